Context: an optimization exercise on an open-source flow, tuned for small area. The choices shown serve that exercise and are no tape-out recipe.
Where RTL was checked, it was by simulation tests only, not by an equivalence proof against the original.
Order is by start time. A run may have started before the one above it ended, and the first run may already hold edits.
Not every run is shown, and edits may drop behaviour that the tests do not exercise.
For runs 7 to 9, only the layout was checked, not whether the RTL still works.
In runs 18 to 21 the design's own scripts or RTL, not TritonCTS, make the clock network.
The clock port is modelled as an ideal driver, which makes a skipped or thinned clock tree look cheaper than it is; a real chip needs a root buffer or a tree.
Power and IR drop assume default switching activity.

### design.v
`timescale 1ns / 100ps
module dx_spi_core
#(
	parameter DATA_WIDTH = 32,
	parameter DATA_COUNT_WIDTH = 8,   
	parameter SCLK_COUNT_WIDTH = 16
)
(
	input wire clk,
	input wire rst,
	input wire [DATA_COUNT_WIDTH-1:0] spi_width_i,
	input wire cpol_i,  
	input wire cpha_i,
	input wire [SCLK_COUNT_WIDTH-1:0] sclk_div_i,
	input wire mosi_stb,
	input wire [DATA_WIDTH-1:0] mosi_data_i,
	output reg miso_stb,
	output wire [DATA_WIDTH-1:0] miso_data_o,
	output wire ready_o,
	output reg [2:0] state_o,
	output wire [DATA_COUNT_WIDTH-1:0] data_count_o,
	output reg wr_edge,
	output reg rd_edge,
	output reg sclk,
	output reg mosi,
	input wire miso,
	output reg csn
);
reg [2:0] state;
reg ready;
reg [DATA_COUNT_WIDTH-1:0] spi_width;
reg cpol;
reg cpha;
reg [SCLK_COUNT_WIDTH-1:0] sclk_div;
reg [DATA_COUNT_WIDTH-1:0] data_count;
reg [DATA_WIDTH-1:0] mosi_data;
reg [DATA_WIDTH-1:0] miso_data;
reg [SCLK_COUNT_WIDTH-1:0] sclk_count;
wire sclk_count_begin;
wire sclk_count_done;
always @(posedge clk) begin
	if(rst | (mosi_stb & ready) | (mosi_stb & miso_stb)) begin
		sclk_count <= {SCLK_COUNT_WIDTH{1'b0}};
	end else if(~ready) begin
		if(sclk_count_done) begin
			sclk_count <= {SCLK_COUNT_WIDTH{1'b0}};
		end
		else begin
			sclk_count <= sclk_count + 1'b1;
		end
	end else begin
		sclk_count <= {SCLK_COUNT_WIDTH{1'b0}};
	end
end
assign sclk_count_begin = (sclk_count == {SCLK_COUNT_WIDTH{1'b0}});
assign sclk_count_done  = (sclk_count == sclk_div);
wire   data_count_done;
assign data_count_done  = (data_count == spi_width);
localparam ST_IDLE = 0;
localparam ST_CONFIG = 1;
localparam ST_PRE = 2;
localparam ST_EDGE_A = 3;
localparam ST_EDGE_B = 4;
localparam ST_POST = 5;
always @(posedge clk) begin
	if(rst) begin
		state <= ST_IDLE;
		ready <= 1'b1;
		data_count <= {DATA_COUNT_WIDTH{1'b0}};
		wr_edge    <= 1'b0;
		rd_edge    <= 1'b0;
		csn  <= 1'b1;
		sclk <= cpol;
		cpol <= 1'b0;
		mosi <= 1'b0;
		miso_data <= {DATA_WIDTH{1'b0}};
		miso_stb  <= 1'b0;
	end else begin
		case(state)
		ST_IDLE: begin
			data_count <= {DATA_COUNT_WIDTH{1'b0}};
			wr_edge    <= 1'b0;
			rd_edge    <= 1'b0;
			csn  <= 1'b1;
			sclk <= cpol;
			mosi <= 1'b0;
			miso_stb <= 1'b0;
			if(mosi_stb) begin
				state <= ST_CONFIG;
				ready <= 1'b0;
				spi_width <= spi_width_i;
				cpol      <= cpol_i;
				cpha      <= cpha_i;
				sclk_div  <= sclk_div_i;
				mosi_data <= mosi_data_i;
			end else begin
				ready <= 1'b1;
			end
		end
		ST_CONFIG: begin
			if(sclk_count_done) begin
				state <= ST_PRE;
			end else begin
				sclk <= cpol;
				miso_data <= {DATA_WIDTH{1'b0}};
			end
		end
		ST_PRE: begin
			if(sclk_count_done) begin
				state <= ST_EDGE_A;
			end
			if(sclk_count_begin) begin
				csn <= 1'b0;
			end
			if(~cpha) begin  
				if(sclk_count_done) begin
				end else if(sclk_count_begin) begin
					data_count <= data_count + 1'b1;
					wr_edge    <= 1'b1;
					mosi      <= mosi_data[DATA_WIDTH-1];
					mosi_data <= {mosi_data[DATA_WIDTH-2:0], 1'b0};
				end else begin
				end
			end else begin   
				if(sclk_count_done) begin
				end else if(sclk_count_begin) begin
				end else begin
				end
			end
		end
		ST_EDGE_A: begin
			if(sclk_count_done) begin
				if(data_count_done) begin
					state <= ST_POST;
				end else begin
					state <= ST_EDGE_B;
				end
			end
			sclk <= ~cpol;
			if(~cpha) begin  
				if(sclk_count_done) begin
				end else if(sclk_count_begin) begin
    				wr_edge    <= 1'b0;
					rd_edge    <= 1'b1;
					miso_data <= {miso_data[DATA_WIDTH-2:0], miso};
				end else begin
				end
			end else begin   
				if(sclk_count_done) begin
				end else if(sclk_count_begin) begin
					data_count <= data_count + 1'b1;
					wr_edge    <= 1'b1;
					rd_edge    <= 1'b0;
					mosi      <= mosi_data[DATA_WIDTH-1];
					mosi_data <= {mosi_data[DATA_WIDTH-2:0], 1'b0};
				end else begin
				end
			end
		end
		ST_EDGE_B: begin
			if(sclk_count_done) begin
				state <= ST_EDGE_A;
			end
			sclk <= cpol;
			if(~cpha) begin  
				if(sclk_count_done) begin
				end else if(sclk_count_begin) begin
					data_count <= data_count + 1'b1;
					wr_edge    <= 1'b1;
					rd_edge    <= 1'b0;
					mosi      <= mosi_data[DATA_WIDTH-1];
					mosi_data <= {mosi_data[DATA_WIDTH-2:0], 1'b0};
				end else begin
				end
			end else begin   
				if(sclk_count_done) begin
				end else if(sclk_count_begin) begin
    				wr_edge    <= 1'b0;
					rd_edge    <= 1'b1;
					miso_data <= {miso_data[DATA_WIDTH-2:0], miso};
				end else begin
				end
			end
		end
		ST_POST: begin
			if(sclk_count_done) begin
				state <= ST_IDLE;
				miso_stb <= 1'b1;
			end
			sclk <= cpol;
			if(~cpha) begin  
				if(sclk_count_done) begin
				end else if(sclk_count_begin) begin
					data_count <= {DATA_COUNT_WIDTH{1'b0}};
					rd_edge    <= 1'b0;
					mosi <= 1'b0;
				end else begin
				end
			end else begin   
				if(sclk_count_done) begin
				end else if(sclk_count_begin) begin
				    wr_edge    <= 1'b0;
					rd_edge    <= 1'b1;
					miso_data <= {miso_data[DATA_WIDTH-2:0], miso};
				end else begin
				end
			end
		end
		default: begin
			state <= ST_IDLE;
		end
		endcase
	end
end
assign miso_data_o = miso_data;
assign ready_o = ready;
assign data_count_o = data_count;
always @(posedge clk) begin
	state_o <= state;
end
endmodule
### run.sh
#!/bin/bash
# synth_recipe.tcl (not shown) runs the flow's synth.tcl, then flattens the netlist and writes it again
# the make line also repeats each setting of config.mk as NAME=value (left out here)
make -C /OpenROAD-flow-scripts/flow DESIGN_CONFIG=/design/flow/config.mk WORK_HOME=/design/flow/orfs CLKGATE_MAP_FILE= SYNTH_SCRIPT=/design/flow/synth_recipe.tcl finish
### config.mk
export PLATFORM = sky130hd
export DESIGN_NAME = dx_spi_core
export DESIGN_NICKNAME = dx_spi_core
export VERILOG_FILES = /design/flow/design.v
export SDC_FILE = /design/flow/constraint.sdc
export NUM_CORES = 4
export LEC_CHECK = 0
export CAP_MARGIN = 20
export CORE_MARGIN = 2
export CORE_UTILIZATION = 40
export SLEW_MARGIN = 20
### constraint.sdc
create_clock -name core_clock -period 5.0 [get_ports {clk}]
set_input_delay 1.0000 -clock core_clock [delete_from_list [all_inputs] [get_ports {clk}]]
set_output_delay 1.0000 -clock core_clock [all_outputs]
set_load 0.01 [all_outputs]
==> results of run 1 <==
worst max-delay path, cell delays in order (launching register included):
cell	delay [ps]
dfxtp_1	910
nor2_1	280
a21oi_4	840
nor2_1	130
nor3_2	150
buf_4	390
cell usage after synthesis (all sizes together) (3+ instances only):
master | instances | area (um2)
nor2b | 3 | 18.8
xnor2 | 12 | 105
dfxtp | 69 | 1380
a211oi | 4 | 35.0
o21ai | 5 | 25.0
buf | 10 | 68.8
nand4 | 4 | 31.3
xor2 | 33 | 289
ha | 3 | 37.5
edfxtp | 58 | 1740
a21oi | 50 | 250
clkbuf | 21 | 78.8
nor3 | 9 | 45.0
nand2 | 45 | 169
inv | 7 | 26.3
nor4 | 10 | 87.6
and3 | 3 | 18.8
nor2 | 41 | 154
mux2 | 31 | 349
nand3 | 49 | 245
and2 | 6 | 37.5
power by group through the flow:
stage | clock network, W | logic (W) | registers, W
detailed placement | 0 | 0.000168 | 0.00116
global placement | 0 | 0.000166 | 0.00116
finish | 0.00117 | 0.000167 | 0.00114
CTS | 0.00120 | 0.000169 | 0.00114
global route | 0.00124 | 0.000183 | 0.00114
floorplan | 0 | 0.0000894 | 0.00116
cell type report:
type / instances / area share, %
flip-flops and latches: 127 / 43.3
multi-input cells: 332 / 29.5
repair buffers: 114 / 15.7
clock buffers: 29 / 7.81
well taps: 176 / 3.05
inverters: 8 / 0.416
clock inverters: 3 / 0.226
stage by stage:
step,worst slack [ps],instances
floorplan,784,498
global placement,1990,757
detailed placement,1920,757
CTS,1910,789
global route,1640,789
finish,1930,789
sequential cells by signal (all words and copies together), names as in the netlist:
register,flops
miso_data,32
mosi_data,32
sclk_count,16
sclk_div,16
data_count,8
spi_width,8
state,3
state_o,3
cpha,1
cpol,1
csn,1
miso_stb,1
mosi,1
rd_edge,1
ready,1
sclk,1
wr_edge,1
worst min path at each step:
stage	endpoint	slack (ps)	startpoint	depth (start not counted)
after floorplan	state_o[1]	380	state[1]	0
after CTS	miso_data[31]	460	miso_data[31]	2
after global routing	miso_data[31]	480	miso_data[31]	2
after detailed placement	miso_data[31]	450	miso_data[31]	2
after global placement	miso_data[31]	440	miso_data[31]	2
final	miso_data[31]	450	miso_data[31]	2
routing by layer:
metal  wire length (um)  share of wire (%)  vias to the layer above
met5                  0                  0                        -
met3                766                6.6                       17
met1               5200                 45                     1872
li1                   -                  -                     1975
met4                195                1.7                        0
met2               5360                 47                      101
cells by family after synthesis:
group / Yosys count
DFF: 127
xor gates and xnor gates: 45
AOI/OAI and AO/OA: 73
and+or+nand+nor: 178
muxes: 33
buffers and inverters: 39
adders and majority gates: 3
==> flow_metrics.tcl, run 1 <==
set metrics [dict create \
    crit_required_ps 5060 \
    ctsRootBufferMaster "clkbuf_16" \
    powerDensity_nw_per_um2 344 \
    grt_most_used_layer "met2" \
    hold_ws_ps 454 \
    grt_first_pass_wirelength_um 18800 \
    wirelength_um 11500 \
    slew_viol_final 0 \
    multi_input_area_um2 2120 \
    grt_pass1_vias 3861 \
    synthMuxAreaShare_pct 6.84 \
    synthCells 498 \
    dieWidth_um 120 \
    crit_type "reg2reg" \
    grt_use_met2_pct 25.9 \
    clock_path_buffers 2 \
    hold_viol 0 \
    gp_congestion 0.824 \
    final_layout_size_suffix_gt1_share_pct 12.1 \
    clock_sinks 127 \
    r2r_end "mosi_data[7]" \
    hp-class "reg2reg" \
    place_area_um2 6630 \
    synthSimpleGateAreaFrac_pct 16.0 \
    core.rowCount 42 \
    final_core_util_pct 54.7 \
    final_common_cell "clkdlybuf4s50_1" \
    period_minus_slack_ps 3070 \
    critPathMaxFanout 33 \
    clk_latency_ps 410 \
    crit-reg2reg-launch "state[2]" \
    ctsResizeCount 0 \
    total_power_w 0.00248 \
    die_h_um 120 \
    cts_made_buffers 17 \
    cp-startpoint "state[2]" \
    leakagePower_nw 2.49 \
    critPathArrivalTime_ps 3130 \
    swShare_pct 20.8 \
    die_area_um2 14400 \
    period_share_pct 61.3 \
    relSlewSlack_pct 29.4 \
    remaining_drc_errors 0 \
    antenna_found_initial 0 \
    max_freq_mhz 326 \
    synth_top_family_by_area "simple AND/OR/NAND/NOR gates" \
    sequentialPowerShare_pct 46.0 \
    vias_per_cell 5.03 \
    synth_adder_area_share_pct 0.696 \
    clockPowerShare_pct 47.3 \
    critPathLaunchType "flop" \
    status "complete, no violations" \
    synth_xor_area_share_pct 7.31 \
    use_met3_pct 6.42 \
    antenna_cells 0 \
    firstDrtPassIters 4 \
    area_growth_pct 33.7 \
    grt_usage_pct 16.7 \
    wl_per_cell_um 14.6 \
    nets 665 \
    seq_area_frac_synth_pct 57.9 \
    htreeDepth 4 \
    cts_tree "built" \
    rsz0062_at_grt "false" \
    dp_hpwl_um 7750 \
    ios 112 \
    path_clk_slew_ps 50 \
    regArea_um2 3120 \
    synth-compound-area-share_pct 7.93 \
    tightest_slew_ps 1060 \
    synth_warnings 1 \
    fillers 1127 \
    ff2ff_path_depth 5 \
    internal_power_w 0.00196 \
    end_kind "flop" \
    syn_area_um2 5390 \
    crit_path_end "mosi_data[7]" \
    port_buffers 111 \
    ys.flop_type "dfxtp_1" \
    ant_nets 0 \
    synth_seq_cells 127 \
    drt_iter0_drc 211 \
    final_area_um2 7210 \
    p_comb_share_pct 6.7 \
    grt_overflow 0 \
    start_util_pct 40.9 \
    skew_ps 10.6 \
    final_cell_mix "111 x clkdlybuf4s50_1, 69 x dfxtp_1, 58 x edfxtp_1" \
    cts_hold_buf 0 \
    syn_area_per_cell_um2 10.8 \
    use_met1_pct 21.0 \
    yosysUniqueCellTypes 43 \
    r2r_slack_ps 1930 \
    switching_power_w 0.000516 \
    ir_drop_v 0.000271 \
    vias 3965 \
    synth_edf_count 58 \
    async_flop_share_pct 0 \
    finalSetupViolCount 0 \
    fin_tns_setup_ps 0 \
    post-cts-setup-buffer-count 0 \
    maxCapViolations 0 \
    grt_max_degree 34 \
    core_um2 13200 \
]
==> run 2, diff against run 1 <==
==> design.v (replaced) <==
`timescale 1ns / 100ps
module dx_spi_core
#(
	parameter DATA_WIDTH = 32,
	parameter DATA_COUNT_WIDTH = 8,
	parameter SCLK_COUNT_WIDTH = 16
)
(
	input wire clk,
	input wire rst,
	input wire [DATA_COUNT_WIDTH-1:0] spi_width_i,
	input wire cpol_i,
	input wire cpha_i,
	input wire [SCLK_COUNT_WIDTH-1:0] sclk_div_i,
	input wire mosi_stb,
	input wire [DATA_WIDTH-1:0] mosi_data_i,
	output wire miso_stb,
	output wire [DATA_WIDTH-1:0] miso_data_o,
	output wire ready_o,
	output reg [2:0] state_o,
	output wire [DATA_COUNT_WIDTH-1:0] data_count_o,
	output reg wr_edge,
	output reg rd_edge,
	output reg sclk,
	output reg mosi,
	input wire miso,
	output wire csn
);
localparam ST_IDLE   = 3'd0;
localparam ST_CONFIG = 3'd1;
localparam ST_PRE    = 3'd2;
localparam ST_EDGE_A = 3'd3;
localparam ST_EDGE_B = 3'd4;
localparam ST_POST   = 3'd5;
reg [2:0] state;
reg [4:0] spi_width;      
reg cpol;
reg cpha;
reg [15:0] sclk_div;
reg [15:0] sclk_count;
reg [5:0] data_count;
reg [31:0] sr;
wire st_idle = (state == ST_IDLE);
wire st_cfg  = (state == ST_CONFIG);
wire st_pre  = (state == ST_PRE);
wire st_a    = (state == ST_EDGE_A);
wire st_b    = (state == ST_EDGE_B);
wire st_post = (state == ST_POST);
wire accept  = st_idle & mosi_stb;
wire cnt_begin = (sclk_count == 16'd0);
wire cnt_done  = (sclk_count == sclk_div);
wire wr_ev = cnt_begin & (cpha ? st_a : (st_pre | st_b));
wire rd_ev = cnt_begin & (cpha ? (st_b | st_post) : st_a);
wire end_ev = cnt_begin & st_post & ~cpha;
wire [4:0] w_in = spi_width_i[4:0];
wire [31:0] keep;
genvar gi;
generate
	for (gi = 0; gi < 32; gi = gi + 1) begin : g_keep
		if (gi == 31)
			assign keep[gi] = ~rst;
		else
			assign keep[gi] = ~rst & ((w_in == 5'd0) | ({1'b0, w_in} >= 6'd32 - gi));
	end
endgenerate
always @(posedge clk) begin
	if (st_idle | cnt_done)
		sclk_count <= 16'd0;
	else
		sclk_count <= sclk_count + 1'b1;
end
always @(posedge clk) begin
	if (rst) begin
		state <= ST_IDLE;
	end else begin
		case (state)
		ST_IDLE:   if (mosi_stb) state <= ST_CONFIG;
		ST_CONFIG: if (cnt_done) state <= ST_PRE;
		ST_PRE:    if (cnt_done) state <= ST_EDGE_A;
		ST_EDGE_A: if (cnt_done) state <= (data_count[4:0] == spi_width) ? ST_POST : ST_EDGE_B;
		ST_EDGE_B: if (cnt_done) state <= ST_EDGE_A;
		ST_POST:   if (cnt_done) state <= ST_IDLE;
		default:   state <= ST_IDLE;
		endcase
	end
end
always @(posedge clk) begin
	if (rst)
		cpol <= 1'b0;
	else if (accept)
		cpol <= cpol_i;
end
always @(posedge clk) begin
	if (accept) begin
		spi_width <= spi_width_i[4:0];
		cpha      <= cpha_i;
		sclk_div  <= sclk_div_i;
	end
end
always @(posedge clk) begin
	if (rst | accept)
		sr <= mosi_data_i & keep;
	else if (wr_ev)
		sr <= {sr[30:0], 1'b0};
	else if (rd_ev)
		sr[0] <= miso;
end
always @(posedge clk) begin
	sclk <= cpol ^ st_a;
end
always @(posedge clk) begin
	if (st_idle | end_ev)
		mosi <= 1'b0;
	else if (wr_ev)
		mosi <= sr[31];
end
always @(posedge clk) begin
	if (st_idle | end_ev)
		data_count <= 6'd0;
	else if (wr_ev)
		data_count <= data_count + 1'b1;
end
always @(posedge clk) begin
	if (st_idle) begin
		wr_edge <= 1'b0;
		rd_edge <= 1'b0;
	end else if (wr_ev) begin
		wr_edge <= 1'b1;
		rd_edge <= 1'b0;
	end else if (rd_ev) begin
		wr_edge <= 1'b0;
		rd_edge <= 1'b1;
	end else if (end_ev) begin
		rd_edge <= 1'b0;
	end
end
always @(posedge clk) begin
	state_o <= state;
end
assign miso_stb = st_idle & (state_o == ST_POST);
assign ready_o = st_idle & ~miso_stb;
assign csn = ready_o | st_cfg | (st_pre & cnt_begin);
assign miso_data_o = sr;
assign data_count_o = {2'b00, data_count};
endmodule
==> run 2 against run 1 <==
  * Register-to-register slack improved by 490 ps
  * Count of clock-buffer cells in the layout fell by 19
  * Critical path depth up 2
  * Flip-flop and latch count down 40
  * Total power is 36% lower
  * Global-route usage grew 2.9 points
  * Clock power is 58% lower
  * Via count decreased by 12%
==> flow_metrics.tcl, run 2 <==
set metrics [dict create \
    max_freq_mhz 255 \
    largest_reg_flops 32 \
    synth.most_common_cell "nand2_1" \
    die_h_um 108 \
    clk_latency_ps 360 \
    skew_ps 14.1 \
    yosysUniqueCellTypes 56 \
    ys.flop_type "edfxtp_1" \
    area_growth_pct 31.0 \
    critPathArrivalTime_ps 2920 \
    port_buffers 106 \
    wl_per_cell_um 16.1 \
    sequentialPowerShare_pct 53.0 \
    grt_overflow 0 \
    core_um2 10400 \
    dieWidth_um 108 \
    antenna_found_initial 0 \
    die_area_um2 11600 \
    critPathLaunchType "flop" \
    relSlewSlack_pct 51.3 \
    maxCapViolations 0 \
    ctsResizeCount 0 \
    final_layout_size_suffix_gt1_share_pct 6.16 \
    cts_made_buffers 9 \
    crit_required_ps 4000 \
    internal_power_w 0.00118 \
    ir_drop_v 0.000181 \
    top_register "sr" \
    final_cell_mix "106 x clkdlybuf4s50_1, 64 x nand2_1, 54 x edfxtp_1" \
    clock_path_buffers 2 \
    fillers 987 \
    grt_usage_pct 19.6 \
    synthCells 439 \
    htreeDepth 3 \
    dp.cells 656 \
    finalSetupViolCount 0 \
    slew_viol_final 0 \
    cts_tree "built" \
    fin_tns_setup_ps 0 \
    clock_sinks 87 \
    dp_hpwl_um 7420 \
    final_common_cell "clkdlybuf4s50_1" \
    synth_edf_count 54 \
    cts_hold_buf 0 \
    syn_area_um2 4300 \
    synth_seq_cells 87 \
    finalNonFillerCells 672 \
    core.rowCount 37 \
    syn_area_per_cell_um2 9.79 \
    critPathMaxFanout 18 \
    ant_nets 0 \
    leakagePower_nw 1.94 \
    switching_power_w 0.000405 \
    hold_ws_ps 470 \
    firstDrtPassIters 4 \
    vias_per_cell 5.20 \
    ios 112 \
    seq_area_frac_synth_pct 53.1 \
    period_minus_slack_ps 3920 \
    largest_registers "sr x32, sclk_count x16, sclk_div x16" \
    crit_type "reg2out" \
    vias 3495 \
    remaining_drc_errors 0 \
    synth.area.top_cells "edfxtp_1 38%, dfxtp_1 15%, nand2_1 5.6%" \
    async_flop_share_pct 0 \
    path_clk_slew_ps 90 \
    hold_viol 0 \
    period_share_pct 78.4 \
    end_kind "output port" \
    post-cts-setup-buffer-count 0 \
    tightest_slew_ps 728 \
    start_util_pct 41.4 \
    grt_first_pass_wirelength_um 17700 \
    swShare_pct 25.5 \
    nets 596 \
    synth_common_cells "64 x nand2_1, 54 x edfxtp_1, 42 x a21oi_1" \
    ctsRootBufferMaster "clkbuf_8" \
    rsz0062_at_grt "false" \
    antenna_cells 0 \
    wirelength_um 10800 \
    grt_max_degree 36 \
    synth_top_area_share_pct 37.7 \
    yosys.area.top_type "edfxtp_1" \
    gp_congestion 0.867 \
    synth_warnings 1 \
    grt_pass1_vias 3481 \
    p_comb_share_pct 16.0 \
    clockPowerShare_pct 31.0 \
    status "complete, no violations" \
    drt_iter0_drc 169 \
    powerDensity_nw_per_um2 282 \
    hp-class "reg2reg" \
]
run 2: kinds of logic after synthesis:
kind of cell    after synthesis  synth area share, %
buf+inv                      38                 3.87
compound gates               86                 12.1
flops                        87                 53.1
simple gates                181                 21.1
mux                           2                0.466
other cells                   1               0.0873
xor+xnor                     41                 8.36
fa+ha+maj                     3                0.874
run 2: through the flow:
step	instance area, um2	power, W	util, %	setup slack (ps)
floorplan	4300	0.000973	-	1120
detailed placement	5430	0.00111	52.4	1530
CTS	5630	0.00161	54.3	1080
finish	5630	0.00159	54.3	1080
global route	5630	0.00166	54.3	916
global placement	5430	0.00111	52.4	1540
run 2: final cells by class:
type,count,area (um2),area share (%)
clock buffer,10,138,2.45
clock inverter,6,60.1,1.07
inverter,8,30.0,0.534
multi-input combinational,315,1860,33.0
sequential,87,2280,40.6
tap,136,170,3.02
timing repair buffer,110,1090,19.4
run 2: critical path: stages, from the launching register on:
cell and delay, ps:
dfxtp_1 360, inv_1 100, ha_1 180, nor4b_2 270, nand4_2 470, or3_1 480
a21oi_1 140, clkdlybuf4s50_1 560
run 2: per-layer routing:
layer,vias up,GRT usage [%],routed length (um)
li1,1733,-,-
met1,1647,26.8,4900
met2,107,29.6,4980
met3,8,6.60,791
met4,0,5.86,132
met5,-,0,0
run 2: path summary, 6_finish.rpt:
kind	slack, ps	from	cells after the start	end
min reg2reg	470	cpol	1	sclk
min	470	cpol	1	sclk
max	1080	sclk_count[0]	7	csn
max reg2reg	2420	state[2]	7	sr[27]
run 2: power groups by stage:
stage	combinational (W)	clock, W	sequential, W
after detailed placement	0.000255	0	0.000857
after global placement	0.000253	0	0.000857
after global routing	0.000277	0.000539	0.000849
final	0.000254	0.000492	0.000842
after CTS	0.000257	0.000507	0.000842
after floorplan	0.000108	0	0.000865
==> run 3, diff against run 2 <==
--- a/design.v
+++ b/design.v
@@ -47,7 +47,7 @@
 wire st_b    = (state == ST_EDGE_B);
 wire st_post = (state == ST_POST);
 wire accept  = st_idle & mosi_stb;
-wire cnt_begin = (sclk_count == 16'd0);
+reg cnt_begin;            
 wire cnt_done  = (sclk_count == sclk_div);
 wire wr_ev = cnt_begin & (cpha ? st_a : (st_pre | st_b));
 wire rd_ev = cnt_begin & (cpha ? (st_b | st_post) : st_a);
@@ -68,6 +68,7 @@
 		sclk_count <= 16'd0;
 	else
 		sclk_count <= sclk_count + 1'b1;
+	cnt_begin <= st_idle | cnt_done;
 end
 always @(posedge clk) begin
 	if (rst) begin
@@ -100,10 +101,8 @@
 always @(posedge clk) begin
 	if (rst | accept)
 		sr <= mosi_data_i & keep;
-	else if (wr_ev)
-		sr <= {sr[30:0], 1'b0};
 	else if (rd_ev)
-		sr[0] <= miso;
+		sr <= {sr[30:0], miso};
 end
 always @(posedge clk) begin
 	sclk <= cpol ^ st_a;
==> flow/run.sh (new file) <==
#!/bin/bash
export BUFFER_PORTS_ARGS="-buffer_cell sky130_fd_sc_hd__buf_1"
bash standard.sh > standard.log 2>&1
==> standard.sh (new file) <==
#!/bin/bash
# synth_recipe.tcl (not shown) runs the flow's synth.tcl, then flattens the netlist and writes it again
# the make line also repeats each setting of config.mk as NAME=value (left out here)
make -C /OpenROAD-flow-scripts/flow DESIGN_CONFIG=/design/flow/config.mk WORK_HOME=/design/flow/orfs CLKGATE_MAP_FILE= SYNTH_SCRIPT=/design/flow/synth_recipe.tcl "${@:-finish}"
removed: run.sh
==> run 3 against run 2 <==
  * Register-to-register slack worse by 650 ps
  * Synthesized area decreased by 4.2%
  * Count of clock-buffer cells in the layout is the same
  * Cell count is 5.7% lower
  * Highest routed layer unchanged
  * Via count shrank 6.9%
  * Wire length down 12%
  * Fmax grew 21%
  * Non-clock buffer count fell by 1
  * First-iteration DRC count down 5.3%
  * Total power grew 2.3%
  * Critical path depth is the same
==> flow_metrics.tcl, run 3 <==
set metrics [dict create \
    use_met1_pct 23.0 \
    synthMuxAreaShare_pct 0.486 \
    grt_max_degree 45 \
    vias 3255 \
    port_buffers 106 \
    swShare_pct 26.6 \
    wl_per_cell_um 15.1 \
    antenna_found_initial 0 \
    synth_xor_area_share_pct 8.94 \
    ctsRootBufferMaster "clkbuf_8" \
    clock_path_buffers 2 \
    drt_iter0_drc 160 \
    synth_edf_count 54 \
    crit_top_cell "buf_4" \
    ios 112 \
    die_h_um 105 \
    finalNonFillerCells 634 \
    use_met3_pct 6.06 \
    fin_tns_setup_ps 0 \
    top_register "sr" \
    synth_top_area_share_pct 39.4 \
    syn_area_per_cell_um2 10.4 \
    end_kind "flop" \
    synth-compound-area-share_pct 10.4 \
    ys.flop_type "edfxtp_1" \
    hold_viol 0 \
    grt_first_pass_wirelength_um 15000 \
    ant_nets 0 \
    finalSetupViolCount 0 \
    maxCapViolations 0 \
    synth.area.top_cells "edfxtp_1 39%, dfxtp_1 17%, xnor2_1 5.5%" \
    synth.most_common_cell "edfxtp_1" \
    max_freq_mhz 309 \
    cts_tree "built" \
    crit_type "reg2reg" \
    start_util_pct 40.6 \
    leakagePower_nw 1.58 \
    synth_seq_cells 88 \
    total_power_w 0.00162 \
    grt_overflow 0 \
    post-cts-setup-buffer-count 0 \
    final_cell_mix "106 x buf_1, 54 x edfxtp_1, 51 x nand2_1" \
    firstDrtPassIters 4 \
    grt_pass1_vias 3028 \
    r2r_end "sr[3]" \
    ctsResizeCount 0 \
    critPathLaunchType "flop" \
    largest_registers "sr x32, sclk_count x16, sclk_div x16" \
    multi_input_area_um2 1670 \
    yosys.area.top_type "edfxtp_1" \
    hp-class "reg2reg" \
    vias_per_cell 5.13 \
    crit-reg2reg-launch "state[0]" \
    htreeDepth 3 \
    wirelength_um 9540 \
    remaining_drc_errors 0 \
    synthCells 395 \
    slowest_delay_ps 920 \
    min_to "mosi" \
    slowest_stage "nor2_1" \
    nets 557 \
    relSlewSlack_pct 30.3 \
    period_share_pct 64.7 \
    tightest_slew_ps 1040 \
    regArea_um2 2300 \
    crit_required_ps 5080 \
    clk_latency_ps 370 \
    final_common_cell "buf_1" \
    worst-path-buf-inv 3 \
    async_flop_share_pct 0 \
    powerDensity_nw_per_um2 339 \
    clock_sinks 88 \
    critPathArrivalTime_ps 3320 \
    status "complete, no violations" \
    area_growth_pct 16.6 \
    grt_usage_pct 17.5 \
    slew_viol_final 0 \
    hold_depth 2 \
    synth_adder_area_share_pct 0.851 \
    yosysUniqueCellTypes 49 \
    dp_hpwl_um 6780 \
    period_minus_slack_ps 3230 \
    path_clk_slew_ps 90 \
    synth_warnings 1 \
    sequentialPowerShare_pct 54.6 \
    ff2ff_path_depth 7 \
    cts_made_buffers 9 \
    gp_congestion 0.805 \
    synth_common_cells "54 x edfxtp_1, 51 x nand2_1, 36 x nor2_1" \
    cts_hold_buf 0 \
    core_um2 10100 \
    r2r_slack_ps 1770 \
    core.rowCount 37 \
    critPathMaxFanout 44 \
    dieWidth_um 105 \
    fillers 1003 \
    dp.cells 618 \
    switching_power_w 0.000432 \
    grt_use_met2_pct 26.3 \
    grt_most_used_layer "met2" \
    syn_area_um2 4120 \
    crit_chain "nor3_2, nand2_1, buf_4, inv_2, nor2_1, o21ai_2, buf_4" \
    largest_reg_flops 32 \
    ir_drop_v 0.000128 \
    rsz0062_at_grt "false" \
    clockPowerShare_pct 32.7 \
    die_area_um2 11100 \
    cp-startpoint "state[0]" \
    synth_top_family_by_area "simple AND/OR/NAND/NOR gates" \
    final_layout_size_suffix_gt1_share_pct 5.02 \
    synthSimpleGateAreaFrac_pct 19.6 \
    p_comb_share_pct 12.7 \
    min-delay-start "mosi" \
    internal_power_w 0.00119 \
    skew_ps 9.63 \
    seq_area_frac_synth_pct 55.9 \
    crit_family "simple AND/OR/NAND/NOR gates" \
    antenna_cells 0 \
]
## run 3: changes by cell type after synthesis, moves of 5 or more
cell and change:
a21oi_1 -10, a32o_1 +11, clkbuf_1 -9, nand2_1 -13, nand3_1 +5, nor3_1 -6, o211ai_1 -5, o21ai_0 -8
## run 3: stage by stage
step / area, um2 / utilization [%] / hold WS, ps / worst slack, ps
after floorplan: 4120 / - / 326 / 1300
final: 4800 / 47.3 / 466 / 1770
after global placement: 4590 / 45.2 / 446 / 1550
after CTS: 4800 / 47.3 / 470 / 1710
after detailed placement: 4590 / 45.2 / 456 / 1470
after global routing: 4800 / 47.3 / 520 / 1430
## run 3: worst min-delay path, cell delays in order (launching register included)
cell and delay (ps):
dfxtp_1 320, nand2_1 50, a21oi_1 60
## run 3: worst max-delay path by stage
stage                        end  slack [ps]  cells after the start
after detailed placement   sr[5]        1470                      7
after global placement     sr[8]        1550                      7
after floorplan            sr[0]        1300                      6
after global routing       sr[3]        1430                      7
final                      sr[3]        1770                      7
after CTS                 sr[22]        1710                      7
## run 3: power by group through the flow
stage / registers (W) / logic (W) / clock network, W
floorplan: 0.000906 / 0.000129 / 0
global placement: 0.000901 / 0.000206 / 0
detailed placement: 0.000902 / 0.000210 / 0
CTS: 0.000887 / 0.000211 / 0.000547
global route: 0.000895 / 0.000233 / 0.000574
finish: 0.000887 / 0.000207 / 0.000531
## run 3: cells by family after synthesis
logic type	count (synthesis)
compound gates	66
xor+xnor	42
fa+ha+maj	3
buf+inv	29
flops	88
mux	2
other cells	1
simple gates	164
## run 3: final cells by class
| class | instances | area share, % |
|---|---|---|
| multi-input cells | 279 | 34.8 |
| inverters | 6 | 0.469 |
| clock inverters | 6 | 1.75 |
| repair buffers | 109 | 8.76 |
| clock buffers | 10 | 2.66 |
| flip-flops and latches | 88 | 48.0 |
| well taps | 136 | 3.55 |
## run 3: per-layer routing
metal	share of wire, %	wire, um
met1	44	4240
met2	46	4380
met3	8.1	777
met4	1.5	142
met5	0	0
==> run 4, diff against run 3 <==
==> flow/run.sh (replaced) <==
#!/bin/bash
export BUFFER_PORTS_ARGS="-buffer_cell sky130_fd_sc_hd__buf_1"
export CTS_ARGS="-sink_clustering_enable -repair_clock_nets -dont_use_dummy_load -buf_list sky130_fd_sc_hd__clkbuf_8"
bash standard.sh > standard.log 2>&1
==> run 4 against run 3 <==
  * Largest power group unchanged
  * Die area did not move
  * Critical path type unchanged
  * Fmax down 0.68%
  * Wire length decreased by 0.47%
  * Combinational power about the same
  * Synthesized area unchanged
  * Highest routed layer unchanged
==> flow_metrics.tcl, run 4 <==
set metrics [dict create \
    dp_hpwl_um 6780 \
    ctsRootBufferMaster "clkbuf_8" \
    area_growth_pct 14.4 \
    hold_viol 0 \
    async_flop_share_pct 0 \
    finalSetupViolCount 0 \
    critPathArrivalTime_ps 3320 \
    synth_top_area_share_pct 39.4 \
    firstDrtPassIters 5 \
    period_share_pct 65.1 \
    dieWidth_um 105 \
    fin_tns_setup_ps 0 \
    synthMuxAreaShare_pct 0.486 \
    fillers 1007 \
    die_area_um2 11100 \
    critPathLaunchType "flop" \
    largest_reg_flops 32 \
    core_um2 10100 \
    ir_drop_v 0.000127 \
    crit_required_ps 5060 \
    clock_path_buffers 2 \
    worst-path-buf-inv 3 \
    vias 3236 \
    final_core_util_pct 46.5 \
    end_kind "flop" \
    path_clk_slew_ps 80 \
    hp-class "reg2reg" \
    synth_common_cells "54 x edfxtp_1, 51 x nand2_1, 36 x nor2_1" \
    remaining_drc_errors 0 \
    final_common_cell "buf_1" \
    skew_ps 19.9 \
    vias_per_cell 5.16 \
    gp_congestion 0.805 \
    slowest_stage "nor2_1" \
    ctsResizeCount 0 \
    core.rowCount 37 \
    crit-reg2reg-launch "state[1]" \
    ys.flop_type "edfxtp_1" \
    seq_area_frac_synth_pct 55.9 \
    maxCapViolations 0 \
    syn_area_per_cell_um2 10.4 \
    synth.most_common_cell "edfxtp_1" \
    slew_viol_final 0 \
    synth_edf_count 54 \
    max_freq_mhz 307 \
    die_h_um 105 \
    crit_top_cell "buf_4" \
    grt_max_degree 45 \
    top_register "sr" \
    synth-compound-area-share_pct 10.4 \
    min_to "mosi" \
    multi_input_area_um2 1670 \
    nets 557 \
    cts_tree "built" \
    crit_chain "nor3_2, nand2_1, buf_4, inv_2, nor2_1, o21ai_2, buf_4" \
    powerDensity_nw_per_um2 313 \
    synth_adder_area_share_pct 0.851 \
    layout_setup_ws_ps 1740 \
    yosys.area.top_type "edfxtp_1" \
    antenna_found_initial 0 \
    leakagePower_nw 1.54 \
    ff2ff_path_depth 7 \
    synth.area.top_cells "edfxtp_1 39%, dfxtp_1 17%, xnor2_1 5.5%" \
    synth_top_family_by_area "simple AND/OR/NAND/NOR gates" \
    critPathMaxFanout 44 \
    drt_iter0_drc 156 \
    synthCells 395 \
    tightest_slew_ps 1050 \
    port_buffers 106 \
    place_ws_ps 1470 \
    wirelength_um 9500 \
    relSlewSlack_pct 29.5 \
    start_util_pct 40.6 \
    status "complete, no violations" \
    grt_overflow 0 \
    synthSimpleGateAreaFrac_pct 19.6 \
    r2r_slack_ps 1740 \
    min-delay-start "mosi" \
    antenna_cells 0 \
    slowest_delay_ps 930 \
    rsz0062_at_grt "false" \
    grt_first_pass_wirelength_um 14900 \
    cts_made_buffers 9 \
    period_minus_slack_ps 3260 \
    r2r_end "sr[3]" \
    clock_sinks 88 \
    cp-startpoint "state[1]" \
    yosysUniqueCellTypes 49 \
    ios 112 \
    htreeDepth 3 \
    synth_xor_area_share_pct 8.94 \
    ant_nets 0 \
    wl_per_cell_um 15.1 \
    grt_usage_pct 17.3 \
    post-cts-setup-buffer-count 0 \
    final_layout_size_suffix_gt1_share_pct 4.07 \
    crit_type "reg2reg" \
    grt_pass1_vias 3021 \
    crit_family "simple AND/OR/NAND/NOR gates" \
    synth_seq_cells 88 \
    cts_hold_buf 0 \
    regArea_um2 2300 \
    syn_area_um2 4120 \
    largest_registers "sr x32, sclk_count x16, sclk_div x16" \
    synth_warnings 1 \
    final_cell_mix "106 x buf_1, 54 x edfxtp_1, 51 x nand2_1" \
    clk_latency_ps 360 \
    hold_depth 2 \
]
==> run 4: cell counts after synthesis <==
Identical to the previous run, type by type.
==> run 4: worst max-delay path by stage <==
stage,slack (ps),cells past startpoint,to
3_3_place_gp,1550,7,sr[8]
4_1_cts,1710,7,sr[22]
6_report,1740,7,sr[3]
2_1_floorplan,1300,6,sr[0]
5_1_grt,1430,7,sr[3]
3_5_place_dp,1470,7,sr[5]
==> run 4: cell families (layout without fill, tap and decap cells) <==
family                   count (synthesis)  count (layout)
AND/OR/NAND/NOR                        164             164
flip-flops                              88              88
AO/OA/AOI/OAI                           66              66
XOR/XNOR                                42              42
buffers and inverters                   29             124
adder cells (fa/ha/maj)                  3               3
multiplexers                             2               2
other                                    1               2
==> run 4: metrics by stage <==
step | cells | hold slack, ps | total power, W | cell area, um2
2_1_floorplan | 396 | 326 | 0.00103 | 4120
3_3_place_gp | 618 | 446 | 0.00111 | 4590
3_5_place_dp | 618 | 456 | 0.00111 | 4590
4_1_cts | 627 | 469 | 0.00149 | 4710
5_1_grt | 627 | 519 | 0.00155 | 4710
6_report | 627 | 467 | 0.00148 | 4710
==> run 4: worst min-delay path, stage by stage (launching register included) <==
cell and delay [ps]:
dfxtp_1 320, nand2_1 50, a21oi_1 60
==> run 4: cell type report <==
type                       count  share of cell area, %
clock buffer                   9                   2.63
tap                          136                   3.61
inverter                       6                  0.478
timing repair buffer         109                   8.93
multi-input combinational    279                   35.5
sequential                    88                   48.9
==> run 4: metal layers <==
metal	global-route usage (%)	wire length (um)	vias up
met5	0	0	-
met4	6.57	143	0
met3	6.06	646	14
met2	26.2	4420	98
met1	22.9	4290	1525
li1	-	-	1599
==> run 4: power by group <==
part           total, W  leakage [nW]  internal [W]  switching (W)
registers      0.000887         0.829      0.000843      0.0000446
clock network  0.000381        0.0647      0.000161       0.000219
logic          0.000207         0.647     0.0000716       0.000135
total           0.00148          1.54       0.00108       0.000399
==> run 5, diff against run 4 <==
==> flow/run.sh (replaced) <==
#!/bin/bash
export BUFFER_PORTS_ARGS="-buffer_cell sky130_fd_sc_hd__buf_1"
export CTS_ARGS="-sink_clustering_enable -repair_clock_nets -dont_use_dummy_load -buf_list {sky130_fd_sc_hd__clkbuf_4 sky130_fd_sc_hd__clkbuf_8}"
bash standard.sh > standard.log 2>&1
==> run 5 against run 4 <==
  * Largest cell class unchanged
  * Cell count unchanged
  * Critical path depth unchanged
  * Critical endpoint unchanged
  * Still clean on timing, DRC and antenna
  * Largest power group unchanged
  * First-iteration DRC count unchanged
  * Via count unchanged
  * Fmax stayed put
  * Die area stayed put
  * Sequential power hardly changed
  * Flip-flop and latch count did not move
  * Wire length did not move
  * Register-to-register slack is essentially flat
  * Sequential share of layout area stayed put
==> flow_metrics.tcl, run 5 <==
set metrics [dict create \
    status "complete, no violations" \
    slew_viol_final 0 \
    async_flop_share_pct 0 \
    switching_power_w 0.000399 \
    final_common_cell "buf_1" \
    worst-path-buf-inv 3 \
    clock_sinks 88 \
    min-delay-start "mosi" \
    relSlewSlack_pct 29.5 \
    core_um2 10100 \
    end_kind "flop" \
    synth.area.top_cells "edfxtp_1 39%, dfxtp_1 17%, xnor2_1 5.5%" \
    cts_tree "built" \
    gp_congestion 0.805 \
    r2r_end "sr[3]" \
    antenna_found_initial 0 \
    slowest_stage "nor2_1" \
    synth_edf_count 54 \
    die_h_um 105 \
    crit_top_cell "buf_4" \
    internal_power_w 0.00108 \
    tightest_slew_ps 1050 \
    crit_required_ps 5060 \
    fin_tns_setup_ps 0 \
    crit_chain "nor3_2, nand2_1, buf_4, inv_2, nor2_1, o21ai_2, buf_4" \
    yosysUniqueCellTypes 49 \
    cts_made_buffers 9 \
    period_share_pct 65.1 \
    dieWidth_um 105 \
    critPathArrivalTime_ps 3320 \
    syn_area_per_cell_um2 10.4 \
    antenna_cells 0 \
    remaining_drc_errors 0 \
    hold_depth 2 \
    largest_reg_flops 32 \
    yosys.area.top_type "edfxtp_1" \
    synthSimpleGateAreaFrac_pct 19.6 \
    synth_top_family_by_area "simple AND/OR/NAND/NOR gates" \
    powerDensity_nw_per_um2 313 \
    p_comb_share_pct 14.0 \
    synthCells 395 \
    leakagePower_nw 1.54 \
    skew_ps 19.9 \
    seq_area_frac_synth_pct 55.9 \
    synth_warnings 1 \
    crit_family "simple AND/OR/NAND/NOR gates" \
    slowest_delay_ps 930 \
    grt_usage_pct 17.3 \
    wl_met1_um 4290 \
    ios 112 \
    path_clk_slew_ps 80 \
    hp-class "reg2reg" \
    synth_top_area_share_pct 39.4 \
    cts_hold_buf 0 \
    synth-compound-area-share_pct 10.4 \
    synth_common_cells "54 x edfxtp_1, 51 x nand2_1, 36 x nor2_1" \
    r2r_slack_ps 1740 \
    htreeDepth 3 \
    core.rowCount 37 \
    ff2ff_path_depth 7 \
    finalSetupViolCount 0 \
    wl_per_cell_um 15.1 \
    sequentialPowerShare_pct 60.1 \
    top_register "sr" \
    hold_ws_ps 467 \
    final_layout_size_suffix_gt1_share_pct 4.07 \
    ys.flop_type "edfxtp_1" \
    clock_path_buffers 2 \
    port_buffers 106 \
    area_growth_pct 14.4 \
    wl_met2_um 4420 \
    highest_layer "met4" \
    grt_overflow 0 \
    start_util_pct 40.6 \
    clockPowerShare_pct 25.8 \
    final_cell_mix "106 x buf_1, 54 x edfxtp_1, 51 x nand2_1" \
    swShare_pct 27.1 \
    min_to "mosi" \
    critPathMaxFanout 44 \
    critPathLaunchType "flop" \
    vias_per_cell 5.16 \
    maxCapViolations 0 \
    largest_registers "sr x32, sclk_count x16, sclk_div x16" \
    routed-wl-met3_um 646 \
    period_minus_slack_ps 3260 \
    clk_latency_ps 360 \
    grt_pass1_vias 3021 \
    synthMuxAreaShare_pct 0.486 \
    post-cts-setup-buffer-count 0 \
    ant_nets 0 \
    ctsResizeCount 0 \
    crit_type "reg2reg" \
    crit-reg2reg-launch "state[1]" \
    die_area_um2 11100 \
    synth_seq_cells 88 \
    dp_hpwl_um 6780 \
    synth_adder_area_share_pct 0.851 \
    hold_viol 0 \
    firstDrtPassIters 5 \
    wirelength_um 9500 \
    syn_area_um2 4120 \
    ir_drop_v 0.000127 \
    grt_max_degree 45 \
    synth.most_common_cell "edfxtp_1" \
    synth_xor_area_share_pct 8.94 \
    nets 557 \
    max_freq_mhz 307 \
    ctsRootBufferMaster "clkbuf_8" \
    drt_iter0_drc 156 \
    rsz0062_at_grt "false" \
    grt_first_pass_wirelength_um 14900 \
    vias 3236 \
]
==> run 5: cell families after synthesis <==
logic type,after synthesis
AOI/OAI and AO/OA,66
xor gates and xnor gates,42
adders and majority gates,3
buffers and inverters,29
DFF,88
muxes,2
other,1
and+or+nand+nor,164
==> run 5: final cells by class <==
| cell class | count | area (um2) |
|---|---|---|
| Sequential cell | 88 | 2300 |
| Clock buffer | 9 | 124 |
| Tap cell | 136 | 170 |
| Fill cell | 1007 | 5430 |
| Multi-Input combinational cell | 279 | 1670 |
| Inverter | 6 | 22.5 |
| Timing Repair Buffer | 109 | 420 |
==> run 5: power groups by stage <==
stage / Sequential [W] / Clock, W / Combinational [W]
floorplan: 0.000906 / 0 / 0.000129
finish: 0.000887 / 0.000381 / 0.000207
global route: 0.000895 / 0.000422 / 0.000233
detailed placement: 0.000902 / 0 / 0.000210
CTS: 0.000887 / 0.000396 / 0.000211
global placement: 0.000901 / 0 / 0.000206
==> run 5: layer usage <==
layer  track usage (%)  vias to the layer above
li1                  -                     1599
met1              22.9                     1525
met4              6.57                        0
met2              26.2                       98
met5                 0                        -
met3              6.06                       14
==> run 5: worst max path at each step <==
stage	from	end	slack [ps]	depth (start not counted)
after global placement	mosi_stb	sr[8]	1550	7
final	state[1]	sr[3]	1740	7
after global routing	state[0]	sr[3]	1430	7
after detailed placement	mosi_stb	sr[5]	1470	7
after floorplan	state[1]	sr[0]	1300	6
after CTS	state[0]	sr[22]	1710	7
==> run 5: worst register-to-register path, stage by stage (launching register included) <==
cell and delay (ps):
dfxtp_1 690, nor3_2 110, nand2_1 110, buf_4 290, inv_2 410, nor2_1 940
o21ai_2 100, buf_4 310
==> run 5: stage by stage <==
step                      area (um2)  power, W  util, %  std cells  worst slack (ps)
after global placement          4590   0.00111     45.2        618              1550
after global routing            4710   0.00155     46.5        627              1430
final                           4710   0.00148     46.5        627              1740
after floorplan                 4120   0.00103        -        396              1300
after CTS                       4710   0.00149     46.5        627              1710
after detailed placement        4590   0.00111     45.2        618              1470
==> run 6, diff against run 5 <==
==> flow/run.sh (replaced) <==
#!/bin/bash
# The standard layout (standard.sh) with three changes:
#  - synthesis maps the logic with an area-oriented ABC script (synth_area.tcl),
#  - the port buffers are the smallest buffer cell (buf_1),
#  - the clock tree uses clkbuf_8 and no dummy loads.
set -euo pipefail
here=$(pwd)
export AREA_ABC_SCRIPT="$here/flow/area.abc"
export BUFFER_PORTS_ARGS="-buffer_cell sky130_fd_sc_hd__buf_1"
export CTS_ARGS="-sink_clustering_enable -repair_clock_nets -dont_use_dummy_load -buf_list sky130_fd_sc_hd__clkbuf_8"
sed "s#SYNTH_SCRIPT=[^ ]*#SYNTH_SCRIPT=$here/flow/synth_area.tcl#" standard.sh > standard_area.sh
grep -q "SYNTH_SCRIPT=$here/flow/synth_area.tcl" standard_area.sh
bash standard_area.sh > standard.log 2>&1
==> flow/area.abc (new file) <==
strash
dch
amap
strash
dch -f
amap
strash
dch -f
amap
strash
dch -f
amap
topo
==> flow/synth_area.tcl (new file) <==
# The standard synthesis (synth_recipe.tcl), with the final technology
# mapping done by an area-oriented ABC script (flow/area.abc) instead of
# ORFS's delay-oriented one. Registers are not touched by ABC.
proc synth {args} { yosys synth -nofsm -noshare {*}$args }
proc abc {args} {
  set i [lsearch -exact $args -script]
  if { $i >= 0 } {
    set args [lreplace $args [expr {$i + 1}] [expr {$i + 1}] $::env(AREA_ABC_SCRIPT)]
  }
  yosys abc {*}$args
}
source $::env(SCRIPTS_DIR)/synth.tcl
# left out here: clear keep_hierarchy, flatten, clean up, hide names made inside functions, write 1_2_yosys.v
==> run 6 against run 5 <==
  * Critical path depth shrank 1
  * Flip-flop and latch count is the same
  * Worst setup slack gained 150 ps
  * Clock power is essentially flat
  * Highest routed layer unchanged
  * Worst hold slack lost 64 ps
  * Total power grew 45%
  * Largest cell class unchanged
==> flow_metrics.tcl, run 6 <==
set metrics [dict create \
    status "complete, no violations" \
    synthCells 368 \
    cts_tree "built" \
    final_common_cell "buf_1" \
    swShare_pct 35.8 \
    wl_per_cell_um 15.0 \
    largest_reg_flops 32 \
    async_flop_share_pct 0 \
    yosys.area.top_type "edfxtp_1" \
    critPathMaxFanout 7 \
    finalSetupViolCount 0 \
    htreeDepth 3 \
    crit-reg2reg-launch "state[2]" \
    die_h_um 101 \
    hold_viol 0 \
    ys.flop_type "edfxtp_1" \
    seq_area_frac_synth_pct 61.5 \
    dp_hpwl_um 6700 \
    cts_made_buffers 9 \
    period_share_pct 62.2 \
    sequentialPowerShare_pct 53.4 \
    nets 551 \
    ir_drop_v 0.000201 \
    r2r_end "sr[7]" \
    vias_per_cell 5.25 \
    syn_area_per_cell_um2 10.2 \
    max_freq_mhz 322 \
    cts_hold_buf 0 \
    synth.most_common_cell "nor2_1" \
    path_clk_slew_ps 50 \
    grt_max_degree 34 \
    syn_area_um2 3740 \
    final_cell_mix "106 x buf_1, 57 x nor2_1, 54 x edfxtp_1" \
    top_register "sr" \
    ant_nets 0 \
    clk_latency_ps 360 \
    post-cts-setup-buffer-count 0 \
    largest_registers "sr x32, sclk_count x16, sclk_div x16" \
    die_area_um2 10100 \
    switching_power_w 0.000767 \
    synth_warnings 1 \
    antenna_cells 0 \
    ctsResizeCount 0 \
    crit_required_ps 4000 \
    vias 3130 \
    core_um2 9150 \
    synth_common_cells "58 x nor2_1, 54 x edfxtp_1, 45 x nand2_1" \
    antenna_found_initial 0 \
    wirelength_um 8950 \
    leakagePower_nw 1.45 \
    final_layout_size_suffix_gt1_share_pct 2.68 \
    core.rowCount 35 \
    powerDensity_nw_per_um2 486 \
    tightest_slew_ps 866 \
    slew_viol_final 0 \
    critPathLaunchType "flop" \
    p_comb_share_pct 28.8 \
    grt_first_pass_wirelength_um 14400 \
    gp_congestion 0.794 \
    clock_path_buffers 2 \
    synth_top_area_share_pct 43.3 \
    crit_path_end "csn" \
    hp-class "reg2reg" \
    cp-startpoint "state[2]" \
    ctsRootBufferMaster "clkbuf_8" \
    skew_ps 30.7 \
    firstDrtPassIters 4 \
    relSlewSlack_pct 41.9 \
    yosysUniqueCellTypes 35 \
    ios 112 \
    final_core_util_pct 48.3 \
    grt_overflow 0 \
    period_minus_slack_ps 3110 \
    fin_tns_setup_ps 0 \
    remaining_drc_errors 0 \
    dieWidth_um 101 \
    grt_pass1_vias 2992 \
    clock_sinks 88 \
    area_growth_pct 18.0 \
    end_kind "output port" \
    crit_type "reg2out" \
    r2r_slack_ps 2050 \
    ff2ff_path_depth 8 \
    synth.area.top_cells "edfxtp_1 43%, dfxtp_1 18%, nor2_1 5.8%" \
    drt_iter0_drc 111 \
    grt_usage_pct 18.7 \
    rsz0062_at_grt "false" \
    port_buffers 106 \
    synth_edf_count 54 \
    critPathArrivalTime_ps 2110 \
    start_util_pct 40.9 \
    internal_power_w 0.00138 \
    synth_seq_cells 88 \
    maxCapViolations 0 \
    clockPowerShare_pct 17.8 \
]
## run 6: changes by cell type in the layout (fill, tap and decap cells not counted), sizes merged, moves of 16 or more
| cell | change |
|---|---|
| nand3 | -32 |
| xnor2 | -26 |
| o21ai | +23 |
| nor2 | +22 |
| clkinv | +36 |
| xor2 | -16 |
## run 6: power groups by stage
stage               Clock, W  Combinational (W)  Sequential, W
floorplan                  0           0.000326        0.00120
global placement           0           0.000616        0.00115
detailed placement         0           0.000625        0.00116
CTS                 0.000393           0.000626        0.00115
global route        0.000419           0.000695        0.00117
finish              0.000382           0.000617        0.00115
## run 6: cell type report
cell class	instances	area [um2]
clock buffers	9	124
fillers	882	4740
inverters	36	135
multi-input cells	243	1300
flip-flops and latches	88	2300
well taps	111	139
repair buffers	109	420
## run 6: critical path, stage by stage (launching register included)
cell	delay [ps]
dfxtp_1	350
nor3_1	640
clkinv_1	280
nor2b_1	200
nor2_1	60
o31ai_1	60
buf_1	180
## run 6: routing by layer
| metal | vias to the layer above | GRT usage, % | wire length, um |
|---|---|---|---|
| li1 | 1584 | - | - |
| met1 | 1425 | 24.0 | 4140 |
| met2 | 119 | 29.4 | 4030 |
| met3 | 2 | 8.18 | 737 |
| met4 | 0 | 3.79 | 30 |
| met5 | - | 0 | 0 |
## run 6: stage by stage
stage               power (W)  setup slack [ps]  cells  hold slack (ps)  area [um2]
CTS                   0.00217              1890    596              403        4420
floorplan             0.00153               688    369              380        3750
global route          0.00229              1540    596              418        4420
finish                0.00215              1890    596              402        4420
global placement      0.00177              1610    587              394        4290
detailed placement    0.00178              1560    587              394        4290
## run 6: how the worst min path moves through the flow
stage             start    endpoint  slack [ps]  cells past startpoint
2_1_floorplan  state[0]  state_o[0]         380                      0
3_3_place_gp   state[0]  state_o[0]         390                      0
3_5_place_dp   state[0]  state_o[0]         390                      0
4_1_cts        state[0]  state_o[0]         400                      0
5_1_grt        state[0]  state_o[0]         420                      0
6_report       state[0]  state_o[0]         400                      0
## run 6: kinds of logic (layout without fill, tap and decap cells)
| family | Yosys count | in the layout | share of synthesized area (%) |
|---|---|---|---|
| AOI/OAI and AO/OA | 110 | 110 | 19.3 |
| adders and majority gates | 2 | 2 | 0.669 |
| buffers and inverters | 38 | 154 | 4.01 |
| DFF | 88 | 88 | 61.5 |
| other | 1 | 2 | 0.100 |
| and+or+nand+nor | 129 | 129 | 14.4 |
==> run 7, diff against run 6 <==
--- a/design.v
+++ b/design.v
@@ -98,11 +98,13 @@
 		sclk_div  <= sclk_div_i;
 	end
 end
+wire sr_load  = rst | accept;
+wire sr_shift = ~sr_load & rd_ev;
+wire sr_hold  = ~sr_load & ~rd_ev;
 always @(posedge clk) begin
-	if (rst | accept)
-		sr <= mosi_data_i & keep;
-	else if (rd_ev)
-		sr <= {sr[30:0], miso};
+	sr <= (mosi_data_i & keep & {32{accept}})
+	    | ({sr[30:0], miso} & {32{sr_shift}})
+	    | (sr & {32{sr_hold}});
 end
 always @(posedge clk) begin
 	sclk <= cpol ^ st_a;
==> flow/run.sh (replaced) <==
#!/bin/bash
# The standard layout (standard.sh) with these changes:
#  - synthesis maps the logic with an area-oriented ABC script (synth_area.tcl),
#  - the port buffers are the smallest buffer cell (buf_1),
#  - the clock tree uses clkbuf_8 and no dummy loads; after CTS, clock
#    buffers driving at most CLK_SMALL_FANOUT pins become clkbuf_4.
set -euo pipefail
here=$(pwd)
export AREA_ABC_SCRIPT="$here/flow/area.abc"
export BUFFER_PORTS_ARGS="-buffer_cell sky130_fd_sc_hd__buf_1"
export CTS_ARGS="-sink_clustering_enable -repair_clock_nets -dont_use_dummy_load -buf_list sky130_fd_sc_hd__clkbuf_8"
export POST_CTS_TCL="$here/flow/clk_resize.tcl"
export CLK_SMALL_FANOUT=11
sed "s#SYNTH_SCRIPT=[^ ]*#SYNTH_SCRIPT=$here/flow/synth_area.tcl#" standard.sh > standard_area.sh
grep -q "SYNTH_SCRIPT=$here/flow/synth_area.tcl" standard_area.sh
bash standard_area.sh > standard.log 2>&1
==> flow/clk_resize.tcl (new file) <==
# POST_CTS hook: the clock tree is built with clkbuf_8; buffers that drive
# few pins are then swapped to clkbuf_4 (same footprint origin, narrower, so
# the placement stays legal).
set small_fanout $::env(CLK_SMALL_FANOUT)
set block [ord::get_db_block]
foreach inst [$block getInsts] {
  if { [[$inst getMaster] getName] ne "sky130_fd_sc_hd__clkbuf_8" } { continue }
  set fo 0
  foreach it [$inst getITerms] {
    if { [$it isOutputSignal] && [$it getNet] ne "NULL" } {
      set fo [expr {[llength [[$it getNet] getITerms]] - 1}]
    }
  }
  if { $fo <= $small_fanout } {
    puts "clk_resize: [$inst getName] fanout $fo -> clkbuf_4"
    replace_cell [$inst getName] sky130_fd_sc_hd__clkbuf_4
  }
}
==> run 7 against run 6 <==
  * Still clean
  * Synthesized cell count up 9.5%
  * Worst setup slack lost 9.3 ps
  * Via count up 7.1%
  * Fmax down 0.30%
  * Cell count up 5.4%
  * Design area decreased by 3.1%
  * Synthesized area decreased by 2.5%
  * Combinational power fell by 5.3%
==> flow_metrics.tcl, run 7 <==
set metrics [dict create \
    die_h_um 99.5 \
    dp.cells 619 \
    grt_first_pass_wirelength_um 14600 \
    wirelength_um 9240 \
    finalNonFillerCells 628 \
    skew_ps 42.6 \
    synth.most_common_cell "dfxtp_1" \
    crit_required_ps 5290 \
    p_comb_share_pct 30.8 \
    yosysUniqueCellTypes 36 \
    cts_tree "built" \
    status "complete, no violations" \
    top_register "sr" \
    relSlewSlack_pct 48.3 \
    r2r_end "sr[23]" \
    period_minus_slack_ps 3120 \
    final_cell_mix "106 x buf_1, 66 x dfxtp_1, 60 x clkinv_1" \
    core_um2 8760 \
    yosys.area.top_type "dfxtp_1" \
    syn_area_um2 3650 \
    dp_hpwl_um 7000 \
    maxCapViolations 0 \
    critPathArrivalTime_ps 3410 \
    grt_max_degree 24 \
    grt_overflow 0 \
    r2r_slack_ps 1890 \
    tightest_slew_ps 771 \
    hold_ws_ps 379 \
    vias_per_cell 5.34 \
    grt_usage_pct 18.8 \
    internal_power_w 0.00118 \
    multi_input_area_um2 1430 \
    area_growth_pct 17.3 \
    dieWidth_um 99.5 \
    remaining_drc_errors 0 \
    clock_sinks 88 \
    firstDrtPassIters 5 \
    synth_seq_cells 88 \
    crit_type "in2reg" \
    antenna_cells 0 \
    crit_path_end "sr[23]" \
    crit-reg2reg-launch "state[1]" \
    cp-startpoint "mosi_stb" \
    max_freq_mhz 321 \
    final_layout_size_suffix_gt1_share_pct 2.31 \
    ios 112 \
    port_buffers 106 \
    async_flop_share_pct 0 \
    start_util_pct 41.6 \
    path_clk_slew_ps 80 \
    synth_warnings 1 \
    syn_area_per_cell_um2 9.05 \
    drt_iter0_drc 205 \
    regArea_um2 1980 \
    ys.flop_type "dfxtp_1" \
    period_share_pct 62.4 \
    synth_top_area_share_pct 36.2 \
    switching_power_w 0.000711 \
    seq_area_frac_synth_pct 54.3 \
    fillers 876 \
    fin_tns_setup_ps 0 \
    hp-class "reg2reg" \
    die_area_um2 9900 \
    critPathLaunchType "input pin" \
    antenna_found_initial 0 \
    synth_common_cells "66 x dfxtp_1, 60 x clkinv_1, 53 x nor2_1" \
    critPathMaxFanout 23 \
    clockPowerShare_pct 16.9 \
    ant_nets 0 \
    ff2ff_path_depth 9 \
    end_kind "flop" \
    largest_reg_flops 32 \
    synth_edf_count 22 \
    rsz0062_at_grt "false" \
    ir_drop_v 0.000197 \
    leakagePower_nw 1.39 \
    wl_per_cell_um 14.7 \
    vias 3353 \
    hold_viol 0 \
    core.rowCount 34 \
    grt_pass1_vias 3068 \
    gp_congestion 0.900 \
    finalSetupViolCount 0 \
    synth.area.top_cells "dfxtp_1 36%, edfxtp_1 18%, clkinv_1 6.2%" \
    final_common_cell "buf_1" \
    nets 586 \
    synthCells 403 \
    powerDensity_nw_per_um2 443 \
    slew_viol_final 0 \
    clk_latency_ps 420 \
    sequentialPowerShare_pct 52.3 \
    swShare_pct 37.5 \
    largest_registers "sr x32, sclk_count x16, sclk_div x16" \
]
## run 7: cell types whose count changed in the layout (fill, tap and decap cells not counted), moves of 10 or more
| cell | delta |
|---|---|
| a32o_1 | -11 |
| nand3_1 | +10 |
| edfxtp_1 | -32 |
| dfxtp_1 | +32 |
| clkinv_1 | +24 |
| o221ai_1 | +17 |
## run 7: how the worst min path moves through the flow
stage / startpoint / to / slack [ps] / depth (start not counted)
floorplan: state[2] / state_o[2] / 350 / 0
global placement: state[2] / state_o[2] / 360 / 0
detailed placement: state[2] / state_o[2] / 360 / 0
global route: state[2] / state_o[2] / 390 / 0
finish: state[2] / state_o[2] / 380 / 0
## run 7: power groups by stage
stage          clock, W  sequential [W]  combinational [W]
2_1_floorplan         0         0.00102           0.000348
3_3_place_gp          0         0.00101           0.000575
3_5_place_dp          0         0.00101           0.000586
5_1_grt        0.000359         0.00101           0.000657
6_report       0.000321        0.000992           0.000584
## run 7: cell type report
cell class	count	area share, %
sequential	88	46.3
multi-input combinational	254	33.4
timing repair buffer	109	9.83
clock buffer	9	2.02
tap	108	3.16
inverter	60	5.26
## run 7: per-stage QoR
step / total power, W / setup slack, ps / utilization (%) / area [um2]
after floorplan: 0.00137 / 1650 / - / 3650
after global placement: 0.00158 / 1480 / 47.8 / 4190
after detailed placement: 0.00159 / 1410 / 47.8 / 4190
after global routing: 0.00203 / 1510 / 48.8 / 4280
final: 0.00190 / 1880 / 48.8 / 4280
## run 7: kinds of logic (layout without fill, tap and decap cells)
kind of cell             Yosys count  in the layout  share of synthesized area [%]
AND/OR/NAND/NOR                  136            136                           16.3
AO/OA/AOI/OAI                    111            111                           21.3
flip-flops                        88             88                           54.3
buffers and inverters             62            178                           6.59
XOR/XNOR                           3              3                          0.721
adder cells (fa/ha/maj)            2              2                          0.686
other                              1              2                          0.103
## run 7: worst max-delay path, stage by stage
cell and delay [ps]:
buf_1 90, nand2_1 100, clkinv_1 620, or2_0 490, nor2_1 100, buf_4 240, clkinv_1 430, o221ai_1 340
## run 7: metal layers
layer	part of all wire [%]	track usage, %	vias up	wire length (um)
met2	44	28.0	117	4090
met4	1.2	7.06	0	107
met3	6.4	4.71	11	593
met1	48	26.4	1529	4440
li1	-	-	1696	-
met5	0	0	-	0
==> run 8, diff against run 7 <==
--- a/flow/run.sh
+++ b/flow/run.sh
@@ -10,7 +10,7 @@
 export BUFFER_PORTS_ARGS="-buffer_cell sky130_fd_sc_hd__buf_1"
 export CTS_ARGS="-sink_clustering_enable -repair_clock_nets -dont_use_dummy_load -buf_list sky130_fd_sc_hd__clkbuf_8"
 export POST_CTS_TCL="$here/flow/clk_resize.tcl"
-export CLK_SMALL_FANOUT=11
+export CLK_SMALL_FANOUT=10
 sed "s#SYNTH_SCRIPT=[^ ]*#SYNTH_SCRIPT=$here/flow/synth_area.tcl#" standard.sh > standard_area.sh
 grep -q "SYNTH_SCRIPT=$here/flow/synth_area.tcl" standard_area.sh
 bash standard_area.sh > standard.log 2>&1
==> flow/clk_resize.tcl (replaced) <==
# POST_CTS hook: the clock tree is built with clkbuf_8; buffers that drive
# few pins (all but the root) are then swapped to clkbuf_4 (same footprint origin, narrower, so
# the placement stays legal).
set small_fanout $::env(CLK_SMALL_FANOUT)
set block [ord::get_db_block]
foreach inst [$block getInsts] {
  if { [[$inst getMaster] getName] ne "sky130_fd_sc_hd__clkbuf_8" } { continue }
  set fo 0
  set root 0
  foreach it [$inst getITerms] {
    if { [$it getNet] eq "NULL" } { continue }
    if { [$it isOutputSignal] } {
      set fo [expr {[llength [[$it getNet] getITerms]] - 1}]
    } elseif { [$it isInputSignal] && [llength [[$it getNet] getBTerms]] > 0 } {
      # driven straight from the clock port: the root buffer, left as it is
      set root 1
    }
  }
  if { $root } { continue }
  if { $fo <= $small_fanout } {
    puts "clk_resize: [$inst getName] fanout $fo -> clkbuf_4"
    replace_cell [$inst getName] sky130_fd_sc_hd__clkbuf_4
  }
}
==> run 8 against run 7 <==
  * Still clean on timing, DRC and antenna
  * Die area stayed put
  * Global-route usage stayed put
  * Sequential power hardly changed
  * Flip-flop and latch count stayed put
  * Non-clock buffer count stayed put
  * Count of clock-buffer cells in the layout stayed put
  * Clock skew is 22 ps lower
  * Utilization is 0.29 points higher
  * Critical path depth stayed put
  * Synthesized cell count stayed put
  * First-iteration DRC count is 3.9% lower
  * Largest cell class unchanged
==> flow_metrics.tcl, run 8 <==
set metrics [dict create \
    status "complete, no violations" \
    worst-path-buf-inv 4 \
    synth_warnings 1 \
    multi_input_area_um2 1430 \
    area_growth_pct 18.0 \
    grt_first_pass_wirelength_um 14600 \
    ff2ff_path_depth 9 \
    place_area_um2 4190 \
    synthSimpleGateAreaFrac_pct 16.3 \
    wl_per_cell_um 14.7 \
    crit_family "buffers and inverters" \
    syn_area_um2 3650 \
    critPathMaxFanout 23 \
    synth_top_family_by_area "compound AO/OA/AOI/OAI gates" \
    gp_congestion 0.900 \
    final_layout_size_suffix_gt1_share_pct 2.31 \
    synthMuxAreaShare_pct 0 \
    final_core_util_pct 49.1 \
    critPathLaunchType "input pin" \
    synth.most_common_cell "dfxtp_1" \
    final_cell_mix "106 x buf_1, 66 x dfxtp_1, 60 x clkinv_1" \
    final_area_um2 4300 \
    leakagePower_nw 1.40 \
    yosysUniqueCellTypes 36 \
    yosys.area.top_type "dfxtp_1" \
    tightest_slew_ps 777 \
    r2r_end "sr[5]" \
    synthCells 403 \
    place_ws_ps 1410 \
    crit_top_cell "clkinv_1" \
    clock_sinks 88 \
    synth_top_area_share_pct 36.2 \
    grt_overflow 0 \
    port_buffers 106 \
    crit_path_end "sr[5]" \
    synth_edf_count 22 \
    r2r_slack_ps 1890 \
    synth_adder_area_share_pct 0.686 \
    skew_ps 20.8 \
    ys.flop_type "dfxtp_1" \
    final_common_cell "buf_1" \
    relSlewSlack_pct 47.9 \
    core.rowCount 34 \
    dieWidth_um 99.5 \
    vias_per_cell 5.36 \
    nets 586 \
    maxCapViolations 0 \
    path_clk_slew_ps 80 \
    slew_viol_final 0 \
    period_share_pct 63.5 \
    regArea_um2 1980 \
    top_register "sr" \
    ir_drop_v 0.000197 \
    synth_common_cells "66 x dfxtp_1, 60 x clkinv_1, 53 x nor2_1" \
    antenna_found_initial 0 \
    cts_tree "built" \
    grt_pass1_vias 3068 \
    fillers 874 \
    synth-compound-area-share_pct 21.3 \
    async_flop_share_pct 0 \
    synth_xor_area_share_pct 0.720 \
    hp-class "reg2reg" \
    remaining_drc_errors 0 \
    synth.area.top_cells "dfxtp_1 36%, edfxtp_1 18%, clkinv_1 6.2%" \
    slowest_stage "clkinv_1" \
    synth_seq_cells 88 \
    cp-startpoint "mosi_stb" \
    vias 3365 \
    seq_area_frac_synth_pct 54.3 \
    grt_max_degree 24 \
    crit_chain "buf_1, nand2_1, clkinv_1, or2_0, nor2_1, buf_4, clkinv_1, o221ai_1" \
    syn_area_per_cell_um2 9.05 \
    slowest_delay_ps 620 \
    crit_required_ps 5240 \
    grt_usage_pct 18.8 \
    die_h_um 99.5 \
    crit-reg2reg-launch "state[1]" \
    start_util_pct 41.6 \
    critPathArrivalTime_ps 3420 \
    finalSetupViolCount 0 \
    ios 112 \
    wirelength_um 9240 \
    rsz0062_at_grt "false" \
    hold_viol 0 \
    clk_latency_ps 350 \
    max_freq_mhz 315 \
    drt_iter0_drc 197 \
    largest_registers "sr x32, sclk_count x16, sclk_div x16" \
    ant_nets 0 \
    period_minus_slack_ps 3180 \
    antenna_cells 0 \
    core_um2 8760 \
    fin_tns_setup_ps 0 \
    dp_hpwl_um 7000 \
    firstDrtPassIters 5 \
    cp_num_cells 8 \
    die_area_um2 9900 \
    layout_setup_ws_ps 1820 \
    end_kind "flop" \
    largest_reg_flops 32 \
    crit_type "in2reg" \
    powerDensity_nw_per_um2 450 \
]
==> run 8: cell counts after synthesis <==
No cell type changed its count.
==> run 8: where the power goes <==
group	switching, W	internal (W)
sequential	0.0000963	0.000896
combinational	0.000403	0.000180
clock	0.000214	0.000145
total	0.000714	0.00122
==> run 8: cell families after synthesis <==
kind of cell / after synthesis
buf+inv: 62
flops: 88
fa+ha+maj: 2
xor+xnor: 3
simple gates: 136
compound gates: 111
other cells: 1
==> run 8: area by class of cell <==
cell class | instances | share of cell area, %
sequential | 88 | 46.1
multi-input combinational | 254 | 33.2
timing repair buffer | 109 | 9.77
inverter | 60 | 5.23
tap | 108 | 3.14
clock buffer | 9 | 2.59
==> run 8: per-layer routing <==
layer,share of wire (%),GRT usage [%],vias to the layer above
li1,-,-,1696
met1,48,26.4,1538
met2,44,28.0,122
met3,6.5,4.71,9
met4,1.0,7.06,0
met5,0,0,-
==> run 8: how the worst min path moves through the flow <==
stage               cells after the start     start          to
global placement                        0  state[2]  state_o[2]
finish                                  0  state[2]  state_o[2]
floorplan                               0  state[2]  state_o[2]
global route                            0  state[2]  state_o[2]
detailed placement                      0  state[2]  state_o[2]
==> run 8: metrics by stage <==
stage	std cells	hold slack, ps	total power [W]
after floorplan	404	351	0.00137
final	628	379	0.00193
after global placement	619	361	0.00158
after detailed placement	619	360	0.00159
after global routing	628	389	0.00207
==> run 9, diff against run 8 <==
--- a/flow/run.sh
+++ b/flow/run.sh
@@ -10,7 +10,7 @@
 export BUFFER_PORTS_ARGS="-buffer_cell sky130_fd_sc_hd__buf_1"
 export CTS_ARGS="-sink_clustering_enable -repair_clock_nets -dont_use_dummy_load -buf_list sky130_fd_sc_hd__clkbuf_8"
 export POST_CTS_TCL="$here/flow/clk_resize.tcl"
-export CLK_SMALL_FANOUT=10
+export CLK_SMALL_FANOUT=11
 sed "s#SYNTH_SCRIPT=[^ ]*#SYNTH_SCRIPT=$here/flow/synth_area.tcl#" standard.sh > standard_area.sh
 grep -q "SYNTH_SCRIPT=$here/flow/synth_area.tcl" standard_area.sh
 bash standard_area.sh > standard.log 2>&1
==> run 9 against run 8 <==
  * Still clean
  * Count of clock-buffer cells in the layout is the same
  * Fmax is essentially flat
  * Register-to-register slack is essentially flat
  * Non-clock buffer count is the same
  * Combinational power is essentially flat
  * Die area is the same
  * Sequential power is essentially flat
  * Sequential share of layout area grew 0.20 points
  * Global-route usage is the same
  * Synthesized cell count is the same
  * Worst hold slack is essentially flat
  * Clock power shrank 7.8%
==> flow_metrics.tcl, run 9 <==
set metrics [dict create \
    status "complete, no violations" \
    period_share_pct 63.5 \
    finalNonFillerCells 628 \
    rsz0062_at_grt "false" \
    syn_area_per_cell_um2 9.05 \
    highest_layer "met4" \
    synth.area.top_cells "dfxtp_1 36%, edfxtp_1 18%, clkinv_1 6.2%" \
    wl_per_cell_um 14.7 \
    nets 586 \
    slew_viol_final 0 \
    path_clk_slew_ps 80 \
    core_um2 8760 \
    remaining_drc_errors 0 \
    seq_area_frac_synth_pct 54.3 \
    core.rowCount 34 \
    gp_congestion 0.900 \
    synthCells 403 \
    fin_tns_setup_ps 0 \
    crit_chain "buf_1, nand2_1, clkinv_1, or2_0, nor2_1, buf_4, clkinv_1, o221ai_1" \
    yosysUniqueCellTypes 36 \
    dieWidth_um 99.5 \
    largest_registers "sr x32, sclk_count x16, sclk_div x16" \
    hold_viol 0 \
    ant_nets 0 \
    critPathArrivalTime_ps 3410 \
    die_area_um2 9900 \
    synth_seq_cells 88 \
    leakagePower_nw 1.40 \
    maxCapViolations 0 \
    dp_hpwl_um 7000 \
    cp-startpoint "mosi_stb" \
    clk_latency_ps 360 \
    yosys.area.top_type "dfxtp_1" \
    ys.flop_type "dfxtp_1" \
    synth_edf_count 22 \
    slowest_stage "clkinv_1" \
    routed-wl-met3_um 578 \
    crit-reg2reg-launch "state[1]" \
    largest_reg_flops 32 \
    critPathLaunchType "input pin" \
    start_util_pct 41.6 \
    final_common_cell "buf_1" \
    synth_common_cells "66 x dfxtp_1, 60 x clkinv_1, 53 x nor2_1" \
    async_flop_share_pct 0 \
    final_cell_mix "106 x buf_1, 66 x dfxtp_1, 60 x clkinv_1" \
    finalSetupViolCount 0 \
    switching_power_w 0.000710 \
    slowest_delay_ps 620 \
    grt_pass1_vias 3068 \
    clockPowerShare_pct 17.4 \
    cp_num_cells 8 \
    hp-class "reg2reg" \
    die_h_um 99.5 \
    period_minus_slack_ps 3170 \
    clock_sinks 88 \
    syn_area_um2 3650 \
    wl_met2_um 4080 \
    relSlewSlack_pct 48.3 \
    wirelength_um 9220 \
    grt_usage_pct 18.8 \
    crit_required_ps 5230 \
    synth_warnings 1 \
    regArea_um2 1980 \
    grt_overflow 0 \
    skew_ps 41.3 \
    crit_type "in2reg" \
    vias 3355 \
    crit_family "buffers and inverters" \
    ios 112 \
    wl_met1_um 4440 \
    ff2ff_path_depth 9 \
    worst-path-buf-inv 4 \
    vias_per_cell 5.34 \
    synth_top_area_share_pct 36.2 \
    synth.most_common_cell "dfxtp_1" \
    grt_max_degree 24 \
    swShare_pct 37.3 \
    end_kind "flop" \
    grt_first_pass_wirelength_um 14600 \
    crit_path_end "sr[23]" \
    powerDensity_nw_per_um2 445 \
    antenna_cells 0 \
    r2r_end "sr[23]" \
    firstDrtPassIters 5 \
    sequentialPowerShare_pct 52.1 \
    final_layout_size_suffix_gt1_share_pct 2.31 \
    fillers 875 \
    top_register "sr" \
    max_freq_mhz 315 \
    drt_iter0_drc 211 \
    internal_power_w 0.00119 \
    p_comb_share_pct 30.6 \
    antenna_found_initial 0 \
    crit_top_cell "clkinv_1" \
    ir_drop_v 0.000197 \
    r2r_slack_ps 1900 \
    cts_tree "built" \
    dp.cells 619 \
    critPathMaxFanout 23 \
    area_growth_pct 17.5 \
    multi_input_area_um2 1430 \
    port_buffers 106 \
    tightest_slew_ps 771 \
]
-- run 9: cell types whose count changed in the layout (fill, tap and decap cells not counted) --
| cell | before | now |
|---|---|---|
| clkbuf_4 | 2 | 5 |
| clkbuf_8 | 7 | 4 |
-- run 9: logic make-up after synthesis --
kind of cell | share of synthesized area, %
DFF | 54.3
other | 0.103
and+or+nand+nor | 16.3
xor gates and xnor gates | 0.721
AOI/OAI and AO/OA | 21.3
adders and majority gates | 0.686
buffers and inverters | 6.59
-- run 9: layout make-up --
class                           count  share of cell area (%)
Inverter                           60                    5.26
Clock buffer                        9                    2.16
Multi-Input combinational cell    254                    33.4
Tap cell                          108                    3.15
Sequential cell                    88                    46.3
Timing Repair Buffer              109                    9.81
-- run 9: worst min path at each step --
| stage | from | to | slack, ps | cells past startpoint |
|---|---|---|---|---|
| finish | state[2] | state_o[2] | 380 | 0 |
| global route | state[2] | state_o[2] | 390 | 0 |
| detailed placement | state[2] | state_o[2] | 360 | 0 |
| global placement | state[2] | state_o[2] | 360 | 0 |
| floorplan | state[2] | state_o[2] | 350 | 0 |
-- run 9: power by group through the flow --
stage	logic, W	clock network (W)	registers [W]
after floorplan	0.000348	0	0.00102
after global placement	0.000575	0	0.00101
after detailed placement	0.000586	0	0.00101
after global routing	0.000657	0.000369	0.00101
final	0.000582	0.000331	0.000992
-- run 9: metal layers --
layer	up-vias	track usage, %
li1	1696	-
met1	1534	26.4
met2	112	28.0
met3	13	4.71
met4	0	7.06
met5	-	0
-- run 9: metrics by stage --
step | cell area, um2 | worst slack (ps) | hold WS, ps | power, W | utilization, %
3_3_place_gp | 4190 | 1480 | 361 | 0.00158 | 47.8
3_5_place_dp | 4190 | 1410 | 360 | 0.00159 | 47.8
5_1_grt | 4280 | 1510 | 389 | 0.00204 | 48.9
2_1_floorplan | 3650 | 1650 | 351 | 0.00137 | -
6_report | 4280 | 1830 | 379 | 0.00190 | 48.9
==> run 10, diff against run 9 <==
--- a/design.v
+++ b/design.v
@@ -19,8 +19,8 @@
 	output wire ready_o,
 	output reg [2:0] state_o,
 	output wire [DATA_COUNT_WIDTH-1:0] data_count_o,
-	output reg wr_edge,
-	output reg rd_edge,
+	output wire wr_edge,
+	output wire rd_edge,
 	output reg sclk,
 	output reg mosi,
 	input wire miso,
@@ -121,20 +121,12 @@
 	else if (wr_ev)
 		data_count <= data_count + 1'b1;
 end
-always @(posedge clk) begin
-	if (st_idle) begin
-		wr_edge <= 1'b0;
-		rd_edge <= 1'b0;
-	end else if (wr_ev) begin
-		wr_edge <= 1'b1;
-		rd_edge <= 1'b0;
-	end else if (rd_ev) begin
-		wr_edge <= 1'b0;
-		rd_edge <= 1'b1;
-	end else if (end_ev) begin
-		rd_edge <= 1'b0;
-	end
-end
+wire st_bp = st_b | st_post;
+wire first_a = (state_o == ST_PRE);    
+assign wr_edge = cpha ? ((st_a & ~cnt_begin) | (st_bp & cnt_begin))
+                      : (((st_pre | st_b) & ~cnt_begin) | (st_a & cnt_begin));
+assign rd_edge = cpha ? ((st_a & cnt_begin & ~first_a) | (st_bp & ~cnt_begin) | miso_stb)
+                      : ((st_a & ~cnt_begin) | (st_bp & cnt_begin));
 always @(posedge clk) begin
 	state_o <= state;
 end
--- a/flow/run.sh
+++ b/flow/run.sh
@@ -10,7 +10,7 @@
 export BUFFER_PORTS_ARGS="-buffer_cell sky130_fd_sc_hd__buf_1"
 export CTS_ARGS="-sink_clustering_enable -repair_clock_nets -dont_use_dummy_load -buf_list sky130_fd_sc_hd__clkbuf_8"
 export POST_CTS_TCL="$here/flow/clk_resize.tcl"
-export CLK_SMALL_FANOUT=11
+export CLK_SMALL_FANOUT=10
 sed "s#SYNTH_SCRIPT=[^ ]*#SYNTH_SCRIPT=$here/flow/synth_area.tcl#" standard.sh > standard_area.sh
 grep -q "SYNTH_SCRIPT=$here/flow/synth_area.tcl" standard_area.sh
 bash standard_area.sh > standard.log 2>&1
==> run 10 against run 9 <==
  * Sequential share of layout area down 0.70 points
  * Utilization is 0.26 points lower
  * Combinational power is 4.6% higher
  * Sequential power shrank 5.0%
  * First-iteration DRC count shrank 18%
==> flow_metrics.tcl, run 10 <==
set metrics [dict create \
    yosysUniqueCellTypes 37 \
    antenna_found_initial 0 \
    vias_per_cell 5.35 \
    yosys.area.top_type "dfxtp_1" \
    hold_viol 0 \
    hold_ws_ps 409 \
    ant_nets 0 \
    antenna_cells 0 \
    drt_iter0_drc 174 \
    crit_required_ps 4000 \
    clk_latency_ps 360 \
    wirelength_um 9370 \
    core_um2 8760 \
    final_common_cell "buf_1" \
    largest_reg_flops 32 \
    synth_top_area_share_pct 35.3 \
    critPathMaxFanout 6 \
    synthCells 410 \
    place_area_um2 4160 \
    die_area_um2 9840 \
    start_util_pct 41.4 \
    finalSetupViolCount 0 \
    ios 112 \
    path_clk_slew_ps 110 \
    min_to "state_o[1]" \
    grt_usage_pct 19.3 \
    max_freq_mhz 294 \
    wl_per_cell_um 14.8 \
    grt_max_degree 23 \
    synth_seq_cells 86 \
    hold_depth 0 \
    synth.most_common_cell "clkinv_1" \
    ir_drop_v 0.000143 \
    fin_tns_setup_ps 0 \
    dp_hpwl_um 7240 \
    synth_common_cells "68 x clkinv_1, 64 x dfxtp_1, 64 x nor2_1" \
    ys.flop_type "dfxtp_1" \
    maxCapViolations 0 \
    tightest_slew_ps 800 \
    remaining_drc_errors 0 \
    min-delay-start "state[1]" \
    nets 592 \
    period_minus_slack_ps 3400 \
    powerDensity_nw_per_um2 443 \
    crit-reg2reg-launch "state[0]" \
    relSlewSlack_pct 46.3 \
    grt_overflow 0 \
    core.rowCount 34 \
    slew_viol_final 0 \
    finalNonFillerCells 634 \
    final_area_um2 4260 \
    dieWidth_um 99.2 \
    cts_tree "built" \
    end_kind "output port" \
    area_growth_pct 17.5 \
    synth.area.top_cells "dfxtp_1 35%, edfxtp_1 18%, clkinv_1 7.0%" \
    critPathArrivalTime_ps 2400 \
    period_share_pct 68.0 \
    die_h_um 99.2 \
    r2r_end "sr[30]" \
    final_cell_mix "106 x buf_1, 68 x clkinv_1, 64 x nor2_1, 64 x dfxtp_1, 32 x o21ai_0" \
    skew_ps 33.2 \
    clock_sinks 86 \
    leakagePower_nw 1.41 \
    status "complete, no violations" \
    ff2ff_path_depth 7 \
    grt_first_pass_wirelength_um 15000 \
    final_layout_size_suffix_gt1_share_pct 2.09 \
    largest_registers "sr x32, sclk_count x16, sclk_div x16" \
    rsz0062_at_grt "false" \
    crit_type "reg2out" \
    critPathLaunchType "flop" \
    r2r_slack_ps 1780 \
    synth_edf_count 22 \
    firstDrtPassIters 5 \
    async_flop_share_pct 0 \
    vias 3395 \
    top_register "sr" \
    port_buffers 106 \
    synth_warnings 1 \
    dp.cells 625 \
    syn_area_um2 3630 \
    hp-class "reg2reg" \
    gp_congestion 0.887 \
    grt_pass1_vias 3225 \
    seq_area_frac_synth_pct 53.6 \
    syn_area_per_cell_um2 8.84 \
]
==> run 10: changes by cell type after synthesis, sizes merged, moves of 3 or more <==
cell | before | now
o22ai | 3 | 6
clkinv | 60 | 68
o21ai | 27 | 32
nor2b | 4 | 1
o211ai | 6 | 2
nand2 | 38 | 27
nor2 | 53 | 64
==> run 10: worst max-delay path by stage <==
stage	start	endpoint	slack [ps]
floorplan	spi_width_i[2]	sr[29]	2260
global placement	spi_width_i[2]	sr[29]	1440
detailed placement	spi_width_i[2]	sr[29]	1350
global route	state[0]	rd_edge	1370
finish	state[0]	rd_edge	1600
==> run 10: power by group <==
group / switching, W / leakage, nW / internal (W)
clock network: 0.000207 / 0.0544 / 0.000128
logic: 0.000425 / 0.623 / 0.000184
registers: 0.0000861 / 0.728 / 0.000856
total: 0.000718 / 1.41 / 0.00117
==> run 10: per-stage QoR <==
| stage | utilization (%) | total power, W | worst slack (ps) |
|---|---|---|---|
| after floorplan | - | 0.00135 | 2260 |
| after global placement | 47.5 | 0.00156 | 1440 |
| after detailed placement | 47.5 | 0.00157 | 1350 |
| after global routing | 48.6 | 0.00202 | 1370 |
| final | 48.6 | 0.00189 | 1600 |
==> run 10: kinds of logic after synthesis <==
logic type	count (synthesis)	synth area share [%]
adder cells (fa/ha/maj)	2	0.690
AND/OR/NAND/NOR	134	15.9
flip-flops	86	53.6
other	1	0.103
buffers and inverters	70	7.45
AO/OA/AOI/OAI	117	22.3
==> run 10: cell type report <==
class / count / area [um2]
fillers: 890 / 4500
flip-flops and latches: 86 / 1940
multi-input cells: 255 / 1420
repair buffers: 108 / 413
inverters: 68 / 255
well taps: 108 / 135
clock buffers: 9 / 98.8
==> run 10: critical path, cell delays in order, from the launching register on <==
cell and delay [ps]:
dfxtp_1 440, clkinv_1 160, nor3_1 460, clkinv_1 240, nor2_1 220, a221oi_1 110, o21ai_0 230, buf_1 190
==> run 10: metal layers <==
metal,track usage (%),vias up,wire length (um)
met2,32.0,129,4340
li1,-,1721,-
met3,6.32,6,733
met1,24.3,1539,4210
met4,4.74,0,85
met5,0,-,0
==> run 11, diff against run 10 <==
--- a/design.v
+++ b/design.v
@@ -52,15 +52,31 @@
 wire wr_ev = cnt_begin & (cpha ? st_a : (st_pre | st_b));
 wire rd_ev = cnt_begin & (cpha ? (st_b | st_post) : st_a);
 wire end_ev = cnt_begin & st_post & ~cpha;
-wire [4:0] w_in = spi_width_i[4:0];
-wire [31:0] keep;
+wire ld_ok = accept & ~rst;
+wire [1:0] w_hi = spi_width_i[4:3];
+wire [2:0] w_lo = spi_width_i[2:0];
+wire w_32 = (spi_width_i[4:0] == 5'd0);
+wire [3:0] hi_gt, hi_eq;     
+wire [7:0] lo_ge;            
 genvar gi;
+generate
+	for (gi = 0; gi < 4; gi = gi + 1) begin : g_hi
+		assign hi_gt[gi] = ld_ok & (w_32 | (w_hi > gi));
+		assign hi_eq[gi] = ld_ok & ~w_32 & (w_hi == gi);
+	end
+	for (gi = 0; gi < 8; gi = gi + 1) begin : g_lo
+		assign lo_ge[gi] = (w_lo >= gi);
+	end
+endgenerate
+wire [31:0] sr_keep;
 generate
 	for (gi = 0; gi < 32; gi = gi + 1) begin : g_keep
 		if (gi == 31)
-			assign keep[gi] = ~rst;
+			assign sr_keep[gi] = ld_ok;
+		else if (gi == 0)
+			assign sr_keep[gi] = ld_ok & w_32;
 		else
-			assign keep[gi] = ~rst & ((w_in == 5'd0) | ({1'b0, w_in} >= 6'd32 - gi));
+			assign sr_keep[gi] = hi_gt[(32 - gi) / 8] | (hi_eq[(32 - gi) / 8] & lo_ge[(32 - gi) % 8]);
 	end
 endgenerate
 always @(posedge clk) begin
@@ -102,7 +118,7 @@
 wire sr_shift = ~sr_load & rd_ev;
 wire sr_hold  = ~sr_load & ~rd_ev;
 always @(posedge clk) begin
-	sr <= (mosi_data_i & keep & {32{accept}})
+	sr <= (mosi_data_i & sr_keep)
 	    | ({sr[30:0], miso} & {32{sr_shift}})
 	    | (sr & {32{sr_hold}});
 end
==> run 11 against run 10 <==
  * Clock power increased by 2%
  * Fmax up 7.5%
  * Register-to-register slack better by 440 ps
  * Sequential power rose by 1%
  * Via count is 2.8% lower
  * Largest cell class unchanged
==> flow_metrics.tcl, run 11 <==
set metrics [dict create \
    wirelength_um 8920 \
    fin_tns_setup_ps 0 \
    slew_viol_final 0 \
    dieWidth_um 98.8 \
    grt_pass1_vias 3166 \
    ios 112 \
    grt_overflow 0 \
    synth.area.top_cells "dfxtp_1 36%, edfxtp_1 18%, nor2_1 7.2%" \
    syn_area_per_cell_um2 8.99 \
    nets 584 \
    finalNonFillerCells 626 \
    multi_input_area_um2 1460 \
    end_kind "flop" \
    path_clk_slew_ps 110 \
    gp_congestion 0.836 \
    critPathArrivalTime_ps 3450 \
    regArea_um2 1940 \
    start_util_pct 41.2 \
    drt_iter0_drc 163 \
    skew_ps 31.1 \
    yosys.area.top_type "dfxtp_1" \
    grt_usage_pct 19.1 \
    synth.most_common_cell "nor2_1" \
    synth_edf_count 22 \
    synth_seq_cells 86 \
    die_h_um 98.8 \
    hold_ws_ps 407 \
    largest_registers "sr x32, sclk_count x16, sclk_div x16" \
    core.rowCount 34 \
    tightest_slew_ps 618 \
    grt_max_degree 26 \
    top_register "sr" \
    firstDrtPassIters 5 \
    relSlewSlack_pct 58.4 \
    hp-class "reg2reg" \
    crit_type "in2reg" \
    rsz0062_at_grt "false" \
    vias_per_cell 5.27 \
    final_common_cell "buf_1" \
    syn_area_um2 3600 \
    clock_sinks 86 \
    period_share_pct 63.3 \
    largest_reg_flops 32 \
    vias 3300 \
    status "complete, no violations" \
    crit_required_ps 5290 \
    max_freq_mhz 316 \
    synth_common_cells "69 x nor2_1, 64 x dfxtp_1, 50 x clkinv_1" \
    synthCells 400 \
    final_core_util_pct 48.8 \
    grt_first_pass_wirelength_um 14900 \
    clk_latency_ps 360 \
    remaining_drc_errors 0 \
    ys.flop_type "dfxtp_1" \
    dp_hpwl_um 6790 \
    ir_drop_v 0.000124 \
    critPathLaunchType "input pin" \
    critPathMaxFanout 11 \
    ant_nets 0 \
    final_cell_mix "106 x buf_1, 69 x nor2_1, 64 x dfxtp_1" \
    seq_area_frac_synth_pct 54.0 \
    synth_warnings 1 \
    dp.cells 617 \
    maxCapViolations 0 \
    area_growth_pct 18.3 \
    port_buffers 106 \
    powerDensity_nw_per_um2 426 \
    antenna_cells 0 \
    core_um2 8720 \
    cts_tree "built" \
    wl_per_cell_um 14.3 \
    finalSetupViolCount 0 \
    yosysUniqueCellTypes 33 \
    hold_viol 0 \
    fillers 877 \
    async_flop_share_pct 0 \
    leakagePower_nw 1.41 \
    die_area_um2 9770 \
    synth_top_area_share_pct 35.6 \
    final_layout_size_suffix_gt1_share_pct 2.70 \
    antenna_found_initial 0 \
    period_minus_slack_ps 3160 \
]
[run 11: cell types whose count changed after synthesis, sizes merged, moves of 6 or more]
cell | before | now
a221o | 4 | 14
nand3 | 15 | 9
nand2 | 27 | 33
o21a | 1 | 10
clkinv | 68 | 50
o221ai | 17 | 7
[run 11: kinds of logic (layout without fill, tap and decap cells)]
group | count (synthesis) | count (layout) | share of synthesized area [%]
buffers and inverters | 52 | 169 | 5.63
AOI/OAI and AO/OA | 121 | 121 | 23.4
and+or+nand+nor | 138 | 138 | 16.1
adders and majority gates | 2 | 2 | 0.696
other | 1 | 2 | 0.104
DFF | 86 | 86 | 54.0
[run 11: final timing paths]
check	start	endpoint	slack [ps]	depth (start not counted)
max	spi_width_i[2]	sr[11]	1840	11
min	state[0]	state_o[0]	410	0
max reg2reg	state[0]	sr[11]	2220	13
min reg2reg	state[0]	state_o[0]	410	0
[run 11: area by class of cell]
class / instances / share of cell area, %
Sequential cell: 86 / 45.6
Multi-Input combinational cell: 263 / 34.3
Timing Repair Buffer: 110 / 10.1
Inverter: 50 / 4.41
Tap cell: 108 / 3.17
Clock buffer: 9 / 2.47
[run 11: report_power, final]
part / switching (W) / internal, W
sequential: 0.0000980 / 0.000857
clock: 0.000206 / 0.000136
combinational: 0.000344 / 0.000173
[run 11: worst max-delay path, stage by stage]
cell and delay (ps):
buf_1 170, nor2_1 380, clkinv_1 150, nor2_1 210
nand2_1 110, nor3_1 530, a31oi_1 190, nand2_1 360
nand2_1 110, a21oi_1 130, a221o_1 110
[run 11: through the flow]
step | setup WS [ps] | cell area, um2 | power, W
after floorplan | 1440 | 3600 | 0.00129
after global placement | 1570 | 4150 | 0.00148
after detailed placement | 1530 | 4150 | 0.00149
after global routing | 1440 | 4260 | 0.00196
final | 1840 | 4260 | 0.00181
[run 11: metal layers]
metal | wire [um] | vias to the layer above | GRT usage [%]
li1 | - | 1696 | -
met1 | 4120 | 1489 | 25.1
met2 | 3990 | 107 | 30.0
met3 | 727 | 8 | 6.17
met4 | 80 | 0 | 6.32
met5 | 0 | - | 0
==> run 12, diff against run 11 <==
--- a/design.v
+++ b/design.v
@@ -52,31 +52,15 @@
 wire wr_ev = cnt_begin & (cpha ? st_a : (st_pre | st_b));
 wire rd_ev = cnt_begin & (cpha ? (st_b | st_post) : st_a);
 wire end_ev = cnt_begin & st_post & ~cpha;
-wire ld_ok = accept & ~rst;
-wire [1:0] w_hi = spi_width_i[4:3];
-wire [2:0] w_lo = spi_width_i[2:0];
-wire w_32 = (spi_width_i[4:0] == 5'd0);
-wire [3:0] hi_gt, hi_eq;     
-wire [7:0] lo_ge;            
+wire [4:0] w_in = spi_width_i[4:0];
+wire [31:0] keep;
 genvar gi;
-generate
-	for (gi = 0; gi < 4; gi = gi + 1) begin : g_hi
-		assign hi_gt[gi] = ld_ok & (w_32 | (w_hi > gi));
-		assign hi_eq[gi] = ld_ok & ~w_32 & (w_hi == gi);
-	end
-	for (gi = 0; gi < 8; gi = gi + 1) begin : g_lo
-		assign lo_ge[gi] = (w_lo >= gi);
-	end
-endgenerate
-wire [31:0] sr_keep;
 generate
 	for (gi = 0; gi < 32; gi = gi + 1) begin : g_keep
 		if (gi == 31)
-			assign sr_keep[gi] = ld_ok;
-		else if (gi == 0)
-			assign sr_keep[gi] = ld_ok & w_32;
+			assign keep[gi] = ~rst;
 		else
-			assign sr_keep[gi] = hi_gt[(32 - gi) / 8] | (hi_eq[(32 - gi) / 8] & lo_ge[(32 - gi) % 8]);
+			assign keep[gi] = ~rst & ((w_in == 5'd0) | ({1'b0, w_in} >= 6'd32 - gi));
 	end
 endgenerate
 always @(posedge clk) begin
@@ -118,7 +102,7 @@
 wire sr_shift = ~sr_load & rd_ev;
 wire sr_hold  = ~sr_load & ~rd_ev;
 always @(posedge clk) begin
-	sr <= (mosi_data_i & sr_keep)
+	sr <= (mosi_data_i & keep & {32{accept}})
 	    | ({sr[30:0], miso} & {32{sr_shift}})
 	    | (sr & {32{sr_hold}});
 end
--- a/flow/run.sh
+++ b/flow/run.sh
@@ -8,7 +8,7 @@
 here=$(pwd)
 export AREA_ABC_SCRIPT="$here/flow/area.abc"
 export BUFFER_PORTS_ARGS="-buffer_cell sky130_fd_sc_hd__buf_1"
-export CTS_ARGS="-sink_clustering_enable -repair_clock_nets -dont_use_dummy_load -buf_list sky130_fd_sc_hd__clkbuf_8"
+export CTS_ARGS="-repair_clock_nets -dont_use_dummy_load -buf_list sky130_fd_sc_hd__clkbuf_16"
 export POST_CTS_TCL="$here/flow/clk_resize.tcl"
 export CLK_SMALL_FANOUT=10
 sed "s#SYNTH_SCRIPT=[^ ]*#SYNTH_SCRIPT=$here/flow/synth_area.tcl#" standard.sh > standard_area.sh
==> run 12 against run 11 <==
  * Still clean on timing, DRC and antenna
  * Non-clock buffer count is 2 lower
  * Highest routed layer unchanged
  * Design area is 3.1% higher
  * Global-route usage is 0.17 points higher
  * Cell count is 1.3% higher
  * Clock skew is 18 ps lower
  * Via count is 2.9% higher
  * First-iteration DRC count is 6.1% higher
  * Largest power group unchanged
  * Synthesized area is 0.80% higher
  * Register-to-register slack worse by 430 ps
  * Sequential share of layout area is 1.4 points lower
  * Flip-flop and latch count stayed put
==> flow_metrics.tcl, run 12 <==
set metrics [dict create \
    antenna_cells 0 \
    grt_usage_pct 19.3 \
    ir_drop_v 0.000207 \
    synth_warnings 1 \
    end_kind "output port" \
    synth_common_cells "68 x clkinv_1, 64 x dfxtp_1, 64 x nor2_1" \
    critPathMaxFanout 6 \
    fillers 871 \
    final_layout_size_suffix_gt1_share_pct 2.09 \
    antenna_found_initial 0 \
    synth_seq_cells 86 \
    firstDrtPassIters 5 \
    swShare_pct 35.3 \
    internal_power_w 0.00136 \
    nets 592 \
    core_um2 8760 \
    synth_top_family_by_area "compound AO/OA/AOI/OAI gates" \
    largest_registers "sr x32, sclk_count x16, sclk_div x16" \
    core.rowCount 34 \
    ios 112 \
    async_flop_share_pct 0 \
    die_area_um2 9840 \
    final_cell_mix "106 x buf_1, 68 x clkinv_1, 64 x nor2_1, 64 x dfxtp_1, 32 x o21ai_0" \
    gp_congestion 0.887 \
    synth_adder_area_share_pct 0.690 \
    clk_latency_ps 330 \
    crit-reg2reg-launch "state[0]" \
    regArea_um2 1940 \
    total_power_w 0.00210 \
    yosys.area.top_type "dfxtp_1" \
    synth_xor_area_share_pct 0 \
    rsz0062_at_grt "false" \
    drt_iter0_drc 173 \
    path_clk_slew_ps 50 \
    start_util_pct 41.4 \
    r2r_slack_ps 1790 \
    period_share_pct 67.0 \
    slew_viol_final 0 \
    switching_power_w 0.000740 \
    synth.most_common_cell "clkinv_1" \
    wl_per_cell_um 14.8 \
    sequentialPowerShare_pct 45.0 \
    die_h_um 99.2 \
    dieWidth_um 99.2 \
    grt_pass1_vias 3233 \
    ys.flop_type "dfxtp_1" \
    max_freq_mhz 298 \
    min-delay-start "state[1]" \
    p_comb_share_pct 29.1 \
    syn_area_um2 3630 \
    finalSetupViolCount 0 \
    maxCapViolations 0 \
    seq_area_frac_synth_pct 53.6 \
    remaining_drc_errors 0 \
    synthMuxAreaShare_pct 0 \
    hold_depth 0 \
    synthSimpleGateAreaFrac_pct 15.9 \
    place_ws_ps 1350 \
    vias 3396 \
    synth-compound-area-share_pct 22.3 \
    critPathLaunchType "flop" \
    critPathArrivalTime_ps 2350 \
    powerDensity_nw_per_um2 478 \
    grt_overflow 0 \
    skew_ps 12.7 \
    dp_hpwl_um 7240 \
    final_common_cell "buf_1" \
    largest_reg_flops 32 \
    status "complete, no violations" \
    synthCells 410 \
    clockPowerShare_pct 26.0 \
    fin_tns_setup_ps 0 \
    area_growth_pct 21.0 \
    top_register "sr" \
    synth_edf_count 22 \
    synth_top_area_share_pct 35.3 \
    tightest_slew_ps 798 \
    hp-class "reg2reg" \
    wirelength_um 9360 \
    period_minus_slack_ps 3350 \
    yosysUniqueCellTypes 37 \
    ff2ff_path_depth 7 \
    min_to "state_o[1]" \
    layout_setup_ws_ps 1650 \
    vias_per_cell 5.36 \
    crit_required_ps 4000 \
    r2r_end "sr[31]" \
    relSlewSlack_pct 46.5 \
    leakagePower_nw 1.46 \
    ant_nets 0 \
    clock_sinks 86 \
    crit_type "reg2out" \
    syn_area_per_cell_um2 8.84 \
    port_buffers 106 \
    synth.area.top_cells "dfxtp_1 35%, edfxtp_1 18%, clkinv_1 7.0%" \
    cts_tree "built" \
    multi_input_area_um2 1420 \
    grt_first_pass_wirelength_um 15100 \
    grt_max_degree 23 \
    hold_viol 0 \
]
==> run 12: cell count changes after synthesis, moves of 4 or more <==
| cell | change |
|---|---|
| nor2_1 | -5 |
| a22oi_1 | -4 |
| nand2_1 | -6 |
| clkinv_1 | +18 |
| o21a_1 | -9 |
| nand3_1 | +6 |
| and3_1 | +5 |
| a221o_1 | -10 |
| o221ai_1 | +10 |
==> run 12: worst max path at each step <==
stage,start,to,slack (ps),cells past startpoint
6_report,state[0],rd_edge,1650,7
5_1_grt,spi_width_i[2],sr[29],1390,13
3_5_place_dp,spi_width_i[2],sr[29],1350,13
3_3_place_gp,spi_width_i[2],sr[29],1440,13
2_1_floorplan,spi_width_i[2],sr[29],2260,12
==> run 12: cell type report <==
class / count / area share, %
Inverter: 68 / 5.82
Timing Repair Buffer: 108 / 9.41
Clock buffer: 9 / 5.13
Tap cell: 108 / 3.08
Multi-Input combinational cell: 255 / 32.3
Sequential cell: 86 / 44.3
==> run 12: critical path, cell delays in order (launching register included) <==
cell and delay (ps):
dfxtp_1 410, clkinv_1 160, nor3_1 460, clkinv_1 240
nor2_1 220, a221oi_1 110, o21ai_0 230, buf_1 190
==> run 12: power by group through the flow <==
stage,Sequential (W),Combinational [W],Clock [W]
after floorplan,0.000967,0.000383,0
after global placement,0.000955,0.000603,0
after detailed placement,0.000958,0.000612,0
after global routing,0.000960,0.000687,0.000589
final,0.000944,0.000610,0.000545
==> run 12: per-layer routing <==
layer,wire length [um],GRT usage [%],vias up
met5,0,0,-
met4,140,5.58,0
met3,647,5.90,10
met2,4320,32.0,107
met1,4240,24.4,1556
li1,-,-,1723
==> run 12: cells by family (layout without fill, tap and decap cells) <==
family | Yosys count | count (layout)
buf+inv | 70 | 185
other cells | 1 | 2
compound gates | 117 | 117
flops | 86 | 86
fa+ha+maj | 2 | 2
simple gates | 134 | 134
==> run 12: per-stage QoR <==
stage | cells | hold WS, ps | cell area (um2) | utilization [%]
5_1_grt | 634 | 410 | 4390 | 50.1
2_1_floorplan | 411 | 368 | 3630 | -
6_report | 634 | 402 | 4390 | 50.1
3_5_place_dp | 625 | 391 | 4160 | 47.5
3_3_place_gp | 625 | 391 | 4160 | 47.5
==> run 13, diff against run 12 <==
--- a/flow/run.sh
+++ b/flow/run.sh
@@ -8,7 +8,7 @@
 here=$(pwd)
 export AREA_ABC_SCRIPT="$here/flow/area.abc"
 export BUFFER_PORTS_ARGS="-buffer_cell sky130_fd_sc_hd__buf_1"
-export CTS_ARGS="-repair_clock_nets -dont_use_dummy_load -buf_list sky130_fd_sc_hd__clkbuf_16"
+export CTS_ARGS="-sink_clustering_enable -repair_clock_nets -dont_use_dummy_load -buf_list sky130_fd_sc_hd__clkbuf_16 -sink_clustering_size 90 -sink_clustering_max_diameter 400"
 export POST_CTS_TCL="$here/flow/clk_resize.tcl"
 export CLK_SMALL_FANOUT=10
 sed "s#SYNTH_SCRIPT=[^ ]*#SYNTH_SCRIPT=$here/flow/synth_area.tcl#" standard.sh > standard_area.sh
==> run 13 against run 12 <==
  * Still clean on timing, DRC and antenna
  * Synthesized area is the same
  * Critical path type unchanged
  * Clock power is essentially flat
  * Wire length is the same
  * Critical endpoint unchanged
  * Worst hold slack is the same
  * Count of clock-buffer cells in the layout is the same
  * Worst setup slack is the same
  * Fmax is the same
==> flow_metrics.tcl, run 13 <==
set metrics [dict create \
    largest_registers "sr x32, sclk_count x16, sclk_div x16" \
    path_clk_slew_ps 50 \
    tightest_slew_ps 798 \
    grt_first_pass_wirelength_um 15100 \
    finalSetupViolCount 0 \
    synth_warnings 1 \
    dp.cells 625 \
    nets 592 \
    wl_per_cell_um 14.8 \
    critPathLaunchType "flop" \
    ir_drop_v 0.000207 \
    port_buffers 106 \
    switching_power_w 0.000740 \
    dp_hpwl_um 7240 \
    finalNonFillerCells 634 \
    p_comb_share_pct 29.1 \
    synthCells 410 \
    synth_common_cells "68 x clkinv_1, 64 x dfxtp_1, 64 x nor2_1" \
    drt_iter0_drc 173 \
    slowest_stage "nor3_1" \
    yosysUniqueCellTypes 37 \
    grt_usage_pct 19.3 \
    seq_area_frac_synth_pct 53.6 \
    swShare_pct 35.3 \
    antenna_cells 0 \
    crit_top_cell "clkinv_1" \
    critPathMaxFanout 6 \
    maxCapViolations 0 \
    synth.most_common_cell "clkinv_1" \
    grt_max_degree 23 \
    firstDrtPassIters 5 \
    ys.flop_type "dfxtp_1" \
    async_flop_share_pct 0 \
    remaining_drc_errors 0 \
    synth_seq_cells 86 \
    final_common_cell "buf_1" \
    yosys.area.top_type "dfxtp_1" \
    sequentialPowerShare_pct 45.0 \
    grt_overflow 0 \
    crit_required_ps 4000 \
    grt_pass1_vias 3233 \
    leakagePower_nw 1.46 \
    core.rowCount 34 \
    start_util_pct 41.4 \
    hold_viol 0 \
    cts_tree "built" \
    end_kind "output port" \
    dieWidth_um 99.2 \
    status "complete, no violations" \
    period_share_pct 67.0 \
    use_met3_pct 5.90 \
    antenna_found_initial 0 \
    min-delay-start "state[1]" \
    wirelength_um 9360 \
    rsz0062_at_grt "false" \
    powerDensity_nw_per_um2 478 \
    area_growth_pct 21.0 \
    core_um2 8760 \
    final_cell_mix "106 x buf_1, 68 x clkinv_1, 64 x nor2_1, 64 x dfxtp_1, 32 x o21ai_0" \
    vias_per_cell 5.36 \
    hp-class "reg2reg" \
    max_freq_mhz 298 \
    clock_sinks 86 \
    clockPowerShare_pct 26.0 \
    syn_area_per_cell_um2 8.84 \
    use_met1_pct 24.4 \
    clk_latency_ps 330 \
    slew_viol_final 0 \
    top_register "sr" \
    grt_most_used_layer "met2" \
    final_layout_size_suffix_gt1_share_pct 2.09 \
    fin_tns_setup_ps 0 \
    relSlewSlack_pct 46.5 \
    internal_power_w 0.00136 \
    critPathArrivalTime_ps 2350 \
    largest_reg_flops 32 \
    synth.area.top_cells "dfxtp_1 35%, edfxtp_1 18%, clkinv_1 7.0%" \
    skew_ps 12.7 \
    synth_top_area_share_pct 35.3 \
    period_minus_slack_ps 3350 \
    die_area_um2 9840 \
    die_h_um 99.2 \
    synth_edf_count 22 \
    gp_congestion 0.887 \
    slowest_delay_ps 460 \
    cp-startpoint "state[0]" \
    layout_setup_ws_ps 1650 \
    r2r_slack_ps 1790 \
    ant_nets 0 \
    ios 112 \
    crit_type "reg2out" \
    syn_area_um2 3630 \
    crit_chain "clkinv_1, nor3_1, clkinv_1, nor2_1, a221oi_1, o21ai_0, buf_1" \
    place_ws_ps 1350 \
    crit-reg2reg-launch "state[0]" \
    grt_use_met2_pct 32.0 \
    vias 3396 \
]
-- run 13: through the flow --
step	area (um2)	total power [W]	utilization, %	hold slack (ps)
2_1_floorplan	3630	0.00135	-	368
3_3_place_gp	4160	0.00156	47.5	391
3_5_place_dp	4160	0.00157	47.5	391
5_1_grt	4390	0.00224	50.1	410
6_report	4390	0.00210	50.1	402
-- run 13: area by class of cell --
class / count / area, um2
multi-input cells: 255 / 1420
well taps: 108 / 135
fillers: 871 / 4380
clock buffers: 9 / 225
inverters: 68 / 255
flip-flops and latches: 86 / 1940
repair buffers: 108 / 413
-- run 13: power by group through the flow --
stage                     Clock (W)  Combinational, W  Sequential [W]
after floorplan                   0          0.000383        0.000967
after global placement            0          0.000603        0.000955
after detailed placement          0          0.000612        0.000958
after global routing       0.000589          0.000687        0.000960
final                      0.000545          0.000610        0.000944
-- run 13: worst paths after layout --
| path | end | cells past startpoint |
|---|---|---|
| max reg2reg | sr[31] | 7 |
| min reg2reg | state_o[1] | 0 |
| max | rd_edge | 7 |
| min | state_o[1] | 0 |
-- run 13: per-layer routing --
metal | share of wire, % | routed length, um
met5 | 0 | 0
met2 | 46 | 4320
met3 | 6.9 | 647
met4 | 1.5 | 140
met1 | 45 | 4240
-- run 13: logic make-up (layout without fill, tap and decap cells) --
family	after synthesis	in the layout	synth area share (%)
AO/OA/AOI/OAI	117	117	22.3
AND/OR/NAND/NOR	134	134	15.9
flip-flops	86	86	53.6
buffers and inverters	70	185	7.45
other	1	2	0.103
adder cells (fa/ha/maj)	2	2	0.690
-- run 13: critical path, delay by kind of cell, from the launching register on --
family / cells / cell delay (ps)
simple gates: 2 / 680
compound gates: 2 / 340
buf+inv: 3 / 590
flops: 1 / 410
==> run 14, diff against run 13 <==
--- a/design.v
+++ b/design.v
@@ -52,15 +52,31 @@
 wire wr_ev = cnt_begin & (cpha ? st_a : (st_pre | st_b));
 wire rd_ev = cnt_begin & (cpha ? (st_b | st_post) : st_a);
 wire end_ev = cnt_begin & st_post & ~cpha;
-wire [4:0] w_in = spi_width_i[4:0];
-wire [31:0] keep;
+wire ld_ok = accept & ~rst;
+wire [1:0] w_hi = spi_width_i[4:3];
+wire [2:0] w_lo = spi_width_i[2:0];
+wire w_32 = (spi_width_i[4:0] == 5'd0);
+wire [3:0] hi_gt, hi_eq;     
+wire [7:0] lo_ge;            
 genvar gi;
+generate
+	for (gi = 0; gi < 4; gi = gi + 1) begin : g_hi
+		assign hi_gt[gi] = ld_ok & (w_32 | (w_hi > gi));
+		assign hi_eq[gi] = ld_ok & ~w_32 & (w_hi == gi);
+	end
+	for (gi = 0; gi < 8; gi = gi + 1) begin : g_lo
+		assign lo_ge[gi] = (w_lo >= gi);
+	end
+endgenerate
+wire [31:0] sr_keep;
 generate
 	for (gi = 0; gi < 32; gi = gi + 1) begin : g_keep
 		if (gi == 31)
-			assign keep[gi] = ~rst;
+			assign sr_keep[gi] = ld_ok;
+		else if (gi == 0)
+			assign sr_keep[gi] = ld_ok & w_32;
 		else
-			assign keep[gi] = ~rst & ((w_in == 5'd0) | ({1'b0, w_in} >= 6'd32 - gi));
+			assign sr_keep[gi] = hi_gt[(32 - gi) / 8] | (hi_eq[(32 - gi) / 8] & lo_ge[(32 - gi) % 8]);
 	end
 endgenerate
 always @(posedge clk) begin
@@ -102,7 +118,7 @@
 wire sr_shift = ~sr_load & rd_ev;
 wire sr_hold  = ~sr_load & ~rd_ev;
 always @(posedge clk) begin
-	sr <= (mosi_data_i & keep & {32{accept}})
+	sr <= (mosi_data_i & sr_keep)
 	    | ({sr[30:0], miso} & {32{sr_shift}})
 	    | (sr & {32{sr_hold}});
 end
--- a/flow/run.sh
+++ b/flow/run.sh
@@ -8,7 +8,7 @@
 here=$(pwd)
 export AREA_ABC_SCRIPT="$here/flow/area.abc"
 export BUFFER_PORTS_ARGS="-buffer_cell sky130_fd_sc_hd__buf_1"
-export CTS_ARGS="-sink_clustering_enable -repair_clock_nets -dont_use_dummy_load -buf_list sky130_fd_sc_hd__clkbuf_16 -sink_clustering_size 90 -sink_clustering_max_diameter 400"
+export CTS_ARGS="-sink_clustering_enable -repair_clock_nets -dont_use_dummy_load -buf_list sky130_fd_sc_hd__clkbuf_8"
 export POST_CTS_TCL="$here/flow/clk_resize.tcl"
 export CLK_SMALL_FANOUT=10
 sed "s#SYNTH_SCRIPT=[^ ]*#SYNTH_SCRIPT=$here/flow/synth_area.tcl#" standard.sh > standard_area.sh
==> flow/area.abc (replaced) <==
&get -n
&st
&dch
&nf -R 1000 -p
&put
&get -n
&st
&dch
&nf -R 1000 -p
&put
&get -n
&st
&dch
&nf -R 1000 -p
&put
&get -n
&st
&dch
&nf -R 1000 -p
&put
&get -n
&st
&dch
&nf -R 1000 -p
&put
&get -n
&st
&dch
&nf -R 1000 -p
&put
&get -n
&st
&dch
&nf -R 1000 -p
&put
&get -n
&st
&dch
&nf -R 1000 -p
&put
topo
==> run 14 against run 13 <==
  * Fmax grew 9.1%
  * Global-route usage fell by 1.3 points
  * Flip-flop and latch count unchanged
  * Worst setup slack better by 280 ps
  * Clock skew increased by 9.0 ps
  * Register-to-register slack better by 280 ps
  * Non-clock buffer count rose by 2
  * Die area fell by 3.1%
==> flow_metrics.tcl, run 14 <==
set metrics [dict create \
    end_kind "flop" \
    final_area_um2 4170 \
    tightest_slew_ps 882 \
    hold_ws_ps 446 \
    firstDrtPassIters 4 \
    synth_top_area_share_pct 36.5 \
    dp_hpwl_um 6320 \
    top_register "sr" \
    grt_pass1_vias 2895 \
    place_area_um2 4070 \
    largest_registers "sr x32, sclk_count x16, sclk_div x16" \
    multi_input_area_um2 1520 \
    fillers 878 \
    nets 535 \
    die_h_um 97.7 \
    syn_area_per_cell_um2 10.0 \
    syn_area_um2 3510 \
    yosysUniqueCellTypes 37 \
    seq_area_frac_synth_pct 55.3 \
    ir_drop_v 0.000178 \
    critPathArrivalTime_ps 3290 \
    core_um2 8640 \
    dieWidth_um 97.7 \
    rsz0062_at_grt "false" \
    leakagePower_nw 1.47 \
    fin_tns_setup_ps 0 \
    grt_usage_pct 18.0 \
    crit_type "in2reg" \
    status "complete, no violations" \
    ios 112 \
    final_layout_size_suffix_gt1_share_pct 2.99 \
    vias_per_cell 5.42 \
    wl_per_cell_um 14.9 \
    period_minus_slack_ps 3070 \
    path_clk_slew_ps 100 \
    powerDensity_nw_per_um2 417 \
    critPathMaxFanout 25 \
    port_buffers 106 \
    async_flop_share_pct 0 \
    maxCapViolations 0 \
    crit_required_ps 5220 \
    yosys.area.top_type "dfxtp_1" \
    area_growth_pct 18.7 \
    critPathLaunchType "input pin" \
    regArea_um2 1940 \
    final_common_cell "buf_1" \
    wirelength_um 8610 \
    synth_edf_count 22 \
    remaining_drc_errors 0 \
    grt_max_degree 33 \
    max_freq_mhz 325 \
    drt_iter0_drc 149 \
    synthCells 351 \
    antenna_found_initial 0 \
    dp.cells 568 \
    finalSetupViolCount 0 \
    synth_warnings 1 \
    hold_viol 0 \
    relSlewSlack_pct 40.7 \
    vias 3126 \
    final_cell_mix "106 x buf_1, 64 x dfxtp_1, 43 x nand2_1" \
    gp_congestion 0.837 \
    antenna_cells 0 \
    skew_ps 21.7 \
    die_area_um2 9540 \
    synth.area.top_cells "dfxtp_1 36%, edfxtp_1 19%, xnor2_1 4.7%" \
    synth.most_common_cell "dfxtp_1" \
    grt_overflow 0 \
    final_core_util_pct 48.2 \
    period_share_pct 61.4 \
    synth_common_cells "64 x dfxtp_1, 43 x nand2_1, 30 x nor2_1" \
    hp-class "reg2reg" \
    start_util_pct 40.7 \
    ys.flop_type "dfxtp_1" \
    core.rowCount 34 \
    synth_seq_cells 86 \
    grt_first_pass_wirelength_um 14000 \
    largest_reg_flops 32 \
    finalNonFillerCells 577 \
    clk_latency_ps 350 \
    ant_nets 0 \
    slew_viol_final 0 \
    clock_sinks 86 \
    cts_tree "built" \
]
==> run 14: final timing paths <==
path | startpoint | to | slack, ps | cells after the start
setup reg to reg | state[2] | sr[5] | 2070 | 10
hold reg to reg | state[2] | state_o[2] | 450 | 0
setup / recovery | mosi_stb | sr[5] | 1930 | 10
hold / removal | state[2] | state_o[2] | 450 | 0
==> run 14: kinds of logic (layout without fill, tap and decap cells) <==
kind of cell / Yosys count / in the layout / share of synthesized area (%)
AOI/OAI and AO/OA: 93 / 93 / 18.4
xor gates and xnor gates: 25 / 25 / 6.24
adders and majority gates: 2 / 2 / 0.713
buffers and inverters: 14 / 131 / 1.71
DFF: 86 / 86 / 55.3
muxes: 3 / 3 / 0.855
other: 1 / 2 / 0.107
and+or+nand+nor: 127 / 127 / 16.7
==> run 14: cell type report <==
type                            instances  share of cell area [%]
Multi-Input combinational cell        252                    36.4
Inverter                               12                    1.08
Timing Repair Buffer                  110                    10.3
Tap cell                              108                    3.24
Sequential cell                        86                    46.6
Clock buffer                            9                    2.37
==> run 14: per-layer routing <==
metal	GRT usage, %	vias up	share of wire (%)
met1	24.5	1466	47
met4	5.45	0	1.7
met2	27.6	91	45
li1	-	1556	-
met5	0	-	0
met3	5.47	13	6.6
==> run 14: worst max-delay path: stages <==
cell and delay [ps]:
buf_1 90, and3_1 160, buf_4 240, nor2b_1 180
and3_1 280, a21oi_1 580, nor2_1 300, nand2_1 140
a21oi_1 50, a221o_1 270
==> run 14: where the power goes <==
group          internal, W  switching [W]
Sequential        0.000845      0.0000983
Combinational     0.000167       0.000291
Clock             0.000128       0.000208
==> run 14: per-stage QoR <==
| step | setup WS [ps] | total power, W |
|---|---|---|
| after floorplan | 1360 | 0.00124 |
| after global placement | 1620 | 0.00141 |
| after detailed placement | 1600 | 0.00142 |
| after global routing | 1760 | 0.00185 |
| final | 1930 | 0.00174 |
==> run 15, diff against run 14 <==
--- a/flow/run.sh
+++ b/flow/run.sh
@@ -8,7 +8,7 @@
 here=$(pwd)
 export AREA_ABC_SCRIPT="$here/flow/area.abc"
 export BUFFER_PORTS_ARGS="-buffer_cell sky130_fd_sc_hd__buf_1"
-export CTS_ARGS="-sink_clustering_enable -repair_clock_nets -dont_use_dummy_load -buf_list sky130_fd_sc_hd__clkbuf_8"
+export CTS_ARGS="-sink_clustering_enable -repair_clock_nets -dont_use_dummy_load -buf_list sky130_fd_sc_hd__clkbuf_8 -sink_clustering_levels 1 -sink_clustering_size 30"
 export POST_CTS_TCL="$here/flow/clk_resize.tcl"
 export CLK_SMALL_FANOUT=10
 sed "s#SYNTH_SCRIPT=[^ ]*#SYNTH_SCRIPT=$here/flow/synth_area.tcl#" standard.sh > standard_area.sh
==> run 15 against run 14 <==
  * Total power is the same
  * Clock power about the same
  * Wire length stayed put
  * Still clean on timing, DRC and antenna
  * Highest routed layer unchanged
==> flow_metrics.tcl, run 15 <==
set metrics [dict create \
    grt_max_degree 33 \
    grt_overflow 0 \
    antenna_cells 0 \
    clock_sinks 86 \
    rsz0062_at_grt "false" \
    ys.flop_type "dfxtp_1" \
    grt_usage_pct 18.0 \
    synth_seq_cells 86 \
    final_common_cell "buf_1" \
    final_layout_size_suffix_gt1_share_pct 2.99 \
    synth_top_area_share_pct 36.5 \
    critPathArrivalTime_ps 3290 \
    finalNonFillerCells 577 \
    syn_area_um2 3510 \
    r2r_slack_ps 2070 \
    ant_nets 0 \
    path_clk_slew_ps 100 \
    syn_area_per_cell_um2 10.0 \
    min_to "state_o[2]" \
    dp_hpwl_um 6320 \
    synth.most_common_cell "dfxtp_1" \
    period_minus_slack_ps 3070 \
    nets 535 \
    hold_viol 0 \
    largest_registers "sr x32, sclk_count x16, sclk_div x16" \
    start_util_pct 40.7 \
    grt_first_pass_wirelength_um 14000 \
    area_growth_pct 18.7 \
    die_h_um 97.7 \
    tightest_slew_ps 882 \
    r2r_end "sr[5]" \
    ios 112 \
    end_kind "flop" \
    wl_per_cell_um 14.9 \
    total_power_w 0.00174 \
    max_freq_mhz 325 \
    grt_pass1_vias 2895 \
    final_cell_mix "106 x buf_1, 64 x dfxtp_1, 43 x nand2_1" \
    synth_warnings 1 \
    yosysUniqueCellTypes 37 \
    crit_required_ps 5220 \
    largest_reg_flops 32 \
    crit_type "in2reg" \
    finalSetupViolCount 0 \
    maxCapViolations 0 \
    synth.area.top_cells "dfxtp_1 36%, edfxtp_1 19%, xnor2_1 4.7%" \
    hp-class "reg2reg" \
    crit-reg2reg-launch "state[2]" \
    relSlewSlack_pct 40.7 \
    firstDrtPassIters 4 \
    powerDensity_nw_per_um2 417 \
    core_um2 8640 \
    status "complete, no violations" \
    vias_per_cell 5.42 \
    ff2ff_path_depth 10 \
    seq_area_frac_synth_pct 55.3 \
    leakagePower_nw 1.47 \
    async_flop_share_pct 0 \
    vias 3126 \
    dieWidth_um 97.7 \
    slew_viol_final 0 \
    min-delay-start "state[2]" \
    ir_drop_v 0.000178 \
    skew_ps 21.7 \
    synth_common_cells "64 x dfxtp_1, 43 x nand2_1, 30 x nor2_1" \
    antenna_found_initial 0 \
    die_area_um2 9540 \
    dp.cells 568 \
    period_share_pct 61.4 \
    synth_edf_count 22 \
    core.rowCount 34 \
    yosys.area.top_type "dfxtp_1" \
    wirelength_um 8610 \
    remaining_drc_errors 0 \
    hold_depth 0 \
    hold_ws_ps 446 \
    gp_congestion 0.837 \
    critPathMaxFanout 25 \
    top_register "sr" \
    cts_tree "built" \
    fin_tns_setup_ps 0 \
    synthCells 351 \
    clk_latency_ps 350 \
    drt_iter0_drc 149 \
    critPathLaunchType "input pin" \
    port_buffers 106 \
]
==> run 15: per-layer routing <==
| metal | global-route usage, % | share of wire, % | vias up |
|---|---|---|---|
| met5 | 0 | 0 | - |
| met4 | 5.45 | 1.7 | 0 |
| met3 | 5.47 | 6.6 | 13 |
| met2 | 27.6 | 45 | 91 |
| met1 | 24.5 | 47 | 1466 |
| li1 | - | - | 1556 |
==> run 15: layout make-up <==
class / instances / area, um2
fillers: 878 / 4470
flip-flops and latches: 86 / 1940
multi-input cells: 252 / 1520
repair buffers: 110 / 428
well taps: 108 / 135
clock buffers: 9 / 98.8
inverters: 12 / 45.0
==> run 15: logic make-up after synthesis <==
family	Yosys count	synth area share, %
other	1	0.107
buffers and inverters	14	1.71
xor gates and xnor gates	25	6.24
adders and majority gates	2	0.713
DFF	86	55.3
and+or+nand+nor	127	16.7
muxes	3	0.855
AOI/OAI and AO/OA	93	18.4
==> run 15: per-stage QoR <==
stage	setup WS, ps	instance area (um2)	utilization [%]
global placement	1620	4070	47.1
global route	1760	4170	48.2
floorplan	1360	3510	-
finish	1930	4170	48.2
detailed placement	1600	4070	47.1
==> run 15: worst max path at each step <==
| stage | startpoint | to | slack (ps) | depth (start not counted) |
|---|---|---|---|---|
| 6_report | mosi_stb | sr[5] | 1930 | 10 |
| 5_1_grt | mosi_stb | sr[3] | 1760 | 10 |
| 3_5_place_dp | mosi_stb | sr[8] | 1600 | 9 |
| 3_3_place_gp | mosi_stb | sr[8] | 1620 | 9 |
| 2_1_floorplan | mosi_stb | sr[12] | 1360 | 4 |
==> run 15: power by group <==
| part | internal (W) | total, W | switching (W) |
|---|---|---|---|
| clock | 0.000128 | 0.000335 | 0.000208 |
| sequential | 0.000845 | 0.000943 | 0.0000983 |
| combinational | 0.000167 | 0.000458 | 0.000291 |
==> run 15: worst max-delay path, stage by stage <==
cell and delay (ps):
buf_1 90, and3_1 160, buf_4 240, nor2b_1 180, and3_1 280, a21oi_1 580
nor2_1 300, nand2_1 140, a21oi_1 50, a221o_1 270
==> run 16, diff against run 15 <==
--- a/flow/run.sh
+++ b/flow/run.sh
@@ -8,7 +8,7 @@
 here=$(pwd)
 export AREA_ABC_SCRIPT="$here/flow/area.abc"
 export BUFFER_PORTS_ARGS="-buffer_cell sky130_fd_sc_hd__buf_1"
-export CTS_ARGS="-sink_clustering_enable -repair_clock_nets -dont_use_dummy_load -buf_list sky130_fd_sc_hd__clkbuf_8 -sink_clustering_levels 1 -sink_clustering_size 30"
+export CTS_ARGS="-sink_clustering_enable -repair_clock_nets -dont_use_dummy_load -buf_list sky130_fd_sc_hd__clkbuf_8"
 export POST_CTS_TCL="$here/flow/clk_resize.tcl"
 export CLK_SMALL_FANOUT=10
 sed "s#SYNTH_SCRIPT=[^ ]*#SYNTH_SCRIPT=$here/flow/synth_area.tcl#" standard.sh > standard_area.sh
--- a/config.mk
+++ b/config.mk
@@ -5,7 +5,7 @@
 export SDC_FILE = /design/flow/constraint.sdc
 export NUM_CORES = 4
 export LEC_CHECK = 0
-export CAP_MARGIN = 20
+export CAP_MARGIN = 0
 export CORE_MARGIN = 2
 export CORE_UTILIZATION = 40
-export SLEW_MARGIN = 20
+export SLEW_MARGIN = 0
==> run 16 against run 15 <==
  * Critical endpoint unchanged
  * Highest routed layer unchanged
  * Still clean on timing, DRC and antenna
  * Via count did not move
  * Fmax unchanged
  * Clock power is essentially flat
  * Combinational power about the same
  * First-iteration DRC count unchanged
  * Sequential power barely moved
  * Design area stayed put
  * Clock skew unchanged
  * Wire length did not move
==> flow_metrics.tcl, run 16 <==
set metrics [dict create \
    dp_hpwl_um 6320 \
    cp-startpoint "mosi_stb" \
    r2r_slack_ps 2070 \
    die_area_um2 9540 \
    syn_area_per_cell_um2 10.0 \
    drt_iter0_drc 149 \
    final_layout_size_suffix_gt1_share_pct 2.99 \
    synth_edf_count 22 \
    yosysUniqueCellTypes 37 \
    vias_per_cell 5.42 \
    fillers 878 \
    largest_reg_flops 32 \
    finalSetupViolCount 0 \
    grt_pass1_vias 2895 \
    critPathMaxFanout 25 \
    syn_area_um2 3510 \
    fin_tns_setup_ps 0 \
    slew_viol_final 0 \
    clk_latency_ps 350 \
    top_register "sr" \
    ios 112 \
    firstDrtPassIters 4 \
    yosys.area.top_type "dfxtp_1" \
    seq_area_frac_synth_pct 55.3 \
    status "complete, no violations" \
    critPathLaunchType "input pin" \
    maxCapViolations 0 \
    antenna_cells 0 \
    skew_ps 21.7 \
    wirelength_um 8610 \
    path_clk_slew_ps 100 \
    layout_setup_ws_ps 1930 \
    synth_seq_cells 86 \
    hold_viol 0 \
    synthCells 351 \
    synth_top_area_share_pct 36.5 \
    wl_per_cell_um 14.9 \
    tightest_slew_ps 882 \
    start_util_pct 40.7 \
    area_growth_pct 18.7 \
    end_kind "flop" \
    synth_common_cells "64 x dfxtp_1, 43 x nand2_1, 30 x nor2_1" \
    core_um2 8640 \
    max_freq_mhz 325 \
    min-delay-start "state[2]" \
    r2r_end "sr[5]" \
    crit_type "in2reg" \
    leakagePower_nw 1.47 \
    grt_usage_pct 18.0 \
    nets 535 \
    synth.area.top_cells "dfxtp_1 36%, edfxtp_1 19%, xnor2_1 4.7%" \
    async_flop_share_pct 0 \
    critPathArrivalTime_ps 3290 \
    final_common_cell "buf_1" \
    crit-reg2reg-launch "state[2]" \
    port_buffers 106 \
    rsz0062_at_grt "false" \
    grt_max_degree 33 \
    clock_sinks 86 \
    final_cell_mix "106 x buf_1, 64 x dfxtp_1, 43 x nand2_1" \
    relSlewSlack_pct 40.7 \
    ff2ff_path_depth 10 \
    largest_registers "sr x32, sclk_count x16, sclk_div x16" \
    period_share_pct 61.4 \
    period_minus_slack_ps 3070 \
    die_h_um 97.7 \
    antenna_found_initial 0 \
    hp-class "reg2reg" \
    synth.most_common_cell "dfxtp_1" \
    place_ws_ps 1600 \
    cts_tree "built" \
    ir_drop_v 0.000178 \
    crit_required_ps 5220 \
    vias 3126 \
    grt_overflow 0 \
    dieWidth_um 97.7 \
    gp_congestion 0.837 \
    remaining_drc_errors 0 \
    hold_ws_ps 446 \
    ys.flop_type "dfxtp_1" \
    core.rowCount 34 \
    ant_nets 0 \
    grt_first_pass_wirelength_um 14000 \
    crit_path_end "sr[5]" \
    synth_warnings 1 \
    powerDensity_nw_per_um2 417 \
]
## run 16: cell counts in the layout (fill, tap and decap cells not counted)
No cell type changed its count.
## run 16: kinds of logic (layout without fill, tap and decap cells)
family          after synthesis  count (layout)  synth area share (%)
fa+ha+maj                     2               2                 0.713
compound gates               93              93                  18.4
simple gates                127             127                  16.7
mux                           3               3                 0.855
buf+inv                      14             131                  1.71
flops                        86              86                  55.3
xor+xnor                     25              25                  6.24
other cells                   1               2                 0.107
## run 16: how the worst min path moves through the flow
stage / end / slack [ps] / depth (start not counted)
3_5_place_dp: state_o[0] / 440 / 0
5_1_grt: state_o[2] / 460 / 0
3_3_place_gp: state_o[1] / 440 / 0
2_1_floorplan: state_o[0] / 400 / 0
6_report: state_o[2] / 450 / 0
## run 16: through the flow
step / area, um2 / util, % / total power [W] / std cells
finish: 4170 / 48.2 / 0.00174 / 577
global route: 4170 / 48.2 / 0.00185 / 577
detailed placement: 4070 / 47.1 / 0.00142 / 568
global placement: 4070 / 47.1 / 0.00141 / 568
floorplan: 3510 / - / 0.00124 / 352
## run 16: critical path, cell delays in order
cell,delay [ps]
buf_1,90
and3_1,160
buf_4,240
nor2b_1,180
and3_1,280
a21oi_1,580
nor2_1,300
nand2_1,140
a21oi_1,50
a221o_1,270
## run 16: area by class of cell
class,instances,area (um2),share of cell area (%)
repair buffers,110,428,10.3
inverters,12,45.0,1.08
flip-flops and latches,86,1940,46.6
well taps,108,135,3.24
multi-input cells,252,1520,36.4
clock buffers,9,98.8,2.37
## run 16: routing by layer
metal | share of wire (%) | up-vias | global-route usage, % | routed length, um
met5 | 0 | - | 0 | 0
met4 | 1.7 | 0 | 5.45 | 148
met1 | 47 | 1466 | 24.5 | 4020
met3 | 6.6 | 13 | 5.47 | 568
li1 | - | 1556 | - | -
met2 | 45 | 91 | 27.6 | 3870
## run 16: power by group
group | switching [W] | total, W | internal (W)
clock network | 0.000208 | 0.000335 | 0.000128
registers | 0.0000983 | 0.000943 | 0.000845
logic | 0.000291 | 0.000458 | 0.000167
total | 0.000597 | 0.00174 | 0.00114
==> run 17, diff against run 16 <==
--- a/config.mk
+++ b/config.mk
@@ -7,5 +7,5 @@
 export LEC_CHECK = 0
 export CAP_MARGIN = 0
 export CORE_MARGIN = 2
-export CORE_UTILIZATION = 40
+export CORE_UTILIZATION = 60
 export SLEW_MARGIN = 0
==> run 17 against run 16 <==
  * Still clean
  * Global-route usage rose by 8.7 points
  * Design area shrank 1.1%
  * Synthesized cell count unchanged
  * Wire length decreased by 3.9%
  * Sequential share of layout area is 0.51 points higher
  * Critical path type unchanged
  * Largest power group unchanged
==> flow_metrics.tcl, run 17 <==
set metrics [dict create \
    wirelength_um 8280 \
    area_growth_pct 17.4 \
    largest_registers "sr x32, sclk_count x16, sclk_div x16" \
    synth_top_family_by_area "compound AO/OA/AOI/OAI gates" \
    synth_common_cells "64 x dfxtp_1, 43 x nand2_1, 30 x nor2_1" \
    clk_latency_ps 360 \
    end_kind "flop" \
    critPathArrivalTime_ps 3280 \
    powerDensity_nw_per_um2 421 \
    top_register "sr" \
    syn_area_per_cell_um2 10.0 \
    ios 112 \
    clock_sinks 86 \
    nets 535 \
    slew_viol_final 0 \
    crit-reg2reg-launch "state[2]" \
    antenna_found_initial 0 \
    grt_usage_pct 26.7 \
    hold_viol 0 \
    hp-class "reg2reg" \
    core_um2 5570 \
    hold_depth 0 \
    largest_reg_flops 32 \
    ys.flop_type "dfxtp_1" \
    synth-compound-area-share_pct 18.4 \
    use_met3_pct 6.18 \
    ir_drop_v 0.000273 \
    syn_area_um2 3510 \
    async_flop_share_pct 0 \
    synth_xor_area_share_pct 6.24 \
    grt_overflow 0 \
    max_freq_mhz 326 \
    seq_area_frac_synth_pct 55.3 \
    period_minus_slack_ps 3060 \
    maxCapViolations 0 \
    dp_hpwl_um 6110 \
    min_to "state_o[0]" \
    grt_first_pass_wirelength_um 13200 \
    r2r_slack_ps 2050 \
    yosysUniqueCellTypes 37 \
    r2r_end "sr[3]" \
    yosys.area.top_type "dfxtp_1" \
    vias_per_cell 5.89 \
    port_buffers 106 \
    grt_max_degree 33 \
    synth_edf_count 22 \
    grt_most_used_layer "met2" \
    synthSimpleGateAreaFrac_pct 16.7 \
    place_area_um2 4020 \
    final_common_cell "buf_1" \
    fin_tns_setup_ps 0 \
    grt_use_met2_pct 45.9 \
    critPathLaunchType "input pin" \
    status "complete, no violations" \
    wl_per_cell_um 15.3 \
    crit_type "in2reg" \
    synth_warnings 1 \
    tightest_slew_ps 916 \
    dieWidth_um 80.5 \
    use_met1_pct 31.8 \
    relSlewSlack_pct 38.4 \
    synth_top_area_share_pct 36.5 \
    rsz0062_at_grt "false" \
    crit_required_ps 5220 \
    firstDrtPassIters 6 \
    vias 3186 \
    final_core_util_pct 73.9 \
    min-delay-start "state[0]" \
    antenna_cells 0 \
    start_util_pct 63.0 \
    final_cell_mix "106 x buf_1, 64 x dfxtp_1, 43 x nand2_1" \
    critPathMaxFanout 25 \
    ff2ff_path_depth 10 \
    grt_pass1_vias 2956 \
    path_clk_slew_ps 100 \
    ant_nets 0 \
    synth.most_common_cell "dfxtp_1" \
    finalSetupViolCount 0 \
    synth_seq_cells 86 \
    remaining_drc_errors 0 \
    synth_adder_area_share_pct 0.713 \
    period_share_pct 61.3 \
    synthCells 351 \
    leakagePower_nw 1.47 \
    final_area_um2 4120 \
    die_area_um2 6480 \
    fillers 452 \
    drt_iter0_drc 234 \
    final_layout_size_suffix_gt1_share_pct 2.99 \
    die_h_um 80.5 \
    cts_tree "built" \
    skew_ps 30.3 \
    synth.area.top_cells "dfxtp_1 36%, edfxtp_1 19%, xnor2_1 4.7%" \
    core.rowCount 27 \
    total_power_w 0.00173 \
    gp_congestion 0.853 \
    synthMuxAreaShare_pct 0.855 \
]
[run 17: cell counts in the layout (fill, tap and decap cells not counted)]
No cell type changed its count.
[run 17: worst max-delay path by stage]
stage                        start      to  depth (start not counted)
after floorplan           mosi_stb  sr[12]                          4
after global placement    mosi_stb   sr[3]                         10
after detailed placement  mosi_stb   sr[3]                         10
after global routing      mosi_stb   sr[3]                         10
final                     mosi_stb   sr[3]                         10
[run 17: cells by family (layout without fill, tap and decap cells)]
group | Yosys count | in the layout
and+or+nand+nor | 127 | 127
AOI/OAI and AO/OA | 93 | 93
DFF | 86 | 86
xor gates and xnor gates | 25 | 25
buffers and inverters | 14 | 131
muxes | 3 | 3
adders and majority gates | 2 | 2
other | 1 | 2
[run 17: cell type report]
| type | instances | area (um2) | area share (%) |
|---|---|---|---|
| Sequential cell | 86 | 1940 | 47.1 |
| Multi-Input combinational cell | 252 | 1520 | 36.8 |
| Inverter | 12 | 45.0 | 1.09 |
| Clock buffer | 9 | 98.8 | 2.40 |
| Tap cell | 72 | 90.1 | 2.19 |
| Timing Repair Buffer | 110 | 428 | 10.4 |
[run 17: metrics by stage]
step	worst slack [ps]	cells	hold slack, ps
final	1940	541	445
after global routing	1700	541	462
after detailed placement	1630	532	431
after global placement	1600	532	432
after floorplan	1360	352	403
[run 17: per-layer routing]
metal / wire length, um / vias to the layer above
li1: - / 1560
met4: 180 / 0
met1: 3360 / 1476
met3: 581 / 21
met2: 4150 / 129
met5: 0 / -
[run 17: critical path, cell delays in order]
cell,delay (ps)
buf_1,80
and3_1,160
buf_4,230
nor2b_1,180
and3_1,280
a21oi_1,570
nor2_1,290
nand2_1,130
a21oi_1,60
a221o_1,290
[run 17: where the power goes]
group	leakage (nW)	internal, W	switching, W
clock	0.0544	0.000128	0.000204
combinational	0.692	0.000167	0.000293
sequential	0.729	0.000845	0.0000970
==> run 18, diff against run 17 <==
==> flow/run.sh (replaced) <==
#!/bin/bash
# The standard layout (standard.sh) with these changes:
#  - synthesis maps the logic with an area-oriented ABC script (synth_area.tcl),
#  - the port buffers are the smallest buffer cell (buf_1),
#  - after CTS, the clock tree is replaced by one level of three clkbuf_16,
#    each driving a band of flip-flops (clk_tree.tcl).
set -euo pipefail
here=$(pwd)
export AREA_ABC_SCRIPT="$here/flow/area.abc"
export BUFFER_PORTS_ARGS="-buffer_cell sky130_fd_sc_hd__buf_1"
export CTS_ARGS="-sink_clustering_enable -repair_clock_nets -dont_use_dummy_load -buf_list sky130_fd_sc_hd__clkbuf_8"
export POST_CTS_TCL="$here/flow/clk_tree.tcl"
export CLK_TREE_K=3
export CLK_TREE_BUF=sky130_fd_sc_hd__clkbuf_16
sed "s#SYNTH_SCRIPT=[^ ]*#SYNTH_SCRIPT=$here/flow/synth_area.tcl#" standard.sh > standard_area.sh
grep -q "SYNTH_SCRIPT=$here/flow/synth_area.tcl" standard_area.sh
bash standard_area.sh > standard.log 2>&1
==> flow/clk_tree.tcl (new file) <==
# POST_CTS hook: replace the clock tree that CTS built by a single level of
# CLK_TREE_K buffers (CLK_TREE_BUF), each driving one band of flip-flops
# (split by y position) and all driven by the clock port; then legalize.
proc rebuild_clock_tree {K buf} {
  set block [ord::get_db_block]
  set clknet [$block findNet clk]
  set sinks {}
  set bufs {}
  set todo [list $clknet]
  while {[llength $todo]} {
    set n [lindex $todo 0]
    set todo [lrange $todo 1 end]
    foreach it [$n getITerms] {
      if {![$it isInputSignal]} { continue }
      set inst [$it getInst]
      set m [[$inst getMaster] getName]
      if {[string match "*clkbuf*" $m] || [string match "*clkinv*" $m]} {
        lappend bufs $inst
        foreach o [$inst getITerms] {
          if {[$o isOutputSignal] && [$o getNet] ne "NULL"} { lappend todo [$o getNet] }
        }
      } else {
        lappend sinks $it
      }
    }
  }
  set nets {}
  foreach b $bufs {
    foreach o [$b getITerms] {
      if {[$o isOutputSignal] && [$o getNet] ne "NULL"} { lappend nets [$o getNet] }
    }
  }
  puts "clk_tree: removing [llength $bufs] clock buffers, [llength $sinks] sinks"
  foreach it $sinks { $it disconnect }
  foreach b $bufs { odb::dbInst_destroy $b }
  foreach n $nets { odb::dbNet_destroy $n }
  set pts {}
  foreach it $sinks {
    set l [[$it getInst] getLocation]
    lappend pts [list [lindex $l 0] [lindex $l 1] $it]
  }
  set pts [lsort -integer -index 1 $pts]
  set n [llength $pts]
  set master [[ord::get_db] findMaster $buf]
  for {set g 0} {$g < $K} {incr g} {
    set grp [lrange $pts [expr {$g * $n / $K}] [expr {($g + 1) * $n / $K - 1}]]
    set sx 0
    set sy 0
    foreach p $grp {
      set sx [expr {$sx + [lindex $p 0]}]
      set sy [expr {$sy + [lindex $p 1]}]
    }
    set cx [expr {$sx / [llength $grp]}]
    set cy [expr {$sy / [llength $grp]}]
    set inst [odb::dbInst_create $block $master "clkbuf_leaf_$g"]
    $inst setLocation $cx $cy
    $inst setPlacementStatus PLACED
    $inst setSourceType TIMING
    set net [odb::dbNet_create $block "clknet_leaf_$g"]
    $net setSigType CLOCK
    foreach it [$inst getITerms] {
      set mt [[$it getMTerm] getName]
      if {$mt eq "A"} { $it connect $clknet }
      if {$mt eq "X"} { $it connect $net }
    }
    foreach p $grp { [lindex $p 2] connect $net }
    puts "clk_tree: clkbuf_leaf_$g drives [llength $grp] sinks"
  }
}
rebuild_clock_tree $::env(CLK_TREE_K) $::env(CLK_TREE_BUF)
detailed_placement
check_placement -verbose
estimate_parasitics -placement
report_clock_skew
--- a/config.mk
+++ b/config.mk
@@ -5,7 +5,7 @@
 export SDC_FILE = /design/flow/constraint.sdc
 export NUM_CORES = 4
 export LEC_CHECK = 0
-export CAP_MARGIN = 0
+export CAP_MARGIN = 20
 export CORE_MARGIN = 2
-export CORE_UTILIZATION = 60
-export SLEW_MARGIN = 0
+export CORE_UTILIZATION = 40
+export SLEW_MARGIN = 20
removed: flow/clk_resize.tcl
==> run 18 against run 17 <==
  * Register-to-register slack is essentially flat
  * Utilization down 26 points
  * Clock skew decreased by 21 ps
  * Cell count increased by 5.5%
  * Worst hold slack gained 12 ps
  * Combinational power barely moved
  * Via count is 3.5% lower
  * Fmax fell by 5.8%
  * Critical endpoint is now sr[8]
  * Largest cell class unchanged
  * Highest routed layer unchanged
==> flow_metrics.tcl, run 18 <==
set metrics [dict create \
    status "complete, no violations" \
    vias 3075 \
    tightest_slew_ps 887 \
    dieWidth_um 97.7 \
    final_common_cell "buf_1" \
    ant_nets 0 \
    start_util_pct 40.7 \
    grt_pass1_vias 2841 \
    antenna_cells 0 \
    ios 112 \
    synth.area.top_cells "dfxtp_1 36%, edfxtp_1 19%, xnor2_1 4.7%" \
    remaining_drc_errors 0 \
    syn_area_per_cell_um2 10.0 \
    firstDrtPassIters 5 \
    gp_congestion 0.837 \
    ys.flop_type "dfxtp_1" \
    period_share_pct 65.0 \
    relSlewSlack_pct 40.4 \
    final_core_util_pct 48.0 \
    crit_type "in2reg" \
    antenna_found_initial 0 \
    fin_tns_setup_ps 0 \
    final_cell_mix "106 x buf_1, 64 x dfxtp_1, 43 x nand2_1" \
    critPathArrivalTime_ps 3320 \
    critPathLaunchType "input pin" \
    r2r_slack_ps 2040 \
    leakagePower_nw 1.46 \
    fillers 867 \
    yosys.area.top_type "dfxtp_1" \
    die_area_um2 9540 \
    crit_required_ps 5060 \
    wl_per_cell_um 14.9 \
    slew_viol_final 0 \
    critPathMaxFanout 25 \
    synth_edf_count 22 \
    hold_viol 0 \
    end_kind "flop" \
    grt_max_degree 33 \
    synth_common_cells "64 x dfxtp_1, 43 x nand2_1, 30 x nor2_1" \
    synth.most_common_cell "dfxtp_1" \
    die_h_um 97.7 \
    syn_area_um2 3510 \
    nets 529 \
    hp-class "reg2reg" \
    port_buffers 106 \
    powerDensity_nw_per_um2 407 \
    largest_registers "sr x32, sclk_count x16, sclk_div x16" \
    drt_iter0_drc 189 \
    largest_reg_flops 32 \
    area_growth_pct 18.0 \
    synth_seq_cells 86 \
    synthCells 351 \
    maxCapViolations 0 \
    period_minus_slack_ps 3250 \
    top_register "sr" \
    final_layout_size_suffix_gt1_share_pct 1.73 \
    grt_usage_pct 17.4 \
    skew_ps 9.73 \
    core_um2 8640 \
    seq_area_frac_synth_pct 55.3 \
    finalSetupViolCount 0 \
    yosysUniqueCellTypes 37 \
    grt_overflow 0 \
    synth_top_area_share_pct 36.5 \
    grt_first_pass_wirelength_um 13900 \
    path_clk_slew_ps 110 \
    core.rowCount 34 \
    clock_sinks 86 \
    vias_per_cell 5.39 \
    ir_drop_v 0.000175 \
    dp_hpwl_um 6320 \
    clk_latency_ps 170 \
    max_freq_mhz 307 \
    rsz0062_at_grt "false" \
    wirelength_um 8510 \
    async_flop_share_pct 0 \
    synth_warnings 1 \
]
run 18: cell count changes in the layout (fill, tap and decap cells not counted):
cell	delta
clkbuf_16	+3
clkbuf_4	-4
clkbuf_8	-5
run 18: cells by family (layout without fill, tap and decap cells):
logic type | count (synthesis) | in the layout | share of synthesized area, %
adders and majority gates | 2 | 2 | 0.713
and+or+nand+nor | 127 | 127 | 16.7
buffers and inverters | 14 | 125 | 1.71
AOI/OAI and AO/OA | 93 | 93 | 18.4
xor gates and xnor gates | 25 | 25 | 6.24
other | 1 | 2 | 0.107
DFF | 86 | 86 | 55.3
muxes | 3 | 3 | 0.855
run 18: worst paths after layout:
check / endpoint / depth (start not counted) / from
min: state_o[1] / 0 / state[1]
max: sr[8] / 9 / mosi_stb
min reg2reg: state_o[1] / 0 / state[1]
max reg2reg: sr[8] / 9 / state[2]
run 18: final cells by class, without the clock buffers:
cell class / instances / area, um2 / share of cell area (%)
inverter: 12 / 45.0 / 1.09
multi-input combinational: 252 / 1520 / 36.6
sequential: 86 / 1940 / 46.9
tap: 108 / 135 / 3.26
timing repair buffer: 110 / 428 / 10.3
run 18: metal layers:
metal	track usage (%)	vias up	part of all wire [%]
met5	0	-	0
met4	4.17	0	1.6
met3	2.95	10	5.9
met2	27.5	86	45
met1	24.9	1441	48
li1	-	1538	-
run 18: power breakdown:
group          switching (W)  internal [W]
Combinational       0.000293      0.000167
Clock               0.000172      0.000111
Sequential         0.0000985      0.000845
run 18: critical path, stage by stage:
cell      delay (ps)
buf_1             90
and3_1           160
buf_4            240
nor2b_1          180
and3_1           290
a21oi_1          580
nor2_1           310
a222oi_1         360
clkinv_1         100
run 18: metrics by stage:
step / power [W] / instances / cell area (um2) / worst slack, ps / hold WS [ps]
after floorplan: 0.00124 / 352 / 3510 / 1360 / 403
after global placement: 0.00141 / 568 / 4070 / 1620 / 435
after detailed placement: 0.00142 / 568 / 4070 / 1600 / 440
after global routing: 0.00180 / 571 / 4140 / 1580 / 477
final: 0.00169 / 571 / 4140 / 1750 / 457
==> run 19, diff against run 18 <==
--- a/flow/run.sh
+++ b/flow/run.sh
@@ -4,12 +4,14 @@
 #  - the port buffers are the smallest buffer cell (buf_1),
 #  - after CTS, the clock tree is replaced by one level of three clkbuf_16,
 #    each driving a band of flip-flops (clk_tree.tcl).
+#  - buf_4 buffers added by placement repair become buf_1 (buf_down.tcl).
 set -euo pipefail
 here=$(pwd)
 export AREA_ABC_SCRIPT="$here/flow/area.abc"
 export BUFFER_PORTS_ARGS="-buffer_cell sky130_fd_sc_hd__buf_1"
 export CTS_ARGS="-sink_clustering_enable -repair_clock_nets -dont_use_dummy_load -buf_list sky130_fd_sc_hd__clkbuf_8"
 export POST_CTS_TCL="$here/flow/clk_tree.tcl"
+export POST_GLOBAL_PLACE_TCL="$here/flow/buf_down.tcl"
 export CLK_TREE_K=3
 export CLK_TREE_BUF=sky130_fd_sc_hd__clkbuf_16
 sed "s#SYNTH_SCRIPT=[^ ]*#SYNTH_SCRIPT=$here/flow/synth_area.tcl#" standard.sh > standard_area.sh
==> flow/buf_down.tcl (new file) <==
# POST_GLOBAL_PLACE hook: buffers that placement's repair inserted as buf_4
# become buf_1; the repair_design of the next step fixes any slew or
# capacitance limit that this would break.
set block [ord::get_db_block]
foreach inst [$block getInsts] {
  if { [[$inst getMaster] getName] eq "sky130_fd_sc_hd__buf_4" } {
    puts "buf_down: [$inst getName] -> buf_1"
    replace_cell [$inst getName] sky130_fd_sc_hd__buf_1
  }
}
==> run 19 against run 18 <==
  * Worst hold slack worse by 3.1 ps
  * Still clean
  * Largest cell class unchanged
  * Clock skew down 0.71 ps
  * Fmax down 9.6%
  * Critical endpoint is now sr[3]
  * Design area down 0.27%
  * Clock power about the same
  * Global-route usage up 0.31 points
  * Utilization down 0.13 points
  * Die area unchanged
  * Cell count unchanged
==> flow_metrics.tcl, run 19 <==
set metrics [dict create \
    grt_overflow 0 \
    yosys.area.top_type "dfxtp_1" \
    period_minus_slack_ps 3600 \
    hold_ws_ps 454 \
    port_buffers 106 \
    max_freq_mhz 278 \
    synth_common_cells "64 x dfxtp_1, 43 x nand2_1, 30 x nor2_1" \
    core.rowCount 34 \
    critPathMaxFanout 25 \
    seq_area_frac_synth_pct 55.3 \
    remaining_drc_errors 0 \
    slew_viol_final 0 \
    wl_per_cell_um 14.9 \
    ff2ff_path_depth 10 \
    period_share_pct 71.9 \
    synth.area.top_cells "dfxtp_1 36%, edfxtp_1 19%, xnor2_1 4.7%" \
    finalSetupViolCount 0 \
    clk_latency_ps 170 \
    synth.most_common_cell "dfxtp_1" \
    end_kind "flop" \
    synth_warnings 1 \
    yosysUniqueCellTypes 37 \
    ant_nets 0 \
    skew_ps 9.02 \
    ys.flop_type "dfxtp_1" \
    tightest_slew_ps 861 \
    synthCells 351 \
    largest_registers "sr x32, sclk_count x16, sclk_div x16" \
    min-delay-start "state[0]" \
    start_util_pct 40.7 \
    firstDrtPassIters 5 \
    grt_pass1_vias 2886 \
    drt_iter0_drc 204 \
    vias_per_cell 5.47 \
    grt_usage_pct 17.7 \
    syn_area_per_cell_um2 10.0 \
    nets 529 \
    hold_viol 0 \
    rsz0062_at_grt "false" \
    synth_seq_cells 86 \
    hp-class "reg2reg" \
    antenna_found_initial 0 \
    core_um2 8640 \
    ios 112 \
    r2r_end "sr[3]" \
    powerDensity_nw_per_um2 407 \
    top_register "sr" \
    fin_tns_setup_ps 0 \
    dieWidth_um 97.7 \
    antenna_cells 0 \
    synth_edf_count 22 \
    grt_first_pass_wirelength_um 14100 \
    ir_drop_v 0.000166 \
    largest_reg_flops 32 \
    clock_sinks 86 \
    critPathLaunchType "input pin" \
    relSlewSlack_pct 42.1 \
    crit-reg2reg-launch "state[2]" \
    final_layout_size_suffix_gt1_share_pct 1.51 \
    leakagePower_nw 1.45 \
    critPathArrivalTime_ps 3720 \
    syn_area_um2 3510 \
    die_h_um 97.7 \
    path_clk_slew_ps 110 \
    grt_max_degree 33 \
    wirelength_um 8520 \
    cp-startpoint "mosi_stb" \
    r2r_slack_ps 1710 \
    maxCapViolations 0 \
    area_growth_pct 17.7 \
    crit_path_end "sr[3]" \
    async_flop_share_pct 0 \
    place_ws_ps 1260 \
    layout_setup_ws_ps 1400 \
    crit_required_ps 5120 \
    final_common_cell "buf_1" \
    synth_top_area_share_pct 36.5 \
    die_area_um2 9540 \
    status "complete, no violations" \
    dp_hpwl_um 6330 \
    final_cell_mix "107 x buf_1, 64 x dfxtp_1, 43 x nand2_1" \
    crit_type "in2reg" \
    vias 3121 \
]
==> run 19: worst min path at each step <==
stage | cells past startpoint | slack, ps | to
final | 0 | 450 | state_o[0]
after global routing | 0 | 480 | state_o[0]
after detailed placement | 0 | 440 | state_o[0]
after global placement | 0 | 440 | state_o[1]
after floorplan | 0 | 400 | state_o[0]
==> run 19: critical path, cell delays in order <==
cell     delay, ps
buf_1          110
and3_1         150
buf_2          470
nor2b_1        250
buf_1          500
a21oi_1        370
nor2_1         500
nand2_1        100
a21oi_1        140
a221o_1        120
==> run 19: layout make-up, without the clock buffers <==
type,instances,area [um2]
fill,872,4500
timing repair buffer,110,417
multi-input combinational,252,1520
inverter,12,45.0
sequential,86,1940
tap,108,135
==> run 19: metrics by stage <==
step | std cells | util, % | cell area, um2 | power (W)
2_1_floorplan | 352 | - | 3510 | 0.00124
3_3_place_gp | 568 | 47.1 | 4070 | 0.00141
3_5_place_dp | 568 | 47.0 | 4060 | 0.00142
5_1_grt | 571 | 47.8 | 4130 | 0.00179
6_report | 571 | 47.8 | 4130 | 0.00168
==> run 19: power breakdown <==
| part | leakage [nW] | total [W] | switching, W | internal (W) |
|---|---|---|---|---|
| Clock | 0.0370 | 0.000283 | 0.000172 | 0.000111 |
| Sequential | 0.729 | 0.000944 | 0.0000987 | 0.000846 |
| Combinational | 0.687 | 0.000453 | 0.000291 | 0.000162 |
| Total | 1.45 | 0.00168 | 0.000562 | 0.00112 |
==> run 19: cells by family (layout without fill, tap and decap cells) <==
logic type	count (synthesis)	in the layout	synth area share, %
buf+inv	14	125	1.71
flops	86	86	55.3
other cells	1	2	0.107
compound gates	93	93	18.4
fa+ha+maj	2	2	0.713
simple gates	127	127	16.7
mux	3	3	0.855
xor+xnor	25	25	6.24
==> run 19: layer usage <==
metal  share of wire (%)  GRT usage [%]  vias to the layer above
met5                   0              0                        -
met4                0.99           3.63                        0
met3                 7.6           3.67                        6
met2                  46           28.3                      110
met1                  46           24.8                     1464
li1                    -              -                     1541
==> run 20, diff against run 19 <==
--- a/flow/run.sh
+++ b/flow/run.sh
@@ -4,7 +4,7 @@
 #  - the port buffers are the smallest buffer cell (buf_1),
 #  - after CTS, the clock tree is replaced by one level of three clkbuf_16,
 #    each driving a band of flip-flops (clk_tree.tcl).
-#  - buf_4 buffers added by placement repair become buf_1 (buf_down.tcl).
+#  - buf_4 buffers added by placement repair become buf_2 (buf_down.tcl).
 set -euo pipefail
 here=$(pwd)
 export AREA_ABC_SCRIPT="$here/flow/area.abc"
==> flow/buf_down.tcl (replaced) <==
# POST_GLOBAL_PLACE hook: buffers that placement's repair inserted as buf_4
# become buf_2; the repair_design of the next step fixes any slew or
# capacitance limit that this would break.
set block [ord::get_db_block]
foreach inst [$block getInsts] {
  if { [[$inst getMaster] getName] eq "sky130_fd_sc_hd__buf_4" } {
    puts "buf_down: [$inst getName] -> buf_2"
    replace_cell [$inst getName] sky130_fd_sc_hd__buf_2
  }
}
==> run 20 against run 19 <==
  * Critical endpoint is now sr[8]
  * Critical path depth fell by 1
  * Die area did not move
  * Design area barely moved
  * Worst hold slack barely moved
  * Via count rose by 0.16%
  * Combinational power barely moved
==> flow_metrics.tcl, run 20 <==
set metrics [dict create \
    status "complete, no violations" \
    grt_usage_pct 17.7 \
    hp-class "reg2reg" \
    use_met3_pct 3.67 \
    async_flop_share_pct 0 \
    grt_max_degree 33 \
    ys.flop_type "dfxtp_1" \
    finalSetupViolCount 0 \
    relSlewSlack_pct 42.1 \
    largest_reg_flops 32 \
    remaining_drc_errors 0 \
    grt_overflow 0 \
    max_freq_mhz 302 \
    clk_latency_ps 170 \
    largest_registers "sr x32, sclk_count x16, sclk_div x16" \
    wl_per_cell_um 14.9 \
    powerDensity_nw_per_um2 407 \
    synth.area.top_cells "dfxtp_1 36%, edfxtp_1 19%, xnor2_1 4.7%" \
    synth_edf_count 22 \
    rsz0062_at_grt "false" \
    wirelength_um 8490 \
    crit_required_ps 5060 \
    ir_drop_v 0.000168 \
    clock_sinks 86 \
    top_register "sr" \
    crit_chain "buf_1, and3_1, buf_2, nor2b_1, and3_1, a21oi_1, nor2_1, a222oi_1, clkinv_1" \
    firstDrtPassIters 5 \
    synth_common_cells "64 x dfxtp_1, 43 x nand2_1, 30 x nor2_1" \
    final_area_um2 4130 \
    vias 3126 \
    antenna_cells 0 \
    slowest_stage "a21oi_1" \
    antenna_found_initial 0 \
    path_clk_slew_ps 110 \
    vias_per_cell 5.47 \
    yosys.area.top_type "dfxtp_1" \
    core_um2 8640 \
    ff2ff_path_depth 9 \
    period_share_pct 66.2 \
    slew_viol_final 0 \
    core.rowCount 34 \
    end_kind "flop" \
    area_growth_pct 17.7 \
    place_area_um2 4060 \
    final_layout_size_suffix_gt1_share_pct 1.73 \
    skew_ps 8.92 \
    synth_seq_cells 86 \
    grt_pass1_vias 2886 \
    period_minus_slack_ps 3310 \
    ant_nets 0 \
    synth_warnings 1 \
    die_area_um2 9540 \
    final_common_cell "buf_1" \
    hold_ws_ps 454 \
    grt_use_met2_pct 28.3 \
    port_buffers 106 \
    drt_iter0_drc 185 \
    final_cell_mix "106 x buf_1, 64 x dfxtp_1, 43 x nand2_1" \
    yosysUniqueCellTypes 37 \
    critPathArrivalTime_ps 3370 \
    crit_top_cell "and3_1" \
    die_h_um 97.7 \
    critPathMaxFanout 25 \
    synthCells 351 \
    synth.most_common_cell "dfxtp_1" \
    syn_area_per_cell_um2 10.0 \
    total_power_w 0.00168 \
    tightest_slew_ps 861 \
    maxCapViolations 0 \
    start_util_pct 40.7 \
    use_met1_pct 24.8 \
    ios 112 \
    dieWidth_um 97.7 \
    grt_most_used_layer "met2" \
    hold_depth 0 \
    fin_tns_setup_ps 0 \
    crit_type "in2reg" \
    slowest_delay_ps 550 \
    grt_first_pass_wirelength_um 14100 \
    seq_area_frac_synth_pct 55.3 \
    nets 529 \
    hold_viol 0 \
    critPathLaunchType "input pin" \
    dp_hpwl_um 6330 \
    syn_area_um2 3510 \
    synth_top_area_share_pct 36.5 \
    leakagePower_nw 1.46 \
]
## run 20: through the flow
stage	utilization (%)	worst slack [ps]	std cells
global route	47.9	1420	571
finish	47.9	1690	571
global placement	47.1	1620	568
floorplan	-	1360	352
detailed placement	47.0	1480	568
## run 20: layout make-up, without the clock buffers
cell class / count / area (um2)
inverter: 12 / 45.0
sequential: 86 / 1940
timing repair buffer: 110 / 418
multi-input combinational: 252 / 1520
tap: 108 / 135
fill: 873 / 4500
## run 20: final timing paths
path,end,slack [ps],from
max,sr[8],1690,mosi_stb
min,state_o[0],450,state[0]
max reg2reg,sr[8],1980,state[2]
min reg2reg,state_o[0],450,state[0]
## run 20: kinds of logic (layout without fill, tap and decap cells)
group | Yosys count | in the layout | synth area share [%]
muxes | 3 | 3 | 0.855
buffers and inverters | 14 | 125 | 1.71
other | 1 | 2 | 0.107
DFF | 86 | 86 | 55.3
xor gates and xnor gates | 25 | 25 | 6.24
AOI/OAI and AO/OA | 93 | 93 | 18.4
adders and majority gates | 2 | 2 | 0.713
and+or+nand+nor | 127 | 127 | 16.7
## run 20: worst max-delay path: cells and delay by family
family	cells	cell delay, ps
AO/OA/AOI/OAI	2	910
AND/OR/NAND/NOR	4	960
buffers and inverters	3	490
## run 20: per-layer routing
layer  part of all wire, %  routed length (um)  vias up
met5                     0                   0        -
met4                   1.0                  89        0
met3                   7.5                 640        6
met2                    46                3910      109
met1                    45                3850     1471
li1                      -                   -     1540
## run 20: where the power goes
group | total (W) | switching (W) | internal [W]
Clock | 0.000284 | 0.000173 | 0.000111
Sequential | 0.000944 | 0.0000983 | 0.000846
Combinational | 0.000453 | 0.000291 | 0.000162
Total | 0.00168 | 0.000562 | 0.00112
==> run 21, diff against run 20 <==
--- a/design.v
+++ b/design.v
@@ -48,7 +48,7 @@
 wire st_post = (state == ST_POST);
 wire accept  = st_idle & mosi_stb;
 reg cnt_begin;            
-wire cnt_done  = (sclk_count == sclk_div);
+wire cnt_done  = ~cnt_begin & (sclk_count == 16'd1);
 wire wr_ev = cnt_begin & (cpha ? st_a : (st_pre | st_b));
 wire rd_ev = cnt_begin & (cpha ? (st_b | st_post) : st_a);
 wire end_ev = cnt_begin & st_post & ~cpha;
@@ -80,10 +80,10 @@
 	end
 endgenerate
 always @(posedge clk) begin
-	if (st_idle | cnt_done)
-		sclk_count <= 16'd0;
+	if (cnt_begin)
+		sclk_count <= sclk_div;
 	else
-		sclk_count <= sclk_count + 1'b1;
+		sclk_count <= sclk_count - 1'b1;
 	cnt_begin <= st_idle | cnt_done;
 end
 always @(posedge clk) begin
==> run 21 against run 20 <==
  * Critical endpoint unchanged
  * Still clean on timing, DRC and antenna
  * Critical path depth down 2
  * Synthesized area is 0.82% lower
  * Highest routed layer unchanged
  * Largest power group unchanged
  * Worst setup slack gained 110 ps
  * Flip-flop and latch count unchanged
  * Worst hold slack got worse by 12 ps
==> flow_metrics.tcl, run 21 <==
set metrics [dict create \
    status "complete, no violations" \
    slew_viol_final 0 \
    start_util_pct 40.5 \
    period_minus_slack_ps 3200 \
    ir_drop_v 0.000179 \
    critPathMaxFanout 11 \
    synth_common_cells "67 x nand2_1, 64 x dfxtp_1, 36 x o21ai_0" \
    min-delay-start "state[0]" \
    crit_type "in2reg" \
    total_power_w 0.00183 \
    place_ws_ps 1650 \
    final_cell_mix "106 x buf_1, 67 x nand2_1, 63 x dfxtp_1" \
    relSlewSlack_pct 41.1 \
    firstDrtPassIters 5 \
    grt_pass1_vias 2903 \
    clock_sinks 86 \
    synth_warnings 1 \
    remaining_drc_errors 0 \
    synth_seq_cells 86 \
    final_common_cell "buf_1" \
    yosysUniqueCellTypes 36 \
    wl_met2_um 3700 \
    antenna_cells 0 \
    top_register "sr" \
    finalSetupViolCount 0 \
    synthCells 359 \
    syn_area_um2 3480 \
    grt_first_pass_wirelength_um 14100 \
    r2r_end "sr[8]" \
    final_core_util_pct 47.7 \
    max_freq_mhz 313 \
    ys.flop_type "dfxtp_1" \
    core.rowCount 34 \
    vias 3065 \
    wirelength_um 8250 \
    final_layout_size_suffix_gt1_share_pct 1.70 \
    synth.most_common_cell "nand2_1" \
    slowest_stage "a21oi_1" \
    min_to "state_o[0]" \
    powerDensity_nw_per_um2 446 \
    die_area_um2 9470 \
    dp_hpwl_um 6010 \
    synth_top_area_share_pct 36.8 \
    grt_usage_pct 17.7 \
    clk_latency_ps 170 \
    crit-reg2reg-launch "state[2]" \
    r2r_slack_ps 2210 \
    crit_chain "buf_1, nor3_1, and3_1, a21oi_1, nor2_1, a222oi_1, clkinv_1" \
    critPathLaunchType "input pin" \
    path_clk_slew_ps 110 \
    largest_reg_flops 32 \
    hold_viol 0 \
    critPathArrivalTime_ps 3260 \
    hold_depth 0 \
    crit_required_ps 5060 \
    crit_family "compound AO/OA/AOI/OAI gates" \
    ios 112 \
    nets 537 \
    dieWidth_um 97.3 \
    drt_iter0_drc 193 \
    synth.area.top_cells "dfxtp_1 37%, edfxtp_1 19%, nand2_1 7.2%" \
    skew_ps 10.8 \
    tightest_slew_ps 876 \
    end_kind "flop" \
    grt_max_degree 41 \
    period_share_pct 64.0 \
    leakagePower_nw 1.49 \
    highest_layer "met4" \
    die_h_um 97.3 \
    wl_met1_um 3860 \
    layout_setup_ws_ps 1800 \
    yosys.area.top_type "dfxtp_1" \
    worst-path-buf-inv 2 \
    slowest_delay_ps 610 \
    async_flop_share_pct 0 \
    maxCapViolations 0 \
    largest_registers "sr x32, sclk_count x16, sclk_div x16" \
    wl_per_cell_um 14.3 \
    vias_per_cell 5.30 \
    grt_overflow 0 \
    area_growth_pct 17.8 \
    port_buffers 106 \
    synth_edf_count 22 \
    antenna_found_initial 0 \
    ant_nets 0 \
    core_um2 8590 \
    ff2ff_path_depth 9 \
    hp-class "reg2reg" \
    rsz0062_at_grt "false" \
    seq_area_frac_synth_pct 55.8 \
    fin_tns_setup_ps 0 \
    syn_area_per_cell_um2 9.70 \
    routed-wl-met3_um 583 \
]
[run 21: cell count changes after synthesis, sizes merged, moves of 5 or more]
cell / delta
a21oi: -6
and3: -6
nand2: +24
nand3: -5
nor2: -7
nor3: -7
o21ai: +19
xnor2: -11
[run 21: worst reg2reg max path: cells and delay by family, from the launching register on]
kind	cells	cell delay (ps)
buffers and inverters	2	310
AOI/OAI and AO/OA	2	980
and+or+nand+nor	5	890
DFF	1	490
[run 21: per-layer routing]
metal / up-vias / GRT usage, %
met1: 1421 / 25.5
met3: 8 / 3.96
met5: - / 0
li1: 1544 / -
met2: 92 / 27.4
met4: 0 / 3.85
[run 21: cell families after synthesis]
kind of cell             after synthesis  share of synthesized area, %
flip-flops                            86                          55.8
AO/OA/AOI/OAI                        104                          19.8
XOR/XNOR                              17                          4.28
other                                  1                         0.108
multiplexers                           2                         0.575
AND/OR/NAND/NOR                      130                          16.5
adder cells (fa/ha/maj)                3                          1.08
buffers and inverters                 16                          1.94
[run 21: worst max-delay path by stage]
| stage | from | end | slack [ps] | cells past startpoint |
|---|---|---|---|---|
| after floorplan | mosi_stb | sr[12] | 1140 | 5 |
| after global placement | spi_width_i[2] | sr[8] | 1670 | 7 |
| after detailed placement | spi_width_i[2] | sr[8] | 1650 | 7 |
| after global routing | rst | sr[18] | 1570 | 8 |
| final | spi_width_i[2] | sr[8] | 1800 | 7 |
[run 21: power breakdown]
| part | total, W | switching [W] | internal [W] |
|---|---|---|---|
| logic | 0.000501 | 0.000303 | 0.000198 |
| registers | 0.00104 | 0.000161 | 0.000883 |
| clock network | 0.000285 | 0.000174 | 0.000112 |
| total | 0.00183 | 0.000638 | 0.00119 |
[run 21: metrics by stage]
stage	instances	cell area [um2]	hold WS, ps
6_report	578	4100	442
5_1_grt	578	4100	459
2_1_floorplan	360	3490	391
3_3_place_gp	575	4030	419
3_5_place_dp	575	4020	424
[run 21: layout make-up, without the clock buffers]
class                      count  area, um2
fill                         881       4490
sequential                    86       1940
multi-input combinational    258       1480
timing repair buffer         109        413
tap                          108        135
inverter                      14       52.6

==> afterwards: timing with drivers on the ports <==
No port has a modelled driver above. Below, the same layouts with a new extraction and two added sets of constraints.
Step 1 sets driving cells, clkbuf_16 on the clock port and buf_2 on the other inputs (assumed; they add their load-dependent delay and slew).
Step 2 adds t to the input delays and takes it off the output delays; t is the mean of the earliest and latest rising clock arrival at the registers after step 1. Input paths then give back, and output paths get back, about the clock's delay inside the block.
Three values: no drivers, after step 1, after step 2; two values: the first two.
| run | t, ns | slack for setup (ns) | worst register clock-pin slew, ns | pins driven straight from the clock port |
|---|---|---|---|---|
| run 1 | 0.446 | 1.934 / 1.934 / 1.934 | 0.06 / 0.06 | 1 |
| run 2 | 0.386 | 1.080 / 1.045 / 1.431 | 0.09 / 0.09 | 1 |
| run 3 | 0.398 | 1.767 / 1.767 / 1.502 | 0.09 / 0.09 | 1 |
| run 4 | 0.383 | 1.745 / 1.745 / 1.473 | 0.09 / 0.09 | 1 |
| run 5 | 0.383 | 1.745 / 1.745 / 1.473 | 0.09 / 0.09 | 1 |
| run 6 | 0.380 | 1.890 / 1.859 / 1.526 | 0.09 / 0.09 | 1 |
| run 7 | 0.436 | 1.881 / 1.891 / 1.455 | 0.12 / 0.12 | 1 |
| run 8 | 0.372 | 1.824 / 1.837 / 1.464 | 0.10 / 0.10 | 1 |
| run 9 | 0.374 | 1.825 / 1.838 / 1.464 | 0.12 / 0.12 | 1 |
| run 10 | 0.372 | 1.598 / 1.567 / 1.287 | 0.11 / 0.11 | 1 |
| run 11 | 0.374 | 1.837 / 1.840 / 1.466 | 0.11 / 0.11 | 1 |
| run 12 | 0.359 | 1.649 / 1.613 / 1.302 | 0.06 / 0.06 | 1 |
| run 13 | 0.359 | 1.649 / 1.613 / 1.302 | 0.06 / 0.06 | 1 |
| run 14 | 0.363 | 1.928 / 1.935 / 1.572 | 0.10 / 0.10 | 1 |
| run 15 | 0.363 | 1.928 / 1.935 / 1.572 | 0.10 / 0.10 | 1 |
| run 16 | 0.363 | 1.928 / 1.935 / 1.572 | 0.10 / 0.10 | 1 |
| run 17 | 0.369 | 1.936 / 1.942 / 1.573 | 0.10 / 0.10 | 1 |
| run 18 | 0.223 | 1.748 / 1.785 / 1.563 | 0.11 / 0.11 | 3 |
| run 19 | 0.223 | 1.404 / 1.436 / 1.214 | 0.11 / 0.11 | 3 |
| run 20 | 0.223 | 1.690 / 1.725 / 1.502 | 0.11 / 0.11 | 3 |
| run 21 | 0.224 | 1.802 / 1.837 / 1.613 | 0.11 / 0.11 | 3 |
After both steps every run listed still meets setup and hold. The setup slack of run 7, which loses most, moves by +0.010 ns with the drivers and by -0.426 ns with both steps.
